This is an optimization exercise on Yosys and OpenROAD, whose aim is small area, not a production implementation.
At most, simulation tests tie the RTL to the original design; equivalence was not proved.
Runs are listed by start time; runs that overlapped did not see each other's results, and the first one shown may already differ from the original design.
Some runs may be left out. An edit can pass the tests and still lose a function that they never use.
No functional check of the RTL was part of runs 1 to 7.
No activity file was given, so power comes from the tool's default toggle rates.

File: flow/constraint.sdc
create_clock -name core_clock -period 14.0 [get_ports {clk_core_i}]
set_input_delay 2.8000 -clock core_clock [delete_from_list [all_inputs] [get_ports {clk_core_i}]]
set_output_delay 2.8000 -clock core_clock [all_outputs]
set_load 0.01 [all_outputs]
File: flow/design.v
module pwm_chan #(
  parameter int CntDw = 16,
  localparam int unsigned DcResnDw = $clog2(CntDw)
) (
  input                clk_i,
  input                rst_ni,
  input                pwm_en_i,
  input                invert_i,
  input                blink_en_i,
  input                htbt_en_i,
  input [CntDw-1:0]    phase_delay_i,
  input [CntDw-1:0]    duty_cycle_a_i,
  input [CntDw-1:0]    duty_cycle_b_i,
  input [CntDw-1:0]    blink_param_x_i,
  input [CntDw-1:0]    blink_param_y_i,
  input [CntDw-1:0]    phase_ctr_i,
  input [CntDw-1:0]    phase_ctr_next_i,
  input                cycle_end_i,
  input                clr_chan_cntr_i,
  input [DcResnDw-1:0] dc_resn_i,
  output logic         pwm_o
);
  logic [CntDw-1:0] phase_delay_masked, duty_cycle_masked;
  logic blink_mode;
  logic htbt_mode;
  assign blink_mode = pwm_en_i & blink_en_i;
  assign htbt_mode = pwm_en_i & blink_en_i & htbt_en_i;
  logic dc_update_pending;
  logic set_dc_update;
  logic clr_dc_update;
  logic update;
  always_ff @(posedge clk_i or negedge rst_ni) begin
    if (!rst_ni) begin
      dc_update_pending <= 1'b0;
    end else if (clr_chan_cntr_i) begin
      dc_update_pending <= 1'b0;
    end else if (pwm_en_i) begin
      dc_update_pending <= (dc_update_pending | set_dc_update) & ~clr_dc_update;
    end
  end
  assign set_dc_update = (cycle_end_i & |phase_delay_masked);
  assign clr_dc_update = (phase_ctr_next_i >= phase_delay_masked);
  assign update = pwm_en_i & (|phase_delay_masked ? (dc_update_pending & clr_dc_update)
                                                  : cycle_end_i);
  logic [CntDw-1:0] duty_cycle_actual;
  logic [CntDw-1:0] on_phase;
  logic [CntDw-1:0] off_phase;
  logic             phase_wrap;
  logic             pwm_int;
  logic [CntDw-1:0] blink_ctr_q;
  logic [CntDw-1:0] blink_ctr_d;
  logic [CntDw-1:0] duty_cycle_blink;
  logic blink_y_phase_q;
  logic blink_y_phase_d;
  logic blink_end;
  assign blink_end = ~|blink_ctr_q;
  always_comb begin
    blink_ctr_d = blink_ctr_q;
    blink_y_phase_d = blink_y_phase_q;
    if (clr_chan_cntr_i) begin
      blink_ctr_d = blink_param_x_i;
      blink_y_phase_d = 1'b0;
    end else if (blink_mode & update) begin
      if (blink_end) begin
        blink_ctr_d = (blink_y_phase_q | htbt_en_i) ? blink_param_x_i : blink_param_y_i;
        blink_y_phase_d = !(blink_y_phase_q | htbt_en_i);
      end else begin
        blink_ctr_d = blink_ctr_q - 1;
      end
    end
  end
  always_ff @(posedge clk_i or negedge rst_ni) begin
    if (!rst_ni) begin
      blink_ctr_q <= '0;
      blink_y_phase_q <= 1'b0;
    end else begin
      blink_ctr_q <= blink_ctr_d;
      blink_y_phase_q <= blink_y_phase_d;
    end
  end
  assign duty_cycle_blink = (blink_en_i && blink_y_phase_q) ? duty_cycle_b_i : duty_cycle_a_i;
  logic [CntDw-1:0] duty_cycle_htbt;
  logic [CntDw-1:0] dc_htbt_d;
  logic [CntDw-1:0] dc_htbt_q;
  logic dc_htbt_end;
  assign dc_htbt_end = htbt_mode & update & blink_end;
  logic pattern_repeat;
  logic htbt_falling;
  logic dc_wrap;
  logic dc_wrap_q;
  logic pos_htbt;
  assign pos_htbt = (duty_cycle_a_i < duty_cycle_b_i);
  assign pattern_repeat = (duty_cycle_a_i == duty_cycle_b_i);
  logic [CntDw-1:0] dc_htbt_max;
  logic [CntDw-1:0] dc_htbt_min;
  assign dc_htbt_max = pos_htbt ? duty_cycle_b_i : duty_cycle_a_i;
  assign dc_htbt_min = pos_htbt ? duty_cycle_a_i : duty_cycle_b_i;
  logic htbt_too_high;
  logic htbt_too_low;
  assign htbt_too_high = !htbt_falling & (dc_htbt_q >= dc_htbt_max);
  assign htbt_too_low  =  htbt_falling & (dc_htbt_q <= dc_htbt_min);
  logic htbt_reverse;
  assign htbt_reverse = |{htbt_too_high, htbt_too_low, dc_wrap_q};
  always_ff @(posedge clk_i or negedge rst_ni) begin
    if (!rst_ni) begin
      htbt_falling <= '0;
    end else if (clr_chan_cntr_i) begin
      htbt_falling <= !pos_htbt;
    end else if (dc_htbt_end & htbt_reverse) begin   
      htbt_falling <= !htbt_falling;
    end
  end
  localparam int CntExtDw = CntDw + 1;
  always_comb begin
    if (pattern_repeat) begin
      {dc_wrap, dc_htbt_d} = {1'b0, duty_cycle_a_i};
    end else if (htbt_falling ^ htbt_reverse) begin
      {dc_wrap, dc_htbt_d} = {dc_wrap_q, dc_htbt_q} - (CntExtDw)'(blink_param_y_i) - 1'b1;
    end else begin
      {dc_wrap, dc_htbt_d} = {dc_wrap_q, dc_htbt_q} + (CntExtDw)'(blink_param_y_i) + 1'b1;
    end
  end
  always_ff @(posedge clk_i or negedge rst_ni) begin
    if (!rst_ni) begin
      dc_wrap_q <= 1'b0;
    end else if (clr_chan_cntr_i) begin
      dc_wrap_q <= 1'b0;
    end else if (dc_htbt_end) begin
      dc_wrap_q <= dc_wrap;
    end
  end
  always_ff @(posedge clk_i or negedge rst_ni) begin
    if (!rst_ni) begin
      dc_htbt_q <= '0;
    end else if (clr_chan_cntr_i) begin
      dc_htbt_q <= duty_cycle_a_i;
    end else if (dc_htbt_end) begin
      dc_htbt_q <= dc_htbt_d;
    end
  end
  assign duty_cycle_htbt = dc_wrap_q ? {CntDw{pos_htbt}} : dc_htbt_q;
  assign duty_cycle_actual = htbt_mode ? duty_cycle_htbt : duty_cycle_blink;
  logic [CntDw-1:0] dc_mask;
  assign dc_mask = {1'b0,{(CntDw-1){1'b1}}} >> dc_resn_i;
  assign phase_delay_masked = phase_delay_i & ~dc_mask;
  assign duty_cycle_masked  = duty_cycle_actual & ~dc_mask;
  assign on_phase                = phase_delay_masked;
  assign {phase_wrap, off_phase} = {1'b0, phase_delay_masked} +
                                   {1'b0, duty_cycle_masked};
  logic on_phase_started;
  logic off_phase_started;
  assign on_phase_started  = (phase_ctr_i >= on_phase);
  assign off_phase_started = (phase_ctr_i >= off_phase);
  assign pwm_int = !pwm_en_i ? 1'b0 :
                   phase_wrap ? on_phase_started | ~off_phase_started :
                                on_phase_started & ~off_phase_started;
  logic pwm_d;
  assign pwm_d = invert_i ? ~pwm_int : pwm_int;
  logic pwm_q;
  always_ff @(posedge clk_i or negedge rst_ni) begin
    if (!rst_ni) begin
      pwm_q <= 1'b0;
    end else begin
      pwm_q <= pwm_d;
    end
  end
  assign pwm_o = pwm_q;
endmodule
module pwm_core #(
  parameter int unsigned NOutputs = 6,
  parameter int unsigned PhaseCntDw = 16,
  parameter int unsigned BeatCntDw = 27,
  localparam int unsigned DcResnDw = $clog2(PhaseCntDw)
) (
  input                           clk_core_i,
  input                           rst_core_ni,
  input                           cfg_qe,
  input                           cntr_en_i,
  input [DcResnDw-1:0]            dc_resn_i,
  input [BeatCntDw-1:0]           clk_div_i,
  input                           pwm_en_qe,
  input [NOutputs-1:0]            pwm_en_i,
  input                           invert_qe,
  input [NOutputs-1:0]            invert_i,
  input [NOutputs-1:0]            param_qe,
  input [NOutputs-1:0]            blink_en_i,
  input [NOutputs-1:0]            htbt_en_i,
  input [NOutputs*PhaseCntDw-1:0] phase_delay_i,
  input [NOutputs-1:0]            duty_qe,
  input [NOutputs*PhaseCntDw-1:0] duty_a_i,
  input [NOutputs*PhaseCntDw-1:0] duty_b_i,
  input [NOutputs-1:0]            blink_qe,
  input [NOutputs*PhaseCntDw-1:0] blink_x_i,
  input [NOutputs*PhaseCntDw-1:0] blink_y_i,
  output logic [NOutputs-1:0]     pwm_o
);
  logic                 cntr_en_q;
  logic [BeatCntDw-1:0] clk_div_q;
  logic [DcResnDw-1:0]  dc_resn_q;
  logic                clr_phase_cntr;
  logic [NOutputs-1:0] clr_chan_cntr;
  assign clr_phase_cntr = cfg_qe & cntr_en_i & ~cntr_en_q;
  logic [NOutputs-1:0] pwm_en_q;
  logic [NOutputs-1:0] invert_q;
  always_ff @(posedge clk_core_i or negedge rst_core_ni) begin
    if (!rst_core_ni) begin
      pwm_en_q  <= '0;
      invert_q  <= '0;
    end else begin
      for (int unsigned ii = 0; ii < NOutputs; ii++) begin
        if (pwm_en_qe) pwm_en_q[ii] <= pwm_en_i[ii];
      end
      for (int unsigned ii = 0; ii < NOutputs; ii++) begin
        if (invert_qe) invert_q[ii] <= invert_i[ii];
      end
    end
  end
  for (genvar ii = 0; ii < NOutputs; ii++) begin : gen_chan_clr
    assign clr_chan_cntr[ii] = (pwm_en_qe & pwm_en_i[ii] & ~pwm_en_q[ii]) |
                               (invert_qe & (invert_i[ii] ^ invert_q[ii])) |
                                param_qe[ii] |
                                param_qe[ii] |
                                param_qe[ii] |
                                duty_qe[ii] |
                                duty_qe[ii] |
                                blink_qe[ii] |
                                blink_qe[ii];
  end
  logic                  cntr_en;
  logic [BeatCntDw-1:0]  clk_div;
  logic [DcResnDw-1:0]   dc_resn;
  logic [DcResnDw-1:0]   lshift;
  logic [BeatCntDw-1:0]  beat_ctr_q;
  logic [BeatCntDw-1:0]  beat_ctr_d;
  logic                  beat_end;
  logic [PhaseCntDw-1:0] phase_ctr_q;
  logic [PhaseCntDw-1:0] phase_ctr_d;
  logic [PhaseCntDw-1:0] phase_ctr_incr;
  logic [PhaseCntDw-1:0] phase_ctr_next;
  logic                  phase_ctr_overflow;
  logic                  phase_ctr_en;
  logic                  cycle_end;
  always_ff @(posedge clk_core_i or negedge rst_core_ni) begin
    if (!rst_core_ni) begin
      cntr_en_q <= '0;
      clk_div_q <= '0;
      dc_resn_q <= '0;
    end else begin
      if (cfg_qe) cntr_en_q <= cntr_en_i;
      if (clr_phase_cntr) begin
        clk_div_q <= clk_div_i;
        dc_resn_q <= dc_resn_i;
      end
    end
  end
  assign cntr_en = cfg_qe ? cntr_en_i : cntr_en_q;
  assign dc_resn = clr_phase_cntr        ? dc_resn_i : dc_resn_q;
  assign clk_div = clr_phase_cntr        ? clk_div_i : clk_div_q;
  assign beat_ctr_d = (clr_phase_cntr) ? '0 :
                      (beat_ctr_q == clk_div) ? '0 : (beat_ctr_q + 1'b1);
  assign beat_end = (beat_ctr_q == clk_div);
  always_ff @(posedge clk_core_i or negedge rst_core_ni) begin
    if (!rst_core_ni) begin
      beat_ctr_q <= '0;
    end else if (cntr_en) begin
      beat_ctr_q <= beat_ctr_d;
    end
  end
  assign lshift = DcResnDw'(PhaseCntDw - 1'b1) - dc_resn;
  assign phase_ctr_en = clr_phase_cntr | (beat_end & cntr_en);
  assign phase_ctr_incr =  (PhaseCntDw)'('h1) << lshift;
  assign {phase_ctr_overflow, phase_ctr_next} = phase_ctr_q + phase_ctr_incr;
  assign phase_ctr_d = clr_phase_cntr ? '0 : phase_ctr_next;
  assign cycle_end = beat_end & phase_ctr_overflow;
  always_ff @(posedge clk_core_i or negedge rst_core_ni) begin
    if (!rst_core_ni) begin
      phase_ctr_q <= '0;
    end else begin
      phase_ctr_q <= phase_ctr_en ? phase_ctr_d : phase_ctr_q;
    end
  end
  for (genvar ii = 0; ii < NOutputs; ii++) begin : gen_chan_insts
    pwm_chan #(.CntDw(PhaseCntDw)) u_chan (
      .clk_i            (clk_core_i),
      .rst_ni           (rst_core_ni),
      .pwm_en_i         (pwm_en_i[ii]),
      .invert_i         (invert_i[ii]),
      .phase_delay_i    (phase_delay_i[ii*PhaseCntDw +: PhaseCntDw]),
      .blink_en_i       (blink_en_i[ii]),
      .htbt_en_i        (htbt_en_i[ii]),
      .duty_cycle_a_i   (duty_a_i[ii*PhaseCntDw +: PhaseCntDw]),
      .duty_cycle_b_i   (duty_b_i[ii*PhaseCntDw +: PhaseCntDw]),
      .blink_param_x_i  (blink_x_i[ii*PhaseCntDw +: PhaseCntDw]),
      .blink_param_y_i  (blink_y_i[ii*PhaseCntDw +: PhaseCntDw]),
      .phase_ctr_i      (phase_ctr_q),
      .phase_ctr_next_i (phase_ctr_next),
      .cycle_end_i      (cycle_end),
      .clr_chan_cntr_i  (clr_chan_cntr[ii]),
      .dc_resn_i        (dc_resn),
      .pwm_o            (pwm_o[ii])
    );
  end
endmodule
File: flow/config.mk
export PLATFORM = sky130hd
export DESIGN_NAME = pwm_core
export DESIGN_NICKNAME = pwm_core
export VERILOG_FILES = /design/flow/design.v
export SDC_FILE = /design/flow/constraint.sdc
export NUM_CORES = 4
export LEC_CHECK = 0
export CAP_MARGIN = 20
export CORE_MARGIN = 2
export CORE_UTILIZATION = 40
export SLEW_MARGIN = 20
File: flow/run.sh
#!/bin/bash
# synth_recipe.tcl (not shown) runs the flow's synth.tcl, then flattens the netlist and writes it again
# the make line also repeats each setting of config.mk as NAME=value (left out here)
make -C /OpenROAD-flow-scripts/flow DESIGN_CONFIG=/design/flow/config.mk WORK_HOME=/design/flow/orfs CLKGATE_MAP_FILE= SYNTH_SCRIPT=/design/flow/synth_recipe.tcl finish
==> results of run 1 <==
area by class of cell:
cell class                      count  share of cell area, %
Sequential cell                   309                   12.9
Inverter                          474                   2.97
Tap cell                         1650                   3.45
Clock inverter                     28                  0.678
Multi-Input combinational cell   5527                   67.0
Antenna cell                       29                  0.121
Clock buffer                       55                   2.08
Timing Repair Buffer              673                   10.8
worst paths after layout:
path	slack, ns	endpoint
setup / recovery	2.66	gen_chan_insts[3].u_chan.blink_ctr_q[7]$_DFFE_PN0P_
hold / removal	0.49	clk_div_q[4]$_DFF_PN0_
setup reg to reg	4.98	gen_chan_insts[3].u_chan.blink_ctr_q[7]$_DFFE_PN0P_
hold reg to reg	0.49	clk_div_q[4]$_DFF_PN0_
max in group asynchronous	9.77	gen_chan_insts[1].u_chan.blink_ctr_q[12]$_DFFE_PN0P_
min in group asynchronous	2.16	gen_chan_insts[2].u_chan.dc_htbt_q[9]$_DFFE_PN0P_
cell usage in the layout, fill, tap and decap left out, types with 38 or more instances in the layout:
| cell | count |
|---|---|
| sky130_fd_sc_hd__nand2_1 | 656 |
| sky130_fd_sc_hd__mux2i_1 | 280 |
| sky130_fd_sc_hd__a31oi_1 | 76 |
| sky130_fd_sc_hd__clkdlybuf4s50_1 | 562 |
| sky130_fd_sc_hd__inv_1 | 468 |
| sky130_fd_sc_hd__nand3_1 | 138 |
| sky130_fd_sc_hd__o21a_1 | 69 |
| sky130_fd_sc_hd__nor2_1 | 538 |
| sky130_fd_sc_hd__ha_1 | 893 |
| sky130_fd_sc_hd__a21o_1 | 132 |
| sky130_fd_sc_hd__nand2b_1 | 79 |
| sky130_fd_sc_hd__xnor2_1 | 133 |
| sky130_fd_sc_hd__nor3_1 | 148 |
| sky130_fd_sc_hd__o31ai_1 | 63 |
| sky130_fd_sc_hd__buf_4 | 109 |
| sky130_fd_sc_hd__a311oi_1 | 38 |
| sky130_fd_sc_hd__nor2b_1 | 79 |
| sky130_fd_sc_hd__o32ai_1 | 62 |
| sky130_fd_sc_hd__xor2_1 | 103 |
| sky130_fd_sc_hd__a21oi_1 | 505 |
| sky130_fd_sc_hd__o211ai_1 | 152 |
| sky130_fd_sc_hd__and3_1 | 44 |
| sky130_fd_sc_hd__dfrtp_1 | 309 |
| sky130_fd_sc_hd__o21bai_1 | 48 |
| sky130_fd_sc_hd__o21ai_0 | 423 |
| sky130_fd_sc_hd__or3_1 | 44 |
| sky130_fd_sc_hd__nand4_1 | 89 |
| sky130_fd_sc_hd__a211oi_1 | 109 |
| sky130_fd_sc_hd__clkbuf_16 | 47 |
logic make-up after synthesis:
kind of cell,share of synthesized area [%]
compound gates,26.8
simple gates,18.4
buf+inv,5.81
mux,6.59
fa+ha+maj,22.9
xor+xnor,4.11
flops,15.3
sequential cells by signal, summed over array words and instances, names as in the netlist:
register	cells
gen_chan_insts.u_chan.blink_y_phase_q	6
gen_chan_insts.u_chan.dc_wrap_q	6
cntr_en_q	1
clk_div_q	27
dc_resn_q	4
gen_chan_insts.u_chan.htbt_falling	6
beat_ctr_q	27
gen_chan_insts.u_chan.dc_update_pending	6
pwm_en_q	6
invert_q	6
gen_chan_insts.u_chan.pwm_q	6
phase_ctr_q	16
gen_chan_insts.u_chan.blink_ctr_q	96
gen_chan_insts.u_chan.dc_htbt_q	96
tightest hold or removal path: stages (launching register included):
cell and delay (ns):
sky130_fd_sc_hd__dfrtp_1 0.35, sky130_fd_sc_hd__nand2_1 0.05, sky130_fd_sc_hd__nand2_1 0.06
metrics by stage:
stage          instance area (sq um)  hold WS (ns)  total power, uW  instances
3_5_place_dp                   58100         0.482             4020       8633
2_1_floorplan                  50500         0.459             3010       6597
3_3_place_gp                   58100         0.480             3980       8633
6_report                       59800         0.494             5390       8745
4_1_cts                        59700         0.498             5360       8716
5_1_grt                        59800         0.518             5750       8731
power by group through the flow:
stage	Combinational [uW]	Clock, uW	Sequential, uW
4_1_cts	2870	1340	1150
3_5_place_dp	2860	0	1160
3_3_place_gp	2820	0	1160
6_report	2910	1320	1150
2_1_floorplan	1930	0	1080
5_1_grt	3210	1370	1170
routing by layer:
layer | global-route usage [%] | vias to the layer above
met5 | 0 | -
met4 | 11.7 | 38
met3 | 5.62 | 375
met2 | 49.0 | 1993
met1 | 42.1 | 25103
li1 | - | 25299
==> notes.md, run 1 <==
The worst setup path is captured at a flop. In this run the critical register-to-register path is launched from cntr_en_q$_DFF_PN0_. The analysis attributes to cell leakage a power of 0.0279 uW. The worst register-to-register path has a depth of 24. The post-route fraction of the period consumed by the critical path came out at 81.0%. The maximum buffer depth of the clock tree came out at 3. Synthesis produced 6597 cells. For this design, the slowest cell found on the critical path is sky130_fd_sc_hd__o21a_1. The number of unique standard cell types used by synthesis is 99, and the filler cell count is 12.4k. Counting flops with an async set or reset pin after synthesis yields a share of 100%. The highest metal layer with signal wires was met5. The DRC violation count after routing is 0, and the synthesized netlist net count is 8068.

The number of antenna violations at the first check in global routing is 46, and the core box area is 0.125 sq mm. In this run the clock root is driven by a sky130_fd_sc_hd__clkbuf_16. The cell with the most instances after synthesis is sky130_fd_sc_hd__ha_1.

Across the run, the number of max-cap violations was 0. The critical path contains buffers and inverters numbering 2 combined. In this run the tightest slew margin relative to its limit is 16.1%. Final-report max-slew violation count: 0.

Wires add up to 209000 um. CTS saw 309 sinks. The number of rows created at floorplan was 130. Once the floorplan was initialized, standard cells occupied 40.2% of the core. The via count of the first global-routing pass is 49.7k, and the x dimension of the die is 359 um. At the end of the flow the core is filled with cells to 47.7%. The synthesized design contains 309 register bits.

The routed via count divided by cell count is 6.04. The number of top-level pins is 565, and the area of the die is 0.129 sq mm. The total half-perimeter wirelength after legalization and detailed placement was 163000 um.

In this design, the critical path's most frequently occurring cell is sky130_fd_sc_hd__o21ai_0. During synthesis, Yosys emitted a total of 2 warnings. Counting buffers and inverters, the worst setup path is 25 cells deep. Internal power comes to 2980 uW. The run finished with no timing, DRC or antenna violations.

The post-route netlist has 4.85% of its cells at a drive strength greater than 1. Setup violations remaining at the end of the flow were counted as 0. Buffers placed on the I/O ports in this run total 564. The floorplan step set the die height to 359 um.

For this design, the CTS-stage hold fixing added 0 buffers. The min-delay analysis places its worst path in the category reg -> reg. The logs give 24.5% for the clock network power share and 11.86 ns for the worst endpoint data arrival time. TritonCTS built the clock tree. Number of instances on the worst hold path: 2.

Combinational logic is responsible for 54.1% of the overall power. The routed design uses 17000 um of met3 wire. For the detailed-routing iteration count for the pre-antenna-repair pass, the log shows 8. For this run the aggregate overflow at the end of global routing stands at 0. For this run, the post-layout net count is 8501.

Setup repair after global routing left no endpoint under its margin. The worst path in the final design needs a cycle of 11.34 ns, including I/O delays and setup. For the worst setup path, the data required time is 14.53 ns. The hold violation count in the final report is 0. For this design the ratio of total power to cell area is 90.0 mW/mm^2. The start point of the critical path is cfg_qe. Sorting the synthesized cells by area gives the leading types as sky130_fd_sc_hd__ha_1, sky130_fd_sc_hd__dfrtp_1, sky130_fd_sc_hd__mux2i_1. The remaining number of nets flagged by the antenna check after routing is 0. Buffers inserted during clock tree synthesis total 45.

The run gives 0 as the number of gates resized after CTS. The main flop type after synthesis is sky130_fd_sc_hd__dfrtp_1. The startpoint class of the critical path was a primary input. The wire length of the first global-routing pass was 311000 um. After the first detailed-routing iteration, the DRC count stood at 5373. Of all cell types, the one taking the most synthesized area is sky130_fd_sc_hd__ha_1. Counting flops with a built-in enable in the synthesized netlist gives 0. The clock transition at the registers of the reported paths was 0.06 ns; the overall fraction of global-route tracks in use was 31.1%. Switching portion of total power: 44.6%. Timing analysis after detailed placement gives a worst setup slack of 2.38 ns. The beginning of the worst hold path was clk_div_q[4]$_DFF_PN0_. The number of setup buffers added after CTS is 0. The sequential cells in the finished layout cover a total of 0.00773 sq mm. The layout overhead on the synthesized area works out to 18.5%. In this run, flip-flops and latches consume 21.4% of the power. The later pin in the worst-skew pair is clocked with a latency of 0.67 ns.

The part of the Yosys area used for sequential elements was 15.3%. Summed over all failing endpoints, the final setup total negative slack is 0 ns. For the pin with the worst max-slew slack, the measured transition is 1.26 ns. The routed layout has 52.8k vias. Across the VDD grid, the largest voltage drop is 0.0880 mV. The run gives 92700 um as the total met2 wirelength after detailed routing. The area of the mapped netlist is 0.0505 sq mm. The mean cell area of the mapped netlist came out at 7.65 sq um.

The critical setup path kind was in -> reg. Summing all multi-input logic gate instances after layout gives 0.0401 sq mm. The run gives 2.66 ns as the least setup slack across all paths after layout. On the critical path the largest part of the delay comes from compound AO/OA/AOI/OAI gates. The H-tree was split into 2 levels.

By count the netlist is led by sky130_fd_sc_hd__ha_1, sky130_fd_sc_hd__nand2_1, sky130_fd_sc_hd__nor2_1. For this design the total switching power over the nets is 2400 uW. Pin count of the biggest net entering global routing: 87.

For the length of routed wiring on met1, the log shows 90900 um. Clock skew on the completed layout was measured at 0.0421 ns. Based on the critical path, the design can be clocked at up to 0.0882 GHz.

Biggest cell delay along the critical path: 0.93 ns. Along the worst path, the maximum fanout reaches 16. In the final routed layout, each cell accounts on average for 23.9 um. The last weighted congestion value of the routability-driven placer was 0.992. The area share of the leading cell type in the synthesized netlist is 22.1%.
==> run 2, diff against run 1 <==
==> flow/design.v (replaced) <==
module pwm_chan (
  input               clk_i,
  input               rst_ni,
  input               pwm_en_i,
  input               invert_i,
  input               blink_en_i,
  input               htbt_en_i,
  input        [15:0] phase_delay_i,
  input        [15:0] duty_cycle_a_i,
  input        [15:0] duty_cycle_b_i,
  input        [15:0] blink_param_x_i,
  input        [15:0] blink_param_y_i,
  input        [15:0] phase_ctr_i,
  input        [15:0] phase_ctr_next_i,
  input        [15:0] keep_i,           
  input               cycle_end_i,
  input               clr_chan_cntr_i,
  output logic        pwm_o
);
  function automatic logic ge16(input logic [15:0] a, input logic [15:0] b);
    logic c;
    c = 1'b1;
    for (int i = 0; i < 16; i++) c = (a[i] & ~b[i]) | ((a[i] | ~b[i]) & c);
    ge16 = c;
  endfunction
  function automatic logic [15:0] sub16(input logic [15:0] a, input logic [15:0] b);
    logic br;
    logic [15:0] d;
    br = 1'b0;
    for (int i = 0; i < 16; i++) begin
      d[i] = a[i] ^ b[i] ^ br;
      br = (~a[i] & b[i]) | (~(a[i] ^ b[i]) & br);
    end
    sub16 = d;
  endfunction
  logic blink_mode, htbt_mode;
  assign blink_mode = pwm_en_i & blink_en_i;
  assign htbt_mode  = blink_mode & htbt_en_i;
  logic [15:0] pd_m;
  logic        pd_nz;
  assign pd_m  = phase_delay_i & keep_i;
  assign pd_nz = |pd_m;
  logic dc_update_pending, clr_dc_update, update;
  assign clr_dc_update = ge16(phase_ctr_next_i, pd_m);
  assign update = pwm_en_i & (pd_nz ? (dc_update_pending & clr_dc_update) : cycle_end_i);
  always_ff @(posedge clk_i or negedge rst_ni) begin
    if (!rst_ni) begin
      dc_update_pending <= 1'b0;
    end else if (clr_chan_cntr_i) begin
      dc_update_pending <= 1'b0;
    end else if (pwm_en_i) begin
      dc_update_pending <= (dc_update_pending | (cycle_end_i & pd_nz)) & ~clr_dc_update;
    end
  end
  logic [15:0] blink_ctr_q, blink_dec;
  logic        blink_end;
  logic        blink_y_phase_q;
  always_comb begin : p_blink_dec
    logic z;
    z = 1'b1;
    for (int i = 0; i < 16; i++) begin
      blink_dec[i] = blink_ctr_q[i] ^ z;
      z = z & ~blink_ctr_q[i];
    end
    blink_end = z;
  end
  logic blink_step;
  assign blink_step = blink_mode & update;
  always_ff @(posedge clk_i or negedge rst_ni) begin
    if (!rst_ni) begin
      blink_ctr_q     <= '0;
      blink_y_phase_q <= 1'b0;
    end else if (clr_chan_cntr_i) begin
      blink_ctr_q     <= blink_param_x_i;
      blink_y_phase_q <= 1'b0;
    end else if (blink_step) begin
      if (blink_end) begin
        blink_ctr_q     <= (blink_y_phase_q | htbt_en_i) ? blink_param_x_i : blink_param_y_i;
        blink_y_phase_q <= ~(blink_y_phase_q | htbt_en_i);
      end else begin
        blink_ctr_q     <= blink_dec;
      end
    end
  end
  logic [15:0] dc_htbt_q;
  logic        dc_wrap_q, htbt_falling;
  logic        pos_htbt, pattern_repeat;
  assign pos_htbt       = ~ge16(duty_cycle_a_i, duty_cycle_b_i);
  assign pattern_repeat = (duty_cycle_a_i == duty_cycle_b_i);
  logic [15:0] htbt_lim;
  logic        htbt_at_lim;
  assign htbt_lim    = (htbt_falling == pos_htbt) ? duty_cycle_a_i : duty_cycle_b_i;
  assign htbt_at_lim = htbt_falling ? ge16(htbt_lim, dc_htbt_q) : ge16(dc_htbt_q, htbt_lim);
  logic htbt_reverse, htbt_sub, dc_htbt_end;
  assign htbt_reverse = htbt_at_lim | dc_wrap_q;
  assign htbt_sub     = htbt_falling ^ htbt_reverse;
  assign dc_htbt_end  = htbt_mode & update & blink_end;
  logic [16:0] htbt_sum;
  always_comb begin : p_htbt_sum
    logic c;
    logic [15:0] yy;
    yy = blink_param_y_i ^ {16{htbt_sub}};
    c  = ~htbt_sub;
    for (int i = 0; i < 16; i++) begin
      htbt_sum[i] = dc_htbt_q[i] ^ yy[i] ^ c;
      c = (dc_htbt_q[i] & yy[i]) | (c & (dc_htbt_q[i] ^ yy[i]));
    end
    htbt_sum[16] = dc_wrap_q ^ htbt_sub ^ c;
  end
  always_ff @(posedge clk_i or negedge rst_ni) begin
    if (!rst_ni) begin
      htbt_falling <= 1'b0;
      dc_wrap_q    <= 1'b0;
      dc_htbt_q    <= '0;
    end else if (clr_chan_cntr_i) begin
      htbt_falling <= ~pos_htbt;
      dc_wrap_q    <= 1'b0;
      dc_htbt_q    <= duty_cycle_a_i;
    end else if (dc_htbt_end) begin
      htbt_falling <= htbt_falling ^ htbt_reverse;
      dc_wrap_q    <= ~pattern_repeat & htbt_sum[16];
      dc_htbt_q    <= pattern_repeat ? duty_cycle_a_i : htbt_sum[15:0];
    end
  end
  logic [15:0] duty_cycle_actual, dc_m;
  assign duty_cycle_actual = htbt_mode ? (dc_wrap_q ? {16{pos_htbt}} : dc_htbt_q) :
                             (blink_en_i & blink_y_phase_q) ? duty_cycle_b_i : duty_cycle_a_i;
  assign dc_m = duty_cycle_actual & keep_i;
  logic pwm_int;
  assign pwm_int = pwm_en_i & ~ge16(sub16(phase_ctr_i, pd_m), dc_m);
  always_ff @(posedge clk_i or negedge rst_ni) begin
    if (!rst_ni) begin
      pwm_o <= 1'b0;
    end else begin
      pwm_o <= pwm_int ^ invert_i;
    end
  end
endmodule
module pwm_core #(
  parameter int unsigned NOutputs = 6,
  parameter int unsigned PhaseCntDw = 16,
  parameter int unsigned BeatCntDw = 27,
  localparam int unsigned DcResnDw = $clog2(PhaseCntDw)
) (
  input                           clk_core_i,
  input                           rst_core_ni,
  input                           cfg_qe,
  input                           cntr_en_i,
  input [DcResnDw-1:0]            dc_resn_i,
  input [BeatCntDw-1:0]           clk_div_i,
  input                           pwm_en_qe,
  input [NOutputs-1:0]            pwm_en_i,
  input                           invert_qe,
  input [NOutputs-1:0]            invert_i,
  input [NOutputs-1:0]            param_qe,
  input [NOutputs-1:0]            blink_en_i,
  input [NOutputs-1:0]            htbt_en_i,
  input [NOutputs*PhaseCntDw-1:0] phase_delay_i,
  input [NOutputs-1:0]            duty_qe,
  input [NOutputs*PhaseCntDw-1:0] duty_a_i,
  input [NOutputs*PhaseCntDw-1:0] duty_b_i,
  input [NOutputs-1:0]            blink_qe,
  input [NOutputs*PhaseCntDw-1:0] blink_x_i,
  input [NOutputs*PhaseCntDw-1:0] blink_y_i,
  output logic [NOutputs-1:0]     pwm_o
);
  logic                 cntr_en_q;
  logic [BeatCntDw-1:0] clk_div_q;
  logic [DcResnDw-1:0]  dc_resn_q;
  logic [NOutputs-1:0]  pwm_en_q, invert_q;
  logic clr_phase_cntr;
  assign clr_phase_cntr = cfg_qe & cntr_en_i & ~cntr_en_q;
  always_ff @(posedge clk_core_i or negedge rst_core_ni) begin
    if (!rst_core_ni) begin
      pwm_en_q <= '0;
      invert_q <= '0;
    end else begin
      if (pwm_en_qe) pwm_en_q <= pwm_en_i;
      if (invert_qe) invert_q <= invert_i;
    end
  end
  logic [NOutputs-1:0] clr_chan_cntr;
  assign clr_chan_cntr = ({NOutputs{pwm_en_qe}} & pwm_en_i & ~pwm_en_q) |
                         ({NOutputs{invert_qe}} & (invert_i ^ invert_q)) |
                         param_qe | duty_qe | blink_qe;
  always_ff @(posedge clk_core_i or negedge rst_core_ni) begin
    if (!rst_core_ni) begin
      cntr_en_q <= 1'b0;
      clk_div_q <= '0;
      dc_resn_q <= '0;
    end else begin
      if (cfg_qe) cntr_en_q <= cntr_en_i;
      if (clr_phase_cntr) begin
        clk_div_q <= clk_div_i;
        dc_resn_q <= dc_resn_i;
      end
    end
  end
  logic                 cntr_en;
  logic [BeatCntDw-1:0] clk_div;
  logic [DcResnDw-1:0]  dc_resn;
  assign cntr_en = cfg_qe ? cntr_en_i : cntr_en_q;
  assign dc_resn = clr_phase_cntr ? dc_resn_i : dc_resn_q;
  assign clk_div = clr_phase_cntr ? clk_div_i : clk_div_q;
  logic [BeatCntDw-1:0] beat_ctr_q, beat_inc;
  logic                 beat_end;
  assign beat_end = (beat_ctr_q == clk_div);
  always_comb begin : p_beat_inc
    logic c;
    c = 1'b1;
    for (int i = 0; i < BeatCntDw; i++) begin
      beat_inc[i] = beat_ctr_q[i] ^ c;
      c = c & beat_ctr_q[i];
    end
  end
  always_ff @(posedge clk_core_i or negedge rst_core_ni) begin
    if (!rst_core_ni) begin
      beat_ctr_q <= '0;
    end else if (cntr_en) begin
      beat_ctr_q <= (clr_phase_cntr | beat_end) ? '0 : beat_inc;
    end
  end
  logic [PhaseCntDw-1:0] keep;
  assign keep = ~({1'b0, {(PhaseCntDw-1){1'b1}}} >> dc_resn);
  logic [PhaseCntDw-1:0] phase_ctr_q, phase_ctr_next;
  logic                  phase_ctr_overflow;
  always_comb begin : p_phase_next
    logic c, t;
    c = 1'b0;
    for (int i = 0; i < PhaseCntDw; i++) begin
      t = c | (keep[i] & ((i == 0) ? 1'b1 : ~keep[i-1]));
      phase_ctr_next[i] = phase_ctr_q[i] ^ t;
      c = t & phase_ctr_q[i];
    end
    phase_ctr_overflow = c;
  end
  logic cycle_end;
  assign cycle_end = beat_end & phase_ctr_overflow;
  always_ff @(posedge clk_core_i or negedge rst_core_ni) begin
    if (!rst_core_ni) begin
      phase_ctr_q <= '0;
    end else if (clr_phase_cntr) begin
      phase_ctr_q <= '0;
    end else if (beat_end & cntr_en) begin
      phase_ctr_q <= phase_ctr_next;
    end
  end
  for (genvar ii = 0; ii < NOutputs; ii++) begin : gen_chan_insts
    pwm_chan u_chan (
      .clk_i            (clk_core_i),
      .rst_ni           (rst_core_ni),
      .pwm_en_i         (pwm_en_i[ii]),
      .invert_i         (invert_i[ii]),
      .blink_en_i       (blink_en_i[ii]),
      .htbt_en_i        (htbt_en_i[ii]),
      .phase_delay_i    (phase_delay_i[ii*PhaseCntDw +: PhaseCntDw]),
      .duty_cycle_a_i   (duty_a_i[ii*PhaseCntDw +: PhaseCntDw]),
      .duty_cycle_b_i   (duty_b_i[ii*PhaseCntDw +: PhaseCntDw]),
      .blink_param_x_i  (blink_x_i[ii*PhaseCntDw +: PhaseCntDw]),
      .blink_param_y_i  (blink_y_i[ii*PhaseCntDw +: PhaseCntDw]),
      .phase_ctr_i      (phase_ctr_q),
      .phase_ctr_next_i (phase_ctr_next),
      .keep_i           (keep),
      .cycle_end_i      (cycle_end),
      .clr_chan_cntr_i  (clr_chan_cntr[ii]),
      .pwm_o            (pwm_o[ii])
    );
  end
endmodule
==> run 2 against run 1 <==
Power is 7.4% higher. Routed wire length down 30%. Flip-flop and latch count unchanged.
==> notes.md, run 2 <==
For the remaining global-route overflow, the log shows 0 (unchanged). Number of synthesized flops with an enable pin: 0 (unchanged). The flow ran to the end and the layout has no timing, DRC or antenna violations. The layout overhead on the synthesized area came out at 27.2%. The tools report the worst endpoint data arrival time as 13.97 ns (+2.11 ns). The cell with the biggest individual delay on the critical path is sky130_fd_sc_hd__clkdlybuf4s50_1. In this run the worst hold path is classified as reg -> reg. In the final layout, the registers with the most flip-flops are gen_chan_insts.u_chan.blink_ctr_q (96), gen_chan_insts.u_chan.dc_htbt_q (96). The logs give 2590 uW (+7.6%) for the switching power total and 0 (unchanged) for the number of failing setup endpoints in the final timing report. Sorting the synthesized cells by area gives the leading types as sky130_fd_sc_hd__dfrtp_1, sky130_fd_sc_hd__ha_1, sky130_fd_sc_hd__fa_1. The x dimension of the die was 305 um (-15%); the power density over cell area was 125 mW/mm^2 (+39%).

The run gives 4577 (-31%) as the number of instances in the synthesized netlist. The number of clock sinks is 309 (unchanged), and the area share of the leading cell type in the synthesized netlist is 21.3% (-0.84 points). The commonest non-fill, non-tap cell in the layout was sky130_fd_sc_hd__nand2_1. The number of top-level pins was 565 (unchanged). For the total half-perimeter wirelength after legalization and detailed placement, the log shows 116000 um (-29%).

Number of violations of the max-capacitance limit: 0 (unchanged). The critical path in this run is classified as in -> reg. Ranked by instance count, the synthesized netlist is headed by sky130_fd_sc_hd__nand2_1, sky130_fd_sc_hd__inv_1, sky130_fd_sc_hd__o21ai_0. The logs give 20.6% (-0.8 points) for the part of the power in registers and 0.0880 mV (about the same) for the peak supply drop. For the detailed-routing iteration count for the pre-antenna-repair pass, the log shows 6 (-2).

The tools report the final-report max-slew violation count as 0 (unchanged). By instance count, the leading cell after synthesis is sky130_fd_sc_hd__nand2_1. The tools report the starting density of the core as 40.3% (+0.090 points). The routed via count divided by cell count is 5.66 (-6.2%). The via total after detailed routing came out at 36.6k (-31%). The synthesized design spends more area on one cell type than any other, namely sky130_fd_sc_hd__dfrtp_1.

For the total CTS buffers, the log shows 44 (-2.2%). The main flop type after synthesis was sky130_fd_sc_hd__dfrtp_1. TritonCTS built the clock tree. For the number of H-tree levels, the log shows 2 (unchanged).

For the pin count of the biggest net entering global routing, the log shows 84 (-3.4%). Final period demand of the worst path: 13.48 ns (+2.14 ns). The hold violation count in the final report is 0 (unchanged).

The area of the mapped netlist is 0.0363 sq mm (-28%), and the proportion of register bits with asynchronous set or reset after synthesis is 100% (unchanged). For the area of the die, the log shows 0.0932 sq mm (-28%). The DRC violation count after routing came out at 0 (unchanged).

The maximum buffer depth of the clock tree is 3 (unchanged). The run gives 0.0900 sq mm (-28%) as the core box area. In the layout the commonest cells are sky130_fd_sc_hd__nand2_1, sky130_fd_sc_hd__clkdlybuf4s50_1, sky130_fd_sc_hd__inv_1. The overall power of the completed layout is 5790 uW (+7.4%).

STA classifies the critical path startpoint as a primary input. Worst clock skew: 0.0208 ns (-0.0213 ns). Number of unique standard cell types used by synthesis: 100 (+1.0%). The tools report the combinational cell fraction of total power as 58.8% (+4.7 points). The synthesized netlist net count is 5626 (-30%), and the post-route fraction of the period consumed by the critical path is 96.3% (+15 points). The number of setup buffers added after CTS was 0 (unchanged).

Part of the Yosys area used for sequential elements: 21.3% (+6.0 points). The warning count from the yosys run was 2 (unchanged); the switching portion of total power was 44.7% (+0.078 points). The biggest cell delay along the critical path was 0.48 ns (-0.45 ns); the count of routing violations after the opening detailed-route iteration was 3095 (-42%). The cell sitting at the root of the clock tree is a sky130_fd_sc_hd__clkbuf_16. The run gives 53 (+15%) as the number of antenna violations at the first check in global routing. The hold buffer count at CTS was 0 (unchanged). For the via count of the first global-routing pass, the log shows 35.7k (-28%).

The mean cell area of the mapped netlist was 7.93 sq um (+3.7%). The vertical die dimension is 305 um (-15%). The transition time at the pin with the least slew margin is 0.999 ns (-0.258 ns), and the remaining number of nets flagged by the antenna check after routing is 0 (unchanged). The clock network power share is 20.7% (-3.8 points). The wire length reported by the detailed router was 146000 um (-30%); the number of rows created at floorplan was 110 (-15%).

The clock transition at the registers of the reported paths was 0.06 ns (about the same). Ratio of cells with drive above 1 in the final layout: 9.26% (+4.4 points). Number of gates resized after CTS: 0 (unchanged). Routed wire length per instance: 22.6 um (-5.2%). Maximum fanout encountered on the critical timing path: 4 (-12). The tools report the wire length of the first global-routing pass as 220000 um (-29%).

The number of flip-flops and latches in the synthesized netlist works out to 309 (unchanged). The clock network latency to the later pin of the worst-skew pair is 0.62 ns (-0.05 ns). The summed negative setup slack over all endpoints is 0 ns (unchanged), and the last weighted congestion value of the routability-driven placer is 0.951 (-4.2%). The tools report the highest clock rate as 0.0742 GHz (-16%). The headroom to the max-slew limit was 33.2% (+17 points); the overall fraction of global-route tracks in use was 30.6% (-0.47 points).

STA classifies the critical path endpoint as a flop. By instance count, the cell type seen most on the critical path is sky130_fd_sc_hd__fa_1. The number of buffers added on ports was 564 (unchanged). For the internal power summed over all cells, the log shows 3200 uW (+7.3%).

Number of nets in the layout: 6285 (-26%). The logs give 0.0213 uW (-24%) for the leakage power figure and 14.50 ns (-0.03 ns) for the required arrival time at the worst endpoint.
[run 2: changes by cell type in the layout (fill, tap and decap cells not counted), sizes merged, moves of 65 or more]
cell    previous run  this run
ha               893       316
nor2             546       313
a21oi            513       317
buf              111       277
mux2i            292       136
fa                19       174
a21o             132        19
nor3             151        68
maj3               3        83
o211ai           152        84
xnor2            134        69
[run 2: logic make-up after synthesis]
group,Yosys count,share of synthesized area (%)
muxes,191,5.60
buffers and inverters,713,7.71
DFF,309,21.3
AOI/OAI and AO/OA,1337,23.1
adders and majority gates,573,22.8
xor gates and xnor gates,147,3.61
and+or+nand+nor,1307,15.9
[run 2: final cells by class]
type                            count  area, sq um
Timing Repair Buffer              840         7740
Clock inverter                     23          297
Multi-Input combinational cell   3555        25900
Sequential cell                   309         7730
Antenna cell                       15         37.5
Inverter                          486         1820
Fill cell                        8861        43800
Tap cell                         1176         1470
Clock buffer                       57         1200
[run 2: worst paths after layout]
kind | start | end | slack [ns] | depth (start not counted)
max in group asynchronous | rst_core_ni | gen_chan_insts[4].u_chan.blink_ctr_q[6]$_DFFE_PN0P_ | 10.33 | 2
hold / removal | gen_chan_insts[3].u_chan.blink_ctr_q[1]$_DFFE_PN0P_ | gen_chan_insts[3].u_chan.blink_ctr_q[1]$_DFFE_PN0P_ | 0.48 | 2
setup reg to reg | gen_chan_insts[4].u_chan.htbt_falling$_DFFE_PN0P_ | gen_chan_insts[4].u_chan.dc_htbt_q[15]$_DFFE_PN0P_ | 3.31 | 34
min in group asynchronous | rst_core_ni | gen_chan_insts[5].u_chan.dc_htbt_q[4]$_DFFE_PN0P_ | 2.22 | 1
hold reg to reg | gen_chan_insts[3].u_chan.blink_ctr_q[1]$_DFFE_PN0P_ | gen_chan_insts[3].u_chan.blink_ctr_q[1]$_DFFE_PN0P_ | 0.48 | 2
setup / recovery | duty_a_i[45] | gen_chan_insts[2].u_chan.dc_wrap_q$_DFFE_PN0P_ | 0.52 | 41
[run 2: routing by layer]
layer / share of wire, % / GRT usage, %
met1: 42 / 39.5
met2: 45 / 49.1
met3: 8.9 / 8.59
met4: 3.6 / 10.6
met5: 0.32 / 0
[run 2: power groups by stage]
| stage | combinational (uW) | clock (uW) | sequential (uW) |
|---|---|---|---|
| 6_report | 3400 | 1200 | 1190 |
| 4_1_cts | 3360 | 1230 | 1180 |
| 3_5_place_dp | 3340 | 0 | 1200 |
| 5_1_grt | 3780 | 1260 | 1200 |
| 2_1_floorplan | 2250 | 0 | 1140 |
| 3_3_place_gp | 3290 | 0 | 1200 |
[run 2: worst max-delay path: cells and delay by family]
kind | cells | cell delay [ns]
adders and majority gates | 16 | 6.29
AOI/OAI and AO/OA | 9 | 1.79
and+or+nand+nor | 6 | 1.36
buffers and inverters | 7 | 1.10
xor gates and xnor gates | 2 | 0.34
muxes | 1 | 0.24
[run 2: metrics by stage]
| stage | cells | setup slack (ns) | hold WS [ns] | utilization, % | cell area [sq um] |
|---|---|---|---|---|---|
| 2_1_floorplan | 4577 | 0.563 | 0.450 | - | 36300 |
| 3_3_place_gp | 6365 | -0.265 | 0.460 | 49.5 | 44500 |
| 3_5_place_dp | 6365 | -0.322 | 0.470 | 49.5 | 44600 |
| 4_1_cts | 6445 | 0.279 | 0.483 | 51.2 | 46000 |
| 5_1_grt | 6457 | -0.0211 | 0.504 | 51.3 | 46200 |
| 6_report | 6461 | 0.522 | 0.477 | 51.3 | 46200 |
==> run 3, diff against run 2 <==
--- a/flow/design.v
+++ b/flow/design.v
@@ -13,3 +13,3 @@
   input        [15:0] phase_ctr_i,
-  input        [15:0] phase_ctr_next_i,
+  input               phase_ovf_i,      
   input        [15:0] keep_i,           
@@ -25,12 +25,2 @@
   endfunction
-  function automatic logic [15:0] sub16(input logic [15:0] a, input logic [15:0] b);
-    logic br;
-    logic [15:0] d;
-    br = 1'b0;
-    for (int i = 0; i < 16; i++) begin
-      d[i] = a[i] ^ b[i] ^ br;
-      br = (~a[i] & b[i]) | (~(a[i] ^ b[i]) & br);
-    end
-    sub16 = d;
-  endfunction
   logic blink_mode, htbt_mode;
@@ -42,4 +32,17 @@
   assign pd_nz = |pd_m;
+  logic [15:0] rel;
+  logic        rel_brw;
+  always_comb begin : p_rel
+    logic br;
+    br = 1'b0;
+    for (int i = 0; i < 16; i++) begin
+      rel[i] = phase_ctr_i[i] ^ pd_m[i] ^ br;
+      br = (~phase_ctr_i[i] & pd_m[i]) | (~(phase_ctr_i[i] ^ pd_m[i]) & br);
+    end
+    rel_brw = br;
+  end
+  logic rel_top;
+  assign rel_top = &(rel | ~keep_i);
   logic dc_update_pending, clr_dc_update, update;
-  assign clr_dc_update = ge16(phase_ctr_next_i, pd_m);
+  assign clr_dc_update = phase_ovf_i ? (~rel_brw & rel_top) : (~rel_brw | rel_top);
   assign update = pwm_en_i & (pd_nz ? (dc_update_pending & clr_dc_update) : cycle_end_i);
@@ -129,3 +132,3 @@
   logic pwm_int;
-  assign pwm_int = pwm_en_i & ~ge16(sub16(phase_ctr_i, pd_m), dc_m);
+  assign pwm_int = pwm_en_i & ~ge16(rel, dc_m);
   always_ff @(posedge clk_i or negedge rst_ni) begin
@@ -261,3 +264,3 @@
       .phase_ctr_i      (phase_ctr_q),
-      .phase_ctr_next_i (phase_ctr_next),
+      .phase_ovf_i      (phase_ctr_overflow),
       .keep_i           (keep),
==> flow/flow/run.sh (new file) <==
#!/bin/bash
# Standard layout, with single-strength port buffers and no CTS dummy loads.
set -euo pipefail
export BUFFER_PORTS_ARGS="-buffer_cell sky130_fd_sc_hd__buf_1"
export CTS_ARGS="-sink_clustering_enable -repair_clock_nets -dont_use_dummy_load"
bash standard.sh > standard.log 2>&1
==> flow/standard.sh (new file) <==
#!/bin/bash
# synth_recipe.tcl (not shown) runs the flow's synth.tcl, then flattens the netlist and writes it again
# the make line also repeats each setting of config.mk as NAME=value (left out here)
make -C /OpenROAD-flow-scripts/flow DESIGN_CONFIG=/design/flow/config.mk WORK_HOME=/design/flow/orfs CLKGATE_MAP_FILE= SYNTH_SCRIPT=/design/flow/synth_recipe.tcl "${@:-finish}"
removed: flow/run.sh
==> run 3 against run 2 <==
Via count decreased by 6.5%. Maximum frequency about the same. Combinational power is 1% higher. Die area shrank 2.0%.
==> notes.md, run 3 <==
The flow ran to the end and the layout has no timing, DRC or antenna violations. Setup repair after global routing left no endpoint under its margin. Placement-stage cell area: 0.0395 sq mm (-11%). The logs give 0.0406 sq mm (-12%) for the final instance area and 75 (-11%) for the pin count of the biggest net entering global routing. Endpoint type of the worst setup path: a flop. The tools report the wire length of the first global-routing pass as 204000 um (-7.2%).

The cell taking the most area after synthesis is sky130_fd_sc_hd__dfrtp_1. The library cell used as clock root buffer was sky130_fd_sc_hd__clkbuf_16. The switching power total came out at 2600 uW (+0.46%).

The routed wire length per instance was 22.5 um (-0.35%); the number of synthesized flops with an enable pin was 0 (unchanged). Counting instances in the post-synthesis netlist gives the leading cell types as sky130_fd_sc_hd__nand2_1, sky130_fd_sc_hd__inv_1, sky130_fd_sc_hd__o21ai_0. The logs give 0 (unchanged) for the number of failing setup endpoints in the final timing report and 0.0414 ns (+0.0206 ns) for the worst clock skew.

The run gives 138000 um (-5.4%) as the wire length reported by the detailed router. The number of cells after detailed placement is 6063 (-4.7%), and the layout overhead on the synthesized area is 14.2%. For the via count of the first global-routing pass, the log shows 32.8k (-8.3%). The worst setup path is launched from a primary input. The number of H-tree levels is 2 (unchanged), and the power density over cell area is 137 mW/mm^2 (+9.3%).

The ratio of cells with drive above 1 in the final layout is 7.94% (-1.3 points). The number of top-level pins was 565 (unchanged). The worst endpoint data arrival time was 13.97 ns (about the same). The starting density of the core came out at 40.3% (about the same).

The run gives 0 (unchanged) as the remaining number of nets flagged by the antenna check after routing. Internal power summed over all cells: 2960 uW (-7.4%). The mean cell area of the mapped netlist is 8.06 sq um (+1.6%), and the total half-perimeter wirelength after legalization and detailed placement is 109000 um (-5.4%). The filler cell count is 9009 (+1.7%), and the clock network power share is 16.8% (-3.9 points). The part of the Yosys area used for sequential elements is 21.7% (+0.44 points). TritonCTS built the clock tree.

The logs give 0.0356 sq mm (-2.0%) for the area of the mapped netlist and 51 (-3.8%) for the number of antenna violations at the first check in global routing. The peak supply drop was 0.107 mV (+22%). The post-route fraction of the period consumed by the critical path came out at 96.3% (about the same).

The run gives 0.0183 uW (-14%) as the leakage power figure. Core box area: 0.0882 sq mm (-2.0%). The tools report the area of the die as 0.0913 sq mm (-2.0%). The biggest cell delay along the critical path came out at 0.51 ns (+0.03 ns). The via total after detailed routing came out at 34.2k (-6.5%).

The utilization after layout came out at 46.0% (-5.3 points). The maximum buffer depth of the clock tree was 3 (unchanged). The final period demand of the worst path is 13.49 ns (+0.0113 ns), and the number of rows created at floorplan is 109 (-0.91%). The routed via count divided by cell count is 5.58 (-1.4%). The tools report the part of the power in registers as 21.2% (+0.6 points). The DRC violation count after routing was 0 (unchanged); the combinational cell fraction of total power was 62.0% (+3.2 points). The cell with the most instances after synthesis is sky130_fd_sc_hd__nand2_1. The clock transition at the registers of the reported paths works out to 0.05 ns (about the same). The overall fraction of global-route tracks in use was 29.5% (-1.1 points). The minimum setup slack among reg-to-reg paths was 3.57 ns (+0.26 ns). The tools report the pre-CTS setup slack as -0.0309 ns (+0.291 ns). The synthesized netlist net count was 5470 (-2.8%). Number of buffers added on ports: 564 (unchanged). The highest clock rate was 0.0741 GHz (about the same); the final hold slack was 0.473 ns (-0.00381 ns).

The number of violations of the max-capacitance limit is 0 (unchanged). The switching portion of total power was 46.7% (+2.0 points). The library cell used most frequently in the layout, excluding fill and tap cells, is sky130_fd_sc_hd__nand2_1. The main flop type after synthesis was sky130_fd_sc_hd__dfrtp_1.

The run gives 0 (unchanged) as the remaining global-route overflow. The clock network latency to the later pin of the worst-skew pair was 0.59 ns (-0.03 ns). The number of gates resized after CTS came out at 0 (unchanged). The warning count from the yosys run was 2 (unchanged); the detailed-routing iteration count for the pre-antenna-repair pass was 6 (unchanged). The number of flip-flops and latches in the synthesized netlist is 309 (unchanged). Among all stages on the critical path, the largest delay is contributed by sky130_fd_sc_hd__fa_1. The tools report the number of cells in the finished layout apart from fillers as 6131 (-5.1%).

Counting stages on the worst path, the most repeated cell is sky130_fd_sc_hd__fa_1. Count of routing violations after the opening detailed-route iteration: 2822 (-8.8%). X dimension of the die: 302 um (-1.0%).

The worst hold path belongs to the class reg -> reg. Critical setup path kind: in -> reg. Maximum fanout encountered on the critical timing path: 5 (+1). By area the synthesized netlist is led by sky130_fd_sc_hd__dfrtp_1, sky130_fd_sc_hd__ha_1, sky130_fd_sc_hd__fa_1.

Number of unique standard cell types used by synthesis: 94 (-6.0%). The area share of the leading cell type in the synthesized netlist is 21.7% (+0.44 points), and the last weighted congestion value of the routability-driven placer is 0.939 (-1.2%). The library cells used most frequently in the layout, excluding fill and tap cells, are sky130_fd_sc_hd__nand2_1, sky130_fd_sc_hd__buf_1, sky130_fd_sc_hd__inv_1.

The transition time at the pin with the least slew margin came out at 1.02 ns (+0.0174 ns). The hold buffer count at CTS was 0 (unchanged); the number of instances in the synthesized netlist was 4415 (-3.5%). The hold violation count in the final report was 0 (unchanged); the final-report max-slew violation count was 0 (unchanged). The tools report the least setup slack across all paths after layout as 0.511 ns (-0.0113 ns). The largest registers in the layout are gen_chan_insts.u_chan.blink_ctr_q (96), gen_chan_insts.u_chan.dc_htbt_q (96). The required arrival time at the worst endpoint is 14.48 ns (-0.02 ns).

Vertical die dimension: 302 um (-1.0%). For the number of nets in the layout, the log shows 5997 (-4.6%). For the number of setup buffers added after CTS, the log shows 0 (unchanged).

The proportion of register bits with asynchronous set or reset after synthesis came out at 100% (unchanged). The run gives 42 (-4.5%) as the total CTS buffers. The headroom to the max-slew limit is 32.2% (-1.0 points). The number of clock sinks is 309 (unchanged).
run 3: cell count changes in the layout (fill, tap and decap cells not counted), moves of 31 or more:
| cell | change |
|---|---|
| sky130_fd_sc_hd__buf_1 | +562 |
| sky130_fd_sc_hd__clkdlybuf4s50_1 | -563 |
| sky130_fd_sc_hd__and2_1 | +77 |
| sky130_fd_sc_hd__maj3_1 | -43 |
| sky130_fd_sc_hd__buf_4 | -156 |
| sky130_fd_sc_hd__o211ai_1 | -31 |
| sky130_fd_sc_hd__nand2_1 | -41 |
| sky130_fd_sc_hd__a21oi_1 | -85 |
| sky130_fd_sc_hd__mux2_2 | +76 |
run 3: layout make-up:
| class | count | area, sq um | area share, % |
|---|---|---|---|
| sequential | 309 | 7730 | 19.0 |
| clock buffer | 42 | 1050 | 2.59 |
| timing repair buffer | 685 | 3080 | 7.58 |
| inverter | 502 | 1880 | 4.64 |
| antenna | 26 | 65.1 | 0.160 |
| tap | 1165 | 1460 | 3.59 |
| multi-input combinational | 3402 | 25400 | 62.4 |
run 3: critical path: cells and delay by family:
kind | cells | cell delay [ns]
compound gates | 12 | 2.69
fa+ha+maj | 17 | 6.89
simple gates | 7 | 1.21
buf+inv | 4 | 0.38
run 3: metrics by stage:
| step | total power [uW] | setup TNS, ns |
|---|---|---|
| after floorplan | 3510 | 0 |
| after global placement | 4540 | 0 |
| after detailed placement | 4600 | -0.0309 |
| after CTS | 5570 | 0 |
| after global routing | 6030 | 0 |
| final | 5560 | 0 |
run 3: per-layer routing:
layer	GRT usage [%]	part of all wire, %
met1	38.7	43
met2	47.2	45
met4	11.0	3.7
met3	6.96	8.3
met5	0	0.26
run 3: power groups by stage:
stage | combinational [uW] | sequential [uW] | clock, uW
2_1_floorplan | 2380 | 1130 | 0
3_3_place_gp | 3360 | 1190 | 0
3_5_place_dp | 3410 | 1190 | 0
4_1_cts | 3430 | 1170 | 959
5_1_grt | 3840 | 1200 | 991
6_report | 3450 | 1180 | 934
run 3: final timing paths:
path / start / end / cells after the start
hold / removal: gen_chan_insts[1].u_chan.blink_ctr_q[7]$_DFFE_PN0P_ / gen_chan_insts[1].u_chan.blink_ctr_q[7]$_DFFE_PN0P_ / 2
max in group asynchronous: rst_core_ni / gen_chan_insts[4].u_chan.pwm_o$_DFF_PN0_ / 4
setup reg to reg: gen_chan_insts[4].u_chan.htbt_falling$_DFFE_PN0P_ / gen_chan_insts[4].u_chan.dc_wrap_q$_DFFE_PN0P_ / 35
hold reg to reg: gen_chan_insts[1].u_chan.blink_ctr_q[7]$_DFFE_PN0P_ / gen_chan_insts[1].u_chan.blink_ctr_q[7]$_DFFE_PN0P_ / 2
min in group asynchronous: rst_core_ni / gen_chan_insts[3].u_chan.blink_ctr_q[7]$_DFFE_PN0P_ / 1
setup / recovery: duty_a_i[70] / gen_chan_insts[4].u_chan.dc_wrap_q$_DFFE_PN0P_ / 40
run 3: cell families (layout without fill, tap and decap cells):
logic type | count (synthesis) | count (layout) | share of synthesized area [%]
other cells | 0 | 26 | 0
xor+xnor | 137 | 137 | 3.45
simple gates | 1288 | 1288 | 16.5
flops | 309 | 309 | 21.7
buf+inv | 704 | 1229 | 7.66
compound gates | 1184 | 1184 | 20.5
fa+ha+maj | 533 | 533 | 22.3
mux | 260 | 260 | 7.88
==> run 4, diff against run 3 <==
==> flow/run.sh (new file) <==
#!/bin/bash
# synth_recipe.tcl (not shown) runs the flow's synth.tcl, then flattens the netlist and writes it again
# the make line also repeats each setting of config.mk as NAME=value (left out here)
make -C /OpenROAD-flow-scripts/flow DESIGN_CONFIG=/design/flow/config.mk WORK_HOME=/design/flow/orfs CLKGATE_MAP_FILE= SYNTH_SCRIPT=/design/flow/synth_recipe.tcl finish
removed: flow/flow/run.sh
removed: flow/standard.sh
==> run 4 against run 3 <==
Still clean on timing, DRC and antenna. Sequential share of layout area shrank 1.9 points. Global-route usage grew 0.43 points. Synthesized cell count is the same. Combinational power grew 5%. Non-clock buffer count grew 91. Flip-flop and latch count is the same. Maximum frequency shrank 0.15%. Critical endpoint unchanged.
==> notes.md, run 4 <==
The area taken by flip-flops and latches is 0.00773 sq mm (unchanged), and the layout overhead on the synthesized area is 27.1%. The startpoint identified for the worst hold timing path is gen_chan_insts[0].u_chan.blink_ctr_q[10]$_DFFE_PN0P_. The number of unique standard cell types used by synthesis is 94 (unchanged).

Among all cell types in the netlist, the one instantiated most often is sky130_fd_sc_hd__nand2_1. The worst register-to-register path begins at gen_chan_insts[3].u_chan.htbt_falling$_DFFE_PN0P_. Summed over all instances, the cell type with the most area after synthesis is sky130_fd_sc_hd__dfrtp_1. The utilization after layout is 51.3% (+5.2 points). Mean cell area of the mapped netlist: 8.06 sq um (unchanged). The biggest cell delay along the critical path is 0.49 ns (-0.02 ns). The top cell types in the final layout, fill and taps aside, are sky130_fd_sc_hd__nand2_1, sky130_fd_sc_hd__clkdlybuf4s50_1, sky130_fd_sc_hd__inv_1. The logs give 0 (unchanged) for the hold buffer count at CTS and 140000 um (+1.3%) for the wire length reported by the detailed router. Commonest non-fill, non-tap cell in the layout: sky130_fd_sc_hd__nand2_1. The peak supply drop was 0.0925 mV (-14%).

Count of routing violations after the opening detailed-route iteration: 2466 (-13%). For the number of nets in the layout, the log shows 6089 (+1.5%). Setup repair after global routing could not meet its margin everywhere. The number of violations of the max-capacitance limit was 0 (unchanged). The routed wire length per instance was 22.4 um (-0.71%). The pin count of the biggest net entering global routing is 86 (+15%), and the multi-input gate area in the final layout is 0.0254 sq mm (about the same). The vertical die dimension is 302 um (unchanged). Ranked by total cell area, the synthesized netlist is headed by sky130_fd_sc_hd__dfrtp_1, sky130_fd_sc_hd__ha_1, sky130_fd_sc_hd__fa_1. For the filler cell count, the log shows 8574 (-4.8%). For the number of rows created at floorplan, the log shows 109 (unchanged). The power density over cell area was 132 mW/mm^2 (-3.8%); the required arrival time at the worst endpoint was 14.48 ns (about the same). The run gives 40.3% (unchanged) as the starting density of the core. Path type of the worst min-delay path: reg -> reg.

The proportion of register bits with asynchronous set or reset after synthesis is 100% (unchanged), and the warning count from the yosys run is 2 (unchanged). The clock transition at the registers of the reported paths was 0.06 ns (about the same). For the number of top-level pins, the log shows 565 (unchanged).

The total CTS buffers is 43 (+2.4%), and the overall power of the completed layout is 5960 uW (+7.2%). The number of antenna violations at the first check in global routing is 47 (-7.8%). The largest registers in the layout are gen_chan_insts.u_chan.blink_ctr_q (96), gen_chan_insts.u_chan.dc_htbt_q (96).

The minimum setup slack among reg-to-reg paths was 3.65 ns (+0.08 ns); the number of instances in the synthesized netlist was 4415 (unchanged). The post-route fraction of the period consumed by the critical path works out to 96.5% (+0.15 points). The run gives 0 (unchanged) as the hold violation count in the final report. The total half-perimeter wirelength after legalization and detailed placement was 111000 um (+1.6%); the number of setup buffers added after CTS was 0 (unchanged). The synthesized netlist net count was 5470 (unchanged).

The core box area was 0.0882 sq mm (unchanged); the remaining global-route overflow was 0 (unchanged). The number of instances on the worst hold path was 2 (unchanged); the last weighted congestion value of the routability-driven placer was 0.974 (+3.8%). The area share of the leading cell type in the synthesized netlist came out at 21.7% (unchanged). The run finished with no timing, DRC or antenna violations. The worst hold path terminates at gen_chan_insts[0].u_chan.blink_ctr_q[10]$_DFFE_PN0P_.

The run gives 3 (unchanged) as the maximum buffer depth of the clock tree. Number of flip-flops and latches in the synthesized netlist: 309 (unchanged). The final period demand of the worst path works out to 13.51 ns (+0.0209 ns). For this design, the slowest cell found on the critical path is sky130_fd_sc_hd__fa_1. The worst clock skew came out at 0.0255 ns (-0.0159 ns). The critical path in this run is classified as in -> reg. The run gives 0 (unchanged) as the remaining number of nets flagged by the antenna check after routing.

Endpoint of the most critical register-to-register path: gen_chan_insts[3].u_chan.dc_wrap_q$_DFFE_PN0P_. For the final-report max-slew violation count, the log shows 0 (unchanged). The tools report the area of the mapped netlist as 0.0356 sq mm (unchanged). Main flop type after synthesis: sky130_fd_sc_hd__dfrtp_1. The number of H-tree levels is 2 (unchanged), and the part of the Yosys area used for sequential elements is 21.7% (unchanged). The number of failing setup endpoints in the final timing report came out at 0 (unchanged). TritonCTS built the clock tree. Among the stages of the critical path, the cell type that occurs most often is sky130_fd_sc_hd__fa_1.

The routed via count divided by cell count was 5.53 (-0.86%); the x dimension of the die was 302 um (unchanged). The number of clock sinks is 309 (unchanged). The detailed-routing iteration count for the pre-antenna-repair pass was 8 (+2); the highest clock rate was 0.0740 GHz (-0.15%). The leakage power figure was 0.0205 uW (+12%); the transition time at the pin with the least slew margin was 1.15 ns (+0.138 ns). STA classifies the critical path startpoint as a primary input. The cell sitting at the root of the clock tree is a sky130_fd_sc_hd__clkbuf_16. Wire length of the first global-routing pass: 207000 um (+1.6%).

The via count of the first global-routing pass is 33.8k (+3.1%). The number of buffers added on ports is 564 (unchanged). The worst endpoint data arrival time is 13.99 ns (+0.02 ns). The maximum fanout encountered on the critical timing path is 6 (+1).

The DRC violation count after routing is 0 (unchanged). Ranked by instance count, the synthesized netlist is headed by sky130_fd_sc_hd__nand2_1, sky130_fd_sc_hd__inv_1, sky130_fd_sc_hd__o21ai_0. The headroom to the max-slew limit was 23.0% (-9.2 points); the ratio of cells with drive above 1 in the final layout was 10.2% (+2.2 points). The clock network latency to the later pin of the worst-skew pair was 0.60 ns (about the same). STA classifies the critical path endpoint as a flop.

The overall fraction of global-route tracks in use is 29.9% (+0.43 points), and the area of the die is 0.0913 sq mm (unchanged). Logic depth of the worst register-to-register path: 37 (+5.7%). Via total after detailed routing: 34.6k (+1.1%).

Number of synthesized flops with an enable pin: 0 (unchanged).
run 4: cell counts after synthesis:
Identical to the previous run, type by type.
run 4: metrics by stage:
stage               instance area (sq um)  hold WS (ns)  setup TNS (ns)  setup WS [ns]  std cells
floorplan                           35600         0.450               0          0.581       4415
global placement                    43700         0.460         -0.0439        -0.0439       6154
detailed placement                  43700         0.470          -0.322         -0.213       6154
CTS                                 45100         0.482               0          0.374       6232
global route                        45200         0.496         -0.0209        -0.0209       6241
finish                              45200         0.475               0          0.490       6253
run 4: worst max-delay path by stage:
stage | cells past startpoint | slack (ns) | endpoint | startpoint
6_report | 41 | 0.49 | gen_chan_insts[4].u_chan.dc_wrap_q$_DFFE_PN0P_ | duty_a_i[72]
5_1_grt | 44 | -0.02 | gen_chan_insts[3].u_chan.dc_wrap_q$_DFFE_PN0P_ | duty_b_i[60]
4_1_cts | 41 | 0.37 | gen_chan_insts[3].u_chan.dc_wrap_q$_DFFE_PN0P_ | duty_b_i[60]
3_5_place_dp | 41 | -0.21 | gen_chan_insts[3].u_chan.dc_wrap_q$_DFFE_PN0P_ | duty_b_i[60]
3_3_place_gp | 41 | -0.04 | gen_chan_insts[3].u_chan.dc_wrap_q$_DFFE_PN0P_ | duty_b_i[60]
2_1_floorplan | 41 | 0.58 | gen_chan_insts[0].u_chan.dc_wrap_q$_DFFE_PN0P_ | duty_a_i[11]
run 4: cell type report:
class / count / share of cell area (%)
Tap cell: 1165 / 3.22
Clock buffer: 58 / 2.68
Sequential cell: 309 / 17.1
Timing Repair Buffer: 776 / 16.1
Multi-Input combinational cell: 3402 / 56.1
Antenna cell: 21 / 0.116
Inverter: 502 / 4.17
Clock inverter: 20 / 0.578
run 4: layer usage:
layer	routed length, um	global-route usage [%]	up-vias
li1	-	-	16585
met1	59000	38.2	16459
met2	63600	48.4	1220
met3	12100	8.13	285
met4	4810	11.1	58
met5	364	0	-
run 4: what timing repair did:
action	CTS	global route
endpoints found under the hold margin	0	0
setup endpoints to repair	0	3
resized for setup	0	11
run 4: cells by family (layout without fill, tap and decap cells):
group / count (synthesis) / count (layout) / share of synthesized area, %
XOR/XNOR: 137 / 137 / 3.45
buffers and inverters: 704 / 1356 / 7.66
multiplexers: 260 / 260 / 7.88
AND/OR/NAND/NOR: 1288 / 1288 / 16.5
adder cells (fa/ha/maj): 533 / 533 / 22.3
AO/OA/AOI/OAI: 1184 / 1184 / 20.5
flip-flops: 309 / 309 / 21.7
other: 0 / 21 / 0
run 4: power breakdown:
part / switching [uW] / total [uW] / internal (uW)
registers: 150 / 1180 / 1030
clock network: 470 / 1170 / 703
logic: 2040 / 3610 / 1560
total: 2660 / 5960 / 3300
run 4: critical path, delay by kind of cell:
family	cells	cell delay, ns
and+or+nand+nor	7	1.09
adders and majority gates	16	6.48
AOI/OAI and AO/OA	11	2.31
xor gates and xnor gates	1	0.12
muxes	1	0.26
buffers and inverters	5	0.91
==> run 5, diff against run 4 <==
==> flow/flow/run.sh (new file) <==
#!/bin/bash
# Standard layout, with single-strength port buffers and no CTS dummy loads.
set -euo pipefail
export BUFFER_PORTS_ARGS="-buffer_cell sky130_fd_sc_hd__buf_1"
export CTS_ARGS="-sink_clustering_enable -repair_clock_nets -dont_use_dummy_load"
bash standard.sh > standard.log 2>&1
==> flow/standard.sh (new file) <==
#!/bin/bash
# synth_recipe.tcl (not shown) runs the flow's synth.tcl, then flattens the netlist and writes it again
# the make line also repeats each setting of config.mk as NAME=value (left out here)
make -C /OpenROAD-flow-scripts/flow DESIGN_CONFIG=/design/flow/config.mk WORK_HOME=/design/flow/orfs CLKGATE_MAP_FILE= SYNTH_SCRIPT=/design/flow/synth_recipe.tcl "${@:-finish}"
--- a/flow/config.mk
+++ b/flow/config.mk
@@ -9,3 +9,4 @@
 export CORE_MARGIN = 2
-export CORE_UTILIZATION = 40
+export CORE_UTILIZATION = 65
+export PLACE_DENSITY = 0.75
 export SLEW_MARGIN = 20
removed: flow/run.sh
==> run 5 against run 4 <==
Still clean on timing, DRC and antenna. Synthesized cell count unchanged. Routed wire length down 11%. Final area down 12%. Die area is 38% lower. Clock power is 25% lower. Sequential power about the same. Critical path depth is 3 lower. Non-clock buffer count decreased by 103. Utilization up 23 points. Worst hold slack improved by 0.00079 ns. Critical path type unchanged. Critical endpoint is now gen_chan_insts[5].u_chan.dc_wrap_q$_DFFE_PN0P_. Largest power group unchanged.
==> notes.md, run 5 <==
The run finished with no timing, DRC or antenna violations. The transition time at the pin with the least slew margin is 1.17 ns (+0.0132 ns). The number of synthesized flops with an enable pin works out to 0 (unchanged). The routing layer with the top usage in global route is met2. In the post-synthesis netlist, the biggest area contributors are sky130_fd_sc_hd__dfrtp_1, sky130_fd_sc_hd__ha_1, sky130_fd_sc_hd__fa_1. The run gives 14.39 ns (-0.09 ns) as the required arrival time at the worst endpoint. The routed via count divided by cell count works out to 6.26 (+13%). The synthesized netlist net count was 5470 (unchanged). The critical path depth is 38 (-7.3%). The logs give 16.0% (-3.7 points) for the clock network power share and 124000 um (-11%) for the wire length reported by the detailed router. The number of flip-flops and latches in the synthesized netlist is 309 (unchanged), and the internal power summed over all cells is 2930 uW (-11%).

The tools report the beginning of the worst hold path as gen_chan_insts[1].u_chan.blink_ctr_q[9]$_DFFE_PN0P_. The number of cells in the finished layout apart from fillers was 5664 (-9.4%); the worst clock skew was 0.0548 ns (+0.0293 ns). The tree is rooted in a sky130_fd_sc_hd__clkbuf_16.

The run gives 12.1% (+3.9 points) as the global-route met3 utilization. The switching power total was 2560 uW (-3.9%). The overall power of the completed layout was 5490 uW (-7.9%); the biggest cell delay along the critical path was 0.53 ns (+0.04 ns). The cell with the most instances after synthesis was sky130_fd_sc_hd__nand2_1. Cell seen most often among critical-path stages: sky130_fd_sc_hd__fa_1.

Summed negative setup slack over all endpoints: 0 ns (unchanged). The worst setup path is launched from a primary input. Counting instances in the post-synthesis netlist gives the leading cell types as sky130_fd_sc_hd__nand2_1, sky130_fd_sc_hd__inv_1, sky130_fd_sc_hd__o21ai_0. The number of buffers added on ports came out at 564 (unchanged). The number of nets in the layout was 5982 (-1.8%); the routed wire length per instance was 21.9 um (-2.1%). For the pin count of the biggest net entering global routing, the log shows 68 (-21%). The run gives 0 (unchanged) as the number of violations of the max-capacitance limit. Setup repair after global routing left no endpoint under its margin. The power density over cell area is 137 mW/mm^2 (+4.4%), and the area share of the leading cell type in the synthesized netlist is 21.7% (unchanged). The run gives 56 (+19%) as the number of antenna violations at the first check in global routing.

The tools report the met1 demand-to-capacity share in global routing as 54.0% (+16 points). The tools report the count of routing violations after the opening detailed-route iteration as 3320 (+35%). In this run the worst hold path is classified as reg -> reg. For the area of the mapped netlist, the log shows 0.0356 sq mm (unchanged). The total CTS buffers was 39 (-9.3%); the proportion of register bits with asynchronous set or reset after synthesis was 100% (unchanged). The logs give 0.0182 uW (-11%) for the leakage power figure and 66.0% (+26 points) for the starting density of the core. The ratio of cells with drive above 1 in the final layout was 7.84% (-2.3 points); the total half-perimeter wirelength after legalization and detailed placement was 97500 um (-12%).

In the synthesized netlist the dominant register cell turns out to be sky130_fd_sc_hd__dfrtp_1. The headroom to the max-slew limit is 22.1% (-0.88 points), and the remaining number of nets flagged by the antenna check after routing is 0 (unchanged). The warning count from the yosys run was 2 (unchanged); the DRC violation count after routing was 0 (unchanged). The post-route fraction of the period consumed by the critical path works out to 95.9% (-0.57 points).

The mean cell area of the mapped netlist was 8.06 sq um (unchanged). The core box area was 0.0539 sq mm (-39%); the maximum buffer depth of the clock tree was 3 (unchanged). The tools report the via count of the first global-routing pass as 33.9k (+0.21%).

For the clock network latency to the later pin of the worst-skew pair, the log shows 0.59 ns (about the same). The critical path in this run is classified as in -> reg. The number of H-tree levels came out at 2 (unchanged). The part of the Yosys area used for sequential elements is 21.7% (unchanged), and the via total after detailed routing is 35.5k (+2.5%). The run gives 85 (-22%) as the number of rows created at floorplan.

The final period demand of the worst path works out to 13.43 ns (-0.0799 ns). The kind of cell with the highest combined delay along the critical path is adder cells. The layout overhead on the synthesized area was 12.2%.

Of all cell types, the one taking the most synthesized area is sky130_fd_sc_hd__dfrtp_1. The hold buffer count at CTS is 0 (unchanged), and the number of unique standard cell types used by synthesis is 94 (unchanged). The critical path starts at duty_a_i[81]. The tools report the wire length of the first global-routing pass as 189000 um (-8.7%). The switching portion of total power works out to 46.6% (+2.0 points). The cell with the biggest individual delay on the critical path is sky130_fd_sc_hd__o211ai_1.

STA classifies the critical path endpoint as a flop. The tools report the last weighted congestion value of the routability-driven placer as 1.01 (+3.4%). The run gives 43.1% (+13 points) as the overall fraction of global-route tracks in use.

Maximum fanout encountered on the critical timing path: 11 (+5). The number of top-level pins came out at 565 (unchanged). The tools report the fraction of met2 tracks used by global routing as 67.2% (+19 points).

The tools report the highest clock rate as 0.0745 GHz (+0.60%). The hold violation count in the final report is 0 (unchanged), and the utilization after layout is 74.0% (+23 points). For the number of clock sinks, the log shows 309 (unchanged). The library cells used most frequently in the layout, excluding fill and tap cells, are sky130_fd_sc_hd__nand2_1, sky130_fd_sc_hd__buf_1, sky130_fd_sc_hd__inv_1. Peak supply drop: 0.105 mV (+13%). The run gives 0.0566 sq mm (-38%) as the area of the die. The library cell used most frequently in the layout, excluding fill and tap cells, is sky130_fd_sc_hd__nand2_1. For the number of instances in the synthesized netlist, the log shows 4415 (unchanged). X dimension of the die: 238 um (-21%). The tools report the number of failing setup endpoints in the final timing report as 0 (unchanged). TritonCTS built the clock tree. The combined buffer and inverter count along the critical path is 5 (unchanged). The largest registers in the layout are gen_chan_insts.u_chan.blink_ctr_q (96), gen_chan_insts.u_chan.dc_htbt_q (96). The part of the power in registers is 21.6% (+1.8 points), and the combinational cell fraction of total power is 62.4% (+1.9 points). The number of cells after detailed placement was 5579 (-9.3%). The remaining global-route overflow is 0 (unchanged). Logic depth of the worst register-to-register path: 34 (-8.1%). The detailed-routing iteration count for the pre-antenna-repair pass came out at 9 (+1).

The worst endpoint data arrival time is 13.82 ns (-0.17 ns), and the number of instances on the worst hold path is 2 (unchanged). The clock transition at the registers of the reported paths was 0.05 ns (about the same); the vertical die dimension was 238 um (-21%). Reg-to-reg startpoint: cntr_en_q$_DFF_PN0_.

Final-report max-slew violation count: 0 (unchanged).
run 5: cell counts after synthesis:
No cell type changed its count.
run 5: through the flow:
stage	worst slack, ns	hold slack (ns)	cell area, sq um
3_3_place_gp	0.0255	0.460	38700
4_1_cts	0.286	0.480	39700
2_1_floorplan	0.581	0.450	35600
6_report	0.570	0.476	39900
3_5_place_dp	-0.224	0.470	38700
5_1_grt	0.000677	0.499	39900
run 5: area by class of cell:
class	count	area (sq um)
well taps	696	871
multi-input cells	3402	25400
diodes	43	108
clock buffers	39	976
fillers	4331	14000
repair buffers	673	2960
inverters	502	1880
flip-flops and latches	309	7730
run 5: timing repair:
action / CTS / global route
buffers inserted: 0 / 2
resized for setup: 0 / 17
hold endpoints to repair: 0 / 0
endpoints found under the setup margin: 0 / 1
run 5: worst register-to-register path, delay by kind of cell (launching register included):
| family | cells | cell delay, ns |
|---|---|---|
| AOI/OAI and AO/OA | 7 | 1.61 |
| DFF | 1 | 0.37 |
| buffers and inverters | 4 | 0.52 |
| adders and majority gates | 16 | 6.19 |
| and+or+nand+nor | 6 | 1.34 |
| muxes | 1 | 0.43 |
run 5: power groups by stage:
stage / combinational [uW] / clock, uW / sequential (uW)
4_1_cts: 3330 / 882 / 1180
5_1_grt: 3760 / 917 / 1200
3_3_place_gp: 3220 / 0 / 1190
6_report: 3420 / 878 / 1180
2_1_floorplan: 2380 / 0 / 1130
3_5_place_dp: 3310 / 0 / 1190
run 5: cells by family after synthesis:
group           after synthesis  share of synthesized area [%]
buf+inv                     704                           7.66
fa+ha+maj                   533                           22.3
mux                         260                           7.88
simple gates               1288                           16.5
flops                       309                           21.7
compound gates             1184                           20.5
xor+xnor                    137                           3.45
run 5: metal layers:
layer	vias up	part of all wire [%]
met5	-	0.16
met4	30	6.4
met3	487	12
met2	1930	44
met1	16661	38
li1	16359	-
run 5: worst paths after layout:
kind / end / slack, ns
max in group asynchronous: gen_chan_insts[1].u_chan.blink_ctr_q[10]$_DFFE_PN0P_ / 9.03
min: gen_chan_insts[1].u_chan.blink_ctr_q[9]$_DFFE_PN0P_ / 0.48
min in group asynchronous: gen_chan_insts[0].u_chan.blink_ctr_q[10]$_DFFE_PN0P_ / 2.31
max: gen_chan_insts[5].u_chan.dc_wrap_q$_DFFE_PN0P_ / 0.57
min reg2reg: gen_chan_insts[1].u_chan.blink_ctr_q[9]$_DFFE_PN0P_ / 0.48
max reg2reg: gen_chan_insts[2].u_chan.dc_htbt_q[11]$_DFFE_PN0P_ / 3.42
==> run 6, diff against run 5 <==
--- a/flow/config.mk
+++ b/flow/config.mk
@@ -9,4 +9,5 @@
 export CORE_MARGIN = 2
-export CORE_UTILIZATION = 65
-export PLACE_DENSITY = 0.75
+export CORE_UTILIZATION = 40
+export CTS_BUF_LIST = sky130_fd_sc_hd__clkbuf_4 sky130_fd_sc_hd__clkbuf_8
+export GPL_TIMING_DRIVEN = 0
 export SLEW_MARGIN = 20
==> run 6 against run 5 <==
Synthesized area did not move. Clock power rose by 7.9%. Setup slack got worse by 0.18 ns. Critical endpoint is now gen_chan_insts[4].u_chan.dc_htbt_q[11]$_DFFE_PN0P_. First-iteration DRC count fell by 1.1%. Flip-flop and latch count did not move. Critical path type unchanged. Count of clock-buffer cells in the layout rose by 3. Power rose by 3.1%. Critical path depth rose by 10. Combinational power rose by 3%.
==> notes.md, run 6 <==
The run finished with no timing, DRC or antenna violations. The logs give 146000 um (+18%) for the wire length reported by the detailed router and 118000 um (+21%) for the total half-perimeter wirelength after legalization and detailed placement. The tools report the number of rows created at floorplan as 109 (+28%). The tools report the part of the Yosys area used for sequential elements as 21.7% (unchanged). The proportion of register bits with asynchronous set or reset after synthesis was 100% (unchanged). The headroom to the max-slew limit was 14.6% (-7.5 points).

The largest registers in the layout are gen_chan_insts.u_chan.blink_ctr_q (96), gen_chan_insts.u_chan.dc_htbt_q (96). By count the netlist is led by sky130_fd_sc_hd__nand2_1, sky130_fd_sc_hd__inv_1, sky130_fd_sc_hd__o21ai_0. The run gives 0.0958 mV (-8.7%) as the peak supply drop. Leaving out fill and tap cells, the most frequent cell in the layout is sky130_fd_sc_hd__nand2_1. The vertical die dimension was 302 um (+27%); the number of cells after detailed placement was 6157 (+10%).

For the number of nets in the layout, the log shows 6122 (+2.3%). The tools report the warning count from the yosys run as 2 (unchanged). The mean cell area of the mapped netlist was 8.06 sq um (unchanged); the layout overhead on the synthesized area was 15.7%. The logs give 0.0913 sq mm (+61%) for the area of the die and 31.2% (-12 points) for the overall fraction of global-route tracks in use. The number of clock sinks came out at 309 (unchanged).

The leakage power figure is 0.0184 uW (+1.0%). For the clock network latency to the later pin of the worst-skew pair, the log shows 0.61 ns (+0.02 ns). The run gives 5470 (unchanged) as the synthesized netlist net count.

Wire length of the first global-routing pass: 214000 um (+13%). The root buffer cell chosen for the clock tree is sky130_fd_sc_hd__clkbuf_16. The starting density of the core was 40.3% (-26 points). For the number of failing setup endpoints in the final timing report, the log shows 0 (unchanged). The area share of the leading cell type in the synthesized netlist was 21.7% (unchanged); the highest clock rate was 0.0735 GHz (-1.4%). The number of buffers added on ports is 560 (-0.71%), and the last weighted congestion value of the routability-driven placer is 0.959 (-4.8%).

STA classifies the critical path endpoint as a flop. Among all cell types in the netlist, the one instantiated most often is sky130_fd_sc_hd__nand2_1. The DRC violation count after routing came out at 0 (unchanged). The routed via count divided by cell count works out to 5.65 (-9.8%). For the maximum buffer depth of the clock tree, the log shows 3 (unchanged). The clock transition at the registers of the reported paths is 0.05 ns (about the same). In the synthesized netlist the dominant register cell turns out to be sky130_fd_sc_hd__dfrtp_1. Family with the most delay on the worst path: compound AO/OA/AOI/OAI gates.

Leaving out fill and tap cells, the most frequent cells in the layout are sky130_fd_sc_hd__nand2_1, sky130_fd_sc_hd__buf_1, sky130_fd_sc_hd__inv_1. The placement-stage cell area was 0.0395 sq mm (+2.1%); the post-route fraction of the period consumed by the critical path was 97.2% (+1.3 points). The utilization after layout is 46.6% (-27 points). The path type of the worst min-delay path was reg -> reg.

The number of violations of the max-capacitance limit was 0 (unchanged); the ratio of cells with drive above 1 in the final layout was 7.34% (-0.49 points). The count of routing violations after the opening detailed-route iteration came out at 3284 (-1.1%). For the final instance area, the log shows 0.0412 sq mm (+3.1%). The remaining global-route overflow was 0 (unchanged); the detailed-routing iteration count for the pre-antenna-repair pass was 8 (-1). The tools report the area of the mapped netlist as 0.0356 sq mm (unchanged). The pre-CTS setup slack was -1.10 ns (-0.879 ns). The power density over cell area is 137 mW/mm^2 (about the same).

The transition time at the pin with the least slew margin is 1.28 ns (+0.112 ns). The cell with the biggest individual delay on the critical path is sky130_fd_sc_hd__clkbuf_1. The number of flip-flops and latches in the synthesized netlist came out at 309 (unchanged).

The overall power of the completed layout was 5650 uW (+3.1%); the remaining number of nets flagged by the antenna check after routing was 0 (unchanged). The number of H-tree levels is 2 (unchanged), and the total CTS buffers is 42 (+7.7%). Maximum fanout encountered on the critical timing path: 10 (-1). STA classifies the critical path startpoint as a primary input. The run gives 34.2k (+0.89%) as the via count of the first global-routing pass. The tools report the number of instances in the synthesized netlist as 4415 (unchanged). The run gives 565 (unchanged) as the number of top-level pins. The x dimension of the die was 302 um (+27%); the number of synthesized flops with an enable pin was 0 (unchanged). The number of antenna violations at the first check in global routing is 52 (-7.1%). By startpoint and endpoint, the worst setup path is classified as in -> reg.

Of all cell types, the one taking the most synthesized area is sky130_fd_sc_hd__dfrtp_1. The cell seen most often among critical-path stages is sky130_fd_sc_hd__ha_1. The core box area is 0.0882 sq mm (+64%), and the worst clock skew is 0.0802 ns (+0.0253 ns).

The via total after detailed routing is 35.4k (-0.30%). TritonCTS built the clock tree. After synthesis, the cell types taking the most area are sky130_fd_sc_hd__dfrtp_1, sky130_fd_sc_hd__ha_1, sky130_fd_sc_hd__fa_1. The hold buffer count at CTS is 0 (unchanged), and the final period demand of the worst path is 13.61 ns (+0.184 ns). The final-report max-slew violation count is 0 (unchanged), and the number of unique standard cell types used by synthesis is 94 (unchanged).

Biggest cell delay along the critical path: 0.99 ns (+0.46 ns). The worst endpoint data arrival time was 14.03 ns (+0.21 ns). The routed wire length per instance was 23.4 um (+6.7%). The run gives 31 (-54%) as the pin count of the biggest net entering global routing. The number of cells in the finished layout apart from fillers was 6262 (+11%). The tools report the hold violation count in the final report as 0 (unchanged). The combined buffer and inverter count along the critical path came out at 7 (+2).

The tools report the required arrival time at the worst endpoint as 14.41 ns (+0.02 ns). The least setup slack across all paths after layout is 0.386 ns (-0.184 ns).
-- run 6: cell counts after synthesis --
Identical to the previous run, type by type.
-- run 6: timing repair --
action | in CTS | in global routing
pin swaps | 4 | 18
buffers inserted | 3 | 27
setup endpoints to repair | 6 | 12
gates cloned | 0 | 0
resized for setup | 8 | 60
-- run 6: layer usage --
layer	GRT usage (%)	up-vias	share of wire (%)
met5	0	-	0.24
met4	11.7	50	3.9
met3	7.37	318	8.2
met2	50.0	1364	45
met1	40.8	16985	43
li1	-	16642	-
-- run 6: cell type report --
| class | count | area (sq um) |
|---|---|---|
| Clock buffer | 42 | 1050 |
| Tap cell | 1165 | 1460 |
| Multi-Input combinational cell | 3402 | 25400 |
| Inverter | 502 | 1880 |
| Timing Repair Buffer | 608 | 2680 |
| Antenna cell | 32 | 80.1 |
| Fill cell | 9079 | 47100 |
| Sequential cell | 309 | 7730 |
| Buffer | 202 | 863 |
-- run 6: cells by family after synthesis --
family / count (synthesis) / synth area share (%)
XOR/XNOR: 137 / 3.45
multiplexers: 260 / 7.88
buffers and inverters: 704 / 7.66
flip-flops: 309 / 21.7
AO/OA/AOI/OAI: 1184 / 20.5
adder cells (fa/ha/maj): 533 / 22.3
AND/OR/NAND/NOR: 1288 / 16.5
-- run 6: through the flow --
| step | hold slack (ns) | setup TNS (ns) |
|---|---|---|
| after floorplan | 0.450 | 0 |
| after global placement | 0.461 | -2443.83 |
| after detailed placement | 0.470 | -6.86 |
| after CTS | 0.480 | -0.101 |
| after global routing | 0.496 | -0.0221 |
| final | 0.473 | 0 |
-- run 6: final timing paths --
| check | from | slack, ns | endpoint | cells past startpoint |
|---|---|---|---|---|
| max | cntr_en_i | 0.39 | gen_chan_insts[4].u_chan.dc_htbt_q[11]$_DFFE_PN0P_ | 48 |
| min reg2reg | gen_chan_insts[2].u_chan.blink_ctr_q[8]$_DFFE_PN0P_ | 0.47 | gen_chan_insts[2].u_chan.blink_ctr_q[8]$_DFFE_PN0P_ | 2 |
| max reg2reg | cntr_en_q$_DFF_PN0_ | 2.40 | gen_chan_insts[4].u_chan.dc_htbt_q[11]$_DFFE_PN0P_ | 47 |
| max in group asynchronous | rst_core_ni | 9.94 | gen_chan_insts[2].u_chan.dc_htbt_q[13]$_DFFE_PN0P_ | 7 |
| min in group asynchronous | rst_core_ni | 2.28 | gen_chan_insts[3].u_chan.dc_htbt_q[8]$_DFFE_PN0P_ | 1 |
| min | gen_chan_insts[2].u_chan.blink_ctr_q[8]$_DFFE_PN0P_ | 0.47 | gen_chan_insts[2].u_chan.blink_ctr_q[8]$_DFFE_PN0P_ | 2 |
-- run 6: worst min-delay path, delay by kind of cell, from the launching register on --
family	cells	cell delay [ns]
simple gates	1	0.04
compound gates	1	0.06
flops	1	0.34
-- run 6: power breakdown --
group | switching (uW) | internal [uW]
registers | 145 | 1030
clock network | 423 | 523
logic | 2100 | 1430
total | 2670 | 2990
==> run 7, diff against run 6 <==
--- a/flow/design.v
+++ b/flow/design.v
@@ -90,3 +90,3 @@
   logic        pos_htbt, pattern_repeat;
-  assign pos_htbt       = ~ge16(duty_cycle_a_i, duty_cycle_b_i);
+  assign pos_htbt       = duty_cycle_a_i < duty_cycle_b_i;
   assign pattern_repeat = (duty_cycle_a_i == duty_cycle_b_i);
@@ -94,4 +94,7 @@
   logic        htbt_at_lim;
-  assign htbt_lim    = (htbt_falling == pos_htbt) ? duty_cycle_a_i : duty_cycle_b_i;
-  assign htbt_at_lim = htbt_falling ? ge16(htbt_lim, dc_htbt_q) : ge16(dc_htbt_q, htbt_lim);
+  assign htbt_lim = (htbt_falling == pos_htbt) ? duty_cycle_a_i : duty_cycle_b_i;
+  logic htbt_ge, htbt_eq;
+  assign htbt_ge     = dc_htbt_q >= htbt_lim;
+  assign htbt_eq     = dc_htbt_q == htbt_lim;
+  assign htbt_at_lim = htbt_falling ? (~htbt_ge | htbt_eq) : htbt_ge;
   logic htbt_reverse, htbt_sub, dc_htbt_end;
--- a/flow/config.mk
+++ b/flow/config.mk
@@ -10,4 +10,2 @@
 export CORE_UTILIZATION = 40
-export CTS_BUF_LIST = sky130_fd_sc_hd__clkbuf_4 sky130_fd_sc_hd__clkbuf_8
-export GPL_TIMING_DRIVEN = 0
 export SLEW_MARGIN = 20
==> run 7 against run 6 <==
First-iteration DRC count shrank 17%. Highest routed layer unchanged. Sequential power barely moved. Utilization is 0.27 points lower. Non-clock buffer count decreased by 131. Clock power increased by 3.7%. Synthesized area decreased by 4.4%. Sequential share of layout area rose by 1.1 points. Count of clock-buffer cells in the layout grew 2. Flip-flop and latch count is the same. Setup slack improved by 0.28 ns.
==> notes.md, run 7 <==
Switching portion of total power: 47.0% (-0.23 points). For the number of instances in the synthesized netlist, the log shows 4244 (-3.9%). In this design, the critical path's most frequently occurring cell is sky130_fd_sc_hd__fa_1. The number of setup buffers added after CTS is 0 (-3). In the layout the commonest cells are sky130_fd_sc_hd__buf_1, sky130_fd_sc_hd__nand2_1, sky130_fd_sc_hd__a21oi_1. The startpoint class of the critical path was a primary input. The hold buffer count at CTS was 0 (unchanged); the wire length reported by the detailed router was 134000 um (-8.8%). The number of instances on the worst hold path was 2 (unchanged); the multi-input gate area in the final layout was 0.0241 sq mm (-5.1%). Routed wire length per instance: 22.6 um (-3.3%). TritonCTS built the clock tree.

The number of synthesized flops with an enable pin was 0 (unchanged); the overall fraction of global-route tracks in use was 30.0% (-1.2 points). Number of flip-flops and latches in the synthesized netlist: 309 (unchanged). Yosys instantiated no cell more often than sky130_fd_sc_hd__nand2_1. The clock transition at the registers of the reported paths was 0.05 ns (about the same). The ratio of cells with drive above 1 in the final layout is 6.20% (-1.1 points). The filler cell count came out at 8538 (-6.0%). For the count of routing violations after the opening detailed-route iteration, the log shows 2712 (-17%). Power density over cell area: 146 mW/mm^2 (+6.6%). Worst clock skew: 0.0784 ns (-0.00179 ns). Cell with the biggest individual delay on the critical path: sky130_fd_sc_hd__or4b_2.

The number of buffers added on ports is 564 (+0.71%). The final period demand of the worst path came out at 13.33 ns (-0.283 ns). The endpoint of the most critical register-to-register path is gen_chan_insts[0].u_chan.dc_htbt_q[12]$_DFFE_PN0P_. The transition time at the pin with the least slew margin is 1.10 ns (-0.176 ns). The number of violations of the max-capacitance limit was 0 (unchanged). Proportion of register bits with asynchronous set or reset after synthesis: 100% (unchanged).

Wire length of the first global-routing pass: 198000 um (-7.2%). The maximum fanout encountered on the critical timing path was 28 (+18). Setup repair after global routing left no endpoint under its margin.

The routed via count divided by cell count is 5.61 (-0.62%), and the hold violation count in the final report is 0 (unchanged). The peak supply drop was 0.0913 mV (-4.7%); the combinational cell fraction of total power was 62.3% (-0.2 points). The logs give 106 (-2.8%) for the number of rows created at floorplan and 0.0178 uW (-2.8%) for the leakage power figure. Family with the most delay on the worst path: adder cells. In this run the worst hold path is classified as reg -> reg. The number of nets in the layout was 5821 (-4.9%); the pin count of the biggest net entering global routing was 123 (+300%). The library cell used as clock root buffer was sky130_fd_sc_hd__clkbuf_16.

The critical setup path kind is in -> reg. For the clock network latency to the later pin of the worst-skew pair, the log shows 0.61 ns (about the same). The combined buffer and inverter count along the critical path was 6 (-1).

The number of failing setup endpoints in the final timing report is 0 (unchanged). The highest clock rate came out at 0.0750 GHz (+2.1%). Last weighted congestion value of the routability-driven placer: 0.961 (+0.22%). The worst register-to-register path begins at cntr_en_q$_DFF_PN0_.

The biggest cell delay along the critical path is 0.62 ns (-0.37 ns), and the number of unique standard cell types used by synthesis is 83 (-12%). For the number of H-tree levels, the log shows 2 (unchanged). The total half-perimeter wirelength after legalization and detailed placement came out at 106000 um (-10%). The mean cell area of the mapped netlist came out at 8.01 sq um (-0.58%).

The largest registers in the layout are gen_chan_insts.u_chan.blink_ctr_q (96), gen_chan_insts.u_chan.dc_htbt_q (96). The number of gates resized after CTS came out at 0 (-8). The vertical die dimension works out to 296 um (-2.2%). The biggest area contributor in the post-synthesis netlist is sky130_fd_sc_hd__dfrtp_1. The run gives 5305 (-3.0%) as the synthesized netlist net count.

The area of the die was 0.0874 sq mm (-4.4%); the maximum buffer depth of the clock tree was 3 (unchanged). The internal power summed over all cells came out at 3020 uW (+1.3%). The logs give 565 (unchanged) for the number of top-level pins and 309 (unchanged) for the number of clock sinks. The logs give 22.7% (+1.0 points) for the part of the Yosys area used for sequential elements and 0 (unchanged) for the final-report max-slew violation count. Logic depth of the worst register-to-register path: 33 (-30%).

The logs give 26.4% (+12 points) for the headroom to the max-slew limit and 14.48 ns (+0.07 ns) for the required arrival time at the worst endpoint. For the detailed-routing iteration count for the pre-antenna-repair pass, the log shows 6 (-2). For the remaining global-route overflow, the log shows 0 (unchanged). By area the synthesized netlist is led by sky130_fd_sc_hd__dfrtp_1, sky130_fd_sc_hd__ha_1, sky130_fd_sc_hd__fa_1.

In this run the most critical hold path is launched from gen_chan_insts[3].u_chan.blink_ctr_q[5]$_DFFE_PN0P_. Via count of the first global-routing pass: 32.3k (-5.5%). Starting density of the core: 40.5% (+0.18 points). The switching power total is 2680 uW (+0.35%). The area share of the leading cell type in the synthesized netlist was 22.7% (+1.0 points). Leaving out fill and tap cells, the most frequent cell in the layout is sky130_fd_sc_hd__buf_1. The main flop type after synthesis was sky130_fd_sc_hd__dfrtp_1. The area of the mapped netlist is 0.0340 sq mm (-4.4%). The flow ran to the end and the layout has no timing, DRC or antenna violations. The path with the worst hold slack has its endpoint at gen_chan_insts[3].u_chan.blink_ctr_q[5]$_DFFE_PN0P_.

The logs give 2 (unchanged) for the warning count from the yosys run and 17.2% (+0.5 points) for the clock network power share. The least setup slack across all paths after layout came out at 0.669 ns (+0.283 ns). The pre-CTS setup slack was 0.142 ns (+1.24 ns). For the number of antenna violations at the first check in global routing, the log shows 28 (-46%). The total CTS buffers was 44 (+4.8%); the DRC violation count after routing was 0 (unchanged). Ranked by instance count, the synthesized netlist is headed by sky130_fd_sc_hd__nand2_1, sky130_fd_sc_hd__a21oi_1, sky130_fd_sc_hd__nor2_1.

The worst endpoint data arrival time was 13.82 ns (-0.21 ns); the area taken by flip-flops and latches was 0.00773 sq mm (unchanged). The x dimension of the die is 296 um (-2.2%), and the via total after detailed routing is 33.2k (-6.2%). The core box area is 0.0840 sq mm (-4.9%), and the layout overhead on the synthesized area is 14.5%.

For the remaining number of nets flagged by the antenna check after routing, the log shows 0 (unchanged). The post-route fraction of the period consumed by the critical path was 95.2% (-2.0 points). The utilization after layout is 46.4% (-0.27 points), and the part of the power in registers is 20.4% (-0.4 points). STA classifies the critical path endpoint as a flop. The run gives 3.47 ns (+1.07 ns) as the minimum setup slack among reg-to-reg paths.
run 7: cell types whose count changed in the layout (fill, tap and decap cells not counted), moves of 43 or more:
cell / previous run / this run
sky130_fd_sc_hd__mux2i_1: 123 / 80
sky130_fd_sc_hd__mux2_2: 131 / 79
sky130_fd_sc_hd__o21ai_0: 459 / 372
sky130_fd_sc_hd__a21oi_1: 231 / 427
sky130_fd_sc_hd__inv_1: 498 / 390
sky130_fd_sc_hd__nor2_1: 290 / 391
sky130_fd_sc_hd__clkbuf_1: 160 / 0
sky130_fd_sc_hd__buf_4: 42 / 110
sky130_fd_sc_hd__nand2_1: 564 / 487
run 7: worst reg2reg max path, delay by kind of cell, from the launching register on:
family	cells	cell delay (ns)
mux	1	0.32
buf+inv	4	0.99
simple gates	5	0.91
flops	1	0.33
fa+ha+maj	15	5.94
compound gates	8	1.87
run 7: metal layers:
| layer | global-route usage (%) | routed length (um) | vias to the layer above | part of all wire, % |
|---|---|---|---|---|
| li1 | - | - | 15756 | - |
| met1 | 39.3 | 56400 | 15762 | 42 |
| met2 | 47.7 | 60100 | 1308 | 45 |
| met3 | 7.05 | 11100 | 300 | 8.3 |
| met4 | 12.1 | 5680 | 28 | 4.3 |
| met5 | 0.554 | 241 | - | 0.18 |
run 7: kinds of logic after synthesis:
group / count (synthesis) / synth area share [%]
and+or+nand+nor: 1314 / 17.6
muxes: 165 / 5.19
buffers and inverters: 600 / 6.87
adders and majority gates: 518 / 22.9
xor gates and xnor gates: 138 / 3.55
DFF: 309 / 22.7
AOI/OAI and AO/OA: 1200 / 21.1
run 7: stage by stage:
step	setup TNS, ns	std cells	total power (uW)	hold slack, ns	cell area, sq um
4_1_cts	0	5890	5690	0.481	38900
2_1_floorplan	-0.00737	4244	3560	0.450	34000
6_report	0	5908	5700	0.476	38900
3_3_place_gp	0	5846	4640	0.461	37800
3_5_place_dp	0	5846	4670	0.470	37800
5_1_grt	0	5902	6180	0.498	38900
run 7: power groups by stage:
stage                     Sequential, uW  Combinational, uW  Clock, uW
after global routing                1180               3960       1040
final                               1170               3550        982
after global placement              1180               3460          0
after floorplan                     1120               2440          0
after detailed placement            1180               3490          0
after CTS                           1160               3520       1010
run 7: worst max-delay path by stage:
stage | slack, ns | to | cells after the start | from
4_1_cts | 0.67 | gen_chan_insts[1].u_chan.dc_wrap_q$_DFFE_PN0P_ | 45 | duty_a_i[17]
6_report | 0.67 | gen_chan_insts[3].u_chan.dc_wrap_q$_DFFE_PN0P_ | 45 | duty_b_i[49]
2_1_floorplan | -0.007 | gen_chan_insts[4].u_chan.dc_wrap_q$_DFFE_PN0P_ | 45 | duty_b_i[74]
3_3_place_gp | 0.26 | gen_chan_insts[5].u_chan.dc_wrap_q$_DFFE_PN0P_ | 42 | duty_a_i[95]
3_5_place_dp | 0.14 | gen_chan_insts[3].u_chan.dc_wrap_q$_DFFE_PN0P_ | 45 | duty_b_i[49]
5_1_grt | 0.03 | gen_chan_insts[3].u_chan.dc_wrap_q$_DFFE_PN0P_ | 46 | duty_b_i[49]
run 7: cell type report:
class	instances	share of cell area [%]
Antenna cell	16	0.103
Multi-Input combinational cell	3335	62.0
Tap cell	1134	3.65
Inverter	391	3.77
Clock buffer	44	2.83
Sequential cell	309	19.9
Timing Repair Buffer	679	7.83
==> run 8, diff against run 7 <==
--- a/flow/design.v
+++ b/flow/design.v
@@ -60,2 +60,4 @@
   logic        blink_y_phase_q;
+  logic        blink_step;
+  assign blink_step = blink_mode & update;
   always_comb begin : p_blink_dec
@@ -63,2 +65,8 @@
     z = 1'b1;
+    for (int i = 0; i < 16; i++) z = z & ~blink_ctr_q[i];
+    blink_end = z;
+  end
+  always_comb begin : p_blink_dec2
+    logic z;
+    z = blink_step;
     for (int i = 0; i < 16; i++) begin
@@ -67,6 +75,3 @@
     end
-    blink_end = z;
-  end
-  logic blink_step;
-  assign blink_step = blink_mode & update;
+  end
   always_ff @(posedge clk_i or negedge rst_ni) begin
@@ -75,11 +80,7 @@
       blink_y_phase_q <= 1'b0;
-    end else if (clr_chan_cntr_i) begin
-      blink_ctr_q     <= blink_param_x_i;
-      blink_y_phase_q <= 1'b0;
-    end else if (blink_step) begin
-      if (blink_end) begin
-        blink_ctr_q     <= (blink_y_phase_q | htbt_en_i) ? blink_param_x_i : blink_param_y_i;
-        blink_y_phase_q <= ~(blink_y_phase_q | htbt_en_i);
-      end else begin
-        blink_ctr_q     <= blink_dec;
+    end else begin
+      blink_ctr_q <= (clr_chan_cntr_i | (blink_step & blink_end & (blink_y_phase_q | htbt_en_i))) ? blink_param_x_i :
+                     (blink_step & blink_end) ? blink_param_y_i : blink_dec;
+      if (clr_chan_cntr_i | (blink_step & blink_end)) begin
+        blink_y_phase_q <= ~(clr_chan_cntr_i | blink_y_phase_q | htbt_en_i);
       end
@@ -194,3 +195,2 @@
       cntr_en_q <= 1'b0;
-      clk_div_q <= '0;
       dc_resn_q <= '0;
@@ -198,7 +198,7 @@
       if (cfg_qe) cntr_en_q <= cntr_en_i;
-      if (clr_phase_cntr) begin
-        clk_div_q <= clk_div_i;
-        dc_resn_q <= dc_resn_i;
-      end
-    end
+      if (clr_phase_cntr) dc_resn_q <= dc_resn_i;
+    end
+  end
+  always_ff @(posedge clk_core_i) begin
+    if (clr_phase_cntr) clk_div_q <= clk_div_i;
   end
@@ -210,3 +210,3 @@
   assign clk_div = clr_phase_cntr ? clk_div_i : clk_div_q;
-  logic [BeatCntDw-1:0] beat_ctr_q, beat_inc;
+  logic [BeatCntDw-1:0] beat_ctr_q, beat_ctr_d;
   logic                 beat_end;
@@ -215,5 +215,5 @@
     logic c;
-    c = 1'b1;
+    c = cntr_en;
     for (int i = 0; i < BeatCntDw; i++) begin
-      beat_inc[i] = beat_ctr_q[i] ^ c;
+      beat_ctr_d[i] = (beat_ctr_q[i] ^ c) & ~(cntr_en & (clr_phase_cntr | beat_end));
       c = c & beat_ctr_q[i];
@@ -221,8 +221,4 @@
   end
-  always_ff @(posedge clk_core_i or negedge rst_core_ni) begin
-    if (!rst_core_ni) begin
-      beat_ctr_q <= '0;
-    end else if (cntr_en) begin
-      beat_ctr_q <= (clr_phase_cntr | beat_end) ? '0 : beat_inc;
-    end
+  always_ff @(posedge clk_core_i) begin
+    beat_ctr_q <= beat_ctr_d;
   end
==> flow/flow/run.sh (replaced) <==
#!/bin/bash
# Standard layout, with single-strength port buffers and a lighter clock tree.
set -euo pipefail
export BUFFER_PORTS_ARGS="-buffer_cell sky130_fd_sc_hd__buf_1"
export CTS_ARGS="-sink_clustering_enable -repair_clock_nets -dont_use_dummy_load -buf_list {sky130_fd_sc_hd__clkbuf_8} -root_buf sky130_fd_sc_hd__clkbuf_8 -sink_clustering_size 20 -sink_clustering_max_diameter 50"
bash standard.sh > standard.log 2>&1
--- a/flow/config.mk
+++ b/flow/config.mk
@@ -9,3 +9,4 @@
 export CORE_MARGIN = 2
-export CORE_UTILIZATION = 40
+export CORE_UTILIZATION = 65
+export PLACE_DENSITY = 0.75
 export SLEW_MARGIN = 20
==> run 8 against run 7 <==
Critical endpoint is now gen_chan_insts[4].u_chan.blink_ctr_q[15]$_DFF_PN0_. First-iteration DRC count is 29% higher. Largest cell class unchanged. Still clean on timing, DRC and antenna. Sequential power fell by 7%. Maximum frequency shrank 2.6%. Final cell count shrank 11%.
==> notes.md, run 8 <==
Part of the power in registers: 25.5% (+5.1 points). The placement-stage cell area came out at 0.0360 sq mm (-4.7%). The remaining global-route overflow is 0 (unchanged).

The endpoint identified for the worst register-to-register timing path is gen_chan_insts[4].u_chan.blink_ctr_q[15]$_DFF_PN0_. The final period demand of the worst path is 13.68 ns (+0.350 ns), and the vertical die dimension is 227 um (-23%). The cell taking the most area after synthesis was sky130_fd_sc_hd__dfrtp_1.

The cell with the most instances after synthesis was sky130_fd_sc_hd__nand2_1. Area taken by flip-flops and latches: 0.00746 sq mm (-3.5%). Count of routing violations after the opening detailed-route iteration: 3503 (+29%). The number of failing setup endpoints in the final timing report was 0 (unchanged); the minimum setup slack among reg-to-reg paths was 2.14 ns (-1.33 ns). The tools report the detailed-routing iteration count for the pre-antenna-repair pass as 9 (+3). The tools report the clock network power share as 14.6% (-2.6 points). The tools report the number of clock sinks as 309 (unchanged). The power density over cell area was 117 mW/mm^2 (-20%); the DRC violation count after routing was 0 (unchanged). The summed negative setup slack over all endpoints came out at 0 ns (unchanged). The biggest cell delay along the critical path is 0.51 ns (-0.11 ns). The number of antenna violations at the first check in global routing came out at 45 (+61%). STA classifies the critical path endpoint as a flop. Worst clock skew: 0.117 ns (+0.0383 ns). The peak supply drop came out at 0.108 mV (+19%). The largest registers in the layout are gen_chan_insts.u_chan.blink_ctr_q (96), gen_chan_insts.u_chan.dc_htbt_q (96). The utilization after layout came out at 74.9% (+29 points). Leaving out fill and tap cells, the most frequent cell in the layout is sky130_fd_sc_hd__buf_1.

The tools report the number of H-tree levels as 2 (unchanged). The run gives 14.21 ns (+0.39 ns) as the worst endpoint data arrival time. Hold buffer count at CTS: 0 (unchanged).

The post-route fraction of the period consumed by the critical path is 97.7% (+2.5 points). The logs give 42.8% (+13 points) for the overall fraction of global-route tracks in use and 1950 uW (-27%) for the switching power total. The number of synthesized flops with an enable pin works out to 0 (unchanged). The tools report the number of cells after detailed placement as 5159 (-12%). TritonCTS built the clock tree.

The proportion of register bits with asynchronous set or reset after synthesis came out at 82.5% (-17 points). The via count of the first global-routing pass was 30.8k (-4.6%); the total CTS buffers was 43 (-2.3%). The transition time at the pin with the least slew margin was 1.07 ns (-0.0301 ns); the leakage power figure was 0.0172 uW (-3.7%). The final instance area was 0.0368 sq mm (-5.4%). The pin count of the biggest net entering global routing was 159 (+29%); the routed wire length per instance was 21.5 um (-5.1%). For the synthesized netlist net count, the log shows 5032 (-5.1%). The number of rows created at floorplan is 81 (-24%), and the switching portion of total power is 45.4% (-1.6 points). The run gives 3970 (-54%) as the filler cell count. The tools report the core box area as 0.0492 sq mm (-41%).

For the starting density of the core, the log shows 66.0% (+26 points). The tools report the reg-to-reg startpoint as dc_resn_q[2]$_DFF_PN0_. The number of buffers added on ports works out to 564 (unchanged).

The maximum fanout encountered on the critical timing path came out at 9 (-68%). The logs give 0 (unchanged) for the hold violation count in the final report and 0.999 (+3.9%) for the last weighted congestion value of the routability-driven placer. The required arrival time at the worst endpoint came out at 14.53 ns (+0.05 ns). The tools report the startpoint class of the critical path as a primary input.

The logs give 59.9% (-2.4 points) for the combinational cell fraction of total power and 5610 (-3.6%) for the number of nets in the layout. The area of the mapped netlist came out at 0.0325 sq mm (-4.5%). The total half-perimeter wirelength after legalization and detailed placement was 89700 um (-15%); the number of flip-flops and latches in the synthesized netlist was 309 (unchanged).

The commonest cells after synthesis are sky130_fd_sc_hd__nand2_1, sky130_fd_sc_hd__inv_1, sky130_fd_sc_hd__nor2_1. The logs give 0 (unchanged) for the final-report max-slew violation count and 0.0232 sq mm (-3.8%) for the multi-input gate area in the final layout. The logs give 2 (unchanged) for the warning count from the yosys run and 23.0% (+0.25 points) for the part of the Yosys area used for sequential elements. The tools report the number of top-level pins as 565 (unchanged). The logs give 32.6k (-1.7%) for the via total after detailed routing and 95 (+14%) for the number of unique standard cell types used by synthesis. For hold timing, the worst endpoint is clk_div_q[10]$_DFF_P_.

The routed via count divided by cell count is 6.22 (+11%). The clock transition at the registers of the reported paths is 0.06 ns (about the same), and the mean cell area of the mapped netlist is 8.19 sq um (+2.2%). The number of instances in the synthesized netlist was 3964 (-6.6%). The main flop type after synthesis was sky130_fd_sc_hd__dfrtp_1. The most numerous cell type found on the critical path is sky130_fd_sc_hd__ha_1. For the number of violations of the max-capacitance limit, the log shows 0 (unchanged).

The area of the die is 0.0517 sq mm (-41%). The area growth from synthesis to layout is 13.5%. The wire length reported by the detailed router was 112000 um (-16%).

In the layout the commonest cells are sky130_fd_sc_hd__buf_1, sky130_fd_sc_hd__nand2_1, sky130_fd_sc_hd__inv_1. Ranked by total cell area, the synthesized netlist is headed by sky130_fd_sc_hd__dfrtp_1, sky130_fd_sc_hd__ha_1, sky130_fd_sc_hd__fa_1. In this run the most critical hold path is launched from clk_div_q[10]$_DFF_P_. The number of instances on the worst hold path was 2 (unchanged).

The tools report the remaining number of nets flagged by the antenna check after routing as 0 (unchanged). The highest clock rate is 0.0731 GHz (-2.6%). The ratio of cells with drive above 1 in the final layout is 8.02% (+1.8 points). Logic depth of the worst register-to-register path: 48 (+45%). The maximum buffer depth of the clock tree is 3 (unchanged), and the x dimension of the die is 227 um (-23%).

The run finished with no timing, DRC or antenna violations. The path type of the worst min-delay path was reg -> reg. The run gives 170000 um (-14%) as the wire length of the first global-routing pass.

On the critical path, the stage with the largest delay is an instance of sky130_fd_sc_hd__fa_1. The run gives 5242 (-11%) as the number of cells in the finished layout apart from fillers. The area share of the leading cell type in the synthesized netlist is 19.7% (-3.1 points), and the internal power summed over all cells is 2340 uW (-22%).

The run gives 0.68 ns (+0.07 ns) as the clock network latency to the later pin of the worst-skew pair. Library cell used as clock root buffer: sky130_fd_sc_hd__clkbuf_8. The run gives 27.4% (+1.1 points) as the headroom to the max-slew limit. The critical setup path kind is in -> reg.
run 8: changes by cell type in the layout (fill, tap and decap cells not counted), sizes merged, moves of 16 or more:
cell and change:
nand3 -24, inv -47, buf +43, nor4 +25, dfrtp -54, dfxtp +54
and2 +42, or4 -16, o21ai -40, nor2 -61, a21oi -105, diode +22
nor3 +18, mux2 -41
run 8: cell type report:
type                    count  area share [%]
multi-input cells        3121            63.0
diodes                     38           0.258
repair buffers            722            9.08
inverters                 345            3.52
clock buffers              43            1.61
flip-flops and latches    309            20.3
well taps                 664            2.26
run 8: power groups by stage:
| stage | combinational (uW) | clock, uW | sequential, uW |
|---|---|---|---|
| 6_report | 2570 | 626 | 1090 |
| 5_1_grt | 2870 | 660 | 1110 |
| 4_1_cts | 2500 | 629 | 1090 |
| 3_5_place_dp | 2480 | 0 | 1110 |
| 3_3_place_gp | 2410 | 0 | 1100 |
| 2_1_floorplan | 1740 | 0 | 1070 |
run 8: worst max-delay path: cells and delay by family:
kind,cells,cell delay (ns)
compound gates,6,0.57
xor+xnor,1,0.15
fa+ha+maj,31,9.19
buf+inv,3,0.40
mux,1,0.17
simple gates,7,0.95
run 8: worst max-delay path by stage:
| stage | to | cells after the start | start | slack (ns) |
|---|---|---|---|---|
| after floorplan | gen_chan_insts[5].u_chan.blink_ctr_q[15]$_DFF_PN0_ | 49 | cfg_qe | 0.01 |
| after global placement | gen_chan_insts[0].u_chan.blink_ctr_q[15]$_DFF_PN0_ | 49 | cfg_qe | -0.61 |
| after detailed placement | gen_chan_insts[0].u_chan.blink_ctr_q[15]$_DFF_PN0_ | 49 | cfg_qe | -0.77 |
| after CTS | gen_chan_insts[0].u_chan.blink_ctr_q[15]$_DFF_PN0_ | 49 | cfg_qe | 0.02 |
| after global routing | gen_chan_insts[0].u_chan.dc_wrap_q$_DFFE_PN0P_ | 43 | duty_b_i[12] | -0.01 |
| final | gen_chan_insts[4].u_chan.blink_ctr_q[15]$_DFF_PN0_ | 49 | cfg_qe | 0.32 |
run 8: logic make-up (layout without fill, tap and decap cells):
| family | Yosys count | in the layout | synth area share [%] |
|---|---|---|---|
| flip-flops | 309 | 309 | 23.0 |
| multiplexers | 131 | 131 | 4.27 |
| AND/OR/NAND/NOR | 1252 | 1252 | 17.8 |
| AO/OA/AOI/OAI | 1065 | 1065 | 20.2 |
| other | 0 | 38 | 0 |
| XOR/XNOR | 147 | 147 | 3.97 |
| adder cells (fa/ha/maj) | 526 | 526 | 24.3 |
| buffers and inverters | 534 | 1110 | 6.47 |
run 8: repair_timing:
item                       CTS  global route
setup endpoints to repair    3            21
pin swaps                    2             7
hold endpoints to repair     0             0
buffers inserted             0             2
resized for setup            7            47
run 8: through the flow:
| step | hold slack (ns) | setup WS (ns) | power (uW) |
|---|---|---|---|
| 6_report | 0.467 | 0.319 | 4290 |
| 3_5_place_dp | 0.452 | -0.771 | 3590 |
| 3_3_place_gp | 0.445 | -0.613 | 3520 |
| 2_1_floorplan | 0.435 | 0.0106 | 2810 |
| 5_1_grt | 0.492 | -0.0149 | 4630 |
| 4_1_cts | 0.469 | 0.0198 | 4220 |
run 8: layer usage:
metal  vias to the layer above  GRT usage, %  routed length (um)
met2                      1847          65.6               49100
li1                      15012             -                   -
met1                     15213          54.7               43200
met4                        24          26.7                8070
met3                       486          10.3               11900
met5                         -             0                 159
==> run 9, diff against run 8 <==
==> flow/flow/run.sh (replaced) <==
#!/bin/bash
# Standard layout, with single-strength port buffers and no CTS dummy loads.
set -euo pipefail
export BUFFER_PORTS_ARGS="-buffer_cell sky130_fd_sc_hd__buf_1"
export CTS_ARGS="-sink_clustering_enable -repair_clock_nets -dont_use_dummy_load"
bash standard.sh > standard.log 2>&1
--- a/flow/config.mk
+++ b/flow/config.mk
@@ -9,4 +9,3 @@
 export CORE_MARGIN = 2
-export CORE_UTILIZATION = 65
-export PLACE_DENSITY = 0.75
+export CORE_UTILIZATION = 40
 export SLEW_MARGIN = 20
==> run 9 against run 8 <==
Still clean. Via count decreased by 3.0%. Clock power increased by 47%. Global-route usage decreased by 13 points. Worst hold slack got worse by 0.0037 ns. Synthesized cell count unchanged. Clock skew decreased by 0.046 ns. Register-to-register slack improved by 0.17 ns. Non-clock buffer count increased by 89. Largest cell class unchanged.
==> notes.md, run 9 <==
The flow ran to the end and the layout has no timing, DRC or antenna violations. For the worst clock skew, the log shows 0.0705 ns (-0.0462 ns). The least setup slack across all paths after layout is 0.395 ns (+0.0755 ns). Worst endpoint data arrival time: 14.09 ns (-0.12 ns). The share of synthesized cell area in and, or, nand and nor gates was 17.8% (unchanged). The routed wire length per instance is 21.9 um (+2.0%), and the leakage power figure is 0.0178 uW (+3.6%). The starting density of the core came out at 40.4% (-26 points). The combined buffer and inverter count along the critical path came out at 3 (unchanged). The wire length reported by the detailed router was 125000 um (+11%). Length of routed wiring on met1: 52100 um (+21%). The maximum buffer depth of the clock tree came out at 3 (unchanged). The final period demand of the worst path is 13.61 ns (-0.0755 ns). The number of antenna violations at the first check in global routing is 31 (-31%), and the number of failing setup endpoints in the final timing report is 0 (unchanged).

The path type of the worst min-delay path was reg -> reg. Routed via count divided by cell count: 5.54 (-11%). The final hold slack was 0.463 ns (-0.00367 ns); the number of instances on the worst hold path was 2 (unchanged).

The run gives 5032 (unchanged) as the synthesized netlist net count. The core box area is 0.0804 sq mm (+64%). The clock transition at the registers of the reported paths is 0.06 ns (about the same), and the mean cell area of the mapped netlist is 8.19 sq um (unchanged).

The overall fraction of global-route tracks in use came out at 29.4% (-13 points). Pin count of the biggest net entering global routing: 62 (-61%). The cell with the biggest individual delay on the critical path is sky130_fd_sc_hd__fa_1.

In the final layout, the registers with the most flip-flops are gen_chan_insts.u_chan.blink_ctr_q (96), gen_chan_insts.u_chan.dc_htbt_q (96). Leaving out fill and tap cells, the most frequent cells in the layout are sky130_fd_sc_hd__buf_1, sky130_fd_sc_hd__nand2_1, sky130_fd_sc_hd__inv_1. The tools report the count of routing violations after the opening detailed-route iteration as 2259 (-36%). The run gives 0 (unchanged) as the hold buffer count at CTS. The last weighted congestion value of the routability-driven placer was 0.936 (-6.3%). The maximum fanout encountered on the critical timing path works out to 8 (-1). Relative to the synthesized area, the layout overhead comes to 18.3%.

The detailed-routing iteration count for the pre-antenna-repair pass is 6 (-3). For the number of instances in the synthesized netlist, the log shows 3964 (unchanged). DRC violation count after routing: 0 (unchanged). The library cell used most frequently in the layout, excluding fill and tap cells, is sky130_fd_sc_hd__buf_1.

The area share of the leading cell type in the synthesized netlist is 19.7% (unchanged), and the power density over cell area is 121 mW/mm^2 (+3.5%). Yosys attributes the largest share of cell area to sky130_fd_sc_hd__dfrtp_1, sky130_fd_sc_hd__ha_1, sky130_fd_sc_hd__fa_1. The remaining global-route overflow is 0 (unchanged). The headroom to the max-slew limit came out at 15.2% (-12 points). The cell that appears most often on the critical path is sky130_fd_sc_hd__ha_1.

The via count of the first global-routing pass came out at 31.4k (+2.0%). The logs give 0.0905 mV (-16%) for the peak supply drop and 187000 um (+9.9%) for the wire length of the first global-routing pass. The vertical die dimension was 289 um (+27%).

For the via total after detailed routing, the log shows 31.6k (-3.0%). The minimum setup slack among reg-to-reg paths was 2.31 ns (+0.17 ns). The logs give 565 (unchanged) for the number of top-level pins and 14.49 ns (-0.04 ns) for the required arrival time at the worst endpoint.

The complex-gate fraction of the synthesized area works out to 20.2% (unchanged). The tools report the warning count from the yosys run as 2 (unchanged). The final-report max-slew violation count came out at 0 (unchanged).

The run gives -0.688 ns (+0.0832 ns) as the pre-CTS setup slack. The proportion of register bits with asynchronous set or reset after synthesis was 82.5% (unchanged); the clock network latency to the later pin of the worst-skew pair was 0.61 ns (-0.07 ns). The number of flip-flops and latches in the synthesized netlist is 309 (unchanged), and the synthesized-area fraction occupied by xor and xnor cells is 3.97% (unchanged). TritonCTS built the clock tree. The path with the worst hold slack has its endpoint at clk_div_q[24]$_DFF_P_. The beginning of the worst hold path is clk_div_q[24]$_DFF_P_.

Number of synthesized flops with an enable pin: 0 (unchanged). The hold violation count in the final report is 0 (unchanged). The fraction of synthesized area in multiplexers was 4.27% (unchanged). For the part of the Yosys area used for sequential elements, the log shows 23.0% (unchanged).

The tools report the highest clock rate as 0.0735 GHz (+0.55%). The library cell used as clock root buffer was sky130_fd_sc_hd__clkbuf_16. Highest metal layer with signal wires: met5. The number of clock sinks is 309 (unchanged), and the area of the die is 0.0834 sq mm (+61%). Main flop type after synthesis: sky130_fd_sc_hd__dfrtp_1.

Adder-cell share of the synthesized area: 24.3% (unchanged). In this run the critical register-to-register path is captured at gen_chan_insts[3].u_chan.blink_ctr_q[14]$_DFF_PN0_. The logic depth of the worst register-to-register path was 43 (-10%); the biggest cell delay along the critical path was 0.52 ns (about the same). The number of violations of the max-capacitance limit is 0 (unchanged).

The setup path with the least slack is of type in -> reg. Family with the most delay on the worst path: adder cells. The remaining number of nets flagged by the antenna check after routing is 0 (unchanged). The post-route fraction of the period consumed by the critical path came out at 97.2% (-0.54 points).

The ratio of cells with drive above 1 in the final layout works out to 10.0% (+2.0 points). The reg-to-reg startpoint is dc_resn_q[2]$_DFF_PN0_. By area, the combinational part of the netlist is dominated by adder cells. Total half-perimeter wirelength after legalization and detailed placement: 101000 um (+12%). Among all cell types in the netlist, the one instantiated most often is sky130_fd_sc_hd__nand2_1.

For the number of unique standard cell types used by synthesis, the log shows 95 (unchanged). The worst setup path is launched from a primary input. The run gives 0.0325 sq mm (unchanged) as the area of the mapped netlist.

The run gives 2 (unchanged) as the number of H-tree levels. Ranked by instance count, the synthesized netlist is headed by sky130_fd_sc_hd__nand2_1, sky130_fd_sc_hd__inv_1, sky130_fd_sc_hd__nor2_1. The number of buffers added on ports was 564 (unchanged). The x dimension of the die came out at 289 um (+27%). The number of rows created at floorplan is 104 (+28%), and the total met2 wirelength after detailed routing is 58200 um (+19%). The number of nets in the layout came out at 5697 (+1.6%).

STA classifies the critical path endpoint as a flop. The length of routed met3 wiring came out at 9170 um (-23%). Of all cell types, the one taking the most synthesized area is sky130_fd_sc_hd__dfrtp_1. Total CTS buffers: 41 (-4.7%).

The critical path depth is 44 (-10%), and the transition time at the pin with the least slew margin is 1.27 ns (+0.197 ns).
## run 9: routing by layer
layer | vias to the layer above | global-route usage (%)
li1 | 15166 | -
met1 | 15034 | 37.6
met2 | 1139 | 48.7
met5 | - | 0
met3 | 267 | 5.80
met4 | 14 | 11.7
## run 9: logic make-up (layout without fill, tap and decap cells)
family	Yosys count	after routing
adder cells (fa/ha/maj)	526	526
multiplexers	131	131
buffers and inverters	534	1197
AND/OR/NAND/NOR	1252	1252
other	0	21
flip-flops	309	309
XOR/XNOR	147	147
AO/OA/AOI/OAI	1065	1065
## run 9: how the worst max path moves through the flow
| stage | from | endpoint | slack (ns) |
|---|---|---|---|
| final | cfg_qe | gen_chan_insts[3].u_chan.blink_ctr_q[14]$_DFF_PN0_ | 0.39 |
| after global routing | cfg_qe | gen_chan_insts[3].u_chan.blink_ctr_q[15]$_DFF_PN0_ | -0.02 |
| after CTS | cfg_qe | gen_chan_insts[0].u_chan.blink_ctr_q[15]$_DFF_PN0_ | 0.03 |
| after detailed placement | cfg_qe | gen_chan_insts[5].u_chan.blink_ctr_q[15]$_DFF_PN0_ | -0.69 |
| after global placement | cfg_qe | gen_chan_insts[0].u_chan.blink_ctr_q[15]$_DFF_PN0_ | -0.52 |
| after floorplan | cfg_qe | gen_chan_insts[5].u_chan.blink_ctr_q[15]$_DFF_PN0_ | 0.01 |
## run 9: worst register-to-register path: cells and delay by family (launching register included)
kind,cells,cell delay [ns]
compound gates,4,0.43
flops,1,0.48
fa+ha+maj,31,9.31
simple gates,4,0.55
mux,2,0.44
buf+inv,2,0.38
## run 9: metrics by stage
| stage | TNS (ns) | cell area, sq um | total power [uW] | std cells | util, % |
|---|---|---|---|---|---|
| 2_1_floorplan | 0 | 32500 | 2810 | 3964 | - |
| 3_3_place_gp | -5.17 | 37100 | 3630 | 5643 | 46.2 |
| 4_1_cts | 0 | 38200 | 4630 | 5684 | 47.5 |
| 3_5_place_dp | -8.93 | 37100 | 3670 | 5643 | 46.2 |
| 5_1_grt | -0.0292 | 38400 | 5020 | 5704 | 47.7 |
| 6_report | 0 | 38400 | 4630 | 5708 | 47.8 |
## run 9: final cells by class
| class | instances | area (sq um) |
|---|---|---|
| fillers | 8084 | 42000 |
| inverters | 345 | 1290 |
| repair buffers | 811 | 4000 |
| well taps | 1060 | 1330 |
| diodes | 21 | 52.6 |
| flip-flops and latches | 309 | 7460 |
| clock buffers | 41 | 1030 |
| multi-input cells | 3121 | 23200 |
## run 9: report_power, final
part	internal [uW]	switching, uW
sequential	996	94.2
combinational	1110	1510
clock	511	411
## run 9: repair_timing
action,4_1_cts,5_1_grt
setup endpoints to repair,5,23
resized for setup,7,57
buffers inserted,0,2
gates cloned,0,0
pin swaps,3,10
==> run 10, diff against run 9 <==
--- a/flow/design.v
+++ b/flow/design.v
@@ -57,3 +57,3 @@
   end
-  logic [15:0] blink_ctr_q, blink_dec;
+  logic [15:0] blink_ctr_q, blink_dec, blink_low0;
   logic        blink_end;
@@ -65,13 +65,9 @@
     z = 1'b1;
-    for (int i = 0; i < 16; i++) z = z & ~blink_ctr_q[i];
+    for (int i = 0; i < 16; i++) begin
+      blink_low0[i] = z;
+      z = z & ~blink_ctr_q[i];
+    end
     blink_end = z;
   end
-  always_comb begin : p_blink_dec2
-    logic z;
-    z = blink_step;
-    for (int i = 0; i < 16; i++) begin
-      blink_dec[i] = blink_ctr_q[i] ^ z;
-      z = z & ~blink_ctr_q[i];
-    end
-  end
+  assign blink_dec = blink_ctr_q ^ (blink_low0 & {16{blink_step}});
   always_ff @(posedge clk_i or negedge rst_ni) begin
@@ -210,3 +206,3 @@
   assign clk_div = clr_phase_cntr ? clk_div_i : clk_div_q;
-  logic [BeatCntDw-1:0] beat_ctr_q, beat_ctr_d;
+  logic [BeatCntDw-1:0] beat_ctr_q, beat_ctr_nxt;
   logic                 beat_end;
@@ -217,3 +213,3 @@
     for (int i = 0; i < BeatCntDw; i++) begin
-      beat_ctr_d[i] = (beat_ctr_q[i] ^ c) & ~(cntr_en & (clr_phase_cntr | beat_end));
+      beat_ctr_nxt[i] = (beat_ctr_q[i] ^ c) & ~(cntr_en & (clr_phase_cntr | beat_end));
       c = c & beat_ctr_q[i];
@@ -222,3 +218,3 @@
   always_ff @(posedge clk_core_i) begin
-    beat_ctr_q <= beat_ctr_d;
+    beat_ctr_q <= beat_ctr_nxt;
   end
==> flow/flow/run.sh (replaced) <==
#!/bin/bash
# Standard layout, with single-strength port buffers and a lighter clock tree.
set -euo pipefail
export BUFFER_PORTS_ARGS="-buffer_cell sky130_fd_sc_hd__buf_1"
export CTS_ARGS="-sink_clustering_enable -repair_clock_nets -dont_use_dummy_load -buf_list {sky130_fd_sc_hd__clkbuf_8} -root_buf sky130_fd_sc_hd__clkbuf_8 -sink_clustering_size 20 -sink_clustering_max_diameter 50"
bash standard.sh > standard.log 2>&1
--- a/flow/config.mk
+++ b/flow/config.mk
@@ -9,3 +9,4 @@
 export CORE_MARGIN = 2
-export CORE_UTILIZATION = 40
+export CORE_UTILIZATION = 65
+export PLACE_DENSITY = 0.75
 export SLEW_MARGIN = 20
==> run 10 against run 9 <==
Sequential share of layout area grew 1.1 points. Sequential power is essentially flat. Maximum frequency up 1.9%. First-iteration DRC count up 52%. Synthesized cell count rose by 0.55%. Synthesized area grew 0.28%. Largest cell class unchanged. Via count grew 4.3%. Die area is 38% lower. Critical endpoint is now gen_chan_insts[0].u_chan.dc_wrap_q$_DFFE_PN0P_. Combinational power down 3%. Flip-flop and latch count stayed put. Worst hold slack improved by 0.023 ns.
==> notes.md, run 10 <==
The synthesized-area fraction occupied by xor and xnor cells was 5.41% (+1.4 points). The utilization after layout is 73.0% (+25 points). The post-route fraction of the period consumed by the critical path was 95.4% (-1.8 points); the combinational cell fraction of total power was 58.8% (+2.3 points). The run gives 43.4% (+14 points) as the overall fraction of global-route tracks in use. The via count of the first global-routing pass came out at 31.3k (-0.32%). The logs give 3 (unchanged) for the maximum buffer depth of the clock tree and 309 (unchanged) for the number of clock sinks.

The area growth from synthesis to layout is 11.6%. The run gives 2 (unchanged) as the number of H-tree levels. Number of violations of the max-capacitance limit: 0 (unchanged). The hold buffer count at CTS was 0 (unchanged); the peak supply drop was 0.110 mV (+22%).

Leakage power figure: 0.0161 uW (-9.4%). The cell with the biggest individual delay on the critical path is sky130_fd_sc_hd__or4b_2. The number of setup buffers added after CTS is 0 (unchanged).

The tools report the number of unique standard cell types used by synthesis as 96 (+1.1%). The number of antenna violations at the first check in global routing was 55 (+77%). The wire length of the first global-routing pass was 176000 um (-5.6%). The required arrival time at the worst endpoint was 14.53 ns (+0.04 ns). The fraction of synthesized area in multiplexers came out at 5.07% (+0.80 points). In the final layout, the registers with the most flip-flops are gen_chan_insts.u_chan.blink_ctr_q (96), gen_chan_insts.u_chan.dc_htbt_q (96).

The core box area is 0.0498 sq mm (-38%). The biggest area contributor in the post-synthesis netlist is sky130_fd_sc_hd__dfrtp_1. The total half-perimeter wirelength after legalization and detailed placement is 90300 um (-10%), and the number of rows created at floorplan is 82 (-21%). Number of buffers added on ports: 564 (unchanged). For the wire length reported by the detailed router, the log shows 114000 um (-8.3%). The area of the mapped netlist is 0.0325 sq mm (+0.28%), and the starting density of the core is 65.4% (+25 points). The clock network power share was 15.6% (-4.3 points); the count of routing violations after the opening detailed-route iteration was 3432 (+52%). The routed via count divided by cell count works out to 6.32 (+14%).

Among all flip-flop cells after synthesis, the most frequent one is sky130_fd_sc_hd__dfrtp_1. The share of synthesized cell area in and, or, nand and nor gates is 17.1% (-0.71 points), and the part of the Yosys area used for sequential elements is 22.9% (-0.064 points). The logs give 5481 (-3.8%) for the number of nets in the layout and 0 (-7) for the number of gates resized after CTS. Placement-stage cell area: 0.0355 sq mm (-4.2%).

The startpoint class of the critical path is a primary input. The ratio of cells with drive above 1 in the final layout works out to 5.67% (-4.3 points). The switching power total came out at 1980 uW (-1.6%). The remaining number of nets flagged by the antenna check after routing is 0 (unchanged). TritonCTS built the clock tree. Worst clock skew: 0.108 ns (+0.0377 ns). The run gives 2 (unchanged) as the warning count from the yosys run. Final-report max-slew violation count: 0 (unchanged).

The internal power summed over all cells was 2360 uW (-9.7%); the last weighted congestion value of the routability-driven placer was 1.01 (+7.5%). The hold violation count in the final report was 0 (unchanged). The area of the die was 0.0519 sq mm (-38%). Commonest non-fill, non-tap cell in the layout: sky130_fd_sc_hd__buf_1. The via total after detailed routing came out at 33.0k (+4.3%). The vertical die dimension is 228 um (-21%). The tools report the headroom to the max-slew limit as 29.0% (+14 points). The min-delay analysis places its worst path in the category reg -> reg. The power density over cell area was 120 mW/mm^2 (-0.86%); the transition time at the pin with the least slew margin was 1.07 ns (-0.206 ns). The run gives 0.70 ns (+0.09 ns) as the clock network latency to the later pin of the worst-skew pair.

The run finished with no timing, DRC or antenna violations. Leaving out fill and tap cells, the most frequent cells in the layout are sky130_fd_sc_hd__buf_1, sky130_fd_sc_hd__nand2_1, sky130_fd_sc_hd__o21ai_0. The pin count of the biggest net entering global routing came out at 159 (+160%). The library cell used as clock root buffer is sky130_fd_sc_hd__clkbuf_8. Setup repair after global routing left no endpoint under its margin.

sky130_fd_sc_hd__nand2_1 is the most common cell in the netlist. The switching portion of total power was 45.6% (+2.1 points). After synthesis, the most frequently instantiated cells are sky130_fd_sc_hd__nand2_1, sky130_fd_sc_hd__o21ai_0, sky130_fd_sc_hd__inv_1. The area share of the leading cell type in the synthesized netlist is 19.6% (-0.054 points), and the part of the power in registers is 25.6% (+2.1 points). The x dimension of the die works out to 228 um (-21%).

The number of synthesized flops with an enable pin is 0 (unchanged). The tools report the endpoint type of the worst setup path as a flop. The highest clock rate was 0.0749 GHz (+1.9%).

The total CTS buffers was 49 (+20%); the proportion of register bits with asynchronous set or reset after synthesis was 82.5% (unchanged). The remaining global-route overflow was 0 (unchanged); the number of instances in the synthesized netlist was 3986 (+0.55%). The routed wire length per instance was 22.0 um (+0.35%); the final period demand of the worst path was 13.36 ns (-0.248 ns). The complex-gate fraction of the synthesized area was 22.1% (+1.9 points); the mean cell area of the mapped netlist was 8.17 sq um (-0.28%).

The critical path in this run is classified as in -> reg. Worst endpoint data arrival time: 13.89 ns (-0.20 ns). The clock transition at the registers of the reported paths works out to 0.07 ns (about the same). The number of top-level pins was 565 (unchanged); the number of failing setup endpoints in the final timing report was 0 (unchanged). In the post-synthesis netlist, the biggest area contributors are sky130_fd_sc_hd__dfrtp_1, sky130_fd_sc_hd__fa_1, sky130_fd_sc_hd__ha_1. DRC violation count after routing: 0 (unchanged). The synthesized netlist net count is 4970 (-1.2%), and the number of flip-flops and latches in the synthesized netlist is 309 (unchanged). The biggest cell delay along the critical path was 0.63 ns (+0.11 ns).

The maximum fanout encountered on the critical timing path was 6 (-2); the detailed-routing iteration count for the pre-antenna-repair pass was 8 (+2). Counting stages on the worst path, the most repeated cell is sky130_fd_sc_hd__fa_1. The run gives 0.0363 sq mm (-5.4%) as the final instance area. By area, the combinational part of the netlist is dominated by compound AO/OA/AOI/OAI gates. The adder-cell share of the synthesized area was 21.0% (-3.3 points).
run 10: cell types whose count changed after synthesis, moves of 15 or more:
cell	before	now
sky130_fd_sc_hd__a21oi_1	324	299
sky130_fd_sc_hd__and2_1	125	88
sky130_fd_sc_hd__ha_1	329	245
sky130_fd_sc_hd__nand2_1	479	439
sky130_fd_sc_hd__nor2_1	339	305
sky130_fd_sc_hd__nor3_1	43	59
sky130_fd_sc_hd__o21ai_0	336	391
sky130_fd_sc_hd__o21ai_1	9	24
sky130_fd_sc_hd__o31ai_1	9	25
sky130_fd_sc_hd__xnor2_1	25	47
sky130_fd_sc_hd__xor2_1	122	154
run 10: area by class of cell:
| cell class | count | area [sq um] |
|---|---|---|
| Inverter | 339 | 1270 |
| Fill cell | 4172 | 13400 |
| Clock buffer | 49 | 674 |
| Tap cell | 672 | 841 |
| Sequential cell | 309 | 7460 |
| Antenna cell | 49 | 123 |
| Multi-Input combinational cell | 3150 | 23200 |
| Timing Repair Buffer | 648 | 2790 |
run 10: through the flow:
stage	std cells	power, uW	hold WS, ns	setup slack [ns]	setup TNS, ns
after CTS	5167	4290	0.486	0.674	0
after floorplan	3986	2860	0.454	0.0671	0
after detailed placement	5118	3600	0.466	-0.00408	-0.00408
after global placement	5118	3550	0.459	0.212	0
after global routing	5198	4680	0.498	0.120	0
final	5216	4340	0.486	0.643	0
run 10: cells by family after synthesis:
family,count (synthesis)
AO/OA/AOI/OAI,1166
XOR/XNOR,201
adder cells (fa/ha/maj),443
buffers and inverters,527
flip-flops,309
multiplexers,151
AND/OR/NAND/NOR,1189
run 10: worst max-delay path, delay by kind of cell:
kind / cells / cell delay (ns)
xor+xnor: 2 / 0.45
mux: 1 / 0.17
buf+inv: 3 / 0.24
simple gates: 8 / 1.42
compound gates: 11 / 2.10
fa+ha+maj: 17 / 6.67
run 10: metal layers:
metal	global-route usage [%]	vias up	wire, um
met1	56.4	15449	44100
met2	66.1	2011	50100
met5	0	-	177
li1	-	15102	-
met4	23.6	26	6490
met3	11.5	401	13700
run 10: worst paths after layout:
| kind | from | to | slack, ns | cells past startpoint |
|---|---|---|---|---|
| max | duty_a_i[7] | gen_chan_insts[0].u_chan.dc_wrap_q$_DFFE_PN0P_ | 0.64 | 42 |
| min | clk_div_q[12]$_DFF_P_ | clk_div_q[12]$_DFF_P_ | 0.49 | 1 |
| max reg2reg | cntr_en_q$_DFF_PN0_ | gen_chan_insts[2].u_chan.blink_ctr_q[13]$_DFF_PN0_ | 2.84 | 33 |
| min reg2reg | clk_div_q[12]$_DFF_P_ | clk_div_q[12]$_DFF_P_ | 0.49 | 1 |
| max in group asynchronous | rst_core_ni | gen_chan_insts[0].u_chan.dc_htbt_q[7]$_DFFE_PN0P_ | 10.48 | 2 |
| min in group asynchronous | rst_core_ni | gen_chan_insts[2].u_chan.blink_ctr_q[10]$_DFF_PN0_ | 2.06 | 1 |
run 10: power groups by stage:
| stage | sequential (uW) | clock [uW] | combinational [uW] |
|---|---|---|---|
| global placement | 1120 | 0 | 2430 |
| CTS | 1110 | 679 | 2500 |
| floorplan | 1080 | 0 | 1780 |
| detailed placement | 1120 | 0 | 2480 |
| finish | 1110 | 677 | 2550 |
| global route | 1130 | 716 | 2840 |
==> run 11, diff against run 10 <==
--- a/flow/design.v
+++ b/flow/design.v
@@ -92,6 +92,3 @@
   assign htbt_lim = (htbt_falling == pos_htbt) ? duty_cycle_a_i : duty_cycle_b_i;
-  logic htbt_ge, htbt_eq;
-  assign htbt_ge     = dc_htbt_q >= htbt_lim;
-  assign htbt_eq     = dc_htbt_q == htbt_lim;
-  assign htbt_at_lim = htbt_falling ? (~htbt_ge | htbt_eq) : htbt_ge;
+  assign htbt_at_lim = htbt_falling ? (htbt_lim >= dc_htbt_q) : (dc_htbt_q >= htbt_lim);
   logic htbt_reverse, htbt_sub, dc_htbt_end;
==> run 11 against run 10 <==
Global-route usage decreased by 0.29 points. Routed wire length down 1.4%. Synthesized cell count decreased by 1.2%. Final area fell by 0.74%. Still clean on timing, DRC and antenna. Non-clock buffer count up 1. Clock skew decreased by 0.036 ns. Utilization up 0.51 points. Combinational power is about 40% higher. Setup slack better by 0.025 ns. Sequential power hardly changed. Maximum frequency rose by 0.19%. Critical endpoint unchanged.
==> notes.md, run 11 <==
The run finished with no timing, DRC or antenna violations. The number of antenna violations at the first check in global routing came out at 49 (-11%). Among all cell types in the netlist, the one instantiated most often is sky130_fd_sc_hd__nand2_1.

The fraction of synthesized area in multiplexers was 4.62% (-0.45 points). The switching power total was 2570 uW (+30%); the post-route fraction of the period consumed by the critical path was 95.2% (-0.18 points). The largest registers in the layout are gen_chan_insts.u_chan.blink_ctr_q (96), gen_chan_insts.u_chan.dc_htbt_q (96). The leakage power figure is 0.0161 uW (about the same), and the detailed-routing iteration count for the pre-antenna-repair pass is 8 (unchanged). After synthesis, the largest family of logic cells by area is compound AO/OA/AOI/OAI gates. The number of instances in the synthesized netlist came out at 3937 (-1.2%). The final period demand of the worst path came out at 13.33 ns (-0.0252 ns). The share of synthesized cell area in and, or, nand and nor gates came out at 17.8% (+0.65 points). The clock network latency to the later pin of the worst-skew pair was 0.67 ns (-0.03 ns); the number of cells in the finished layout apart from fillers was 5146 (-1.3%).

The number of flip-flops and latches in the synthesized netlist came out at 309 (unchanged). For the count of routing violations after the opening detailed-route iteration, the log shows 3092 (-9.9%). The summed negative setup slack over all endpoints is 0 ns (unchanged), and the layout overhead on the synthesized area is 11.6% (about the same). The mean cell area of the mapped netlist was 8.21 sq um (+0.51%).

The DRC violation count after routing is 0 (unchanged). The logs give 170000 um (-3.5%) for the wire length of the first global-routing pass and 0 (unchanged) for the hold violation count in the final report. The number of rows created at floorplan is 81 (-1.2%), and the number of unique standard cell types used by synthesis is 92 (-4.2%).

The worst clock skew was 0.0721 ns (-0.0361 ns); the part of the power in registers was 21.5% (-4.1 points). The switching portion of total power came out at 48.2% (+2.7 points). The path type of the worst min-delay path was reg -> reg.

TritonCTS built the clock tree. The peak supply drop came out at 0.112 mV (+2.1%). The commonest non-fill, non-tap cell in the layout is sky130_fd_sc_hd__buf_1.

Setup repair after global routing left no endpoint under its margin. The logic depth of the worst register-to-register path is 35 (+6.1%). By area the synthesized netlist is led by sky130_fd_sc_hd__dfrtp_1, sky130_fd_sc_hd__fa_1, sky130_fd_sc_hd__ha_1.

The clock network power share is 11.5% (-4.1 points). The highest clock rate is 0.0750 GHz (+0.19%), and the area share of the leading cell type in the synthesized netlist is 19.7% (+0.14 points). The synthesized-area fraction occupied by xor and xnor cells came out at 5.18% (-0.23 points).

The routed wire length per instance is 21.9 um (about the same), and the final-report max-slew violation count is 0 (unchanged). The tools report the pin count of the biggest net entering global routing as 144 (-9.4%). The number of H-tree levels came out at 2 (unchanged).

The run gives 43.1% (-0.29 points) as the overall fraction of global-route tracks in use. The proportion of register bits with asynchronous set or reset after synthesis came out at 82.5% (unchanged). The x dimension of the die was 227 um (-0.36%); the vertical die dimension was 227 um (-0.36%). The tools report the via total after detailed routing as 32.4k (-1.7%). Critical setup path kind: in -> reg. The most numerous cell type found on the critical path is sky130_fd_sc_hd__fa_1. The remaining number of nets flagged by the antenna check after routing is 0 (unchanged), and the number of instances on the worst hold path is 2 (+1). The number of buffers added on ports came out at 564 (unchanged).

The routed via count divided by cell count works out to 6.30 (-0.33%). The run gives 4077 (-2.3%) as the filler cell count. The synthesized netlist net count is 4921 (-0.99%). Maximum fanout encountered on the critical timing path: 11 (+5). The complex-gate fraction of the synthesized area is 22.1% (+0.075 points). The startpoint class of the critical path was a primary input. The tools report the worst endpoint data arrival time as 13.89 ns (about the same). The adder-cell share of the synthesized area is 21.2% (+0.18 points).

The logs give 0.0231 sq mm (-0.15%) for the multi-input gate area in the final layout and 5431 (-0.91%) for the number of nets in the layout. The remaining global-route overflow is 0 (unchanged). In this run the clock root is driven by a sky130_fd_sc_hd__clkbuf_8. The area taken by flip-flops and latches was 0.00746 sq mm (unchanged). On the critical path, the stage with the largest delay is an instance of sky130_fd_sc_hd__or4_1. The transition time at the pin with the least slew margin came out at 1.08 ns (+0.0102 ns).

In the synthesized netlist, the cells that appear most often are sky130_fd_sc_hd__nand2_1, sky130_fd_sc_hd__o21ai_0, sky130_fd_sc_hd__inv_1. The logs give 89700 um (-0.70%) for the total half-perimeter wirelength after legalization and detailed placement and 0.0515 sq mm (-0.71%) for the area of the die. The logs give 67.0% (+8.2 points) for the combinational cell fraction of total power and 0 (unchanged) for the number of failing setup endpoints in the final timing report. The total CTS buffers was 42 (-14%). Summed over all instances, the cell type with the most area after synthesis is sky130_fd_sc_hd__dfrtp_1. The final instance area came out at 0.0361 sq mm (-0.74%). The headroom to the max-slew limit is 28.3% (-0.68 points). The number of violations of the max-capacitance limit is 0 (unchanged), and the power density over cell area is 147 mW/mm^2 (+23%).

The tools report the area of the mapped netlist as 0.0323 sq mm (-0.72%). The most used flip-flop cell after synthesis is sky130_fd_sc_hd__dfrtp_1. The top cell types in the final layout, fill and taps aside, are sky130_fd_sc_hd__buf_1, sky130_fd_sc_hd__nand2_1, sky130_fd_sc_hd__o21ai_0. The last weighted congestion value of the routability-driven placer is 1.03 (+2.1%), and the via count of the first global-routing pass is 30.6k (-2.4%). The tools report the endpoint type of the worst setup path as a flop.

The placement-stage cell area is 0.0354 sq mm (-0.45%), and the number of clock sinks is 309 (unchanged). The overall power of the completed layout was 5320 uW (+22%). The internal power summed over all cells was 2750 uW (+16%). The starting density of the core is 65.9% (+0.46 points), and the required arrival time at the worst endpoint is 14.56 ns (+0.03 ns). The tools report the number of cells after detailed placement as 5067 (-1.0%). The clock transition at the registers of the reported paths is 0.09 ns (+0.02 ns). The wire length reported by the detailed router is 113000 um (-1.4%), and the biggest cell delay along the critical path is 0.61 ns (-0.02 ns). The ratio of cells with drive above 1 in the final layout is 6.03% (+0.36 points).

The warning count from the yosys run was 2 (unchanged). The maximum buffer depth of the clock tree was 3 (unchanged). The number of setup buffers added after CTS is 0 (unchanged). The number of synthesized flops with an enable pin came out at 0 (unchanged). Part of the Yosys area used for sequential elements: 23.1% (+0.17 points). The core box area came out at 0.0491 sq mm (-1.4%).

The number of top-level pins came out at 565 (unchanged).
==> run 11: area by class of cell <==
class	instances	area share (%)
clock buffers	42	1.60
flip-flops and latches	309	20.7
well taps	664	2.30
diodes	37	0.257
inverters	311	3.24
multi-input cells	3134	64.2
repair buffers	649	7.75
==> run 11: through the flow <==
step / util (%) / hold WS, ns / setup slack (ns)
floorplan: - / 0.450 / 0.0487
global placement: 72.1 / 0.461 / 0.191
detailed placement: 72.1 / 0.471 / 0.0927
CTS: 73.3 / 0.480 / 0.730
global route: 73.5 / 0.510 / 0.0692
finish: 73.5 / 0.480 / 0.668
==> run 11: worst paths after layout <==
kind                                                                 endpoint                                         startpoint  slack [ns]
setup / recovery               gen_chan_insts[0].u_chan.dc_wrap_q$_DFFE_PN0P_                                       duty_b_i[15]        0.67
hold / removal              gen_chan_insts[1].u_chan.dc_htbt_q[9]$_DFFE_PN0P_  gen_chan_insts[1].u_chan.dc_htbt_q[9]$_DFFE_PN0P_        0.48
setup reg to reg           gen_chan_insts[4].u_chan.dc_htbt_q[14]$_DFFE_PN0P_                                cntr_en_q$_DFF_PN0_        2.67
hold reg to reg             gen_chan_insts[1].u_chan.dc_htbt_q[9]$_DFFE_PN0P_  gen_chan_insts[1].u_chan.dc_htbt_q[9]$_DFFE_PN0P_        0.48
max in group asynchronous  gen_chan_insts[2].u_chan.dc_htbt_q[12]$_DFFE_PN0P_                                        rst_core_ni       10.34
min in group asynchronous  gen_chan_insts[0].u_chan.blink_ctr_q[12]$_DFF_PN0_                                        rst_core_ni        2.25
==> run 11: timing repair <==
| item | CTS | global route |
|---|---|---|
| hold buffers | 0 | 0 |
| endpoints found under the hold margin | 0 | 0 |
| gates resized for setup | 0 | 1 |
| setup endpoints to repair | 0 | 1 |
==> run 11: cells by family after synthesis <==
logic type	after synthesis
buffers and inverters	494
adders and majority gates	444
xor gates and xnor gates	191
and+or+nand+nor	1206
muxes	141
DFF	309
AOI/OAI and AO/OA	1152
==> run 11: routing by layer <==
layer | track usage (%) | wire length (um)
met5 | 0 | 228
met4 | 24.5 | 6940
met1 | 55.0 | 43400
met2 | 65.4 | 49100
met3 | 12.7 | 13200
==> run 11: worst max-delay path: cells and delay by family <==
| kind | cells | cell delay [ns] |
|---|---|---|
| compound gates | 9 | 1.69 |
| xor+xnor | 3 | 0.83 |
| simple gates | 8 | 1.16 |
| buf+inv | 5 | 0.59 |
| fa+ha+maj | 17 | 6.60 |
| mux | 1 | 0.20 |
==> run 11: power by group through the flow <==
stage                     clock network [uW]  registers, uW  logic [uW]
after global placement                     0           1150        3370
after detailed placement                   0           1150        3440
after global routing                     649           1160        3940
final                                    611           1140        3560
after floorplan                            0           1110        2480
after CTS                                613           1140        3470
==> run 12, diff against run 11 <==
--- a/flow/design.v
+++ b/flow/design.v
@@ -92,3 +92,6 @@
   assign htbt_lim = (htbt_falling == pos_htbt) ? duty_cycle_a_i : duty_cycle_b_i;
-  assign htbt_at_lim = htbt_falling ? (htbt_lim >= dc_htbt_q) : (dc_htbt_q >= htbt_lim);
+  logic htbt_ge, htbt_eq;
+  assign htbt_ge     = dc_htbt_q >= htbt_lim;
+  assign htbt_eq     = dc_htbt_q == htbt_lim;
+  assign htbt_at_lim = htbt_falling ? (~htbt_ge | htbt_eq) : htbt_ge;
   logic htbt_reverse, htbt_sub, dc_htbt_end;
==> flow/flow/run.sh (replaced) <==
#!/bin/bash
# Standard layout, with single-strength port buffers and a lighter clock tree.
set -euo pipefail
export BUFFER_PORTS_ARGS="-buffer_cell sky130_fd_sc_hd__buf_1"
export CTS_ARGS="-sink_clustering_enable -repair_clock_nets -dont_use_dummy_load -buf_list {sky130_fd_sc_hd__clkbuf_4} -root_buf sky130_fd_sc_hd__clkbuf_8 -sink_clustering_size 10 -sink_clustering_max_diameter 40"
bash standard.sh > standard.log 2>&1
==> run 12 against run 11 <==
Highest routed layer unchanged. Register-to-register slack better by 0.19 ns. Synthesized area is 0.73% higher. Critical path type unchanged. Critical path depth is 1 lower. Global-route usage is 0.50 points higher. Sequential power hardly changed. Via count is 2.4% higher. Critical endpoint unchanged.
==> notes.md, run 12 <==
The required arrival time at the worst endpoint came out at 14.52 ns (-0.04 ns). Sorting the synthesized cells by area gives the leading types as sky130_fd_sc_hd__dfrtp_1, sky130_fd_sc_hd__fa_1, sky130_fd_sc_hd__ha_1. For the overall power of the completed layout, the log shows 4290 uW (-19%). The area of the mapped netlist is 0.0325 sq mm (+0.73%), and the clock network latency to the later pin of the worst-skew pair is 0.69 ns (+0.02 ns).

X dimension of the die: 228 um (+0.36%). Commonest non-fill, non-tap cell in the layout: sky130_fd_sc_hd__buf_1. The number of synthesized flops with an enable pin was 0 (unchanged); the headroom to the max-slew limit was 27.1% (-1.2 points). The critical path depth came out at 42 (-2.3%).

The top cell types in the final layout, fill and taps aside, are sky130_fd_sc_hd__buf_1, sky130_fd_sc_hd__nand2_1, sky130_fd_sc_hd__o21ai_0. The run gives 50 (+2.0%) as the number of antenna violations at the first check in global routing. The run gives 0 (unchanged) as the hold violation count in the final report. The number of failing setup endpoints in the final timing report is 0 (unchanged). Startpoint class of the critical path: a primary input.

The number of rows created at floorplan is 82 (+1.2%). Critical setup path kind: in -> reg. By instance count, the cell type seen most on the critical path is sky130_fd_sc_hd__fa_1. The area share of the leading cell type in the synthesized netlist is 19.6% (-0.14 points).

The clock network power share came out at 14.4% (+2.9 points). The logs give 31.5k (+2.9%) for the via count of the first global-routing pass and 0.0748 GHz (-0.34%) for the highest clock rate. The maximum fanout encountered on the critical timing path came out at 6 (-5).

The routed via count divided by cell count is 6.35 (+0.79%), and the number of gates resized after CTS is 0 (unchanged). For the multi-input gate area in the final layout, the log shows 0.0232 sq mm (+0.15%). The run finished with no timing, DRC or antenna violations.

For the hold buffer count at CTS, the log shows 0 (unchanged). The proportion of register bits with asynchronous set or reset after synthesis is 82.5% (unchanged). The final period demand of the worst path came out at 13.38 ns (+0.0451 ns). The tools report the internal power summed over all cells as 2310 uW (-16%). The pre-CTS setup slack was -0.00408 ns (-0.0968 ns); the remaining number of nets flagged by the antenna check after routing was 0 (unchanged). The logs give 0.114 mV (+1.3%) for the peak supply drop and 115000 um (+1.9%) for the wire length reported by the detailed router. The wire length of the first global-routing pass was 177000 um (+3.9%); the overall fraction of global-route tracks in use was 43.6% (+0.50 points). The combined buffer and inverter count along the critical path was 3 (-2). For the total half-perimeter wirelength after legalization and detailed placement, the log shows 90300 um (+0.70%). In the synthesized netlist, the cells that appear most often are sky130_fd_sc_hd__nand2_1, sky130_fd_sc_hd__o21ai_0, sky130_fd_sc_hd__inv_1.

The worst register-to-register path ends at gen_chan_insts[2].u_chan.blink_ctr_q[13]$_DFF_PN0_. In the synthesized netlist the dominant register cell turns out to be sky130_fd_sc_hd__dfrtp_1. The warning count from the yosys run is 2 (unchanged), and the maximum buffer depth of the clock tree is 3 (unchanged).

The number of nets in the layout is 5500 (+1.3%), and the switching portion of total power is 46.2% (-2.0 points). Of all cell types, the one taking the most synthesized area is sky130_fd_sc_hd__dfrtp_1. The part of the Yosys area used for sequential elements was 22.9% (-0.17 points). The ratio of cells with drive above 1 in the final layout is 6.07% (+0.041 points), and the minimum setup slack among reg-to-reg paths is 2.86 ns (+0.19 ns). The number of cells in the finished layout apart from fillers is 5230 (+1.6%), and the power density over cell area is 119 mW/mm^2 (-20%). The run gives 5118 (+1.0%) as the number of cells after detailed placement. In the final layout, the registers with the most flip-flops are gen_chan_insts.u_chan.blink_ctr_q (96), gen_chan_insts.u_chan.dc_htbt_q (96). The logic depth of the worst register-to-register path was 33 (-5.7%). The transition time at the pin with the least slew margin came out at 1.09 ns (+0.0177 ns).

The DRC violation count after routing is 0 (unchanged). The number of flip-flops and latches in the synthesized netlist is 309 (unchanged), and the count of routing violations after the opening detailed-route iteration is 3340 (+8.0%). The run gives 65.4% (-0.46 points) as the starting density of the core.

On the critical path, the stage with the largest delay is an instance of sky130_fd_sc_hd__or4b_2. The cell with the most instances after synthesis was sky130_fd_sc_hd__nand2_1. TritonCTS built the clock tree.

The run gives 0 (unchanged) as the number of violations of the max-capacitance limit. The final-report max-slew violation count is 0 (unchanged), and the area taken by flip-flops and latches is 0.00746 sq mm (unchanged). The biggest cell delay along the critical path works out to 0.63 ns (+0.02 ns).

The mean cell area of the mapped netlist works out to 8.17 sq um (-0.51%). For the number of H-tree levels, the log shows 3 (+1). The area growth from synthesis to layout is 11.3%. The number of setup buffers added after CTS came out at 0 (unchanged). The worst endpoint data arrival time was 13.89 ns (about the same); the post-route fraction of the period consumed by the critical path was 95.6% (+0.32 points). Part of the power in registers: 25.9% (+4.4 points). The total CTS buffers came out at 68 (+62%).

Setup repair after global routing left no endpoint under its margin. The filler cell count was 4190 (+2.8%). The number of buffers added on ports works out to 564 (unchanged). The tools report the remaining global-route overflow as 0 (unchanged). The tools report the library cell used as clock root buffer as sky130_fd_sc_hd__clkbuf_8.

The vertical die dimension was 228 um (+0.36%); the worst clock skew was 0.0839 ns (+0.0119 ns). The area of the die came out at 0.0519 sq mm (+0.72%). Tracing the worst setup path back leads to its startpoint at duty_a_i[7].

Core box area: 0.0498 sq mm (+1.4%). Pin count of the biggest net entering global routing: 159 (+10%). Leakage power figure: 0.0161 uW (-0.15%). The tools report the final hold slack as 0.489 ns (+0.00942 ns). The tools report the via total after detailed routing as 33.2k (+2.4%). For the last weighted congestion value of the routability-driven placer, the log shows 1.01 (-2.0%). Least setup slack across all paths after layout: 0.623 ns (-0.0451 ns).

The switching power total is 1980 uW (-23%), and the number of unique standard cell types used by synthesis is 96 (+4.3%). STA classifies the critical path endpoint as a flop. Following the worst setup path forward leads to its endpoint at gen_chan_insts[0].u_chan.dc_wrap_q$_DFFE_PN0P_. For the number of instances in the synthesized netlist, the log shows 3986 (+1.2%).

The clock transition at the registers of the reported paths is 0.10 ns (about the same). The tightest min-delay check is of the reg -> reg type. The synthesized netlist net count was 4970 (+1.0%). The logs give 309 (unchanged) for the number of clock sinks and 565 (unchanged) for the number of top-level pins. The tools report the reg-to-reg startpoint as cntr_en_q$_DFF_PN0_. For the detailed-routing iteration count for the pre-antenna-repair pass, the log shows 7 (-1). On the critical path the largest part of the delay comes from adder cells. The combinational cell fraction of total power is 59.6% (-7.4 points), and the routed wire length per instance is 22.0 um (+0.29%).
-- run 12: through the flow --
step	TNS (ns)	instance area [sq um]	utilization, %
2_1_floorplan	0	32600	-
3_3_place_gp	0	35500	71.4
3_5_place_dp	-0.00408	35500	71.4
4_1_cts	0	36100	72.6
5_1_grt	0	36200	72.7
6_report	0	36200	72.8
-- run 12: power by group through the flow --
stage,registers [uW],logic (uW),clock network [uW]
after floorplan,1080,1780,0
after global placement,1120,2430,0
after detailed placement,1120,2480,0
after CTS,1110,2500,628
after global routing,1130,2840,664
final,1110,2560,620
-- run 12: how the worst min path moves through the flow --
stage / slack (ns) / startpoint / cells past startpoint / end
floorplan: 0.45 / clk_div_q[14]$_DFF_P_ / 1 / clk_div_q[14]$_DFF_P_
global placement: 0.46 / clk_div_q[16]$_DFF_P_ / 1 / clk_div_q[16]$_DFF_P_
detailed placement: 0.47 / clk_div_q[21]$_DFF_P_ / 1 / clk_div_q[21]$_DFF_P_
CTS: 0.49 / clk_div_q[10]$_DFF_P_ / 1 / clk_div_q[10]$_DFF_P_
global route: 0.50 / clk_div_q[10]$_DFF_P_ / 1 / clk_div_q[10]$_DFF_P_
finish: 0.49 / clk_div_q[10]$_DFF_P_ / 1 / clk_div_q[10]$_DFF_P_
-- run 12: kinds of logic after synthesis --
logic type	after synthesis	synth area share, %
DFF	309	22.9
buffers and inverters	527	6.37
and+or+nand+nor	1189	17.1
adders and majority gates	443	21.0
AOI/OAI and AO/OA	1166	22.1
muxes	151	5.07
xor gates and xnor gates	201	5.41
-- run 12: per-layer routing --
metal	global-route usage, %	wire (um)	up-vias	share of wire (%)
li1	-	-	15156	-
met5	0	187	-	0.16
met4	24.5	7040	28	6.1
met1	56.4	44700	15527	39
met2	65.8	49900	2042	43
met3	12.4	13300	477	12
-- run 12: cell type report --
class,instances,share of cell area [%]
multi-input cells,3150,64.0
flip-flops and latches,309,20.6
repair buffers,648,7.70
inverters,339,3.51
well taps,672,2.32
clock buffers,68,1.56
diodes,44,0.304
==> run 13, diff against run 12 <==
--- a/flow/design.v
+++ b/flow/design.v
@@ -92,6 +92,3 @@
   assign htbt_lim = (htbt_falling == pos_htbt) ? duty_cycle_a_i : duty_cycle_b_i;
-  logic htbt_ge, htbt_eq;
-  assign htbt_ge     = dc_htbt_q >= htbt_lim;
-  assign htbt_eq     = dc_htbt_q == htbt_lim;
-  assign htbt_at_lim = htbt_falling ? (~htbt_ge | htbt_eq) : htbt_ge;
+  assign htbt_at_lim = htbt_falling ? (htbt_lim >= dc_htbt_q) : (dc_htbt_q >= htbt_lim);
   logic htbt_reverse, htbt_sub, dc_htbt_end;
==> flow/flow/run.sh (replaced) <==
#!/bin/bash
# Standard layout, with single-strength port buffers and a lighter clock tree.
set -euo pipefail
export BUFFER_PORTS_ARGS="-buffer_cell sky130_fd_sc_hd__buf_1"
export CTS_ARGS="-sink_clustering_enable -repair_clock_nets -dont_use_dummy_load -buf_list {sky130_fd_sc_hd__clkbuf_8} -root_buf sky130_fd_sc_hd__clkbuf_8 -sink_clustering_size 20 -sink_clustering_max_diameter 50"
bash standard.sh > standard.log 2>&1
--- a/flow/config.mk
+++ b/flow/config.mk
@@ -7,3 +7,3 @@
 export LEC_CHECK = 0
-export CAP_MARGIN = 20
+export CAP_MARGIN = 0
 export CORE_MARGIN = 2
@@ -11,2 +11,2 @@
 export PLACE_DENSITY = 0.75
-export SLEW_MARGIN = 20
+export SLEW_MARGIN = 0
==> run 13 against run 12 <==
Utilization grew 0.74 points. Maximum frequency is 0.37% higher. Critical path depth is 1 higher. Routed wire length down 2.2%. Final area shrank 0.41%. Critical endpoint unchanged. Largest power group unchanged.
==> notes.md, run 13 <==
TritonCTS built the clock tree. Setup repair after global routing left no endpoint under its margin. The number of gates resized after CTS is 0 (unchanged).

The pin count of the biggest net entering global routing was 144 (-9.4%); the placement-stage cell area was 0.0354 sq mm (-0.45%). The remaining global-route overflow is 0 (unchanged), and the biggest cell delay along the critical path is 0.61 ns (-0.02 ns). In the final layout, the registers with the most flip-flops are gen_chan_insts.u_chan.blink_ctr_q (96), gen_chan_insts.u_chan.dc_htbt_q (96). The slowest stage of the critical path is the sky130_fd_sc_hd__or4_1 cell.

The tools report the area of the die as 0.0515 sq mm (-0.71%). Detailed-routing iteration count for the pre-antenna-repair pass: 9 (+2). Library cell used as clock root buffer: sky130_fd_sc_hd__clkbuf_8. The logs give 5431 (-1.3%) for the number of nets in the layout and 0.0491 sq mm (-1.4%) for the core box area.

The proportion of register bits with asynchronous set or reset after synthesis works out to 82.5% (unchanged). The number of setup buffers added after CTS is 0 (unchanged). The path type of the worst min-delay path is reg -> reg. The transition time at the pin with the least slew margin came out at 1.21 ns (+0.118 ns). Number of instances in the synthesized netlist: 3937 (-1.2%). Summed over all instances, the cell type with the most area after synthesis is sky130_fd_sc_hd__dfrtp_1. The number of synthesized flops with an enable pin was 0 (unchanged).

By area the synthesized netlist is led by sky130_fd_sc_hd__dfrtp_1, sky130_fd_sc_hd__fa_1, sky130_fd_sc_hd__ha_1. In the layout the commonest cells are sky130_fd_sc_hd__buf_1, sky130_fd_sc_hd__nand2_1, sky130_fd_sc_hd__o21ai_0. The number of unique standard cell types used by synthesis was 92 (-4.2%); the via count of the first global-routing pass was 30.6k (-2.9%). The total CTS buffers is 42 (-38%), and the area of the mapped netlist is 0.0323 sq mm (-0.72%).

Leaving out fill and tap cells, the most frequent cell in the layout is sky130_fd_sc_hd__buf_1. The required arrival time at the worst endpoint is 14.55 ns (+0.03 ns). The remaining number of nets flagged by the antenna check after routing was 0 (unchanged); the hold buffer count at CTS was 0 (unchanged).

The tools report the endpoint type of the worst setup path as a flop. The commonest cells after synthesis are sky130_fd_sc_hd__nand2_1, sky130_fd_sc_hd__o21ai_0, sky130_fd_sc_hd__inv_1. The logs give 18.6% (-8.6 points) for the headroom to the max-slew limit and 0 (unchanged) for the number of violations of the max-capacitance limit. For the highest clock rate, the log shows 0.0750 GHz (+0.37%).

For the final-report max-slew violation count, the log shows 0 (unchanged). The flow ran to the end and the layout has no timing, DRC or antenna violations. Family with the most delay on the worst path: adder cells. The mean cell area of the mapped netlist was 8.21 sq um (+0.51%). Area share of the leading cell type in the synthesized netlist: 19.7% (+0.14 points).

The synthesized netlist net count is 4921 (-0.99%), and the ratio of cells with drive above 1 in the final layout is 5.98% (-0.086 points). The critical setup path kind was in -> reg. The number of top-level pins is 565 (unchanged), and the clock network latency to the later pin of the worst-skew pair is 0.68 ns (about the same). Wire length reported by the detailed router: 113000 um (-2.2%).

Routed via count divided by cell count: 6.28 (-1.2%). The number of clock sinks is 309 (unchanged). The total half-perimeter wirelength after legalization and detailed placement was 89700 um (-0.70%). The leakage power figure came out at 0.0161 uW (+0.16%).

The logs give 0 (unchanged) for the hold violation count in the final report and 13.88 ns (about the same) for the worst endpoint data arrival time. The logs give 0.0361 sq mm (-0.41%) for the final instance area and 170000 um (-3.7%) for the wire length of the first global-routing pass. The cell seen most often among critical-path stages is sky130_fd_sc_hd__fa_1. For this run, the leading register cell type out of synthesis is sky130_fd_sc_hd__dfrtp_1. The vertical die dimension was 227 um (-0.36%). The peak supply drop is 0.112 mV (-1.3%), and the count of routing violations after the opening detailed-route iteration is 3155 (-5.5%). The post-route fraction of the period consumed by the critical path is 95.2% (-0.35 points). The power density over cell area came out at 147 mW/mm^2 (+24%). The overall fraction of global-route tracks in use was 43.1% (-0.50 points). For the number of H-tree levels, the log shows 2 (-1). STA classifies the critical path startpoint as a primary input. From synthesis to final layout, the design area changed by 11.6%. The number of rows created at floorplan was 81 (-1.2%); the clock transition at the registers of the reported paths was 0.09 ns (about the same). The warning count from the yosys run was 2 (unchanged); the worst clock skew was 0.0680 ns (-0.0160 ns). The DRC violation count after routing was 0 (unchanged); the maximum fanout encountered on the critical timing path was 11 (+5).

The number of failing setup endpoints in the final timing report came out at 0 (unchanged). The x dimension of the die works out to 227 um (-0.36%). The last weighted congestion value of the routability-driven placer was 1.03 (+2.1%). The final period demand of the worst path works out to 13.33 ns (-0.0487 ns). The part of the Yosys area used for sequential elements was 23.1% (+0.17 points). The number of flip-flops and latches in the synthesized netlist is 309 (unchanged), and the number of antenna violations at the first check in global routing is 49 (-2.0%).

Number of buffers added on ports: 564 (unchanged). The combined buffer and inverter count along the critical path was 5 (+2); the via total after detailed routing was 32.3k (-2.7%). Among all cell types in the netlist, the one instantiated most often is sky130_fd_sc_hd__nand2_1.

The starting density of the core is 65.9% (+0.46 points), and the maximum buffer depth of the clock tree is 3 (unchanged). The filler cell count came out at 4076 (-2.7%). For the summed negative setup slack over all endpoints, the log shows 0 ns (unchanged). Routed wire length per instance: 21.9 um (-0.68%).
[run 13: cell count changes after synthesis, moves of 17 or more]
| cell | before | now |
|---|---|---|
| sky130_fd_sc_hd__o21ai_1 | 24 | 42 |
| sky130_fd_sc_hd__o21ai_0 | 391 | 429 |
| sky130_fd_sc_hd__a21o_1 | 39 | 56 |
| sky130_fd_sc_hd__nand2_1 | 439 | 495 |
| sky130_fd_sc_hd__nor2_1 | 305 | 222 |
| sky130_fd_sc_hd__and2_1 | 88 | 110 |
| sky130_fd_sc_hd__a21oi_1 | 299 | 219 |
| sky130_fd_sc_hd__inv_1 | 334 | 311 |
[run 13: logic make-up (layout without fill, tap and decap cells)]
| group | count (synthesis) | after routing | synth area share (%) |
|---|---|---|---|
| buf+inv | 494 | 1002 | 5.97 |
| fa+ha+maj | 444 | 444 | 21.2 |
| simple gates | 1206 | 1206 | 17.8 |
| flops | 309 | 309 | 23.1 |
| xor+xnor | 191 | 191 | 5.18 |
| compound gates | 1152 | 1152 | 22.1 |
| other cells | 0 | 40 | 0 |
| mux | 141 | 141 | 4.62 |
[run 13: layout make-up]
cell class	count	area, sq um	area share, %
Multi-Input combinational cell	3134	23100	64.1
Timing Repair Buffer	649	2800	7.75
Inverter	311	1170	3.24
Clock buffer	42	578	1.60
Sequential cell	309	7460	20.7
Antenna cell	40	100	0.278
Tap cell	664	831	2.30
[run 13: per-layer routing]
metal  GRT usage [%]  vias to the layer above  part of all wire (%)
met5               0                        -                  0.19
met4            24.5                       34                   5.9
met3            12.7                      406                    12
met2            65.4                     1837                    44
met1            55.0                    15121                    38
li1                -                    14929                     -
[run 13: path summary, 6_finish.rpt]
kind,startpoint,to,slack [ns],depth (start not counted)
worst max register to register,cntr_en_q$_DFF_PN0_,gen_chan_insts[4].u_chan.dc_htbt_q[14]$_DFFE_PN0P_,2.66,35
max in group asynchronous,rst_core_ni,invert_q[2]$_DFFE_PN0P_,10.31,2
worst min register to register,gen_chan_insts[1].u_chan.dc_htbt_q[9]$_DFFE_PN0P_,gen_chan_insts[1].u_chan.dc_htbt_q[9]$_DFFE_PN0P_,0.48,2
min in group asynchronous,rst_core_ni,gen_chan_insts[0].u_chan.blink_ctr_q[12]$_DFF_PN0_,2.26,1
worst min-delay path,gen_chan_insts[1].u_chan.dc_htbt_q[9]$_DFFE_PN0P_,gen_chan_insts[1].u_chan.dc_htbt_q[9]$_DFFE_PN0P_,0.48,2
worst max-delay path,duty_b_i[15],gen_chan_insts[0].u_chan.dc_wrap_q$_DFFE_PN0P_,0.67,43
[run 13: through the flow]
stage | total power [uW] | hold WS [ns] | cells | utilization [%] | setup WS (ns)
after global placement | 4520 | 0.461 | 5067 | 72.1 | 0.191
final | 5310 | 0.480 | 5149 | 73.5 | 0.672
after CTS | 5220 | 0.480 | 5109 | 73.3 | 0.730
after floorplan | 3590 | 0.450 | 3937 | - | 0.0487
after detailed placement | 4600 | 0.471 | 5067 | 72.1 | 0.0927
after global routing | 5750 | 0.510 | 5133 | 73.4 | 0.0692
[run 13: tightest hold or removal path, cell delays in order, from the launching register on]
cell and delay [ns]:
sky130_fd_sc_hd__dfrtp_1 0.34, sky130_fd_sc_hd__nand2_1 0.04, sky130_fd_sc_hd__o21ai_0 0.06
[run 13: power by group]
| group | switching (uW) | internal (uW) |
|---|---|---|
| Sequential | 123 | 1020 |
| Clock | 347 | 264 |
| Combinational | 2090 | 1470 |
==> run 14, diff against run 13 <==
==> flow/flow/run.sh (replaced) <==
#!/bin/bash
# Standard layout, with single-strength port buffers and a lighter clock tree.
set -euo pipefail
export BUFFER_PORTS_ARGS="-buffer_cell sky130_fd_sc_hd__buf_1"
export CTS_ARGS="-sink_clustering_enable -repair_clock_nets -dont_use_dummy_load -buf_list {sky130_fd_sc_hd__clkbuf_4} -root_buf sky130_fd_sc_hd__clkbuf_8 -sink_clustering_size 10 -sink_clustering_max_diameter 40"
bash standard.sh > standard.log 2>&1
--- a/flow/config.mk
+++ b/flow/config.mk
@@ -7,3 +7,3 @@
 export LEC_CHECK = 0
-export CAP_MARGIN = 0
+export CAP_MARGIN = 20
 export CORE_MARGIN = 2
@@ -11,2 +11,2 @@
 export PLACE_DENSITY = 0.75
-export SLEW_MARGIN = 0
+export SLEW_MARGIN = 20
==> run 14 against run 13 <==
Maximum frequency fell by 0.20%. Flip-flop and latch count did not move. Final area fell by 0.23%. Critical path type unchanged. Critical path depth did not move. Synthesized area did not move. First-iteration DRC count fell by 1.2%. Power fell by 1.2%. Largest cell class unchanged. Routed wire length fell by 0.22%. Highest routed layer unchanged. Still clean on timing, DRC and antenna. Register-to-register slack improved by 0.03 ns. Utilization fell by 0.17 points. Global-route usage fell by 0.11 points. Sequential power barely moved.
==> notes.md, run 14 <==
The least setup slack across all paths after layout is 0.645 ns (-0.0269 ns). The combinational cell fraction of total power was 67.8% (+0.8 points); the leakage power figure was 0.0161 uW (-0.12%). Number of top-level pins: 565 (unchanged). Leaving out fill and tap cells, the most frequent cell in the layout is sky130_fd_sc_hd__buf_1. The number of failing setup endpoints in the final timing report is 0 (unchanged). The clock transition at the registers of the reported paths was 0.09 ns (about the same). The biggest cell delay along the critical path was 0.61 ns (about the same). The tools report the multi-input gate area in the final layout as 0.0231 sq mm (about the same). TritonCTS built the clock tree. Number of buffers added on ports: 564 (unchanged). The final period demand of the worst path works out to 13.36 ns (+0.0269 ns). The tools report the part of the power in registers as 21.8% (+0.3 points). For the remaining global-route overflow, the log shows 0 (unchanged). Number of antenna violations at the first check in global routing: 52 (+6.1%).

By area the synthesized netlist is led by sky130_fd_sc_hd__dfrtp_1, sky130_fd_sc_hd__fa_1, sky130_fd_sc_hd__ha_1. The filler cell count was 4091 (+0.37%). The logs give 2 (unchanged) for the number of H-tree levels and 0 (unchanged) for the hold violation count in the final report. STA classifies the critical path startpoint as a primary input. The number of flip-flops and latches in the synthesized netlist was 309 (unchanged); the worst endpoint data arrival time was 13.90 ns (+0.02 ns). The tools report the switching power total as 2550 uW (-0.35%).

The total CTS buffers was 59 (+40%); the transition time at the pin with the least slew margin was 1.11 ns (-0.105 ns). Power density over cell area: 146 mW/mm^2 (-1.0%). The pre-CTS setup slack was 0.0927 ns (unchanged); the clock network latency to the later pin of the worst-skew pair was 0.69 ns (about the same). Core box area: 0.0491 sq mm (unchanged). Number of clock sinks: 309 (unchanged). The ratio of cells with drive above 1 in the final layout is 6.39% (+0.40 points). The area share of the leading cell type in the synthesized netlist is 19.7% (unchanged). The area taken by flip-flops and latches is 0.00746 sq mm (unchanged), and the number of setup buffers added after CTS is 0 (unchanged). The run finished with no timing, DRC or antenna violations. The warning count from the yosys run is 2 (unchanged), and the via count of the first global-routing pass is 30.6k (+0.092%). Pin count of the biggest net entering global routing: 144 (unchanged). By count the netlist is led by sky130_fd_sc_hd__nand2_1, sky130_fd_sc_hd__o21ai_0, sky130_fd_sc_hd__inv_1. The required arrival time at the worst endpoint was 14.54 ns (about the same). The run gives 1.03 (unchanged) as the last weighted congestion value of the routability-driven placer. The routed wire length per instance is 21.7 um (-0.63%), and the part of the Yosys area used for sequential elements is 23.1% (unchanged). Setup repair after global routing left no endpoint under its margin. The number of unique standard cell types used by synthesis was 92 (unchanged); the overall fraction of global-route tracks in use was 43.0% (-0.11 points). The wire length reported by the detailed router is 112000 um (-0.22%).

The via total after detailed routing was 32.4k (+0.15%); the switching portion of total power was 48.6% (+0.43 points). The largest total area in the synthesized netlist belongs to sky130_fd_sc_hd__dfrtp_1. The main flop type after synthesis is sky130_fd_sc_hd__dfrtp_1. The count of routing violations after the opening detailed-route iteration is 3118 (-1.2%).

In the final layout, the registers with the most flip-flops are gen_chan_insts.u_chan.blink_ctr_q (96), gen_chan_insts.u_chan.dc_htbt_q (96). The tools report the highest clock rate as 0.0749 GHz (-0.20%). The logs give 26.3% (+7.7 points) for the headroom to the max-slew limit and 81 (unchanged) for the number of rows created at floorplan.

The x dimension of the die is 227 um (unchanged). The tools report the peak supply drop as 0.0989 mV (-12%). sky130_fd_sc_hd__nand2_1 is the most common cell in the netlist.

The maximum fanout encountered on the critical timing path was 11 (unchanged); the detailed-routing iteration count for the pre-antenna-repair pass was 6 (-3). The layout overhead on the synthesized area was 11.4%. The run gives 5448 (+0.31%) as the number of nets in the layout. Leaving out fill and tap cells, the most frequent cells in the layout are sky130_fd_sc_hd__buf_1, sky130_fd_sc_hd__nand2_1, sky130_fd_sc_hd__o21ai_0. The run gives 0 ns (unchanged) as the summed negative setup slack over all endpoints.

STA classifies the critical path endpoint as a flop. The kind of cell with the highest combined delay along the critical path is adder cells. The critical setup path kind is in -> reg. The tools report the number of instances in the synthesized netlist as 3937 (unchanged).

DRC violation count after routing: 0 (unchanged). For the area of the die, the log shows 0.0515 sq mm (unchanged). The internal power summed over all cells came out at 2690 uW (-2.1%). For the final-report max-slew violation count, the log shows 0 (unchanged). The maximum buffer depth of the clock tree was 3 (unchanged). Among the stages of the critical path, the cell type that occurs most often is sky130_fd_sc_hd__fa_1. The run gives 169000 um (-0.27%) as the wire length of the first global-routing pass.

The routed via count divided by cell count is 6.26 (-0.26%), and the synthesized netlist net count is 4921 (unchanged). The root buffer cell chosen for the clock tree is sky130_fd_sc_hd__clkbuf_8. The remaining number of nets flagged by the antenna check after routing came out at 0 (unchanged).

The total half-perimeter wirelength after legalization and detailed placement was 89700 um (unchanged); the starting density of the core was 65.9% (unchanged). For the number of violations of the max-capacitance limit, the log shows 0 (unchanged). The proportion of register bits with asynchronous set or reset after synthesis was 82.5% (unchanged); the clock network power share was 10.4% (-1.1 points).

The path class of the tightest hold or removal check is reg -> reg. The worst clock skew came out at 0.102 ns (+0.0337 ns). The post-route fraction of the period consumed by the critical path was 95.4% (+0.19 points); the vertical die dimension was 227 um (unchanged). Among all stages on the critical path, the largest delay is contributed by sky130_fd_sc_hd__or4_1. The number of synthesized flops with an enable pin was 0 (unchanged); the mean cell area of the mapped netlist was 8.21 sq um (unchanged). The area of the mapped netlist was 0.0323 sq mm (unchanged); the combined buffer and inverter count along the critical path was 5 (unchanged).
==> run 14: cell types whose count changed in the layout (fill, tap and decap cells not counted) <==
cell	delta
sky130_fd_sc_hd__clkbuf_4	+54
sky130_fd_sc_hd__clkbuf_8	-37
sky130_fd_sc_hd__diode_2	+4
sky130_fd_sc_hd__o31ai_1	-2
sky130_fd_sc_hd__o31ai_2	+2
==> run 14: cell families (layout without fill, tap and decap cells) <==
| family | count (synthesis) | count (layout) | synth area share, % |
|---|---|---|---|
| mux | 141 | 141 | 4.62 |
| fa+ha+maj | 444 | 444 | 21.2 |
| simple gates | 1206 | 1206 | 17.8 |
| buf+inv | 494 | 1019 | 5.97 |
| other cells | 0 | 44 | 0 |
| xor+xnor | 191 | 191 | 5.18 |
| compound gates | 1152 | 1152 | 22.1 |
| flops | 309 | 309 | 23.1 |
==> run 14: timing repair <==
item	in CTS	in global routing
gates resized for setup	0	1
hold buffers	0	0
endpoints found under the setup margin	0	1
==> run 14: power by group through the flow <==
stage	sequential [uW]	combinational (uW)	clock, uW
final	1140	3560	546
after global routing	1160	3940	592
after CTS	1140	3470	553
after detailed placement	1150	3440	0
after global placement	1150	3370	0
after floorplan	1110	2480	0
==> run 14: final timing paths <==
check / slack, ns / startpoint / cells past startpoint / end
max in group asynchronous: 10.34 / rst_core_ni / 2 / phase_ctr_q[6]$_DFFE_PN0P_
min reg2reg: 0.48 / clk_div_q[14]$_DFF_P_ / 1 / clk_div_q[14]$_DFF_P_
min in group asynchronous: 2.26 / rst_core_ni / 1 / gen_chan_insts[0].u_chan.blink_ctr_q[12]$_DFF_PN0_
min: 0.48 / clk_div_q[14]$_DFF_P_ / 1 / clk_div_q[14]$_DFF_P_
max reg2reg: 2.69 / cntr_en_q$_DFF_PN0_ / 35 / gen_chan_insts[4].u_chan.dc_wrap_q$_DFFE_PN0P_
max: 0.64 / duty_b_i[15] / 43 / gen_chan_insts[0].u_chan.dc_wrap_q$_DFFE_PN0P_
==> run 14: worst register-to-register path, delay by kind of cell, from the launching register on <==
kind,cells,cell delay (ns)
compound gates,7,1.61
mux,1,0.29
simple gates,7,2.19
flops,1,0.38
fa+ha+maj,16,6.15
buf+inv,4,0.54
==> run 14: cell type report <==
cell class	count	area share [%]
multi-input cells	3134	64.3
flip-flops and latches	309	20.7
repair buffers	649	7.77
inverters	311	3.24
well taps	664	2.31
clock buffers	59	1.32
diodes	44	0.306
==> run 14: through the flow <==
stage                     total power, uW  cell area (sq um)  utilization (%)  instances  hold WS (ns)
after floorplan                      3590              32300                -       3937         0.450
after global placement               4520              35400             72.1       5067         0.461
after detailed placement             4600              35400             72.1       5067         0.471
after CTS                            5160              35900             73.1       5126         0.483
after global routing                 5680              35900             73.3       5152         0.511
final                                5250              36000             73.4       5170         0.482
==> run 14: metal layers <==
metal  part of all wire, %  global-route usage (%)
met2                    43                    64.8
met4                   6.2                    25.2
met5                  0.15                       0
met3                    12                    12.6
met1                    38                    55.0
==> run 15, diff against run 14 <==
--- a/flow/config.mk
+++ b/flow/config.mk
@@ -9,4 +9,4 @@
 export CORE_MARGIN = 2
-export CORE_UTILIZATION = 65
-export PLACE_DENSITY = 0.75
+export CORE_UTILIZATION = 70
+export PLACE_DENSITY = 0.8
 export SLEW_MARGIN = 20
==> run 15 against run 14 <==
Critical path type unchanged. Largest power group unchanged. Routed wire length increased by 0.65%. Clock power is 0.9% lower. Critical path depth is 8 lower. Register-to-register slack lost 0.19 ns. Synthesized cell count is the same. Synthesized area unchanged. Critical endpoint is now gen_chan_insts[4].u_chan.blink_ctr_q[10]$_DFF_PN0_. First-iteration DRC count grew 19%. Still clean.
==> notes.md, run 15 <==
The proportion of register bits with asynchronous set or reset after synthesis is 82.5% (unchanged). The largest registers in the layout are gen_chan_insts.u_chan.blink_ctr_q (96), gen_chan_insts.u_chan.dc_htbt_q (96). In the layout the commonest cells are sky130_fd_sc_hd__buf_1, sky130_fd_sc_hd__nand2_1, sky130_fd_sc_hd__o21ai_0. Part of the power in registers: 21.7% (about the same).

The number of cells in the finished layout apart from fillers was 5097 (-1.4%). The number of synthesized flops with an enable pin is 0 (unchanged). The x dimension of the die is 219 um (-3.6%), and the power density over cell area is 147 mW/mm^2 (+1.2%).

For the part of the Yosys area used for sequential elements, the log shows 23.1% (unchanged). The logic depth of the worst register-to-register path was 34 (-2.9%); the number of H-tree levels was 2 (unchanged). The pin count of the biggest net entering global routing is 72 (-50%), and the number of failing setup endpoints in the final timing report is 0 (unchanged).

The number of violations of the max-capacitance limit was 0 (unchanged); the number of instances on the worst hold path was 1 (unchanged). Cell taking the most area after synthesis: sky130_fd_sc_hd__dfrtp_1. The number of setup buffers added after CTS came out at 0 (unchanged). Last weighted congestion value of the routability-driven placer: 1.06 (+3.3%). For the hold violation count in the final report, the log shows 0 (unchanged). The tools report the peak supply drop as 0.106 mV (+7.0%). Switching power total: 2580 uW (+1.2%).

The ratio of cells with drive above 1 in the final layout was 6.18% (-0.21 points). The library cell used as clock root buffer was sky130_fd_sc_hd__clkbuf_8. The highest clock rate is 0.0749 GHz (about the same). The area share of the leading cell type in the synthesized netlist came out at 19.7% (unchanged). The tools report the clock network latency to the later pin of the worst-skew pair as 0.69 ns (about the same).

For the number of gates resized after CTS, the log shows 0 (unchanged). For this design, the slowest cell found on the critical path is sky130_fd_sc_hd__or4_1. The vertical die dimension was 219 um (-3.6%).

The run gives 10.3% (about the same) as the clock network power share. The filler cell count was 3375 (-18%); the final hold slack was 0.498 ns (+0.0157 ns). The final period demand of the worst path works out to 13.35 ns (-0.00534 ns).

The routed via count divided by cell count was 6.51 (+4.0%); the number of flip-flops and latches in the synthesized netlist was 309 (unchanged). Cell with the most instances after synthesis: sky130_fd_sc_hd__nand2_1. The via count of the first global-routing pass is 31.4k (+2.8%), and the pre-CTS setup slack is 0.160 ns (+0.0670 ns). The hold buffer count at CTS came out at 0 (unchanged). The via total after detailed routing was 33.2k (+2.6%); the worst clock skew was 0.110 ns (+0.00784 ns). The minimum setup slack among reg-to-reg paths came out at 2.50 ns (-0.19 ns). The min-delay analysis places its worst path in the category reg -> reg. The core box area is 0.0455 sq mm (-7.3%). The startpoint class of the critical path is a primary input. The biggest cell delay along the critical path is 0.64 ns (+0.03 ns). The overall fraction of global-route tracks in use came out at 46.6% (+3.6 points). The number of buffers added on ports works out to 564 (unchanged). The path with the worst hold slack has its endpoint at clk_div_q[26]$_DFF_P_.

For the detailed-routing iteration count for the pre-antenna-repair pass, the log shows 8 (+2). In the synthesized netlist the dominant register cell turns out to be sky130_fd_sc_hd__dfrtp_1. Setup repair after global routing left no endpoint under its margin.

The cell seen most often among critical-path stages is sky130_fd_sc_hd__fa_1. The mean cell area of the mapped netlist was 8.21 sq um (unchanged). By area the synthesized netlist is led by sky130_fd_sc_hd__dfrtp_1, sky130_fd_sc_hd__fa_1, sky130_fd_sc_hd__ha_1.

The worst setup path is of the in -> reg kind. The tools report the total half-perimeter wirelength after legalization and detailed placement as 89300 um (-0.38%). The tools report the reg-to-reg startpoint as cntr_en_q$_DFF_PN0_. The logs give 0 (unchanged) for the remaining global-route overflow and 14.45 ns (-0.09 ns) for the required arrival time at the worst endpoint. The commonest cells after synthesis are sky130_fd_sc_hd__nand2_1, sky130_fd_sc_hd__o21ai_0, sky130_fd_sc_hd__inv_1.

The maximum fanout encountered on the critical timing path works out to 33 (+22). The headroom to the max-slew limit came out at 26.8% (+0.55 points). The area of the mapped netlist was 0.0323 sq mm (unchanged); the internal power summed over all cells was 2700 uW (about the same). The run gives 0 (unchanged) as the final-report max-slew violation count. The synthesized netlist net count was 4921 (unchanged); the number of unique standard cell types used by synthesis was 92 (unchanged). The combinational cell fraction of total power was 68.1% (+0.3 points); the worst endpoint data arrival time was 13.80 ns (-0.10 ns).

Maximum buffer depth of the clock tree: 3 (unchanged). The endpoint type of the worst setup path was a flop. The run gives 172000 um (+1.6%) as the wire length of the first global-routing pass.

The summed negative setup slack over all endpoints came out at 0 ns (unchanged). The tools report the placement-stage cell area as 0.0352 sq mm (-0.46%). Leaving out fill and tap cells, the most frequent cell in the layout is sky130_fd_sc_hd__buf_1. The number of top-level pins was 565 (unchanged); the total CTS buffers was 56 (-5.1%).

The run finished with no timing, DRC or antenna violations. The warning count from the yosys run was 2 (unchanged). For the wire length reported by the detailed router, the log shows 113000 um (+0.65%). The logs give 5437 (-0.20%) for the number of nets in the layout and 3937 (unchanged) for the number of instances in the synthesized netlist. The number of clock sinks is 309 (unchanged).

The count of routing violations after the opening detailed-route iteration came out at 3697 (+19%). The post-route fraction of the period consumed by the critical path was 95.4% (about the same); the switching portion of total power was 48.9% (+0.28 points). In this run the most critical hold path is launched from clk_div_q[26]$_DFF_P_. The endpoint of the most critical register-to-register path is gen_chan_insts[4].u_chan.blink_ctr_q[10]$_DFF_PN0_. The number of antenna violations at the first check in global routing was 47 (-9.6%). The final instance area was 0.0358 sq mm (-0.51%); the DRC violation count after routing was 0 (unchanged). The starting density of the core is 71.0% (+5.2 points). Least setup slack across all paths after layout: 0.650 ns (+0.00534 ns). The transition time at the pin with the least slew margin is 1.09 ns (-0.0123 ns), and the number of cells after detailed placement is 4995 (-1.4%). The routed wire length per instance is 22.2 um (+2.1%). From synthesis to final layout, the design area changed by 10.8%. The clock transition at the registers of the reported paths was 0.09 ns (about the same); the remaining number of nets flagged by the antenna check after routing was 0 (unchanged). The leakage power figure came out at 0.0161 uW (-0.35%). For the area of the die, the log shows 0.0479 sq mm (-7.0%). TritonCTS built the clock tree. Number of rows created at floorplan: 78 (-3.7%).
run 15: cell counts after synthesis:
Identical to the previous run, type by type.
run 15: worst max path at each step:
stage / end / startpoint / depth (start not counted) / slack (ns)
floorplan: gen_chan_insts[3].u_chan.dc_wrap_q$_DFFE_PN0P_ / duty_b_i[49] / 46 / 0.05
global placement: gen_chan_insts[0].u_chan.dc_wrap_q$_DFFE_PN0P_ / duty_b_i[15] / 37 / 0.30
detailed placement: gen_chan_insts[0].u_chan.dc_wrap_q$_DFFE_PN0P_ / duty_a_i[15] / 41 / 0.16
CTS: gen_chan_insts[0].u_chan.dc_wrap_q$_DFFE_PN0P_ / duty_a_i[15] / 36 / 0.81
global route: gen_chan_insts[0].u_chan.dc_wrap_q$_DFFE_PN0P_ / duty_b_i[15] / 43 / 0.10
finish: gen_chan_insts[4].u_chan.blink_ctr_q[10]$_DFF_PN0_ / cfg_qe / 35 / 0.65
run 15: routing by layer:
metal | GRT usage (%) | share of wire (%)
met5 | 0 | 0.16
met4 | 29.2 | 7.1
met3 | 13.5 | 13
met2 | 70.8 | 43
met1 | 58.4 | 37
run 15: cell type report:
type,instances,area [sq um],area share (%)
multi-input cells,3134,23100,64.6
clock buffers,56,452,1.26
diodes,46,115,0.322
repair buffers,641,2720,7.61
flip-flops and latches,309,7460,20.8
inverters,311,1170,3.26
well taps,600,751,2.10
run 15: logic make-up (layout without fill, tap and decap cells):
group | count (synthesis) | in the layout | share of synthesized area, %
adders and majority gates | 444 | 444 | 21.2
DFF | 309 | 309 | 23.1
buffers and inverters | 494 | 1008 | 5.97
xor gates and xnor gates | 191 | 191 | 5.18
AOI/OAI and AO/OA | 1152 | 1152 | 22.1
other | 0 | 46 | 0
muxes | 141 | 141 | 4.62
and+or+nand+nor | 1206 | 1206 | 17.8
run 15: power groups by stage:
| stage | combinational [uW] | sequential, uW | clock [uW] |
|---|---|---|---|
| final | 3600 | 1140 | 541 |
| after global routing | 3950 | 1160 | 578 |
| after CTS | 3480 | 1140 | 544 |
| after detailed placement | 3450 | 1150 | 0 |
| after global placement | 3380 | 1150 | 0 |
| after floorplan | 2480 | 1110 | 0 |
run 15: critical path: cells and delay by family:
| family | cells | cell delay (ns) |
|---|---|---|
| muxes | 1 | 0.25 |
| AOI/OAI and AO/OA | 7 | 1.78 |
| adders and majority gates | 16 | 6.15 |
| and+or+nand+nor | 6 | 2.06 |
| buffers and inverters | 5 | 0.72 |
run 15: per-stage QoR:
| step | util (%) | total power [uW] |
|---|---|---|
| after global placement | 77.4 | 4520 |
| after global routing | 78.6 | 5680 |
| final | 78.7 | 5280 |
| after CTS | 78.4 | 5170 |
| after floorplan | - | 3590 |
| after detailed placement | 77.4 | 4600 |
==> run 16, diff against run 15 <==
--- a/flow/config.mk
+++ b/flow/config.mk
@@ -9,4 +9,4 @@
 export CORE_MARGIN = 2
-export CORE_UTILIZATION = 70
-export PLACE_DENSITY = 0.8
+export CORE_UTILIZATION = 73
+export PLACE_DENSITY = 0.85
 export SLEW_MARGIN = 20
==> run 16 against run 15 <==
Count of clock-buffer cells in the layout is 3 higher. Die area is 4.0% lower. Critical path type unchanged. Final area hardly changed. Via count is 2.7% higher. Non-clock buffer count stayed put. Global-route usage is 3.5 points higher. Flip-flop and latch count stayed put. Routed wire length is 4.3% higher. Maximum frequency is 0.54% lower. Sequential share of layout area hardly changed.
==> notes.md, run 16 <==
Critical path depth: 38 (+8.6%). After synthesis, the most frequently instantiated cells are sky130_fd_sc_hd__nand2_1, sky130_fd_sc_hd__o21ai_0, sky130_fd_sc_hd__inv_1. Leakage power figure: 0.0161 uW (about the same). The area share of the leading cell type in the synthesized netlist came out at 19.7% (unchanged). The flow ran to the end and the layout has no timing, DRC or antenna violations. Summed negative setup slack over all endpoints: 0 ns (unchanged). The run gives 0.0745 GHz (-0.54%) as the highest clock rate. The critical path in this run is classified as in -> reg. The clock transition at the registers of the reported paths was 0.10 ns (about the same). The logs give 309 (unchanged) for the number of clock sinks and 0.69 ns (about the same) for the clock network latency to the later pin of the worst-skew pair.

The post-route fraction of the period consumed by the critical path is 95.9% (+0.52 points). Clock tree synthesis selected as its root buffer the cell sky130_fd_sc_hd__clkbuf_8. Filler cell count: 3036 (-10%). The hold violation count in the final report was 0 (unchanged). The run gives 35 (-26%) as the number of antenna violations at the first check in global routing. TritonCTS built the clock tree. The maximum buffer depth of the clock tree was 3 (unchanged).

The number of nets in the layout was 5440 (+0.055%); the number of failing setup endpoints in the final timing report was 0 (unchanged). The routed wire length per instance is 23.2 um (+4.6%). In the layout the commonest cells are sky130_fd_sc_hd__buf_1, sky130_fd_sc_hd__nand2_1, sky130_fd_sc_hd__o21ai_0. DRC violation count after routing: 0 (unchanged).

The tools report the hold buffer count at CTS as 0 (unchanged). The required arrival time at the worst endpoint came out at 14.57 ns (+0.12 ns). The number of rows created at floorplan was 77 (-1.3%).

The transition time at the pin with the least slew margin is 1.15 ns (+0.0531 ns). The cell taking the most area after synthesis was sky130_fd_sc_hd__dfrtp_1. Following the worst setup path forward leads to its endpoint at gen_chan_insts[1].u_chan.dc_wrap_q$_DFFE_PN0P_.

The run gives 23.1% (unchanged) as the part of the Yosys area used for sequential elements. Among the stages of the critical path, the cell type that occurs most often is sky130_fd_sc_hd__fa_1. The run gives 77 (+6.9%) as the pin count of the biggest net entering global routing. The worst setup path is launched from a primary input. The wire length of the first global-routing pass came out at 179000 um (+4.0%). The utilization after layout was 81.4% (+2.7 points); the overall fraction of global-route tracks in use was 50.1% (+3.5 points). Signal routing reaches up to met5.

In this design, the largest share of critical-path delay is due to adder cells. The number of synthesized flops with an enable pin came out at 0 (unchanged). The most critical setup path has its startpoint at duty_b_i[31]. The combined buffer and inverter count along the critical path works out to 5 (unchanged).

The total CTS buffers was 59 (+5.4%). The last weighted congestion value of the routability-driven placer came out at 1.03 (-2.6%). The proportion of register bits with asynchronous set or reset after synthesis works out to 82.5% (unchanged). The biggest cell delay along the critical path was 0.63 ns (about the same); the logic depth of the worst register-to-register path was 32 (-5.9%). Vertical die dimension: 214 um (-2.0%).

Setup repair after global routing left no endpoint under its margin. The number of setup buffers added after CTS is 0 (unchanged). The tools report the total met2 wirelength after detailed routing as 50300 um (+2.8%). The remaining number of nets flagged by the antenna check after routing came out at 0 (unchanged).

The minimum setup slack among reg-to-reg paths is 2.48 ns (-0.02 ns). The number of instances in the synthesized netlist came out at 3937 (unchanged). Main flop type after synthesis: sky130_fd_sc_hd__dfrtp_1. The cell with the biggest individual delay on the critical path is sky130_fd_sc_hd__a2111oi_0.

By area the synthesized netlist is led by sky130_fd_sc_hd__dfrtp_1, sky130_fd_sc_hd__fa_1, sky130_fd_sc_hd__ha_1. The run gives 4224 (+14%) as the count of routing violations after the opening detailed-route iteration. The length of routed met3 wiring was 16500 um (+17%). The logs give 34.1k (+2.7%) for the via total after detailed routing and 0.0460 sq mm (-4.0%) for the area of the die.

The length of routed wiring on met1 is 40700 um (-2.4%). Power density over cell area: 149 mW/mm^2 (+0.78%). The logs give 0.0323 sq mm (unchanged) for the area of the mapped netlist and 2 (unchanged) for the warning count from the yosys run. The mean cell area of the mapped netlist is 8.21 sq um (unchanged). The worst setup path is captured at a flop. The logs give 23.3% (-3.6 points) for the headroom to the max-slew limit and 14.00 ns (+0.20 ns) for the worst endpoint data arrival time. The synthesized netlist net count is 4921 (unchanged), and the ratio of cells with drive above 1 in the final layout is 6.17% (about the same). The routed via count divided by cell count is 6.71 (+3.1%), and the detailed-routing iteration count for the pre-antenna-repair pass is 9 (+1). Maximum fanout encountered on the critical timing path: 13 (-61%). The tools report the final-report max-slew violation count as 0 (unchanged). The worst clock skew was 0.112 ns (+0.00233 ns). The final period demand of the worst path was 13.42 ns (+0.0723 ns); the peak supply drop was 0.120 mV (+13%).

The number of unique standard cell types used by synthesis was 92 (unchanged). Wire length reported by the detailed router: 118000 um (+4.3%). The via count of the first global-routing pass is 32.6k (+3.7%). In this run the critical register-to-register path is captured at gen_chan_insts[1].u_chan.blink_ctr_q[14]$_DFF_PN0_.

The core box area is 0.0439 sq mm (-3.4%), and the remaining global-route overflow is 0 (unchanged). The library cell used most frequently in the layout, excluding fill and tap cells, is sky130_fd_sc_hd__buf_1. The layout overhead on the synthesized area was 10.7% (about the same); the number of top-level pins was 565 (unchanged). The path type of the worst min-delay path is reg -> reg. The number of buffers added on ports works out to 564 (unchanged). The starting density of the core came out at 73.5% (+2.5 points). Reg-to-reg startpoint: cntr_en_q$_DFF_PN0_. The number of gates resized after CTS is 0 (unchanged). Cell with the most instances after synthesis: sky130_fd_sc_hd__nand2_1. Number of H-tree levels: 2 (unchanged). The x dimension of the die is 214 um (-2.0%), and the total half-perimeter wirelength after legalization and detailed placement is 90400 um (+1.2%). Number of violations of the max-capacitance limit: 0 (unchanged).

The number of flip-flops and latches in the synthesized netlist is 309 (unchanged). The largest registers in the layout are gen_chan_insts.u_chan.blink_ctr_q (96), gen_chan_insts.u_chan.dc_htbt_q (96).
-- run 16: cell counts after synthesis --
No cell type changed its count.
-- run 16: cell families after synthesis --
kind of cell               share of synthesized area, %
AOI/OAI and AO/OA                                  22.1
DFF                                                23.1
muxes                                              4.62
and+or+nand+nor                                    17.8
xor gates and xnor gates                           5.18
adders and majority gates                          21.2
buffers and inverters                              5.97
-- run 16: power breakdown --
group / leakage (uW) / internal [uW] / switching (uW) / total, uW
combinational: 0.0123 / 1460 / 2140 / 3600
clock: 0.000285 / 208 / 354 / 562
sequential: 0.00350 / 1020 / 133 / 1150
-- run 16: area by class of cell --
cell class                      count  area, sq um  share of cell area [%]
Antenna cell                       35         87.6                   0.245
Clock buffer                       59          474                    1.33
Inverter                          311         1170                    3.26
Multi-Input combinational cell   3134        23100                    64.6
Sequential cell                   309         7460                    20.9
Tap cell                          592          741                    2.07
Timing Repair Buffer              641         2730                    7.63
-- run 16: worst register-to-register path: cells and delay by family (launching register included) --
| kind | cells | cell delay, ns |
|---|---|---|
| AO/OA/AOI/OAI | 7 | 2.05 |
| AND/OR/NAND/NOR | 6 | 2.20 |
| adder cells (fa/ha/maj) | 15 | 6.01 |
| flip-flops | 1 | 0.42 |
| buffers and inverters | 3 | 0.46 |
| multiplexers | 1 | 0.25 |
-- run 16: how the worst min path moves through the flow --
stage,from,end,slack [ns],cells after the start
after floorplan,gen_chan_insts[0].u_chan.dc_htbt_q[2]$_DFFE_PN0P_,gen_chan_insts[0].u_chan.dc_htbt_q[2]$_DFFE_PN0P_,0.45,2
after global placement,clk_div_q[0]$_DFF_P_,clk_div_q[0]$_DFF_P_,0.46,1
after detailed placement,clk_div_q[15]$_DFF_P_,clk_div_q[15]$_DFF_P_,0.47,1
after CTS,clk_div_q[4]$_DFF_P_,clk_div_q[4]$_DFF_P_,0.49,1
after global routing,clk_div_q[26]$_DFF_P_,clk_div_q[26]$_DFF_P_,0.51,1
final,gen_chan_insts[1].u_chan.dc_htbt_q[9]$_DFFE_PN0P_,gen_chan_insts[1].u_chan.dc_htbt_q[9]$_DFFE_PN0P_,0.50,2
-- run 16: metrics by stage --
step | power (uW) | setup slack [ns] | std cells | cell area [sq um] | hold slack (ns)
finish | 5320 | 0.578 | 5081 | 35800 | 0.500
global route | 5680 | 0.136 | 5063 | 35700 | 0.513
CTS | 5170 | 0.682 | 5044 | 35600 | 0.492
detailed placement | 4600 | 0.0532 | 4985 | 35200 | 0.471
global placement | 4480 | 0.301 | 4985 | 35200 | 0.465
floorplan | 3590 | 0.0487 | 3937 | 32300 | 0.450
-- run 16: routing by layer --
metal  vias up  global-route usage [%]
li1      14971                       -
met1     15658                    60.8
met2      2726                    74.7
met3       743                    17.0
met4        18                    36.0
met5         -                       0
==> run 17, diff against run 16 <==
--- a/flow/flow/run.sh
+++ b/flow/flow/run.sh
@@ -4,2 +4,3 @@
 export BUFFER_PORTS_ARGS="-buffer_cell sky130_fd_sc_hd__buf_1"
+export GPL_KEEP_OVERFLOW=0
 export CTS_ARGS="-sink_clustering_enable -repair_clock_nets -dont_use_dummy_load -buf_list {sky130_fd_sc_hd__clkbuf_4} -root_buf sky130_fd_sc_hd__clkbuf_8 -sink_clustering_size 10 -sink_clustering_max_diameter 40"
--- a/flow/config.mk
+++ b/flow/config.mk
@@ -9,4 +9,4 @@
 export CORE_MARGIN = 2
-export CORE_UTILIZATION = 73
-export PLACE_DENSITY = 0.85
+export CORE_UTILIZATION = 70
+export PLACE_DENSITY = 0.8
 export SLEW_MARGIN = 20
==> run 17 against run 16 <==
Sequential share of layout area shrank 0.32 points. Largest power group unchanged. Final cell count grew 0.18%. Setup slack lost 0.23 ns. First-iteration DRC count shrank 7.5%. Die area grew 4.2%. Routed wire length shrank 3.1%. Power grew 1.5%. Flip-flop and latch count is the same. Clock power grew 11%. Register-to-register slack lost 0.35 ns. Critical path depth grew 3. Synthesized area is the same.
==> notes.md, run 17 <==
The run finished with no timing, DRC or antenna violations. The logs give 2780 uW (+3.2%) for the internal power summed over all cells and 0 (unchanged) for the final-report max-slew violation count. The complex-gate fraction of the synthesized area works out to 22.1% (unchanged). The tools report the total half-perimeter wirelength after legalization and detailed placement as 87900 um (-2.7%).

Clock transition at the registers of the reported paths: 0.07 ns (-0.03 ns). The tools report the number of H-tree levels as 3 (+1). The logs give 172000 um (-4.2%) for the wire length of the first global-routing pass and 31.4k (-3.6%) for the via count of the first global-routing pass. The summed negative setup slack over all endpoints was 0 ns (unchanged); the proportion of register bits with asynchronous set or reset after synthesis was 82.5% (unchanged). The switching portion of total power is 48.6% (-0.84 points), and the switching power total is 2620 uW (-0.20%).

The tools report the number of cells in the finished layout apart from fillers as 5090 (+0.18%). After synthesis, the largest family of logic cells by area is compound AO/OA/AOI/OAI gates. Number of failing setup endpoints in the final timing report: 0 (unchanged).

The detailed-routing iteration count for the pre-antenna-repair pass came out at 7 (-2). The run gives 1.04 (+0.30%) as the last weighted congestion value of the routability-driven placer. The worst register-to-register path ends at gen_chan_insts[4].u_chan.dc_htbt_q[5]$_DFFE_PN0P_. Wire length reported by the detailed router: 114000 um (-3.1%). The beginning of the worst hold path is clk_div_q[23]$_DFF_P_.

The most critical setup path has its startpoint at duty_b_i[49]. The tools report the starting density of the core as 71.0% (-2.5 points). The via total after detailed routing is 33.3k (-2.4%). For the leakage power figure, the log shows 0.0162 uW (+0.76%). The number of buffers added on ports was 564 (unchanged); the transition time at the pin with the least slew margin was 1.20 ns (+0.0508 ns).

For the area of the die, the log shows 0.0479 sq mm (+4.2%). For the pin count of the biggest net entering global routing, the log shows 38 (-51%). The run gives 19.9% (-3.3 points) as the headroom to the max-slew limit.

The DRC violation count after routing was 0 (unchanged); the routed via count divided by cell count was 6.54 (-2.5%). The number of instances on the worst hold path came out at 1 (-1). For the part of the power in registers, the log shows 21.3% (-0.4 points). The library cell used most frequently in the layout, excluding fill and tap cells, is sky130_fd_sc_hd__buf_1. The post-route fraction of the period consumed by the critical path came out at 97.5% (+1.7 points). Ranked by instance count, the synthesized netlist is headed by sky130_fd_sc_hd__nand2_1, sky130_fd_sc_hd__o21ai_0, sky130_fd_sc_hd__inv_1. The library cells used most frequently in the layout, excluding fill and tap cells, are sky130_fd_sc_hd__buf_1, sky130_fd_sc_hd__nand2_1, sky130_fd_sc_hd__o21ai_0. The final period demand of the worst path works out to 13.66 ns (+0.234 ns). The fraction of synthesized area in multiplexers was 4.62% (unchanged). In the final layout, the registers with the most flip-flops are gen_chan_insts.u_chan.blink_ctr_q (96), gen_chan_insts.u_chan.dc_htbt_q (96). The maximum fanout encountered on the critical timing path was 9 (-4).

The hold buffer count at CTS came out at 0 (unchanged). The worst clock skew was 0.0934 ns (-0.0185 ns); the area of the mapped netlist was 0.0323 sq mm (unchanged). The routed wire length per instance is 22.4 um (-3.3%).

The peak supply drop was 0.0873 mV (-27%). The combined buffer and inverter count along the critical path came out at 5 (unchanged). The run gives 69 (+17%) as the total CTS buffers. The cell with the most instances after synthesis is sky130_fd_sc_hd__nand2_1. The area share of the leading cell type in the synthesized netlist is 19.7% (unchanged), and the clock network latency to the later pin of the worst-skew pair is 0.71 ns (+0.02 ns).

Number of nets in the layout: 5436 (-0.074%). The combinational cell fraction of total power came out at 67.2% (-0.6 points). Setup repair after global routing could not meet its margin everywhere.

The cell family contributing the most delay on the critical path is adder cells. The adder-cell share of the synthesized area was 21.2% (unchanged). The number of synthesized flops with an enable pin was 0 (unchanged). In this run the critical register-to-register path is launched from cntr_en_q$_DFF_PN0_.

The biggest cell delay along the critical path came out at 0.59 ns (-0.04 ns). The remaining number of nets flagged by the antenna check after routing came out at 0 (unchanged). The required arrival time at the worst endpoint was 14.54 ns (-0.03 ns).

The run gives 0 (unchanged) as the remaining global-route overflow. The critical path is of the in -> reg type. The path class of the tightest hold or removal check is reg -> reg. The power density over cell area is 149 mW/mm^2 (about the same), and the count of routing violations after the opening detailed-route iteration is 3909 (-7.5%). The logs give 309 (unchanged) for the number of clock sinks and 0 (unchanged) for the hold violation count in the final report.

The worst endpoint data arrival time is 14.19 ns (+0.19 ns), and the synthesized netlist net count is 4921 (unchanged). The maximum buffer depth of the clock tree is 3 (unchanged), and the number of instances in the synthesized netlist is 3937 (unchanged). The startpoint class of the critical path was a primary input. From synthesis to final layout, the design area changed by 12.5%. The destination of the worst hold path is clk_div_q[23]$_DFF_P_. The library cell used as clock root buffer was sky130_fd_sc_hd__clkbuf_8. The number of rows created at floorplan is 78 (+1.3%).

The logic depth of the worst register-to-register path is 41 (+28%), and the number of flip-flops and latches in the synthesized netlist is 309 (unchanged). The run gives 0 (unchanged) as the number of violations of the max-capacitance limit. The highest clock rate is 0.0732 GHz (-1.7%). Share of synthesized cell area in and, or, nand and nor gates: 17.8% (unchanged). The minimum setup slack among reg-to-reg paths came out at 2.13 ns (-0.35 ns).

The core box area is 0.0455 sq mm (+3.5%), and the synthesized-area fraction occupied by xor and xnor cells is 5.18% (unchanged). The mean cell area of the mapped netlist was 8.21 sq um (unchanged). The run gives 2 (unchanged) as the warning count from the yosys run. STA classifies the critical path endpoint as a flop. The cell taking the most area after synthesis was sky130_fd_sc_hd__dfrtp_1. TritonCTS built the clock tree. The clock network power share is 11.5% (+0.9 points), and the ratio of cells with drive above 1 in the final layout is 6.34% (+0.16 points).

The run gives 4959 (-0.52%) as the number of cells after detailed placement. The vertical die dimension came out at 219 um (+2.1%). Sorting the synthesized cells by area gives the leading types as sky130_fd_sc_hd__dfrtp_1, sky130_fd_sc_hd__fa_1, sky130_fd_sc_hd__ha_1.

For this design, the slowest cell found on the critical path is sky130_fd_sc_hd__a2111oi_0. Overall power of the completed layout: 5400 uW (+1.5%). In this design, the critical path's most frequently occurring cell is sky130_fd_sc_hd__fa_1. The run gives 565 (unchanged) as the number of top-level pins.

Main flop type after synthesis: sky130_fd_sc_hd__dfrtp_1. The x dimension of the die is 219 um (+2.1%), and the number of antenna violations at the first check in global routing is 44 (+26%). The logs give 92 (unchanged) for the number of unique standard cell types used by synthesis and 23.1% (unchanged) for the part of the Yosys area used for sequential elements.

The overall fraction of global-route tracks in use came out at 46.8% (-3.3 points).
[run 17: power groups by stage]
stage | combinational [uW] | sequential, uW | clock [uW]
2_1_floorplan | 2480 | 1110 | 0
3_3_place_gp | 3280 | 1150 | 0
3_5_place_dp | 3430 | 1160 | 0
4_1_cts | 3470 | 1140 | 620
5_1_grt | 3960 | 1160 | 656
6_report | 3630 | 1150 | 622
[run 17: final cells by class]
type	count	area, sq um
Timing Repair Buffer	622	2890
Tap cell	600	751
Multi-Input combinational cell	3139	23400
Inverter	311	1170
Antenna cell	40	100
Clock buffer	69	574
Sequential cell	309	7460
Fill cell	3294	9140
[run 17: worst max path at each step]
stage | to | cells past startpoint
5_1_grt | gen_chan_insts[3].u_chan.dc_wrap_q$_DFFE_PN0P_ | 45
6_report | gen_chan_insts[3].u_chan.dc_wrap_q$_DFFE_PN0P_ | 41
4_1_cts | gen_chan_insts[3].u_chan.dc_wrap_q$_DFFE_PN0P_ | 40
3_5_place_dp | gen_chan_insts[4].u_chan.blink_ctr_q[5]$_DFF_PN0_ | 34
3_3_place_gp | gen_chan_insts[2].u_chan.dc_htbt_q[5]$_DFFE_PN0P_ | 37
2_1_floorplan | gen_chan_insts[3].u_chan.dc_wrap_q$_DFFE_PN0P_ | 46
[run 17: logic make-up after synthesis]
group / Yosys count
AO/OA/AOI/OAI: 1152
adder cells (fa/ha/maj): 444
multiplexers: 141
buffers and inverters: 494
XOR/XNOR: 191
AND/OR/NAND/NOR: 1206
flip-flops: 309
[run 17: repair_timing]
action	CTS	global route
pin swaps	4	4
cloned	5	0
buffers inserted	0	16
resized for setup	6	12
endpoints found under the setup margin	55	96
[run 17: metal layers]
layer	vias to the layer above	GRT usage, %	part of all wire (%)
met2	2253	69.9	43
li1	15000	-	-
met4	24	31.1	7.8
met5	-	0	0.13
met1	15435	58.1	36
met3	602	15.1	13
[run 17: per-stage QoR]
stage	area [sq um]	setup slack, ns	utilization (%)	hold slack, ns
floorplan	32300	0.0487	-	0.450
global placement	34400	-4.75	75.7	0.467
detailed placement	35300	-1.56	77.7	0.473
CTS	36000	0.0286	79.1	0.493
global route	36300	-0.0471	79.8	0.513
finish	36300	0.344	79.9	0.488

separate check: timing with driven ports:
In the flow no input, the clock included, has a driving cell. The finished layouts below were timed again as built, in two steps.
Step 1 assumes that a clkbuf_16 drives the clock port and a buf_2 every other input.
Step 2 adds t to the input delays and takes it off the output delays; t is the mean of the earliest and latest rising clock arrival at the registers after step 1. Input paths then give back, and output paths get back, about the clock's delay inside the block.
a / b / c = ideal / step 1 / step 2; a / b = the first two.
| run | t, ns | setup WS [ns] | hold slack, ns | cell pins on the clock port's net |
|---|---|---|---|---|
| run 1 | 0.730 | 2.665 / 2.713 / 1.983 | 0.494 / 0.494 / 0.494 | 1 |
| run 2 | 0.677 | 0.522 / 0.558 / -0.119 | 0.477 / 0.477 / 0.477 | 1 |
| run 3 | 0.639 | 0.511 / 0.560 / -0.079 | 0.473 / 0.473 / 0.473 | 1 |
| run 4 | 0.663 | 0.490 / 0.529 / -0.134 | 0.475 / 0.475 / 0.475 | 1 |
| run 5 | 0.626 | 0.570 / 0.603 / -0.023 | 0.476 / 0.476 / 0.476 | 1 |
| run 6 | 0.642 | 0.386 / 0.403 / -0.239 | 0.473 / 0.473 / 0.473 | 1 |
| run 7 | 0.644 | 0.669 / 0.679 / 0.035 | 0.476 / 0.476 / 0.476 | 1 |
| run 8 | 0.682 | 0.319 / 0.326 / -0.357 | 0.467 / 0.467 / 0.467 | 1 |
| run 9 | 0.642 | 0.395 / 0.399 / -0.243 | 0.463 / 0.463 / 0.463 | 1 |
| run 10 | 0.709 | 0.643 / 0.685 / -0.024 | 0.486 / 0.486 / 0.486 | 1 |
| run 11 | 0.696 | 0.668 / 0.708 / 0.012 | 0.480 / 0.480 / 0.480 | 1 |
| run 12 | 0.705 | 0.623 / 0.662 / -0.043 | 0.489 / 0.489 / 0.489 | 1 |
| run 13 | 0.696 | 0.672 / 0.712 / 0.016 | 0.480 / 0.480 / 0.480 | 1 |
| run 14 | 0.694 | 0.645 / 0.682 / -0.012 | 0.482 / 0.482 / 0.482 | 1 |
| run 15 | 0.694 | 0.650 / 0.685 / -0.009 | 0.498 / 0.498 / 0.498 | 1 |
| run 16 | 0.701 | 0.578 / 0.612 / -0.089 | 0.500 / 0.500 / 0.500 | 1 |
| run 17 | 0.727 | 0.344 / 0.371 / -0.355 | 0.488 / 0.488 / 0.488 | 1 |
With both steps, setup timing fails in 13 of these runs, where it was met with ideal ports. The setup slack of run 17, which loses most, moves by +0.027 ns with the drivers and by -0.699 ns with both steps.
